This is an optimization exercise on Yosys and OpenROAD, whose aim is small area and a short achievable clock period, not a production implementation. Only simulation tests tie the RTL to the original design; equivalence was not proved. The runs stand in the order in which they began. Some may have run side by side, so a run need not build on the results above it, and the first need not be the original design. Not every run is shown, and edits may drop behaviour that the tests do not exercise. In runs 9 to 19 the design's own scripts or RTL, not TritonCTS, make the clock network. The clock input has no modelled driver; a real chip could not lean on it and would need a root buffer or a full tree.

File: design/flow/design.v
`timescale 1ns / 1ps
module DualPortRAM #(
   parameter      DATA_W   = 16,
   parameter      ADDR_W   = 8,
   parameter      MEM_SIZE = 256
)(
   input  wire    clk,
   input  wire    rst,
   input  wire    i_wr_en,
   input  wire    i_rd_en,
   input  wire[ADDR_W-1:0] i_wr_addr,
   input  wire[ADDR_W-1:0] i_rd_addr,
   input  wire[DATA_W-1:0] i_data,
   output wire[DATA_W-1:0] o_data
);
(* ram_style = "auto" *) reg [DATA_W-1:0] memory [0:MEM_SIZE-1];
reg [ADDR_W-1:0] rd_addr_reg;
integer i;
assign o_data = memory[rd_addr_reg];
always @(posedge clk or negedge rst) begin
   if (!rst) begin
      for (i=0; i<MEM_SIZE; i=i+1) begin
         memory[i]      <= {DATA_W{1'b0}};
      end
   end
   else if (i_wr_en) begin
      memory[i_wr_addr] <= i_data;
   end
end
always @(posedge clk or negedge rst) begin
   if (!rst) begin
      rd_addr_reg <= {ADDR_W{1'b0}};
   end
   else if (i_rd_en) begin
      rd_addr_reg <= i_rd_addr;
   end
end
endmodule
`timescale 1ns / 1ps
module FIFO_DPRAM #(
   parameter      DATA_W      = 16,
   parameter      FIFO_DEPTH  = 64
)(
   input  wire    clk,
   input  wire    rst,
   input  wire    i_wr_en,
   input  wire    i_rd_en,
   output wire    o_empty,
   output wire    o_full,
   input  wire[DATA_W-1:0] i_data,
   output wire[DATA_W-1:0] o_data
);
localparam ADDR_W = $clog2(FIFO_DEPTH);
reg[ADDR_W-1:0] wr_ptr;
reg[ADDR_W-1:0] rd_ptr;
reg looped;
reg empty;
reg full;
wire wr_acc;
wire rd_acc;
wire wr_wrap;
wire rd_wrap;
wire looped_nxt;
wire[ADDR_W-1:0] wr_ptr_nxt;
wire[ADDR_W-1:0] rd_ptr_nxt;
assign o_empty = empty;
assign o_full  = full;
assign wr_acc  = i_wr_en && !full;
assign rd_acc  = i_rd_en && (!empty || wr_acc);
assign wr_wrap = wr_acc && (wr_ptr == FIFO_DEPTH -1);
assign rd_wrap = rd_acc && (rd_ptr == FIFO_DEPTH -1);
assign wr_ptr_nxt = !wr_acc ? wr_ptr :
                    (wr_ptr == FIFO_DEPTH -1) ? {ADDR_W{1'b0}} : wr_ptr +1'b1;
assign rd_ptr_nxt = !rd_acc ? rd_ptr :
                    (rd_ptr == FIFO_DEPTH -1) ? {ADDR_W{1'b0}} : rd_ptr +1'b1;
assign looped_nxt = looped ^ wr_wrap ^ rd_wrap;
always @(posedge clk or negedge rst) begin
   if (!rst) begin
      wr_ptr            <= {ADDR_W{1'b0}};
      rd_ptr            <= {ADDR_W{1'b0}};
      looped            <= 1'b0;
      full              <= 1'b0;
      empty             <= 1'b1;
   end
   else begin
      wr_ptr            <= wr_ptr_nxt;
      rd_ptr            <= rd_ptr_nxt;
      looped            <= looped_nxt;
      full              <= looped_nxt && (wr_ptr_nxt == rd_ptr_nxt);
      empty             <= !looped_nxt && (wr_ptr_nxt == rd_ptr_nxt);
   end
end
DualPortRAM #(
   .DATA_W(DATA_W),
   .ADDR_W(ADDR_W),
   .MEM_SIZE(FIFO_DEPTH))
DualPortRAM (
   .clk(clk),
   .rst(rst),
   .i_wr_en(wr_acc),
   .i_rd_en(i_rd_en),
   .i_wr_addr(wr_ptr),
   .i_rd_addr(rd_ptr),
   .i_data(i_data),
   .o_data(o_data)
);
endmodule
File: design/flow/run.sh
#!/bin/bash
# synth_recipe.tcl (not shown) runs the flow's synth.tcl, then flattens the netlist and writes it again
# the make line also repeats each setting of config.mk as NAME=value (left out here)
make -C /OpenROAD-flow-scripts/flow DESIGN_CONFIG=/design/flow/config.mk WORK_HOME=/design/flow/orfs CLKGATE_MAP_FILE= SYNTH_SCRIPT=/design/flow/synth_recipe.tcl finish
File: design/flow/config.mk
export PLATFORM = sky130hd
export DESIGN_NAME = FIFO_DPRAM
export DESIGN_NICKNAME = FIFO_DPRAM
export VERILOG_FILES = /design/flow/design.v
export SDC_FILE = /design/flow/constraint.sdc
export NUM_CORES = 4
export LEC_CHECK = 0
export CAP_MARGIN = 20
export CORE_MARGIN = 2
export CORE_UTILIZATION = 35
export SLEW_MARGIN = 20
File: design/flow/constraint.sdc
create_clock -name core_clock -period 8.0 [get_ports {clk}]
set_input_delay 1.6000 -clock core_clock [delete_from_list [all_inputs] [get_ports {clk}]]
set_output_delay 1.6000 -clock core_clock [all_outputs]
set_load 0.01 [all_outputs]
==> impl_metrics.tcl, run 1 <==
set metrics [dict create \
    cp_max_fo 30 \
    maxSlewViolCount 0 \
    wire_per_inst_um 37.7 \
    pre_cts_slack_ps 1920 \
    crit_slowest_cell "dfrtp_1" \
    drive_gt1_share_pct 42.6 \
    m1WireLength_mm 77.9 \
    wl_met2_mm 83.5 \
    clkTransAtPathRegs_ps 70 \
    htree_levels 3 \
    drtPass1Iterations 6 \
    yosysWarnings 3 \
    seq_area_frac_synth_pct 56.7 \
    path_cells "and4_1 > and2_0 > buf_4 > a22oi_1 > nand2_1 > nor3_1 > a31oi_1 > clkdlybuf4s50_1" \
    rows 133 \
    ios 38 \
    cp.required_ps 6400 \
    cts_tree "built" \
    gp_congestion 0.942 \
    critical_path.max_stage_delay_ps 1030 \
    cts_setup_buffers 0 \
    whs_ps 500 \
    cp-end-kind "output port" \
    crit_arrival_ps 5500 \
    wirelength_mm 200 \
    fmax_mhz 141 \
    ctsRootBufferMaster "clkbuf_16" \
    drtAntennaViolNets 0 \
    numCtsBuffers 110 \
    die-width_um 367 \
    syn2layout_area_growth_pct 14.7 \
    fin_setup_tns_ps 0 \
    synth_fp_nets 3467 \
    start_util_pct 35.2 \
    coreArea_um2 131000 \
    highest_layer "met5" \
    synth_area_per_cell_um2 13.4 \
    layout.nets 3479 \
    gr-total-overflow 0 \
    grt_pass1_wl_mm 274 \
    detailed_place_hpwl_mm 123 \
    outcome "no timing/DRC/antenna violations" \
    synth_cells 3442 \
    setup_ws_ps 896 \
    die_y_um 367 \
    ys.flop_type "dfrtp_1" \
    finalInstanceArea_um2 52900 \
    worstSetupPathType "reg2out" \
    antenna_found_initial 11 \
    gr-usage-all-layers_pct 29.1 \
    worst_hold_path_type "reg2reg" \
    drcViolationCount 0 \
    wl_met3_mm 24.1 \
    crit_family "simple AND/OR/NAND/NOR gates" \
    largest_register_ffs 1024 \
    setup_viol 0 \
    ys_types 68 \
    cts_hold_buf 0 \
    regMostFlops "DualPortRAM.memory" \
    slew_headroom_pct 11.5 \
    syn_area_um2 46200 \
    rsz0062_at_grt "false" \
    cts.sinks 1045 \
    max_slew.worst_pin.slew_ps 1330 \
    grt_max_degree 163 \
    skew_ps 14.0 \
    io_buffers 37 \
    placed_area_um2 49100 \
    maxCapViolations 0 \
    synth-seq-cells 1045 \
    vias 33900 \
    grt_pass1_vias 32600 \
    clkLatencyLatePin_ps 710 \
    min_period_over_period_pct 88.8 \
    avgViaCountPerCell 6.39 \
    postCtsResizedCells 0 \
    report.final.hold_viol_count 0 \
    synth_edf_count 0 \
    critPathLaunchType "flop" \
    drt_iter0_markers 4439 \
    ctsLongestPathBuffers 3 \
    die-area_um2 135000 \
    async_flop_share_pct 100 \
    period_minus_slack_ps 7100 \
    crit_buf_inv 2 \
]
logic make-up after synthesis:
kind of cell,after synthesis,share of synthesized area (%)
adders and majority gates,5,0.136
and+or+nand+nor,491,5.87
muxes,1058,25.8
AOI/OAI and AO/OA,521,8.60
xor gates and xnor gates,11,0.209
buffers and inverters,311,2.76
DFF,1045,56.7
cell usage after synthesis (all sizes together) (6+ instances only):
master / instances / area (um^2)
or4: 7 / 52.6
mux2: 1042 / 11700
nand2: 57 / 214
o21ai: 8 / 40.0
a31oi: 6 / 37.5
buf: 65 / 350
nor3: 17 / 85.1
nor2b: 8 / 50.1
a221oi: 11 / 96.3
nand2b: 6 / 37.5
and2: 34 / 213
nand4: 73 / 457
dfrtp: 1044 / 26100
a22o: 24 / 210
xnor2: 8 / 70.1
mux2i: 16 / 160
and3: 80 / 505
and4: 6 / 52.6
clkbuf: 239 / 897
a2111oi: 28 / 283
nor4: 22 / 138
nor2: 105 / 394
a21oi: 30 / 150
inv: 7 / 26.3
a22oi: 378 / 2840
nand3: 46 / 230
cell usage in the layout, fill, tap and decap left out, types with 7 or more instances in the layout:
cell type | synthesis | routed
a221oi_1 | 11 | 11
a2111oi_0 | 24 | 16
bufinv_16 | 0 | 10
diode_2 | 0 | 7
nand2_1 | 57 | 52
mux2_2 | 1042 | 1042
dfrtp_1 | 1044 | 1044
clkbuf_1 | 239 | 24
or4_1 | 7 | 7
xnor2_1 | 8 | 8
nor2_1 | 105 | 38
buf_4 | 1 | 158
clkbuf_16 | 0 | 112
mux2i_1 | 16 | 16
buf_12 | 0 | 7
and2_1 | 26 | 21
a21oi_1 | 30 | 30
and3_1 | 79 | 79
a22oi_1 | 378 | 378
nor4_1 | 22 | 21
nor3_1 | 17 | 12
a22o_1 | 24 | 24
nor2_4 | 0 | 16
buf_2 | 40 | 15
o21ai_0 | 8 | 7
clkbuf_8 | 0 | 29
nand3_1 | 46 | 46
inv_1 | 7 | 7
nand4_1 | 73 | 73
and2_2 | 0 | 7
nor2_2 | 0 | 51
clkinv_2 | 0 | 20
clkdlybuf4s50_1 | 0 | 20
worst reg2reg max path: stages, from the launching register on:
cell and delay [ps]:
dfrtp_1 420, nor2b_1 530, nand3_1 730, nor2_2 1170, buf_4 540, mux2_2 400
area by class of cell:
| type | count | area (um^2) |
|---|---|---|
| Inverter | 7 | 26.3 |
| Timing Repair Buffer | 204 | 1640 |
| Clock inverter | 39 | 523 |
| Clock buffer | 165 | 3290 |
| Antenna cell | 7 | 17.5 |
| Multi-Input combinational cell | 2086 | 19100 |
| Sequential cell | 1045 | 26200 |
| Tap cell | 1755 | 2200 |
| Fill cell | 12400 | 78200 |
routing by layer:
| layer | global-route usage (%) | vias up |
|---|---|---|
| li1 | - | 12900 |
| met2 | 41.3 | 2418 |
| met1 | 38.5 | 18000 |
| met5 | 0 | - |
| met3 | 9.27 | 649 |
| met4 | 17.8 | 12 |
worst paths after layout:
kind	slack, ps	cells after the start	from	endpoint
worst max register to register	4100	5	full	DualPortRAM.memory[25][1]
worst max-delay path	900	8	DualPortRAM.rd_addr_reg[0]	o_data[15]
worst min-delay path	500	1	DualPortRAM.memory[52][9]	DualPortRAM.memory[52][9]
max in group asynchronous	5280	3	rst	DualPortRAM.memory[2][4]
min in group asynchronous	940	1	rst	DualPortRAM.memory[15][0]
worst min register to register	500	1	DualPortRAM.memory[52][9]	DualPortRAM.memory[52][9]
through the flow:
stage | instances | utilization [%]
after global routing | 5301 | 40.4
after global placement | 5094 | 37.4
final | 5308 | 40.4
after detailed placement | 5097 | 37.5
after CTS | 5301 | 40.4
after floorplan | 3442 | -
Power of run 1 is not shown: the default activity estimate is doubtful for this run.
==> run 2, diff against run 1 <==
==> design/flow/design.v (replaced) <==
`timescale 1ns / 1ps
module DualPortRAM #(
   parameter      DATA_W   = 16,
   parameter      ADDR_W   = 6,
   parameter      MEM_SIZE = 64
)(
   input  wire    clk,
   input  wire    i_wr_en,
   input  wire[ADDR_W-1:0] i_wr_addr,
   input  wire[ADDR_W-1:0] i_rd_addr,
   input  wire[DATA_W-1:0] i_data,
   output reg [DATA_W-1:0] o_data
);
reg [DATA_W*MEM_SIZE-1:0] memory;
genvar k;
generate
   for (k = 0; k < MEM_SIZE; k = k + 1) begin : g_word
      always @(posedge clk) begin
         if (i_wr_en && (i_wr_addr == k))
            memory[k*DATA_W +: DATA_W] <= i_data;
      end
   end
endgenerate
integer i;
always @(*) begin
   o_data = {DATA_W{1'b0}};
   for (i = 0; i < MEM_SIZE; i = i + 1)
      o_data = o_data | ({DATA_W{i_rd_addr == i}} & memory[i*DATA_W +: DATA_W]);
end
endmodule
`timescale 1ns / 1ps
module FIFO_DPRAM #(
   parameter      DATA_W      = 16,
   parameter      FIFO_DEPTH  = 64
)(
   input  wire    clk,
   input  wire    rst,
   input  wire    i_wr_en,
   input  wire    i_rd_en,
   output wire    o_empty,
   output wire    o_full,
   input  wire[DATA_W-1:0] i_data,
   output wire[DATA_W-1:0] o_data
);
localparam ADDR_W = $clog2(FIFO_DEPTH);
reg[ADDR_W-1:0] wr_ptr;
reg[ADDR_W-1:0] rd_ptr;
reg empty;
reg full;
reg[DATA_W-1:0] data_out;
wire[DATA_W-1:0] ram_data;
wire wr_acc;
wire rd_acc;
wire inc;
wire dec;
wire one;
wire almost_full;
assign o_empty = empty;
assign o_full  = full;
assign o_data  = data_out;
assign wr_acc  = i_wr_en && !full;
assign rd_acc  = i_rd_en && (!empty || i_wr_en);
assign inc     = wr_acc && !rd_acc;
assign dec     = rd_acc && !wr_acc;
assign one         = (wr_ptr == rd_ptr + 1'b1);
assign almost_full = (rd_ptr == wr_ptr + 1'b1);
always @(posedge clk or negedge rst) begin
   if (!rst) begin
      wr_ptr            <= {ADDR_W{1'b0}};
      rd_ptr            <= {ADDR_W{1'b0}};
      full              <= 1'b0;
      empty             <= 1'b1;
   end
   else begin
      if (wr_acc)
         wr_ptr         <= wr_ptr + 1'b1;
      if (rd_acc)
         rd_ptr         <= rd_ptr + 1'b1;
      if (inc)
         empty          <= 1'b0;
      else if (dec)
         empty          <= one;
      if (dec)
         full           <= 1'b0;
      else if (inc)
         full           <= almost_full;
   end
end
always @(posedge clk) begin
   data_out <= empty ? i_data : ram_data;
end
DualPortRAM #(
   .DATA_W(DATA_W),
   .ADDR_W(ADDR_W),
   .MEM_SIZE(FIFO_DEPTH))
DualPortRAM (
   .clk(clk),
   .i_wr_en(!full),
   .i_wr_addr(wr_ptr),
   .i_rd_addr(rd_ptr),
   .i_data(i_data),
   .o_data(ram_data)
);
endmodule
==> run 2 against run 1 <==
  * Setup slack better by 2800 ps
  * Register-to-register slack got worse by 360 ps
  * Via count fell by 22%
  * Sequential share of layout area up 19 points
  * Still clean on timing, DRC and antenna
==> impl_metrics.tcl, run 2 <==
set metrics [dict create \
    crit_arrival_ps 2680 \
    cts_hold_buf 0 \
    grt_max_degree 66 \
    m1WireLength_mm 56.2 \
    coreArea_um2 111000 \
    synth_edf_count 1024 \
    async_flop_share_pct 1.33 \
    regMostFlops "DualPortRAM.memory" \
    clkTransAtPathRegs_ps 60 \
    skew_ps 28.5 \
    post-synth-top-count-cell "edfxtp_1" \
    drcViolationCount 0 \
    wire_per_inst_um 42.0 \
    grt_pass1_wl_mm 223 \
    synth_cells 2279 \
    hold_depth 1 \
    rsz0062_at_grt "false" \
    yosysWarnings 2 \
    fin_setup_tns_ps 0 \
    final_util_pct 41.4 \
    die-area_um2 115000 \
    syn2layout_area_growth_pct 16.9 \
    die-width_um 339 \
    report.final.hold_viol_count 0 \
    r2r_setup_slack_ps 3740 \
    drtAntennaViolNets 0 \
    cp-end-kind "output port" \
    cp_max_fo 22 \
    rows 122 \
    wl_met2_mm 70.3 \
    drt_iter0_markers 6267 \
    cp.required_ps 6400 \
    ys.flop_type "edfxtp_1" \
    numCtsBuffers 107 \
    outcome "no timing/DRC/antenna violations" \
    syn_area_um2 39300 \
    ys_types 64 \
    holdPathEnd "wr_ptr[4]" \
    highest_layer "met5" \
    regToRegStartpoint "rd_ptr[2]" \
    largest_register_ffs 1024 \
    n_fill_cell 9832 \
    placed_area_um2 42300 \
    whs_ps 603 \
    most-common-layout-cells "edfxtp_1 (1024), a22oi_1 (374), buf_4 (125)" \
    vias 26500 \
    layout_commonest_cell "edfxtp_1" \
    yosysTopAreaCell "edfxtp_1" \
    finalInstanceArea_um2 45900 \
    cts.sinks 1054 \
    postCtsResizedCells 0 \
    max_slew.worst_pin.slew_ps 1280 \
    period_minus_slack_ps 4280 \
    reg.largest.list "DualPortRAM.memory x1024, data_out x16" \
    grt_pass1_vias 24500 \
    synth-seq-cells 1054 \
    synth_top_area_share_pct 78.3 \
    r2r_cells 8 \
    worstSetupPathType "reg2out" \
    seq_area_frac_synth_pct 80.0 \
    start_util_pct 35.4 \
    slew_headroom_pct 14.4 \
    gp_congestion 1.02 \
    detailed_place_hpwl_mm 99.8 \
    avgViaCountPerCell 6.59 \
    cts_setup_buffers 0 \
    drive_gt1_share_pct 16.8 \
    yosys-top-cells-area "edfxtp_1 (78%), a22oi_1 (7.1%), nor2_1 (1.4%), nand4_1 (1.1%), and3_1 (1.1%)" \
    synth_area_per_cell_um2 17.2 \
    maxCapViolations 0 \
    ctsRootBufferMaster "clkbuf_16" \
    synth_fp_nets 2309 \
    setup_viol 0 \
    worst_hold_path_type "reg2reg" \
    clkLatencyLatePin_ps 710 \
    io_buffers 37 \
    cts_tree "built" \
    regToRegEndpoint "data_out[9]" \
    htree_levels 3 \
    antenna_found_initial 14 \
    die_y_um 339 \
    synthTopCellsByCount "edfxtp_1 (1024), a22oi_1 (374), nor2_1 (142)" \
    min_period_over_period_pct 53.5 \
    drtPass1Iterations 8 \
    fmax_mhz 234 \
    critPathLaunchType "flop" \
    wl_met3_mm 28.5 \
    wirelength_mm 169 \
    gr-total-overflow 0 \
    ctsLongestPathBuffers 3 \
    holdCritStartpoint "wr_ptr[4]" \
    layout.nets 2468 \
    ios 38 \
    maxSlewViolCount 0 \
    gr-usage-all-layers_pct 28.8 \
]
==> run 2: cell types whose count changed in the layout (fill, tap and decap cells not counted), sizes merged, moves of 32 or more <==
cell    before   now
buf        184   147
nand2       57    89
mux2      1042    10
dfrtp     1044    13
edfxtp       0  1024
nor2       105   144
and2        34     2
==> run 2: logic make-up (layout without fill, tap and decap cells) <==
logic type / count (synthesis) / count (layout) / synth area share [%]
AO/OA/AOI/OAI: 516 / 516 / 10.1
multiplexers: 30 / 30 / 0.796
XOR/XNOR: 22 / 22 / 0.491
other: 0 / 8 / 0
flip-flops: 1054 / 1054 / 80.0
AND/OR/NAND/NOR: 508 / 508 / 6.72
adder cells (fa/ha/maj): 10 / 10 / 0.319
buffers and inverters: 139 / 390 / 1.56
==> run 2: how the worst max path moves through the flow <==
stage / to / from / slack, ps / cells past startpoint
2_1_floorplan: full / i_wr_en / 5180 / 6
3_3_place_gp: data_out[14] / rd_ptr[2] / 3690 / 8
3_5_place_dp: data_out[15] / rd_ptr[2] / 4010 / 8
4_1_cts: o_empty / empty / 3800 / 2
5_1_grt: o_empty / empty / 3780 / 2
6_report: o_empty / empty / 3720 / 2
==> run 2: area by class of cell <==
class | count | area, um^2 | share of cell area (%)
sequential | 1054 | 31400 | 68.4
multi-input combinational | 1086 | 7710 | 16.8
clock buffer | 137 | 2870 | 6.25
tap | 1488 | 1860 | 4.05
timing repair buffer | 169 | 1340 | 2.92
clock inverter | 64 | 618 | 1.35
inverter | 20 | 75.1 | 0.163
antenna | 8 | 20.0 | 0.0436
==> run 2: worst max-delay path, stage by stage, from the launching register on <==
cell and delay, ps:
dfstp_2 790, buf_4 550, clkdlybuf4s50_1 650
==> run 2: per-layer routing <==
metal | GRT usage (%) | vias up
met5 | 0 | -
met4 | 18.9 | 10
met3 | 11.3 | 655
met2 | 41.1 | 2843
met1 | 36.1 | 13300
li1 | - | 9691
==> run 2: stage by stage <==
stage	setup WS, ps	std cells
2_1_floorplan	5180	2279
3_3_place_gp	3690	3810
3_5_place_dp	4010	3812
4_1_cts	3800	4013
5_1_grt	3780	4018
6_report	3720	4026
Power of run 2 is not shown: the default activity estimate is doubtful for this run.
==> run 3, diff against run 2 <==
==> design/flow/design.v (replaced) <==
`timescale 1ns / 1ps
module DualPortRAM #(
   parameter      DATA_W   = 16,
   parameter      ADDR_W   = 6,
   parameter      MEM_SIZE = 64
)(
   input  wire    clk,
   input  wire    i_wr_en,
   input  wire    i_rd_en,
   input  wire[ADDR_W-1:0] i_wr_addr,
   input  wire[ADDR_W-1:0] i_rd_addr,
   input  wire[DATA_W-1:0] i_data,
   input  wire[DATA_W-1:0] i_byp_data,
   output wire[DATA_W-1:0] o_data
);
localparam NGRP = MEM_SIZE / 3;
localparam NLEFT = MEM_SIZE - 3*NGRP;
wire [DATA_W*MEM_SIZE-1:0] memory;
wire [MEM_SIZE-1:0]        rd_sel;
wire [DATA_W*(NGRP+1)-1:0] grp_n;
genvar k, b;
generate
   for (k = 0; k < MEM_SIZE; k = k + 1) begin : g_word
      wire we = i_wr_en && (i_wr_addr == k);
      MemWord #(.DATA_W(DATA_W)) u_word (
         .clk(clk),
         .i_we(we),
         .i_keep(!we),
         .i_data(i_data),
         .o_data(memory[k*DATA_W +: DATA_W])
      );
      assign rd_sel[k] = i_rd_en && (i_rd_addr == k);
   end
   for (k = 0; k < NGRP; k = k + 1) begin : g_rd
      RdSel3 #(.DATA_W(DATA_W)) u_sel (
         .i_sel0(rd_sel[3*k]),
         .i_sel1(rd_sel[3*k+1]),
         .i_sel2(rd_sel[3*k+2]),
         .i_data0(memory[(3*k)*DATA_W +: DATA_W]),
         .i_data1(memory[(3*k+1)*DATA_W +: DATA_W]),
         .i_data2(memory[(3*k+2)*DATA_W +: DATA_W]),
         .o_data_n(grp_n[k*DATA_W +: DATA_W])
      );
   end
   if (NLEFT == 1) begin : g_last
      RdSel2 #(.DATA_W(DATA_W)) u_sel (
         .i_sel0(rd_sel[MEM_SIZE-1]),
         .i_sel1(!i_rd_en),
         .i_data0(memory[(MEM_SIZE-1)*DATA_W +: DATA_W]),
         .i_data1(i_byp_data),
         .o_data_n(grp_n[NGRP*DATA_W +: DATA_W])
      );
   end
   else begin : g_last
      RdSel3 #(.DATA_W(DATA_W)) u_sel (
         .i_sel0(rd_sel[MEM_SIZE-2]),
         .i_sel1(rd_sel[MEM_SIZE-1]),
         .i_sel2(!i_rd_en),
         .i_data0(memory[(MEM_SIZE-2)*DATA_W +: DATA_W]),
         .i_data1(memory[(MEM_SIZE-1)*DATA_W +: DATA_W]),
         .i_data2(i_byp_data),
         .o_data_n(grp_n[NGRP*DATA_W +: DATA_W])
      );
   end
   for (b = 0; b < DATA_W; b = b + 1) begin : g_or
      wire [NGRP:0] terms;
      for (k = 0; k <= NGRP; k = k + 1) begin : g_t
         assign terms[k] = grp_n[k*DATA_W + b];
      end
      assign o_data[b] = !(&terms);
   end
endgenerate
endmodule
module MemWord #(
   parameter      DATA_W   = 16
)(
   input  wire    clk,
   input  wire    i_we,
   input  wire    i_keep,
   input  wire[DATA_W-1:0] i_data,
   output reg [DATA_W-1:0] o_data
);
always @(posedge clk) begin
   o_data <= (i_data & {DATA_W{i_we}}) | (o_data & {DATA_W{i_keep}});
end
endmodule
module RdSel3 #(
   parameter      DATA_W   = 16
)(
   input  wire    i_sel0,
   input  wire    i_sel1,
   input  wire    i_sel2,
   input  wire[DATA_W-1:0] i_data0,
   input  wire[DATA_W-1:0] i_data1,
   input  wire[DATA_W-1:0] i_data2,
   output wire[DATA_W-1:0] o_data_n
);
assign o_data_n = ~((i_data0 & {DATA_W{i_sel0}}) |
                    (i_data1 & {DATA_W{i_sel1}}) |
                    (i_data2 & {DATA_W{i_sel2}}));
endmodule
module RdSel2 #(
   parameter      DATA_W   = 16
)(
   input  wire    i_sel0,
   input  wire    i_sel1,
   input  wire[DATA_W-1:0] i_data0,
   input  wire[DATA_W-1:0] i_data1,
   output wire[DATA_W-1:0] o_data_n
);
assign o_data_n = ~((i_data0 & {DATA_W{i_sel0}}) |
                    (i_data1 & {DATA_W{i_sel1}}));
endmodule
`timescale 1ns / 1ps
module FIFO_DPRAM #(
   parameter      DATA_W      = 16,
   parameter      FIFO_DEPTH  = 64
)(
   input  wire    clk,
   input  wire    rst,
   input  wire    i_wr_en,
   input  wire    i_rd_en,
   output wire    o_empty,
   output wire    o_full,
   input  wire[DATA_W-1:0] i_data,
   output wire[DATA_W-1:0] o_data
);
localparam ADDR_W = $clog2(FIFO_DEPTH);
reg[ADDR_W-1:0] wr_ptr;
reg[ADDR_W-1:0] rd_ptr;
reg empty;
reg full;
reg[DATA_W-1:0] data_out;
wire[DATA_W-1:0] ram_data;
wire wr_acc;
wire rd_acc;
wire inc;
wire dec;
wire one;
wire almost_full;
wire empty_nxt;
wire full_nxt;
assign o_data  = data_out;
assign wr_acc  = i_wr_en && !full;
assign rd_acc  = i_rd_en && (!empty || i_wr_en);
assign inc     = wr_acc && !rd_acc;
assign dec     = rd_acc && !wr_acc;
assign one         = (wr_ptr == rd_ptr + 1'b1);
assign almost_full = (rd_ptr == wr_ptr + 1'b1);
assign empty_nxt   = inc ? 1'b0 : dec ? one : empty;
assign full_nxt    = dec ? 1'b0 : inc ? almost_full : full;
always @(posedge clk or negedge rst) begin
   if (!rst) begin
      wr_ptr            <= {ADDR_W{1'b0}};
      rd_ptr            <= {ADDR_W{1'b0}};
      full              <= 1'b0;
      empty             <= 1'b1;
   end
   else begin
      if (wr_acc)
         wr_ptr         <= wr_ptr + 1'b1;
      if (rd_acc)
         rd_ptr         <= rd_ptr + 1'b1;
      empty             <= empty_nxt;
      full              <= full_nxt;
   end
end
FlagReg FlagReg (
   .clk(clk),
   .rst(rst),
   .i_empty(empty_nxt),
   .i_full(full_nxt),
   .o_empty(o_empty),
   .o_full(o_full)
);
always @(posedge clk) begin
   data_out <= ram_data;
end
DualPortRAM #(
   .DATA_W(DATA_W),
   .ADDR_W(ADDR_W),
   .MEM_SIZE(FIFO_DEPTH))
DualPortRAM (
   .clk(clk),
   .i_wr_en(!full),
   .i_rd_en(!empty),
   .i_wr_addr(wr_ptr),
   .i_rd_addr(rd_ptr),
   .i_data(i_data),
   .i_byp_data(i_data),
   .o_data(ram_data)
);
endmodule
module FlagReg (
   input  wire    clk,
   input  wire    rst,
   input  wire    i_empty,
   input  wire    i_full,
   output reg     o_empty,
   output reg     o_full
);
always @(posedge clk or negedge rst) begin
   if (!rst) begin
      o_empty           <= 1'b1;
      o_full            <= 1'b0;
   end
   else begin
      o_empty           <= i_empty;
      o_full            <= i_full;
   end
end
endmodule
--- a/design/flow/config.mk
+++ b/design/flow/config.mk
@@ -8,4 +8,7 @@
 export CAP_MARGIN = 20
 export CORE_MARGIN = 2
 export CORE_UTILIZATION = 35
+export CTS_CLUSTER_SIZE = 30
 export SLEW_MARGIN = 20
+export SYNTH_HIERARCHICAL = 1
+export SYNTH_MINIMUM_KEEP_SIZE = 0
==> run 3 against run 2 <==
  * Still clean on timing, DRC and antenna
  * Global-route usage shrank 6.2 points
  * Sequential share of layout area shrank 19 points
  * Die area grew 1.4%
  * Maximum frequency grew 0.88%
  * First-iteration DRC count shrank 14%
  * Flip-flop and latch count grew 2
  * Synthesized cell count grew 42%
  * Wire length shrank 19%
  * Clock skew grew 3.6 ps
  * Non-clock buffer count grew 7
  * Register-to-register slack gained 20 ps
  * Via count grew 15%
  * Critical endpoint is now data_out[6]
  * Highest routed layer is now met4
==> impl_metrics.tcl, run 3 <==
set metrics [dict create \
    outcome "no timing/DRC/antenna violations" \
    yosys-top-cells-area "dfxtp_1 (52%), a22o_1 (23%), buf_6 (8.6%), a222oi_1 (8.4%), nor2_1 (1.3%)" \
    crit_arrival_ps 4770 \
    avgViaCountPerCell 6.39 \
    ys_types 55 \
    min_period_over_period_pct 53.0 \
    setup_viol 0 \
    report.final.hold_viol_count 0 \
    synth_fp_nets 3265 \
    worst_hold_path_type "reg2reg" \
    holdPathEnd "DualPortRAM.g_word[61].u_word.o_data[10]" \
    drcViolationCount 0 \
    gr-total-overflow 0 \
    drtAntennaViolNets 0 \
    ios 38 \
    critPathLaunchType "flop" \
    cp.required_ps 8530 \
    cts.sinks 1056 \
    async_flop_share_pct 1.52 \
    synth_edf_count 0 \
    synthTopCellsByCount "dfxtp_1 (1040), a22o_1 (1024), a222oi_1 (336)" \
    wire_per_inst_um 28.9 \
    numCtsBuffers 106 \
    coreArea_um2 113000 \
    cp_max_fo 17 \
    grt_pass1_vias 28200 \
    regToRegEndpoint "data_out[6]" \
    period_minus_slack_ps 4240 \
    gr-usage-all-layers_pct 22.6 \
    synth_area_per_cell_um2 12.3 \
    r2r_setup_slack_ps 3760 \
    most-common-layout-cells "dfxtp_1 (1040), a22o_1 (1024), a222oi_1 (336)" \
    antenna_found_initial 1 \
    ys.flop_type "dfxtp_1" \
    die_y_um 341 \
    slew_headroom_pct 24.8 \
    grt_pass1_wl_mm 201 \
    r2r_cells 8 \
    clkLatencyLatePin_ps 700 \
    cts_hold_buf 0 \
    layout_commonest_cell "dfxtp_1" \
    postCtsResizedCells 0 \
    largest_register_ffs 1024 \
    cts_setup_buffers 0 \
    syn_area_um2 39800 \
    fin_setup_tns_ps 0 \
    skew_ps 32.1 \
    die-area_um2 117000 \
    wirelength_mm 138 \
    rows 123 \
    vias 30400 \
    worstSetupPathType "reg2reg" \
    maxSlewViolCount 0 \
    hold_depth 1 \
    ctsLongestPathBuffers 3 \
    holdCritStartpoint "DualPortRAM.g_word[61].u_word.o_data[10]" \
    rsz0062_at_grt "false" \
    grt_max_degree 66 \
    regToRegStartpoint "empty" \
    htree_levels 3 \
    post-synth-top-count-cell "dfxtp_1" \
    layout.nets 3200 \
    yosysTopAreaCell "dfxtp_1" \
    regMostFlops "DualPortRAM.g_word.u_word.o_data" \
    die-width_um 341 \
    drt_iter0_markers 5395 \
    ctsRootBufferMaster "clkbuf_16" \
    reg.largest.list "DualPortRAM.g_word.u_word.o_data x1024, data_out x16" \
    start_util_pct 35.4 \
    fmax_mhz 236 \
    yosysWarnings 9 \
    maxCapViolations 0 \
    syn2layout_area_growth_pct 7.83 \
    synth_top_area_share_pct 52.3 \
    synth-seq-cells 1056 \
    synth_cells 3243 \
    gp_congestion 0.983 \
    max_slew.worst_pin.slew_ps 1120 \
    io_buffers 37 \
    drtPass1Iterations 12 \
    cts_tree "built" \
    drive_gt1_share_pct 11.0 \
    cp-end-kind "flop" \
    clkTransAtPathRegs_ps 60 \
    detailed_place_hpwl_mm 88.7 \
    seq_area_frac_synth_pct 53.3 \
]
[run 3: cell count changes in the layout (fill, tap and decap cells not counted), sizes merged, moves of 69 or more]
cell    before   now
dfxtp       16  1040
edfxtp    1024     0
a22o        25  1024
a22oi      374    18
a222oi       1   336
and3        71     2
[run 3: per-module statistics from Yosys, one instance, submodules excluded, excerpt]
| module | flops+latches | copies in the design |
|---|---|---|
| FIFO_DPRAM | 30 | 1 |
| FlagReg | 2 | 1 |
[run 3: cell families (layout without fill, tap and decap cells)]
logic type / count (synthesis) / after routing / synth area share, %
AND/OR/NAND/NOR: 415 / 415 / 5.20
flip-flops: 1056 / 1056 / 53.3
XOR/XNOR: 19 / 19 / 0.418
AO/OA/AOI/OAI: 1390 / 1390 / 31.7
buffers and inverters: 358 / 375 / 9.27
adder cells (fa/ha/maj): 2 / 2 / 0.0628
other: 0 / 1 / 0
multiplexers: 3 / 3 / 0.0817
[run 3: worst max path at each step]
stage	startpoint	slack [ps]	end	cells after the start
after floorplan	i_wr_en	5450	FlagReg.o_empty	4
after global placement	empty	3920	data_out[6]	8
after detailed placement	empty	3960	data_out[6]	8
after CTS	empty	3950	data_out[6]	8
after global routing	empty	3780	data_out[1]	8
final	empty	3760	data_out[6]	8
[run 3: layout make-up]
class,instances,area [um^2]
fill,10900,69700
sequential,1056,21200
multi-input combinational,1829,14900
clock buffer,147,3020
tap,1500,1880
timing repair buffer,176,1370
clock inverter,43,493
inverter,9,33.8
antenna,1,2.50
[run 3: metal layers]
layer  wire length (um)  GRT usage [%]
met3              13300           4.19
met5                  0              0
met1              60000           33.0
met4               5460           8.74
met2              58800           32.7
[run 3: metrics by stage]
stage | setup slack [ps] | std cells | hold slack [ps] | area (um^2) | util (%)
5_1_grt | 3780 | 4760 | 478 | 42900 | 38.1
3_5_place_dp | 3960 | 4569 | 452 | 39400 | 35.0
6_report | 3760 | 4761 | 467 | 43000 | 38.1
4_1_cts | 3950 | 4759 | 472 | 42900 | 38.1
3_3_place_gp | 3920 | 4568 | 451 | 39400 | 35.0
2_1_floorplan | 5450 | 3243 | 439 | 39800 | -
[run 3: critical path, cell delays in order (launching register included)]
cell,delay (ps)
dfstp_2,550
inv_1,100
inv_2,400
or3_1,580
nor2_1,420
a222oi_1,630
nand4_1,290
nor4_1,900
nand4_1,220
Power of run 3 is not shown: the default activity estimate is doubtful for this run.
==> run 4, diff against run 3 <==
--- a/design/flow/config.mk
+++ b/design/flow/config.mk
@@ -9,6 +9,7 @@
 export CORE_MARGIN = 2
 export CORE_UTILIZATION = 35
 export CTS_CLUSTER_SIZE = 30
+export SETUP_SLACK_MARGIN = 5
 export SLEW_MARGIN = 20
 export SYNTH_HIERARCHICAL = 1
 export SYNTH_MINIMUM_KEEP_SIZE = 0
==> run 4 against run 3 <==
  * Critical path depth rose by 3
  * Worst hold slack improved by 1.5 ps
  * Final cell count increased by 2.0%
  * Register-to-register slack better by 1000 ps
  * Synthesized area stayed put
  * Setup slack improved by 1000 ps
  * Core utilization increased by 1.1 points
  * Largest cell class unchanged
==> impl_metrics.tcl, run 4 <==
set metrics [dict create \
    use_met3_pct 4.78 \
    outcome "no timing/DRC/antenna violations" \
    busiest_layer "met2" \
    cp-end-kind "flop" \
    gr-usage-all-layers_pct 22.9 \
    period_minus_slack_ps 3210 \
    max_slew.worst_pin.slew_ps 1140 \
    start_util_pct 35.4 \
    ios 38 \
    placed_cells 4569 \
    final_cells 4855 \
    rows 123 \
    drtPass1Iterations 10 \
    hold_depth 1 \
    numCtsBuffers 106 \
    ys.flop_type "dfxtp_1" \
    worst_hold_path_type "reg2reg" \
    placed_area_um2 39400 \
    synth_cells 3243 \
    yosysWarnings 9 \
    ctsLongestPathBuffers 3 \
    async_flop_share_pct 1.52 \
    grt_max_degree 66 \
    synth_top_area_share_pct 52.3 \
    layout.nets 3295 \
    rsz0062_at_grt "true" \
    critical_path.max_stage_delay_ps 580 \
    antenna_found_initial 1 \
    coreArea_um2 113000 \
    die_y_um 341 \
    gr-total-overflow 0 \
    path_cells "clkinvlp_4 > nand3b_1 > buf_12 > buf_12 > nor2_4 > buf_6 > buf_4 > a222oi_1 > nand4_1 > nor4_4 > nand4_1" \
    avgViaCountPerCell 6.40 \
    clkTransAtPathRegs_ps 60 \
    finalInstanceArea_um2 44200 \
    post-synth-top-count-cell "dfxtp_1" \
    htree_levels 3 \
    synthTopCellsByCount "dfxtp_1 (1040), a22o_1 (1024), a222oi_1 (336)" \
    layout_commonest_cell "dfxtp_1" \
    vias 31100 \
    wire_per_inst_um 29.0 \
    grt_use_met2_pct 33.1 \
    ctsRootBufferMaster "clkbuf_16" \
    drcViolationCount 0 \
    multi_input_area_um2 15300 \
    crit_arrival_ps 3760 \
    fin_setup_tns_ps 0 \
    fmax_mhz 311 \
    cts_hold_buf 0 \
    ys_types 55 \
    largest_register_ffs 1024 \
    synth_edf_count 0 \
    drt_iter0_markers 5513 \
    report.final.hold_viol_count 0 \
    seq_area_um2 21300 \
    worstSetupPathType "reg2reg" \
    setup_viol 0 \
    synth_fp_nets 3265 \
    regMostFlops "DualPortRAM.g_word.u_word.o_data" \
    syn_area_um2 39800 \
    drtAntennaViolNets 0 \
    skew_ps 31.5 \
    clkLatencyLatePin_ps 710 \
    yosys-top-cells-area "dfxtp_1 (52%), a22o_1 (23%), buf_6 (8.6%), a222oi_1 (8.4%), nor2_1 (1.3%)" \
    slew_headroom_pct 23.5 \
    cts_tree "built" \
    grt_pass1_wl_mm 203 \
    antennaDiodeCount 0 \
    cp_max_fo 7 \
    die-area_um2 117000 \
    seq_area_frac_synth_pct 53.3 \
    grt_pass1_vias 28500 \
    critPathLaunchType "flop" \
    synth-seq-cells 1056 \
    most-common-layout-cells "dfxtp_1 (1028), a22o_1 (1024), a222oi_1 (336)" \
    drive_gt1_share_pct 15.4 \
    syn2layout_area_growth_pct 11.0 \
    cts.sinks 1056 \
    io_buffers 37 \
    cp.required_ps 8550 \
    r2r_cells 11 \
    maxSlewViolCount 0 \
    crit_slowest_cell "a222oi_1" \
    min_period_over_period_pct 40.1 \
    whs_ps 468 \
    wirelength_mm 141 \
    gp_congestion 0.983 \
    gr-usage-met1_pct 33.0 \
    n_fill_cell 10800 \
    reg.largest.list "DualPortRAM.g_word.u_word.o_data x1024, data_out x16" \
    maxCapViolations 0 \
    die-width_um 341 \
    yosysTopAreaCell "dfxtp_1" \
    synth_area_per_cell_um2 12.3 \
    detailed_place_hpwl_mm 88.7 \
]
==> run 4: path summary, 6_finish.rpt <==
path | start | to | slack, ps
max | empty | data_out[1] | 4790
min | DualPortRAM.g_word[31].u_word.o_data[3] | DualPortRAM.g_word[31].u_word.o_data[3] | 470
max reg2reg | empty | data_out[1] | 4790
min reg2reg | DualPortRAM.g_word[31].u_word.o_data[3] | DualPortRAM.g_word[31].u_word.o_data[3] | 470
max in group asynchronous | rst | rd_ptr[3] | 6720
min in group asynchronous | rst | full | 870
==> run 4: kinds of logic (layout without fill, tap and decap cells) <==
family	count (synthesis)	after routing	synth area share [%]
muxes	3	3	0.0817
and+or+nand+nor	415	418	5.20
adders and majority gates	2	2	0.0628
AOI/OAI and AO/OA	1390	1390	31.7
buffers and inverters	358	467	9.27
xor gates and xnor gates	19	19	0.418
DFF	1056	1056	53.3
==> run 4: per-layer routing <==
metal / wire (um) / vias to the layer above / part of all wire [%]
li1: - / 13400 / -
met1: 61600 / 15600 / 44
met2: 60000 / 1831 / 43
met3: 13400 / 282 / 9.5
met4: 5720 / 0 / 4.1
met5: 0 / - / 0
==> run 4: layout make-up <==
type	count	area share, %
clock buffer	147	6.83
clock inverter	43	1.12
inverter	9	0.105
multi-input combinational	1832	34.6
sequential	1056	48.1
tap	1500	4.25
timing repair buffer	268	5.05
==> run 4: timing repair <==
item	4_1_cts	5_1_grt
endpoints found under the hold margin	0	0
resized for setup	106	59
setup endpoints to repair	101	226
gates cloned	2	7
pin swaps	48	80
setup buffers	49	38
==> run 4: Yosys stat by module, one instance, submodules excluded, excerpt <==
module	flip-flops and latches	times used	area, um^2
FlagReg	2	1	51.3
FIFO_DPRAM	30	1	1270
==> run 4: critical path, delay by kind of cell (launching register included) <==
kind	cells	cell delay, ps
buf+inv	5	690
compound gates	1	580
simple gates	5	1250
flops	1	550
==> run 4: through the flow <==
step | worst slack [ps] | util, %
6_report | 4790 | 39.2
5_1_grt | 4800 | 39.2
4_1_cts | 4900 | 38.7
3_5_place_dp | 3960 | 35.0
3_3_place_gp | 3920 | 35.0
2_1_floorplan | 5450 | -
Power of run 4 is not shown: the default activity estimate is doubtful for this run.
==> run 5, diff against run 4 <==
--- a/design/flow/design.v
+++ b/design/flow/design.v
@@ -1,18 +1,21 @@
 `timescale 1ns / 1ps
 module DualPortRAM #(
    parameter      DATA_W   = 16,
-   parameter      ADDR_W   = 6,
-   parameter      MEM_SIZE = 64
+   parameter      LO_N     = 8,
+   parameter      HI_N     = 8
 )(
    input  wire    clk,
    input  wire    i_wr_en,
    input  wire    i_rd_en,
-   input  wire[ADDR_W-1:0] i_wr_addr,
-   input  wire[ADDR_W-1:0] i_rd_addr,
+   input  wire[LO_N-1:0] i_wr_lo,
+   input  wire[HI_N-1:0] i_wr_hi,
+   input  wire[LO_N-1:0] i_rd_lo,
+   input  wire[HI_N-1:0] i_rd_hi,
    input  wire[DATA_W-1:0] i_data,
    input  wire[DATA_W-1:0] i_byp_data,
    output wire[DATA_W-1:0] o_data
 );
+localparam MEM_SIZE = LO_N * HI_N;
 localparam NGRP = MEM_SIZE / 3;
 localparam NLEFT = MEM_SIZE - 3*NGRP;
 wire [DATA_W*MEM_SIZE-1:0] memory;
@@ -21,7 +24,7 @@
 genvar k, b;
 generate
    for (k = 0; k < MEM_SIZE; k = k + 1) begin : g_word
-      wire we = i_wr_en && (i_wr_addr == k);
+      wire we = i_wr_en && i_wr_hi[k / LO_N] && i_wr_lo[k % LO_N];
       MemWord #(.DATA_W(DATA_W)) u_word (
          .clk(clk),
          .i_we(we),
@@ -29,7 +32,7 @@
          .i_data(i_data),
          .o_data(memory[k*DATA_W +: DATA_W])
       );
-      assign rd_sel[k] = i_rd_en && (i_rd_addr == k);
+      assign rd_sel[k] = i_rd_en && i_rd_hi[k / LO_N] && i_rd_lo[k % LO_N];
    end
    for (k = 0; k < NGRP; k = k + 1) begin : g_rd
       RdSel3 #(.DATA_W(DATA_W)) u_sel (
@@ -125,10 +128,13 @@
    input  wire[DATA_W-1:0] i_data,
    output wire[DATA_W-1:0] o_data
 );
-localparam ADDR_W = $clog2(FIFO_DEPTH);
-reg[ADDR_W-1:0] wr_ptr;
-reg[ADDR_W-1:0] rd_ptr;
-reg empty;
+localparam LO_N = 8;
+localparam HI_N = FIFO_DEPTH / LO_N;
+reg [LO_N-1:0] wr_lo;
+reg [HI_N-1:0] wr_hi;
+reg [LO_N-1:0] rd_lo;
+reg [HI_N-1:0] rd_hi;
+reg not_empty;
 reg full;
 reg[DATA_W-1:0] data_out;
 wire[DATA_W-1:0] ram_data;
@@ -138,37 +144,50 @@
 wire dec;
 wire one;
 wire almost_full;
-wire empty_nxt;
+wire not_empty_nxt;
 wire full_nxt;
-assign o_data  = data_out;
 assign wr_acc  = i_wr_en && !full;
-assign rd_acc  = i_rd_en && (!empty || i_wr_en);
+assign rd_acc  = i_rd_en && (not_empty || i_wr_en);
 assign inc     = wr_acc && !rd_acc;
 assign dec     = rd_acc && !wr_acc;
-assign one         = (wr_ptr == rd_ptr + 1'b1);
-assign almost_full = (rd_ptr == wr_ptr + 1'b1);
-assign empty_nxt   = inc ? 1'b0 : dec ? one : empty;
-assign full_nxt    = dec ? 1'b0 : inc ? almost_full : full;
+function [LO_N-1:0] rot_lo(input [LO_N-1:0] v);
+   rot_lo = {v[LO_N-2:0], v[LO_N-1]};
+endfunction
+function [HI_N-1:0] rot_hi(input [HI_N-1:0] v);
+   rot_hi = {v[HI_N-2:0], v[HI_N-1]};
+endfunction
+assign one         = (|(wr_lo & rot_lo(rd_lo))) &&
+                     (rd_lo[LO_N-1] ? |(wr_hi & rot_hi(rd_hi)) : |(wr_hi & rd_hi));
+assign almost_full = (|(rd_lo & rot_lo(wr_lo))) &&
+                     (wr_lo[LO_N-1] ? |(rd_hi & rot_hi(wr_hi)) : |(rd_hi & wr_hi));
+assign not_empty_nxt = inc ? 1'b1 : dec ? !one : not_empty;
+assign full_nxt      = dec ? 1'b0 : inc ? almost_full : full;
 always @(posedge clk or negedge rst) begin
    if (!rst) begin
-      wr_ptr            <= {ADDR_W{1'b0}};
-      rd_ptr            <= {ADDR_W{1'b0}};
+      wr_lo             <= {{(LO_N-1){1'b0}}, 1'b1};
+      wr_hi             <= {{(HI_N-1){1'b0}}, 1'b1};
+      rd_lo             <= {{(LO_N-1){1'b0}}, 1'b1};
+      rd_hi             <= {{(HI_N-1){1'b0}}, 1'b1};
+      not_empty         <= 1'b0;
       full              <= 1'b0;
-      empty             <= 1'b1;
    end
    else begin
       if (wr_acc)
-         wr_ptr         <= wr_ptr + 1'b1;
+         wr_lo          <= rot_lo(wr_lo);
+      if (wr_acc && wr_lo[LO_N-1])
+         wr_hi          <= rot_hi(wr_hi);
       if (rd_acc)
-         rd_ptr         <= rd_ptr + 1'b1;
-      empty             <= empty_nxt;
+         rd_lo          <= rot_lo(rd_lo);
+      if (rd_acc && rd_lo[LO_N-1])
+         rd_hi          <= rot_hi(rd_hi);
+      not_empty         <= not_empty_nxt;
       full              <= full_nxt;
    end
 end
 FlagReg FlagReg (
    .clk(clk),
    .rst(rst),
-   .i_empty(empty_nxt),
+   .i_not_empty(not_empty_nxt),
    .i_full(full_nxt),
    .o_empty(o_empty),
    .o_full(o_full)
@@ -176,16 +195,19 @@
 always @(posedge clk) begin
    data_out <= ram_data;
 end
+assign o_data = data_out;
 DualPortRAM #(
    .DATA_W(DATA_W),
-   .ADDR_W(ADDR_W),
-   .MEM_SIZE(FIFO_DEPTH))
+   .LO_N(LO_N),
+   .HI_N(HI_N))
 DualPortRAM (
    .clk(clk),
    .i_wr_en(!full),
-   .i_rd_en(!empty),
-   .i_wr_addr(wr_ptr),
-   .i_rd_addr(rd_ptr),
+   .i_rd_en(not_empty),
+   .i_wr_lo(wr_lo),
+   .i_wr_hi(wr_hi),
+   .i_rd_lo(rd_lo),
+   .i_rd_hi(rd_hi),
    .i_data(i_data),
    .i_byp_data(i_data),
    .o_data(ram_data)
@@ -194,19 +216,23 @@
 module FlagReg (
    input  wire    clk,
    input  wire    rst,
-   input  wire    i_empty,
+   input  wire    i_not_empty,
    input  wire    i_full,
-   output reg     o_empty,
-   output reg     o_full
-);
+   output wire    o_empty,
+   output wire    o_full
+);
+reg not_empty;
+reg full;
 always @(posedge clk or negedge rst) begin
    if (!rst) begin
-      o_empty           <= 1'b1;
-      o_full            <= 1'b0;
+      not_empty         <= 1'b0;
+      full              <= 1'b0;
    end
    else begin
-      o_empty           <= i_empty;
-      o_full            <= i_full;
-   end
-end
-endmodule
+      not_empty         <= i_not_empty;
+      full              <= i_full;
+   end
+end
+assign o_empty = !not_empty;
+assign o_full  = full;
+endmodule
==> run 5 against run 4 <==
  * Flip-flop and latch count grew 20
  * Non-clock buffer count decreased by 186
  * Sequential share of layout area is 2.6 points higher
  * Cell area is 2.8% lower
  * Maximum frequency is 4.7% higher
  * Synthesized cell count is 0.83% lower
  * Die area rose by 1.2%
==> impl_metrics.tcl, run 5 <==
set metrics [dict create \
    slew_headroom_pct 17.1 \
    rsz0062_at_grt "false" \
    die_y_um 343 \
    pre_cts_slack_ps 4520 \
    worst_hold_path_type "reg2reg" \
    async_flop_share_pct 3.35 \
    skew_ps 28.3 \
    crit_arrival_ps 3590 \
    fmax_mhz 326 \
    r2r_cells 5 \
    cts_setup_buffers 0 \
    path_cells "and3_4 > a222oi_1 > nand4_1 > nor4_2 > nand4_1" \
    vias 30100 \
    holdCritStartpoint "DualPortRAM.g_word[35].u_word.o_data[10]" \
    drive_gt1_share_pct 10.4 \
    cp.required_ps 8520 \
    drt_iter0_markers 5155 \
    ctsRootBufferMaster "clkbuf_16" \
    layout.nets 3077 \
    layout_commonest_cell "dfxtp_1" \
    seq_area_um2 21800 \
    clkLatencyLatePin_ps 690 \
    grt_max_degree 66 \
    ys.flop_type "dfxtp_1" \
    crit_slowest_cell "dfrtp_1" \
    setup_ws_ps 4930 \
    syn_area_um2 40300 \
    yosysTopAreaCell "dfxtp_1" \
    max_slew.worst_pin.slew_ps 1240 \
    synth_edf_count 0 \
    maxSlewViolCount 0 \
    cts_tree "built" \
    rows 124 \
    regToRegStartpoint "rd_hi[4]" \
    ios 38 \
    r2r_setup_slack_ps 4930 \
    clkTransAtPathRegs_ps 70 \
    period_minus_slack_ps 3070 \
    gr-usage-all-layers_pct 21.7 \
    wirelength_mm 134 \
    synth_fp_nets 3236 \
    worstSetupPathType "reg2reg" \
    most-common-layout-cells "dfxtp_1 (1027), a22o_1 (1025), a222oi_1 (337)" \
    cts.sinks 1076 \
    n_fill_cell 10900 \
    cp-end-kind "flop" \
    whs_ps 470 \
    die-width_um 343 \
    ys_types 35 \
    regToRegEndpoint "data_out[1]" \
    min_period_over_period_pct 38.3 \
    largest_register_ffs 1024 \
    wire_per_inst_um 28.7 \
    start_util_pct 35.3 \
    synth-seq-cells 1076 \
    cp_max_fo 16 \
    cts_hold_buf 0 \
    cpMostUsedCell "nand4_1" \
    report.final.hold_viol_count 0 \
    critPathLaunchType "flop" \
    drcViolationCount 0 \
    maxCapViolations 0 \
    io_buffers 37 \
    seq_area_frac_synth_pct 53.9 \
    fin_setup_tns_ps 0 \
    htree_levels 3 \
    hold_depth 1 \
    drtAntennaViolNets 0 \
    grt_pass1_wl_mm 195 \
    yosysWarnings 9 \
    ctsLongestPathBuffers 3 \
    synth_cells 3216 \
    synthTopCellsByCount "dfxtp_1 (1040), a22o_1 (1025), a222oi_1 (337)" \
    outcome "no timing/DRC/antenna violations" \
    syn2layout_area_growth_pct 6.50 \
    gp_congestion 0.929 \
    setup_viol 0 \
    post-synth-top-count-cell "dfxtp_1" \
    yosys-top-cells-area "dfxtp_1 (52%), a22o_1 (22%), buf_6 (8.9%), a222oi_1 (8.4%), dfrtp_1 (2.0%)" \
    die-area_um2 118000 \
    reg.largest.list "DualPortRAM.g_word.u_word.o_data x1024, data_out x16" \
    synth_top_area_share_pct 51.6 \
    multi_input_area_um2 14700 \
    regMostFlops "DualPortRAM.g_word.u_word.o_data" \
    numCtsBuffers 105 \
    synth_area_per_cell_um2 12.5 \
    avgViaCountPerCell 6.46 \
    detailed_place_hpwl_mm 80.8 \
    coreArea_um2 114000 \
    grt_pass1_vias 27900 \
    drtPass1Iterations 12 \
    antenna_found_initial 5 \
    holdPathEnd "DualPortRAM.g_word[35].u_word.o_data[10]" \
    critical_path.max_stage_delay_ps 730 \
    gr-total-overflow 0 \
]
run 5: how the worst max path moves through the flow:
stage | from | slack (ps) | end
final | rd_hi[4] | 4930 | data_out[1]
after global routing | data_out[15] | 5010 | o_data[15]
after CTS | not_empty | 4950 | data_out[2]
after detailed placement | not_empty | 4520 | data_out[2]
after global placement | not_empty | 4590 | data_out[2]
after floorplan | i_wr_en | 5480 | FlagReg.not_empty
run 5: metrics by stage:
stage | area [um^2] | std cells | utilization, %
floorplan | 40300 | 3216 | -
global placement | 39100 | 4462 | 34.2
detailed placement | 39100 | 4462 | 34.2
CTS | 42900 | 4657 | 37.5
global route | 42900 | 4657 | 37.6
finish | 42900 | 4659 | 37.6
run 5: per-layer routing:
layer / part of all wire (%) / vias up / GRT usage [%]
met4: 4.7 / 4 / 9.38
met5: 0.022 / - / 0
li1: - / 12900 / -
met1: 44 / 15100 / 32.0
met2: 41 / 1801 / 30.6
met3: 9.9 / 303 / 4.21
run 5: layout make-up:
| cell class | count | share of cell area [%] |
|---|---|---|
| Clock inverter | 33 | 1.05 |
| Timing Repair Buffer | 82 | 1.52 |
| Tap cell | 1512 | 4.40 |
| Multi-Input combinational cell | 1724 | 34.3 |
| Clock buffer | 162 | 7.44 |
| Antenna cell | 2 | 0.0117 |
| Inverter | 68 | 0.594 |
| Sequential cell | 1076 | 50.7 |
run 5: what timing repair did:
item,4_1_cts,5_1_grt
pin swaps,11,13
resized for setup,66,25
setup endpoints to repair,34,17
run 5: cells by family after synthesis:
group / Yosys count / synth area share, %
buffers and inverters: 416 / 9.94
AO/OA/AOI/OAI: 1402 / 31.5
multiplexers: 16 / 0.447
adder cells (fa/ha/maj): 1 / 0.0279
flip-flops: 1076 / 53.9
AND/OR/NAND/NOR: 305 / 4.20
run 5: Yosys stat by module (local to each module, per instance), excerpt:
module | copies in the design | area (um^2) | cells | flip-flops and latches
FlagReg | 1 | 53.8 | 3 | 2
FIFO_DPRAM | 1 | 1850 | 154 | 50
run 5: worst max-delay path: cells and delay by family, from the launching register on:
kind | cells | cell delay [ps]
AOI/OAI and AO/OA | 1 | 520
and+or+nand+nor | 4 | 1660
DFF | 1 | 730
Power of run 5 is not shown: the default activity estimate is doubtful for this run.
==> run 6, diff against run 5 <==
--- a/design/flow/config.mk
+++ b/design/flow/config.mk
@@ -7,8 +7,10 @@
 export LEC_CHECK = 0
 export CAP_MARGIN = 20
 export CORE_MARGIN = 2
-export CORE_UTILIZATION = 35
-export CTS_CLUSTER_SIZE = 30
+export CORE_UTILIZATION = 55
+export CTS_BUF_LIST = sky130_fd_sc_hd__clkbuf_16
+export CTS_CLUSTER_DIAMETER = 60
+export CTS_CLUSTER_SIZE = 28
 export SETUP_SLACK_MARGIN = 5
 export SLEW_MARGIN = 20
 export SYNTH_HIERARCHICAL = 1
==> run 6 against run 5 <==
  * Critical path depth up 3
  * Final cell count down 12%
  * Flip-flop and latch count unchanged
  * Still clean on timing, DRC and antenna
  * Maximum frequency down 4.7%
  * Global-route usage up 13 points
  * Register-to-register slack worse by 150 ps
  * Die area down 36%
  * Synthesized area unchanged
  * Clock skew up 2.9 ps
  * Core utilization up 19 points
==> impl_metrics.tcl, run 6 <==
set metrics [dict create \
    critical_path.max_stage_delay_ps 720 \
    io_buffers 37 \
    pre_cts_slack_ps 4310 \
    synth_edf_count 0 \
    reg.largest.list "DualPortRAM.g_word.u_word.o_data x1024, data_out x16" \
    cp.required_ps 8500 \
    maxCapViolations 0 \
    clkTransAtPathRegs_ps 90 \
    hold_depth 1 \
    grt_max_degree 66 \
    maxSlewViolCount 0 \
    gr-usage-met1_pct 48.9 \
    synthTopCellsByCount "dfxtp_1 (1040), a22o_1 (1025), a222oi_1 (337)" \
    fin_setup_tns_ps 0 \
    syn_area_um2 40300 \
    setup_ws_ps 4780 \
    synth_cells 3216 \
    clkLatencyLatePin_ps 640 \
    syn2layout_area_growth_pct 2.75 \
    largest_register_ffs 1024 \
    synth-seq-cells 1076 \
    gr-total-overflow 0 \
    yosysWarnings 9 \
    drive_gt1_share_pct 9.50 \
    synth_fp_nets 3236 \
    numCtsBuffers 68 \
    vias 30500 \
    layout_commonest_cell "dfxtp_1" \
    seq_area_um2 21700 \
    drcViolationCount 0 \
    busiest_layer "met2" \
    ctsRootBufferMaster "clkbuf_16" \
    n_fill_cell 6019 \
    cts_hold_buf 0 \
    ctsLongestPathBuffers 3 \
    worstSetupPathType "reg2reg" \
    drtAntennaViolNets 0 \
    seq_area_frac_synth_pct 53.9 \
    ys_types 35 \
    outcome "no timing/DRC/antenna violations" \
    gp_congestion 0.935 \
    yosysTopAreaCell "dfxtp_1" \
    post-synth-top-count-cell "dfxtp_1" \
    critPathLaunchType "flop" \
    slew_headroom_pct 23.3 \
    grt_use_met2_pct 51.9 \
    die-width_um 275 \
    rsz0062_at_grt "true" \
    crit_arrival_ps 3720 \
    gr-usage-all-layers_pct 34.3 \
    cts.sinks 1076 \
    wirelength_mm 134 \
    fmax_mhz 311 \
    max_slew.worst_pin.slew_ps 1150 \
    multi_input_area_um2 14800 \
    ios 38 \
    yosys-top-cells-area "dfxtp_1 (52%), a22o_1 (22%), buf_6 (8.9%), a222oi_1 (8.4%), dfrtp_1 (2.0%)" \
    setup_viol 0 \
    r2r_cells 8 \
    period_minus_slack_ps 3220 \
    htree_levels 3 \
    regMostFlops "DualPortRAM.g_word.u_word.o_data" \
    avgViaCountPerCell 7.49 \
    synth_top_area_share_pct 51.6 \
    die-area_um2 75500 \
    drt_iter0_markers 5333 \
    path_cells "buf_6 > buf_16 > and3_1 > buf_4 > a222oi_1 > nand4_1 > nor4_2 > nand4_1" \
    use_met3_pct 6.15 \
    cts_tree "built" \
    die_y_um 275 \
    drtPass1Iterations 10 \
    wire_per_inst_um 32.8 \
    cpMostUsedCell "nand4_1" \
    antenna_found_initial 4 \
    cp_max_fo 16 \
    crit_slowest_cell "a222oi_1" \
    coreArea_um2 72800 \
    rows 99 \
    cp-end-kind "flop" \
    start_util_pct 55.4 \
    report.final.hold_viol_count 0 \
    grt_pass1_vias 28700 \
    async_flop_share_pct 3.35 \
    min_period_over_period_pct 40.2 \
    skew_ps 31.2 \
    most-common-layout-cells "dfxtp_1 (1035), a22o_1 (1025), a222oi_1 (337)" \
    ys.flop_type "dfxtp_1" \
    detailed_place_hpwl_mm 81.9 \
    layout.nets 3085 \
    grt_pass1_wl_mm 197 \
    synth_area_per_cell_um2 12.5 \
    worst_hold_path_type "reg2reg" \
]
-- run 6: cell counts after synthesis --
Identical to the previous run, type by type.
-- run 6: layer usage --
layer | part of all wire [%] | wire [um] | up-vias
li1 | - | - | 12900
met1 | 42 | 55900 | 15600
met2 | 44 | 59100 | 1805
met3 | 9.6 | 12900 | 289
met4 | 4.2 | 5620 | 6
met5 | 0.14 | 188 | -
-- run 6: worst max-delay path, delay by kind of cell, from the launching register on --
| family | cells | cell delay [ps] |
|---|---|---|
| AOI/OAI and AO/OA | 1 | 720 |
| buffers and inverters | 3 | 510 |
| DFF | 1 | 470 |
| and+or+nand+nor | 4 | 1370 |
-- run 6: final timing paths --
path / start / endpoint / slack (ps)
max in group asynchronous: rst / rd_lo[5] / 6350
max reg2reg: not_empty / data_out[9] / 4780
max: not_empty / data_out[9] / 4780
min: DualPortRAM.g_word[47].u_word.o_data[11] / DualPortRAM.g_word[47].u_word.o_data[11] / 470
min reg2reg: DualPortRAM.g_word[47].u_word.o_data[11] / DualPortRAM.g_word[47].u_word.o_data[11] / 470
min in group asynchronous: rst / wr_lo[1] / 1060
-- run 6: modules after synthesis, one instance, submodules excluded, excerpt --
module | cell area [um^2] | flops+latches | times used | cells
FIFO_DPRAM | 1850 | 50 | 1 | 154
FlagReg | 53.8 | 2 | 1 | 3
-- run 6: metrics by stage --
stage / area, um^2 / util, % / cells / hold WS, ps
floorplan: 40300 / - / 3216 / 439
global placement: 38600 / 53.0 / 3931 / 451
detailed placement: 38600 / 53.0 / 3931 / 452
CTS: 41300 / 56.7 / 4064 / 476
global route: 41400 / 56.9 / 4076 / 485
finish: 41400 / 56.9 / 4077 / 475
-- run 6: layout make-up --
class / instances / area share (%)
Antenna cell: 1 / 0.00604
Clock buffer: 73 / 4.41
Clock inverter: 49 / 1.25
Inverter: 68 / 0.616
Multi-Input combinational cell: 1725 / 35.6
Sequential cell: 1076 / 52.5
Tap cell: 959 / 2.90
Timing Repair Buffer: 126 / 2.72
-- run 6: repair_timing --
action                                 4_1_cts  5_1_grt
resized for setup                           76        5
pin swaps                                   12       15
endpoints found under the hold margin        0        0
cloned                                       3        3
setup endpoints to repair                   33        8
setup buffers                                8        9
-- run 6: cell families (layout without fill, tap and decap cells) --
family	after synthesis	in the layout	share of synthesized area, %
mux	16	16	0.447
fa+ha+maj	1	1	0.0279
buf+inv	416	316	9.94
compound gates	1402	1402	31.5
other cells	0	1	0
flops	1076	1076	53.9
simple gates	305	306	4.20
Power of run 6 is not shown: the default activity estimate is doubtful for this run.
==> run 7, diff against run 6 <==
==> design/flow/flow/run.sh (new file) <==
#!/bin/bash
# Layout flow: the standard ORFS flow (standard.sh), with a tighter
# setup-repair target and a clock tree of larger sink clusters.
set -euo pipefail
bash standard.sh \
  SETUP_SLACK_MARGIN=5.3 \
  "CTS_ARGS=-sink_clustering_enable -repair_clock_nets -buf_list sky130_fd_sc_hd__clkbuf_16 -sink_clustering_size 24 -sink_clustering_max_diameter 70" \
  finish > orfs_flow.log 2>&1
==> design/flow/standard.sh (new file) <==
#!/bin/bash
# synth_recipe.tcl (not shown) runs the flow's synth.tcl, then flattens the netlist and writes it again
# the make line also repeats each setting of config.mk as NAME=value (left out here)
make -C /OpenROAD-flow-scripts/flow DESIGN_CONFIG=/design/flow/config.mk WORK_HOME=/design/flow/orfs CLKGATE_MAP_FILE= SYNTH_SCRIPT=/design/flow/synth_recipe.tcl "${@:-finish}"
--- a/design/flow/config.mk
+++ b/design/flow/config.mk
@@ -8,10 +8,6 @@
 export CAP_MARGIN = 20
 export CORE_MARGIN = 2
 export CORE_UTILIZATION = 55
-export CTS_BUF_LIST = sky130_fd_sc_hd__clkbuf_16
-export CTS_CLUSTER_DIAMETER = 60
-export CTS_CLUSTER_SIZE = 28
-export SETUP_SLACK_MARGIN = 5
 export SLEW_MARGIN = 20
 export SYNTH_HIERARCHICAL = 1
 export SYNTH_MINIMUM_KEEP_SIZE = 0
removed: design/flow/run.sh
==> run 7 against run 6 <==
  * Still clean
  * Maximum frequency rose by 7.8%
  * Highest routed layer unchanged
  * Cell area barely moved
  * Via count rose by 0.36%
  * First-iteration DRC count rose by 6.4%
  * Wire length rose by 0.88%
  * Flip-flop and latch count did not move
==> impl_metrics.tcl, run 7 <==
set metrics [dict create \
    outcome "no timing/DRC/antenna violations" \
    cp.required_ps 8500 \
    gr-usage-met1_pct 49.0 \
    post-synth-top-count-cell "dfxtp_1" \
    drtAntennaViolNets 0 \
    skew_ps 46.4 \
    rows 99 \
    use_met3_pct 5.96 \
    ios 38 \
    seq_area_frac_synth_pct 53.9 \
    numCtsBuffers 54 \
    grt_use_met2_pct 51.7 \
    cts_tree "built" \
    gr-total-overflow 0 \
    coreArea_um2 72800 \
    synth_cells 3216 \
    synth_edf_count 0 \
    maxCapViolations 0 \
    fmax_mhz 335 \
    grt_max_degree 66 \
    cpMostUsedCell "nand4_1" \
    fin_setup_tns_ps 0 \
    startpoint "rd_lo[2]" \
    cp-end-kind "flop" \
    clkLatencyLatePin_ps 680 \
    grt_pass1_wl_mm 197 \
    yosys-top-cells-area "dfxtp_1 (52%), a22o_1 (22%), buf_6 (8.9%), a222oi_1 (8.4%), dfrtp_1 (2.0%)" \
    maxSlewViolCount 0 \
    most-common-layout-cells "a22o_1 (1025), dfxtp_1 (1024), a222oi_1 (337)" \
    cts.sinks 1076 \
    min_period_over_period_pct 37.3 \
    gr-usage-all-layers_pct 34.3 \
    async_flop_share_pct 3.35 \
    drive_gt1_share_pct 12.8 \
    io_buffers 37 \
    synth_fp_nets 3236 \
    wire_per_inst_um 33.0 \
    yosysWarnings 9 \
    busiest_layer "met2" \
    htree_levels 2 \
    start_util_pct 55.4 \
    rsz0062_at_grt "true" \
    path_cells "buf_4 > and3_4 > buf_8 > a222oi_1 > nand4_1 > nor4_4 > nand4_1" \
    critPathLaunchType "flop" \
    slew_headroom_pct 24.0 \
    die-area_um2 75500 \
    syn_area_um2 40300 \
    crit_slowest_cell "nor4_4" \
    period_minus_slack_ps 2980 \
    finalInstanceArea_um2 41500 \
    drtPass1Iterations 10 \
    synth-seq-cells 1076 \
    drt_iter0_markers 5672 \
    detailed_place_hpwl_mm 81.9 \
    avgViaCountPerCell 7.50 \
    report.final.hold_viol_count 0 \
    die-width_um 275 \
    n_fill_cell 6030 \
    reg.largest.list "DualPortRAM.g_word.u_word.o_data x1024, data_out x16" \
    cp_max_fo 16 \
    yosysTopAreaCell "dfxtp_1" \
    gp_congestion 0.935 \
    ctsRootBufferMaster "clkbuf_16" \
    setup_viol 0 \
    ys.flop_type "dfxtp_1" \
    vias 30600 \
    cts_hold_buf 0 \
    layout.nets 3121 \
    ctsLongestPathBuffers 3 \
    crit_arrival_ps 3490 \
    synth_area_per_cell_um2 12.5 \
    regToRegStartpoint "rd_lo[2]" \
    synth_top_area_share_pct 51.6 \
    clkTransAtPathRegs_ps 100 \
    worstSetupPathType "reg2reg" \
    ys_types 35 \
    placed_area_um2 38600 \
    holdCritStartpoint "DualPortRAM.g_word[23].u_word.o_data[0]" \
    regMostFlops "DualPortRAM.g_word.u_word.o_data" \
    largest_register_ffs 1024 \
    layout_commonest_cell "a22o_1" \
    antenna_found_initial 3 \
    drcViolationCount 0 \
    die_y_um 275 \
    syn2layout_area_growth_pct 2.83 \
    pre_cts_slack_ps 4310 \
    wirelength_mm 135 \
    grt_pass1_vias 28800 \
    critical_path.max_stage_delay_ps 680 \
    max_slew.worst_pin.slew_ps 1140 \
    worst_hold_path_type "reg2reg" \
    synthTopCellsByCount "dfxtp_1 (1040), a22o_1 (1025), a222oi_1 (337)" \
    setup_ws_ps 5020 \
]
-- run 7: critical path, delay by kind of cell, from the launching register on --
kind,cells,cell delay [ps]
AO/OA/AOI/OAI,1,430
buffers and inverters,2,340
flip-flops,1,390
AND/OR/NAND/NOR,4,1640
-- run 7: worst paths after layout --
kind / end / slack [ps] / depth (start not counted)
min in group asynchronous: full / 1010 / 1
min reg2reg: DualPortRAM.g_word[23].u_word.o_data[0] / 480 / 1
max in group asynchronous: rd_lo[7] / 6370 / 1
max reg2reg: data_out[13] / 5020 / 7
min: DualPortRAM.g_word[23].u_word.o_data[0] / 480 / 1
max: data_out[13] / 5020 / 7
-- run 7: repair_timing --
| action | in CTS | in global routing |
|---|---|---|
| gates resized for setup | 207 | 68 |
| setup buffers | 28 | 35 |
| pin swaps | 58 | 71 |
| endpoints found under the setup margin | 84 | 160 |
| gates cloned | 3 | 7 |
-- run 7: logic make-up (layout without fill, tap and decap cells) --
| group | count (synthesis) | count (layout) | share of synthesized area (%) |
|---|---|---|---|
| flip-flops | 1076 | 1076 | 53.9 |
| AO/OA/AOI/OAI | 1402 | 1402 | 31.5 |
| AND/OR/NAND/NOR | 305 | 312 | 4.20 |
| buffers and inverters | 416 | 319 | 9.94 |
| multiplexers | 16 | 16 | 0.447 |
| adder cells (fa/ha/maj) | 1 | 1 | 0.0279 |
| other | 0 | 2 | 0 |
-- run 7: layout make-up --
class | count | area [um^2] | area share [%]
inverters | 68 | 308 | 0.742
well taps | 959 | 1200 | 2.89
diodes | 2 | 5.00 | 0.0121
clock buffers | 55 | 1380 | 3.32
repair buffers | 170 | 1540 | 3.71
multi-input cells | 1731 | 15000 | 36.3
clock inverters | 26 | 213 | 0.513
flip-flops and latches | 1076 | 21800 | 52.5
-- run 7: modules after synthesis, one instance, submodules excluded, excerpt --
module      cells  copies in the design
FIFO_DPRAM    154                     1
FlagReg         3                     1
-- run 7: metrics by stage --
stage                     instances  utilization [%]  hold WS (ps)
after global placement         3931             53.0           451
after CTS                      4043             56.1           479
final                          4087             56.9           477
after detailed placement       3931             53.0           452
after global routing           4085             56.9           487
after floorplan                3216                -           439
-- run 7: metal layers --
metal | routed length (um) | vias up
met1 | 55900 | 15500
li1 | - | 12900
met4 | 5830 | 2
met2 | 59000 | 1963
met5 | 9 | -
met3 | 14200 | 286
Power of run 7 is not shown: the default activity estimate is doubtful for this run.
==> run 8, diff against run 7 <==
==> design/flow/flow/run.sh (replaced) <==
#!/bin/bash
# Layout flow: the standard ORFS flow (standard.sh), with a tighter
# setup-repair target and a clock tree of larger sink clusters.
set -euo pipefail
bash standard.sh \
  SETUP_SLACK_MARGIN=5.45 \
  "CTS_ARGS=-sink_clustering_enable -repair_clock_nets -buf_list sky130_fd_sc_hd__clkbuf_16 -sink_clustering_size 24 -sink_clustering_max_diameter 70" \
  finish > orfs_flow.log 2>&1
==> run 8 against run 7 <==
  * Still clean on timing, DRC and antenna
  * Critical endpoint unchanged
  * Wire length is 0.24% higher
  * Die area is the same
  * Sequential share of layout area down 0.12 points
==> impl_metrics.tcl, run 8 <==
set metrics [dict create \
    outcome "no timing/DRC/antenna violations" \
    wire_per_inst_um 33.2 \
    layout.nets 3109 \
    drcViolationCount 0 \
    placed_cells 3931 \
    critPathLaunchType "flop" \
    final_cells 4076 \
    max_slew.worst_pin.slew_ps 1150 \
    synth_fp_nets 3236 \
    n_fill_cell 6002 \
    rsz0062_at_grt "true" \
    worstSetupPathType "reg2reg" \
    htree_levels 2 \
    regMostFlops "DualPortRAM.g_word.u_word.o_data" \
    yosysWarnings 9 \
    maxSlewViolCount 0 \
    ys.flop_type "dfxtp_1" \
    gr-usage-all-layers_pct 34.5 \
    coreArea_um2 72800 \
    most-common-layout-cells "a22o_1 (1025), dfxtp_1 (1024), a222oi_1 (337)" \
    grt_pass1_vias 28900 \
    async_flop_share_pct 3.35 \
    drive_gt1_share_pct 13.9 \
    gp_congestion 0.935 \
    syn_area_um2 40300 \
    fmax_mhz 330 \
    die_y_um 275 \
    io_buffers 37 \
    clkTransAtPathRegs_ps 90 \
    maxCapViolations 0 \
    gr-total-overflow 0 \
    vias 30500 \
    cts.sinks 1076 \
    synth_area_per_cell_um2 12.5 \
    ios 38 \
    numCtsBuffers 54 \
    drtPass1Iterations 12 \
    crit_arrival_ps 3530 \
    cp-end-kind "flop" \
    grt_pass1_wl_mm 198 \
    fin_setup_tns_ps 0 \
    synth_cells 3216 \
    syn2layout_area_growth_pct 3.06 \
    detailed_place_hpwl_mm 81.9 \
    min_period_over_period_pct 37.8 \
    ctsLongestPathBuffers 3 \
    drtAntennaViolNets 0 \
    ys_types 35 \
    largest_register_ffs 1024 \
    antenna_found_initial 5 \
    report.final.hold_viol_count 0 \
    yosys-top-cells-area "dfxtp_1 (52%), a22o_1 (22%), buf_6 (8.9%), a222oi_1 (8.4%), dfrtp_1 (2.0%)" \
    slew_headroom_pct 23.6 \
    final_util_pct 57.1 \
    synth-seq-cells 1076 \
    post-synth-top-count-cell "dfxtp_1" \
    die-width_um 275 \
    cts_tree "built" \
    seq_area_frac_synth_pct 53.9 \
    cp_max_fo 19 \
    synthTopCellsByCount "dfxtp_1 (1040), a22o_1 (1025), a222oi_1 (337)" \
    yosysTopAreaCell "dfxtp_1" \
    die-area_um2 75500 \
    clkLatencyLatePin_ps 680 \
    ctsRootBufferMaster "clkbuf_16" \
    setup_viol 0 \
    start_util_pct 55.4 \
    worst_hold_path_type "reg2reg" \
    drt_iter0_markers 5289 \
    avgViaCountPerCell 7.49 \
    synth_edf_count 0 \
    rows 99 \
    period_minus_slack_ps 3030 \
    cp.required_ps 8500 \
    reg.largest.list "DualPortRAM.g_word.u_word.o_data x1024, data_out x16" \
    synth_top_area_share_pct 51.6 \
    layout_commonest_cell "a22o_1" \
    wirelength_mm 135 \
    grt_max_degree 66 \
    skew_ps 43.2 \
]
## run 8: changes by cell type in the layout (fill, tap and decap cells not counted), sizes merged
cell,previous run,this run
clkinvlp,17,36
inv,65,46
clkbuf,56,57
buf,167,154
dlymetal6s2s,0,1
bufbuf,0,1
clkdlybuf4s50,2,1
and3,72,71
diode,2,3
## run 8: metal layers
layer  vias to the layer above  share of wire [%]  GRT usage, %
li1                      12900                  -             -
met1                     15400                 41          49.0
met2                      1908                 44          52.0
met3                       293                 11          6.54
met4                         4                4.4          13.3
met5                         -              0.023             0
## run 8: final cells by class
cell class              instances  area [um^2]  area share [%]
inverters                      68          379           0.912
repair buffers                159         1510            3.64
flip-flops and latches       1076        21800            52.4
well taps                     959         1200            2.89
clock buffers                  55         1380            3.31
clock inverters                26          213           0.512
multi-input cells            1730        15100            36.3
diodes                          3         7.51          0.0181
## run 8: path summary, 6_finish.rpt
check                                                              from                                      end  slack, ps  cells past startpoint
min in group asynchronous                                           rst                                     full       1020                      1
max in group asynchronous                                           rst                                 rd_hi[2]       6390                      1
worst max-delay path                                          not_empty                             data_out[13]       4970                      7
worst min register to register  DualPortRAM.g_word[23].u_word.o_data[0]  DualPortRAM.g_word[23].u_word.o_data[0]        480                      1
worst max register to register                                not_empty                             data_out[13]       4970                      7
worst min-delay path            DualPortRAM.g_word[23].u_word.o_data[0]  DualPortRAM.g_word[23].u_word.o_data[0]        480                      1
## run 8: logic make-up (layout without fill, tap and decap cells)
kind of cell             count (synthesis)  in the layout  share of synthesized area [%]
AO/OA/AOI/OAI                         1402           1402                           31.5
adder cells (fa/ha/maj)                  1              1                         0.0279
buffers and inverters                  416            308                           9.94
flip-flops                            1076           1076                           53.9
multiplexers                            16             16                          0.447
other                                    0              3                              0
AND/OR/NAND/NOR                        305            311                           4.20
## run 8: metrics by stage
stage / instance area, um^2 / setup WS, ps / hold WS (ps)
6_report: 41600 / 4970 / 478
3_3_place_gp: 38600 / 4210 / 451
3_5_place_dp: 38600 / 4310 / 452
5_1_grt: 41600 / 4990 / 487
2_1_floorplan: 40300 / 5480 / 439
4_1_cts: 41100 / 5040 / 479
## run 8: per-module statistics from Yosys (local to each module, per instance), excerpt
module      times used  flops+latches  cells  cell area (um^2)
FIFO_DPRAM           1             50    154              1850
FlagReg              1              2      3              53.8
## run 8: critical path, stage by stage (launching register included)
cell and delay, ps:
dfrtp_2 470, buf_12 170, and3_1 160, buf_6 160, a222oi_1 410, nand4_1 590
nor4_4 710, nand4_1 180
## run 8: timing repair
| action | CTS | global route |
|---|---|---|
| gates cloned | 6 | 6 |
| setup buffers | 39 | 10 |
| setup endpoints to repair | 184 | 417 |
| gates resized for setup | 234 | 90 |
| pin swaps | 71 | 66 |
| hold buffers | 0 | 0 |
Power of run 8 is not shown: the default activity estimate is doubtful for this run.
==> run 9, diff against run 8 <==
==> design/flow/flow/run.sh (replaced) <==
#!/bin/bash
# Layout flow: the standard ORFS flow (standard.sh), with a tighter
# setup-repair target and a two-level clock tree built by flow/cts.tcl in
# place of TritonCTS.
set -euo pipefail
bash standard.sh \
  SETUP_SLACK_MARGIN=5.45 \
  PRE_CTS_TCL="$PWD/flow/cts.tcl" \
  finish > orfs_flow.log 2>&1
==> design/flow/flow/cts.tcl (new file) <==
# Clock tree for this design, built in place of TritonCTS (sourced as
# PRE_CTS_TCL, it replaces the clock_tree_synthesis command that cts.tcl
# calls next). Two buffer levels: the clock port drives NROOT root buffers,
# each root drives the leaf buffers of its part of the die, and each leaf
# drives a compact cluster of about LEAF_N flip-flops. The tree is built the
# same way for every flip-flop; no register is given extra or less delay.

set ::my_cts_leaf_n  [expr {[info exists ::env(FLOW_CTS_LEAF_N)] ? $::env(FLOW_CTS_LEAF_N) : 24}]
set ::my_cts_nroot   [expr {[info exists ::env(FLOW_CTS_NROOT)] ? $::env(FLOW_CTS_NROOT) : 4}]
set ::my_cts_buf     sky130_fd_sc_hd__clkbuf_16

proc my_center {inst} {
  set bb [$inst getBBox]
  return [list [expr {([$bb xMin] + [$bb xMax]) / 2}] [expr {([$bb yMin] + [$bb yMax]) / 2}]]
}

# split items ({x y obj} lists) into groups of about size n: strips along y,
# then runs along x within each strip
proc my_split {items n} {
  set total [llength $items]
  set ngroups [expr {max(1, int(round(double($total) / $n)))}]
  set nstrips [expr {max(1, int(round(sqrt($ngroups))))}]
  set by_y [lsort -real -index 1 $items]
  set groups {}
  set start 0
  set left_groups $ngroups
  for {set s 0} {$s < $nstrips} {incr s} {
    set strips_left [expr {$nstrips - $s}]
    set g_here [expr {int(round(double($left_groups) / $strips_left))}]
    set items_left [expr {$total - $start}]
    set cnt [expr {($s == $nstrips - 1) ? $items_left : int(round(double($items_left) * $g_here / $left_groups))}]
    set strip [lsort -real -index 0 [lrange $by_y $start [expr {$start + $cnt - 1}]]]
    # serpentine is not needed: groups of one strip are runs along x
    set sstart 0
    for {set g 0} {$g < $g_here} {incr g} {
      set gl [expr {$g_here - $g}]
      set c [expr {($g == $g_here - 1) ? ($cnt - $sstart) : int(round(double($cnt - $sstart) / $gl))}]
      lappend groups [lrange $strip $sstart [expr {$sstart + $c - 1}]]
      incr sstart $c
    }
    incr start $cnt
    incr left_groups [expr {-$g_here}]
  }
  return $groups
}

proc my_centroid {group} {
  set sx 0.0; set sy 0.0
  foreach it $group { set sx [expr {$sx + [lindex $it 0]}]; set sy [expr {$sy + [lindex $it 1]}] }
  set n [llength $group]
  return [list [expr {int($sx / $n)}] [expr {int($sy / $n)}]]
}

proc my_make_buf {block master name x y} {
  set inst [odb::dbInst_create $block $master $name]
  set w [[$inst getMaster] getWidth]
  set h [[$inst getMaster] getHeight]
  $inst setLocation [expr {$x - $w / 2}] [expr {$y - $h / 2}]
  $inst setPlacementStatus PLACED
  return $inst
}

proc my_make_net {block name} {
  set net [odb::dbNet_create $block $name]
  $net setSigType CLOCK
  return $net
}

rename clock_tree_synthesis orfs_clock_tree_synthesis
proc clock_tree_synthesis {args} {
  set block [ord::get_db_block]
  set master [[ord::get_db] findMaster $::my_cts_buf]
  set clk_net [[$block findBTerm clk] getNet]
  set sinks {}
  foreach it [$clk_net getITerms] {
    lassign [my_center [$it getInst]] x y
    lappend sinks [list $x $y $it]
  }
  puts "my_cts: [llength $sinks] sinks"
  set leaves {}
  set i 0
  foreach group [my_split $sinks $::my_cts_leaf_n] {
    lassign [my_centroid $group] x y
    set buf [my_make_buf $block $master "clkbuf_leaf_$i" $x $y]
    set net [my_make_net $block "clknet_leaf_$i"]
    [$buf findITerm X] connect $net
    foreach s $group {
      set it [lindex $s 2]
      $it disconnect
      $it connect $net
    }
    lappend leaves [list $x $y $buf]
    incr i
  }
  puts "my_cts: $i leaf buffers"
  set nroot $::my_cts_nroot
  set per [expr {double([llength $leaves]) / $nroot}]
  set j 0
  foreach group [my_split $leaves $per] {
    lassign [my_centroid $group] x y
    set buf [my_make_buf $block $master "clkbuf_root_$j" $x $y]
    set net [my_make_net $block "clknet_root_$j"]
    [$buf findITerm X] connect $net
    [$buf findITerm A] connect $clk_net
    foreach s $group { [[lindex $s 2] findITerm A] connect $net }
    puts "my_cts: root $j drives [llength $group] leaves"
    incr j
  }
  set_propagated_clock [all_clocks]
}
==> run 9 against run 8 <==
  * Still clean
  * Synthesized area did not move
  * Sequential share of layout area rose by 0.70 points
  * Wire length fell by 1.3%
  * Clock skew fell by 25 ps
  * Die area did not move
==> impl_metrics.tcl, run 9 <==
set metrics [dict create \
    layout.nets 3095 \
    die-width_um 275 \
    syn_area_um2 40300 \
    synthMuxAreaShare_pct 0.447 \
    largest_register_ffs 1024 \
    cp_max_fo 17 \
    setup_viol 0 \
    maxSlewViolCount 0 \
    reg.largest.list "DualPortRAM.g_word.u_word.o_data x1024, data_out x16" \
    drcViolationCount 0 \
    die-area_um2 75500 \
    layout_commonest_cell "dfxtp_1" \
    crit_arrival_ps 3290 \
    detailed_place_hpwl_mm 81.9 \
    drt_iter0_markers 5024 \
    drtPass1Iterations 10 \
    synth-seq-cells 1076 \
    skew_ps 18.7 \
    wire_per_inst_um 33.1 \
    synthAdderAreaFrac_pct 0.0279 \
    maxCapViolations 0 \
    report.final.hold_viol_count 0 \
    regMostFlops "DualPortRAM.g_word.u_word.o_data" \
    synth_fp_nets 3236 \
    max_slew.worst_pin.slew_ps 1160 \
    critPathLaunchType "flop" \
    gr-total-overflow 0 \
    drtAntennaViolNets 0 \
    post-synth-top-count-cell "dfxtp_1" \
    worst_hold_path_type "reg2reg" \
    grt_pass1_vias 28500 \
    async_flop_share_pct 3.35 \
    drive_gt1_share_pct 12.5 \
    placed_area_um2 38600 \
    period_minus_slack_ps 2960 \
    grt_max_degree 66 \
    synth_edf_count 0 \
    coreArea_um2 72800 \
    yosysWarnings 9 \
    clkLatencyLatePin_ps 440 \
    outcome "no timing/DRC/antenna violations" \
    fin_setup_tns_ps 0 \
    syn2layout_area_growth_pct 1.65 \
    slew_headroom_pct 22.9 \
    grt_pass1_wl_mm 195 \
    yosys.area_share.simple_pct 4.20 \
    wirelength_mm 133 \
    avgViaCountPerCell 7.53 \
    vias 30400 \
    most-common-layout-cells "dfxtp_1 (1027), a22o_1 (1025), a222oi_1 (337)" \
    yosysTopAreaCell "dfxtp_1" \
    ys_types 35 \
    min_period_over_period_pct 37.0 \
    yosys-top-cells-area "dfxtp_1 (52%), a22o_1 (22%), buf_6 (8.9%), a222oi_1 (8.4%), dfrtp_1 (2.0%)" \
    synth_cells 3216 \
    synth_top_area_share_pct 51.6 \
    synthTopCellsByCount "dfxtp_1 (1040), a22o_1 (1025), a222oi_1 (337)" \
    finalInstanceArea_um2 41000 \
    gr-usage-all-layers_pct 33.7 \
    start_util_pct 55.4 \
    gp_congestion 0.935 \
    rsz0062_at_grt "true" \
    clkTransAtPathRegs_ps 100 \
    io_buffers 37 \
    antenna_found_initial 3 \
    rows 99 \
    worstSetupPathType "reg2reg" \
    die_y_um 275 \
    n_fill_cell 6053 \
    synth_area_per_cell_um2 12.5 \
    fmax_mhz 337 \
    cp-end-kind "flop" \
    ys.flop_type "dfxtp_1" \
    cp.required_ps 8320 \
    synth_compound_area_share_pct 31.5 \
    ios 38 \
    synth_top_family_by_area "compound AO/OA/AOI/OAI gates" \
    seq_area_frac_synth_pct 53.9 \
    synth_xor_area_share_pct 0 \
    whs_ps 478 \
]
==> run 9: cell count changes in the layout (fill, tap and decap cells not counted), moves of 4 or more <==
cell,previous run,this run
clkinv_2,5,0
clkbuf_16,57,50
and3_1,30,34
and3_4,24,13
inv_6,4,0
buf_2,1,9
clkinvlp_4,36,30
buf_6,41,24
==> run 9: cell families after synthesis <==
| family | Yosys count |
|---|---|
| buffers and inverters | 416 |
| multiplexers | 16 |
| AO/OA/AOI/OAI | 1402 |
| adder cells (fa/ha/maj) | 1 |
| AND/OR/NAND/NOR | 305 |
| flip-flops | 1076 |
==> run 9: repair_timing <==
item / in CTS / in global routing
pin swaps: 65 / 53
endpoints found under the hold margin: 0 / 0
hold buffers: 0 / 0
endpoints found under the setup margin: 176 / 397
setup buffers: 37 / 11
gates cloned: 3 / 1
resized for setup: 217 / 77
==> run 9: final timing paths <==
check | startpoint | endpoint | slack, ps | cells past startpoint
max in group asynchronous | rst | rd_lo[7] | 6160 | 1
min in group asynchronous | rst | rd_hi[5] | 1240 | 1
worst max register to register | not_empty | data_out[11] | 5040 | 8
worst max-delay path | not_empty | data_out[11] | 5040 | 8
worst min register to register | DualPortRAM.g_word[8].u_word.o_data[5] | DualPortRAM.g_word[8].u_word.o_data[5] | 480 | 1
worst min-delay path | DualPortRAM.g_word[8].u_word.o_data[5] | DualPortRAM.g_word[8].u_word.o_data[5] | 480 | 1
==> run 9: worst max-delay path, stage by stage, from the launching register on <==
cell	delay, ps
dfrtp_2	450
buf_4	170
buf_16	150
and3_1	180
buf_6	170
a222oi_1	700
nand4_1	430
nor4_4	450
nand4_1	130
==> run 9: per-module statistics from Yosys, one instance, submodules excluded, a selection <==
module / copies in the design / cells inside / area [um^2] / flops+latches
FlagReg: 1 / 3 / 53.8 / 2
FIFO_DPRAM: 1 / 154 / 1850 / 50
==> run 9: layout make-up <==
cell class,count,area (um^2),area share (%)
multi-input cells,1724,15000,36.6
plain buffers,49,1230,2.99
inverters,68,368,0.897
well taps,959,1200,2.93
flip-flops and latches,1076,21800,53.1
diodes,1,2.50,0.00610
repair buffers,156,1440,3.51
==> run 9: through the flow <==
stage                     utilization (%)  cells  setup slack (ps)
after detailed placement             53.0   3931              4310
final                                56.3   4033              5040
after global placement               53.0   3931              4210
after CTS                            55.8   4020              5100
after global routing                 56.3   4032              5060
after floorplan                         -   3216              5480
==> run 9: per-layer routing <==
metal / global-route usage, % / part of all wire, %
met2: 51.6 / 44
met1: 48.7 / 41
met3: 4.75 / 10
met5: 0 / 0.0097
met4: 12.2 / 4.6
Power of run 9 is not shown: the default activity estimate is doubtful for this run.
==> run 10, diff against run 9 <==
--- a/design/flow/design.v
+++ b/design/flow/design.v
@@ -10,7 +10,7 @@
    input  wire[LO_N-1:0] i_wr_lo,
    input  wire[HI_N-1:0] i_wr_hi,
    input  wire[LO_N-1:0] i_rd_lo,
-   input  wire[HI_N-1:0] i_rd_hi,
+   input  wire[HI_N-1:0] i_rd_row,
    input  wire[DATA_W-1:0] i_data,
    input  wire[DATA_W-1:0] i_byp_data,
    output wire[DATA_W-1:0] o_data
@@ -32,7 +32,7 @@
          .i_data(i_data),
          .o_data(memory[k*DATA_W +: DATA_W])
       );
-      assign rd_sel[k] = i_rd_en && i_rd_hi[k / LO_N] && i_rd_lo[k % LO_N];
+      assign rd_sel[k] = i_rd_row[k / LO_N] && i_rd_lo[k % LO_N];
    end
    for (k = 0; k < NGRP; k = k + 1) begin : g_rd
       RdSel3 #(.DATA_W(DATA_W)) u_sel (
@@ -65,14 +65,64 @@
          .o_data_n(grp_n[NGRP*DATA_W +: DATA_W])
       );
    end
-   for (b = 0; b < DATA_W; b = b + 1) begin : g_or
-      wire [NGRP:0] terms;
-      for (k = 0; k <= NGRP; k = k + 1) begin : g_t
-         assign terms[k] = grp_n[k*DATA_W + b];
-      end
-      assign o_data[b] = !(&terms);
-   end
 endgenerate
+localparam NT  = NGRP + 1;
+localparam NL1 = (NT + 3) / 4;
+localparam NL2 = (NL1 + 1) / 2;
+wire [DATA_W*NL1-1:0] l1;
+wire [DATA_W*NL2-1:0] l2_n;
+generate
+   for (k = 0; k < NL1; k = k + 1) begin : g_l1
+      localparam N = (NT - 4*k) >= 4 ? 4 : (NT - 4*k);
+      wire [DATA_W*4-1:0] in;
+      for (b = 0; b < 4; b = b + 1) begin : g_in
+         if (b < N) begin : g_used
+            assign in[b*DATA_W +: DATA_W] = grp_n[(4*k+b)*DATA_W +: DATA_W];
+         end
+         else begin : g_pad
+            assign in[b*DATA_W +: DATA_W] = {DATA_W{1'b1}};
+         end
+      end
+      if (N == 4) begin : g_n4
+         Nand4 #(.DATA_W(DATA_W)) u_nand (
+            .i_a(in[0 +: DATA_W]), .i_b(in[DATA_W +: DATA_W]),
+            .i_c(in[2*DATA_W +: DATA_W]), .i_d(in[3*DATA_W +: DATA_W]),
+            .o_y(l1[k*DATA_W +: DATA_W]));
+      end
+      else if (N == 3) begin : g_n3
+         Nand3 #(.DATA_W(DATA_W)) u_nand (
+            .i_a(in[0 +: DATA_W]), .i_b(in[DATA_W +: DATA_W]),
+            .i_c(in[2*DATA_W +: DATA_W]),
+            .o_y(l1[k*DATA_W +: DATA_W]));
+      end
+      else if (N == 2) begin : g_n2
+         Nand2 #(.DATA_W(DATA_W)) u_nand (
+            .i_a(in[0 +: DATA_W]), .i_b(in[DATA_W +: DATA_W]),
+            .o_y(l1[k*DATA_W +: DATA_W]));
+      end
+      else begin : g_n1
+         assign l1[k*DATA_W +: DATA_W] = ~in[0 +: DATA_W];
+      end
+   end
+   for (k = 0; k < NL2; k = k + 1) begin : g_l2
+      if (2*k+1 < NL1) begin : g_nor2
+         Nor2 #(.DATA_W(DATA_W)) u_nor (
+            .i_a(l1[(2*k)*DATA_W +: DATA_W]), .i_b(l1[(2*k+1)*DATA_W +: DATA_W]),
+            .o_y(l2_n[k*DATA_W +: DATA_W]));
+      end
+      else begin : g_inv
+         assign l2_n[k*DATA_W +: DATA_W] = ~l1[(2*k)*DATA_W +: DATA_W];
+      end
+   end
+endgenerate
+integer i;
+reg [DATA_W-1:0] l3;
+always @(*) begin
+   l3 = {DATA_W{1'b1}};
+   for (i = 0; i < NL2; i = i + 1)
+      l3 = l3 & l2_n[i*DATA_W +: DATA_W];
+end
+assign o_data = ~l3;
 endmodule
 module MemWord #(
    parameter      DATA_W   = 16
@@ -113,6 +163,45 @@
 );
 assign o_data_n = ~((i_data0 & {DATA_W{i_sel0}}) |
                     (i_data1 & {DATA_W{i_sel1}}));
+endmodule
+module Nand4 #(
+   parameter      DATA_W   = 16
+)(
+   input  wire[DATA_W-1:0] i_a,
+   input  wire[DATA_W-1:0] i_b,
+   input  wire[DATA_W-1:0] i_c,
+   input  wire[DATA_W-1:0] i_d,
+   output wire[DATA_W-1:0] o_y
+);
+assign o_y = ~(i_a & i_b & i_c & i_d);
+endmodule
+module Nand3 #(
+   parameter      DATA_W   = 16
+)(
+   input  wire[DATA_W-1:0] i_a,
+   input  wire[DATA_W-1:0] i_b,
+   input  wire[DATA_W-1:0] i_c,
+   output wire[DATA_W-1:0] o_y
+);
+assign o_y = ~(i_a & i_b & i_c);
+endmodule
+module Nand2 #(
+   parameter      DATA_W   = 16
+)(
+   input  wire[DATA_W-1:0] i_a,
+   input  wire[DATA_W-1:0] i_b,
+   output wire[DATA_W-1:0] o_y
+);
+assign o_y = ~(i_a & i_b);
+endmodule
+module Nor2 #(
+   parameter      DATA_W   = 16
+)(
+   input  wire[DATA_W-1:0] i_a,
+   input  wire[DATA_W-1:0] i_b,
+   output wire[DATA_W-1:0] o_y
+);
+assign o_y = ~(i_a | i_b);
 endmodule
 `timescale 1ns / 1ps
 module FIFO_DPRAM #(
@@ -134,6 +223,9 @@
 reg [HI_N-1:0] wr_hi;
 reg [LO_N-1:0] rd_lo;
 reg [HI_N-1:0] rd_hi;
+reg [HI_N-1:0] rd_row;
+wire[LO_N-1:0] rd_lo_nxt;
+wire[HI_N-1:0] rd_hi_nxt;
 reg not_empty;
 reg full;
 reg[DATA_W-1:0] data_out;
@@ -161,6 +253,8 @@
 assign almost_full = (|(rd_lo & rot_lo(wr_lo))) &&
                      (wr_lo[LO_N-1] ? |(rd_hi & rot_hi(wr_hi)) : |(rd_hi & wr_hi));
 assign not_empty_nxt = inc ? 1'b1 : dec ? !one : not_empty;
+assign rd_lo_nxt     = rd_acc ? rot_lo(rd_lo) : rd_lo;
+assign rd_hi_nxt     = (rd_acc && rd_lo[LO_N-1]) ? rot_hi(rd_hi) : rd_hi;
 assign full_nxt      = dec ? 1'b0 : inc ? almost_full : full;
 always @(posedge clk or negedge rst) begin
    if (!rst) begin
@@ -168,6 +262,7 @@
       wr_hi             <= {{(HI_N-1){1'b0}}, 1'b1};
       rd_lo             <= {{(LO_N-1){1'b0}}, 1'b1};
       rd_hi             <= {{(HI_N-1){1'b0}}, 1'b1};
+      rd_row            <= {HI_N{1'b0}};
       not_empty         <= 1'b0;
       full              <= 1'b0;
    end
@@ -176,10 +271,9 @@
          wr_lo          <= rot_lo(wr_lo);
       if (wr_acc && wr_lo[LO_N-1])
          wr_hi          <= rot_hi(wr_hi);
-      if (rd_acc)
-         rd_lo          <= rot_lo(rd_lo);
-      if (rd_acc && rd_lo[LO_N-1])
-         rd_hi          <= rot_hi(rd_hi);
+      rd_lo             <= rd_lo_nxt;
+      rd_hi             <= rd_hi_nxt;
+      rd_row            <= not_empty_nxt ? rd_hi_nxt : {HI_N{1'b0}};
       not_empty         <= not_empty_nxt;
       full              <= full_nxt;
    end
@@ -207,7 +301,7 @@
    .i_wr_lo(wr_lo),
    .i_wr_hi(wr_hi),
    .i_rd_lo(rd_lo),
-   .i_rd_hi(rd_hi),
+   .i_rd_row(rd_row),
    .i_data(i_data),
    .i_byp_data(i_data),
    .o_data(ram_data)
==> run 10 against run 9 <==
  * Cell area shrank 1.2%
  * Maximum frequency grew 9.7%
  * Flip-flop and latch count grew 8
  * Still clean on timing, DRC and antenna
==> impl_metrics.tcl, run 10 <==
set metrics [dict create \
    grt_max_degree 96 \
    seq_area_frac_synth_pct 53.7 \
    synth-seq-cells 1084 \
    synth_fp_nets 3295 \
    worst_hold_path_type "reg2reg" \
    slew_headroom_pct 8.45 \
    critPathLaunchType "flop" \
    regMostFlops "DualPortRAM.g_word.u_word.o_data" \
    synth_xor_area_share_pct 0 \
    die-width_um 276 \
    fin_setup_tns_ps 0 \
    largest_register_ffs 1024 \
    synth_compound_area_share_pct 31.3 \
    synthTopCellsByCount "dfxtp_1 (1040), a22o_1 (1025), a222oi_1 (338)" \
    skew_ps 25.5 \
    grt_pass1_wl_mm 191 \
    synthMuxAreaShare_pct 0.635 \
    yosysWarnings 10 \
    pre_cts_slack_ps 4280 \
    maxCapViolations 0 \
    synth_top_area_share_pct 51.0 \
    async_flop_share_pct 4.06 \
    setup_ws_ps 5300 \
    syn2layout_area_growth_pct -0.751 \
    gr-usage-all-layers_pct 32.0 \
    clkLatencyLatePin_ps 450 \
    most-common-layout-cells "a22o_1 (1025), dfxtp_1 (1024), a222oi_1 (338)" \
    rows 99 \
    period_minus_slack_ps 2700 \
    cp-end-kind "flop" \
    ios 38 \
    synth_edf_count 0 \
    yosys.area_share.simple_pct 5.17 \
    drive_gt1_share_pct 9.12 \
    start_util_pct 55.7 \
    die_y_um 276 \
    synth_cells 3275 \
    min_period_over_period_pct 33.8 \
    antenna_found_initial 5 \
    cts_hold_buf 0 \
    gr-total-overflow 0 \
    layout_commonest_cell "a22o_1" \
    drcViolationCount 0 \
    yosysTopAreaCell "dfxtp_1" \
    wirelength_mm 130 \
    antennaDiodeCount 0 \
    grt_pass1_vias 27900 \
    yosys-top-cells-area "dfxtp_1 (51%), a22o_1 (22%), buf_6 (8.4%), a222oi_1 (8.3%), dfrtp_1 (2.5%)" \
    cp.required_ps 8330 \
    drtPass1Iterations 13 \
    detailed_place_hpwl_mm 76.6 \
    rsz0062_at_grt "true" \
    maxSlewViolCount 0 \
    clkTransAtPathRegs_ps 90 \
    drtAntennaViolNets 0 \
    cp_max_fo 20 \
    vias 30200 \
    ys.flop_type "dfxtp_1" \
    crit_arrival_ps 3030 \
    outcome "no timing/DRC/antenna violations" \
    final_util_pct 55.3 \
    worstSetupPathType "reg2reg" \
    fmax_mhz 370 \
    die-area_um2 76400 \
    synth_top_family_by_area "compound AO/OA/AOI/OAI gates" \
    wire_per_inst_um 32.6 \
    setup_viol 0 \
    io_buffers 37 \
    gp_congestion 0.891 \
    post-synth-top-count-cell "dfxtp_1" \
    avgViaCountPerCell 7.57 \
    layout.nets 3048 \
    synthAdderAreaFrac_pct 0.0276 \
    report.final.hold_viol_count 0 \
    synth_area_per_cell_um2 12.5 \
    coreArea_um2 73200 \
    drt_iter0_markers 5284 \
    max_slew.worst_pin.slew_ps 1370 \
    syn_area_um2 40800 \
    ys_types 31 \
    reg.largest.list "DualPortRAM.g_word.u_word.o_data x1024, data_out x16" \
]
## run 10: cell count changes after synthesis, moves of 22 or more
cell | previous run | this run
and2_1 | 0 | 64
buf_2 | 25 | 47
nand3_1 | 1 | 82
inv_1 | 68 | 5
nor2_1 | 0 | 50
nand2_1 | 112 | 45
## run 10: worst max-delay path, cell delays in order (launching register included)
cell and delay [ps]:
dfrtp_1 1270, nand3_1 880, a22o_1 440
## run 10: worst paths after layout
check | from | to | slack, ps | cells after the start
setup / recovery | wr_lo[2] | DualPortRAM.g_word[42].u_word.o_data[2] | 5300 | 2
hold / removal | DualPortRAM.g_word[27].u_word.o_data[14] | DualPortRAM.g_word[27].u_word.o_data[14] | 480 | 1
setup reg to reg | wr_lo[2] | DualPortRAM.g_word[42].u_word.o_data[2] | 5300 | 2
hold reg to reg | DualPortRAM.g_word[27].u_word.o_data[14] | DualPortRAM.g_word[27].u_word.o_data[14] | 480 | 1
max in group asynchronous | rst | rd_lo[4] | 6370 | 1
min in group asynchronous | rst | rd_hi[6] | 1170 | 1
## run 10: timing repair
action | CTS | global route
gates cloned | 0 | 0
pin swaps | 26 | 31
setup buffers | 6 | 4
gates resized for setup | 172 | 92
setup endpoints to repair | 813 | 808
## run 10: Yosys stat by module, one instance, submodules excluded, excerpt
module / cells / flops+latches / copies in the design
FIFO_DPRAM: 166 / 58 / 1
FlagReg: 3 / 2 / 1
## run 10: per-stage QoR
step	area (um^2)	cells	hold slack (ps)
after floorplan	40800	3275	439
after global placement	38700	3925	451
after detailed placement	38700	3925	452
after CTS	40200	3980	480
after global routing	40500	3985	486
final	40500	3985	477
## run 10: logic make-up (layout without fill, tap and decap cells)
| family | count (synthesis) | in the layout |
|---|---|---|
| AOI/OAI and AO/OA | 1417 | 1417 |
| DFF | 1084 | 1084 |
| and+or+nand+nor | 391 | 391 |
| buffers and inverters | 359 | 110 |
| muxes | 23 | 23 |
| adders and majority gates | 1 | 1 |
## run 10: layer usage
layer | part of all wire [%] | global-route usage, % | vias up
met5 | 0.040 | 0 | -
met3 | 11 | 6.55 | 192
li1 | - | - | 12900
met4 | 3.1 | 8.56 | 8
met1 | 43 | 47.4 | 15300
met2 | 43 | 47.3 | 1798
## run 10: cell type report
| cell class | count | area (um^2) |
|---|---|---|
| Fill cell | 6125 | 32700 |
| Multi-Input combinational cell | 1832 | 15600 |
| Sequential cell | 1084 | 22000 |
| Timing Repair Buffer | 56 | 512 |
| Inverter | 5 | 20.0 |
| Tap cell | 959 | 1200 |
| Buffer | 49 | 1230 |
Power of run 10 is not shown: the default activity estimate is doubtful for this run.
==> run 11, diff against run 10 <==
--- a/design/flow/config.mk
+++ b/design/flow/config.mk
@@ -7,7 +7,7 @@
 export LEC_CHECK = 0
 export CAP_MARGIN = 20
 export CORE_MARGIN = 2
-export CORE_UTILIZATION = 55
-export SLEW_MARGIN = 20
+export CORE_UTILIZATION = 65
+export SLEW_MARGIN = 50
 export SYNTH_HIERARCHICAL = 1
 export SYNTH_MINIMUM_KEEP_SIZE = 0
==> run 11 against run 10 <==
  * Still clean
  * Wire length is 3.6% lower
  * Global-route usage grew 4.9 points
  * Sequential share of layout area fell by 0.22 points
  * Final cell count shrank 2.8%
  * Worst hold slack got worse by 0.69 ps
  * Die area shrank 15%
  * Cell area up 0.47%
  * Highest routed layer unchanged
==> impl_metrics.tcl, run 11 <==
set metrics [dict create \
    syn_area_um2 40800 \
    holdPathEnd "DualPortRAM.g_word[46].u_word.o_data[13]" \
    synthTopCellsByCount "dfxtp_1 (1040), a22o_1 (1025), a222oi_1 (338)" \
    slew_headroom_pct 42.2 \
    drcViolationCount 0 \
    drive_gt1_share_pct 10.8 \
    avgViaCountPerCell 7.86 \
    critPathLaunchType "flop" \
    maxCapViolations 0 \
    crit_arrival_ps 1070 \
    ios 38 \
    synth_cells 3275 \
    holdCritStartpoint "DualPortRAM.g_word[46].u_word.o_data[13]" \
    post-synth-top-count-cell "dfxtp_1" \
    rows 91 \
    syn2layout_area_growth_pct -0.285 \
    grt_max_degree 96 \
    report.final.hold_viol_count 0 \
    regToRegEndpoint "data_out[3]" \
    drt_iter0_markers 6066 \
    yosysWarnings 10 \
    die-area_um2 64800 \
    largest_register_ffs 1024 \
    reg.largest.list "DualPortRAM.g_word.u_word.o_data x1024, data_out x16" \
    synth_top_area_share_pct 51.0 \
    cp.required_ps 6400 \
    period_minus_slack_ps 2670 \
    cts_hold_buf 0 \
    gr-usage-all-layers_pct 36.9 \
    die-width_um 255 \
    ys.flop_type "dfxtp_1" \
    gr-usage-met1_pct 52.5 \
    fmax_mhz 375 \
    yosysTopAreaCell "dfxtp_1" \
    yosys-top-cells-area "dfxtp_1 (51%), a22o_1 (22%), buf_6 (8.4%), a222oi_1 (8.3%), dfrtp_1 (2.5%)" \
    start_util_pct 65.9 \
    synth_fp_nets 3295 \
    min_period_over_period_pct 33.3 \
    seq_area_frac_synth_pct 53.7 \
    antenna_found_initial 4 \
    grt_use_met2_pct 55.6 \
    wirelength_mm 125 \
    synth-seq-cells 1084 \
    busiest_layer "met2" \
    wire_per_inst_um 32.4 \
    skew_ps 18.7 \
    layout.nets 3058 \
    die_y_um 255 \
    ys_types 31 \
    io_buffers 37 \
    detailed_place_hpwl_mm 73.9 \
    rsz0062_at_grt "true" \
    async_flop_share_pct 4.06 \
    synth_edf_count 0 \
    use_met3_pct 5.48 \
    hold_depth 1 \
    vias 30500 \
    maxSlewViolCount 0 \
    drtPass1Iterations 12 \
    most-common-layout-cells "dfxtp_1 (1025), a22o_1 (1025), a222oi_1 (338)" \
    clkTransAtPathRegs_ps 100 \
    grt_pass1_vias 28200 \
    setup_viol 0 \
    final_util_pct 65.7 \
    worstSetupPathType "reg2out" \
    worst_hold_path_type "reg2reg" \
    cp_max_fo 1 \
    gp_congestion 0.943 \
    clkLatencyLatePin_ps 450 \
    regMostFlops "DualPortRAM.g_word.u_word.o_data" \
    r2r_setup_slack_ps 5380 \
    outcome "no timing/DRC/antenna violations" \
    cp-end-kind "output port" \
    regToRegStartpoint "rd_lo[2]" \
    fin_setup_tns_ps 0 \
    coreArea_um2 61900 \
    max_slew.worst_pin.slew_ps 867 \
    gr-total-overflow 0 \
    synth_area_per_cell_um2 12.5 \
    r2r_cells 5 \
    drtAntennaViolNets 0 \
    grt_pass1_wl_mm 184 \
]
-- run 11: kinds of logic after synthesis --
group | after synthesis | synth area share, %
simple gates | 391 | 5.17
mux | 23 | 0.635
buf+inv | 359 | 9.09
fa+ha+maj | 1 | 0.0276
compound gates | 1417 | 31.3
flops | 1084 | 53.7
-- run 11: worst max path at each step --
stage                 startpoint                                       to  slack (ps)  cells after the start
6_report       FlagReg.not_empty                                  o_empty        5330                      2
5_1_grt        FlagReg.not_empty                                  o_empty        5320                      2
4_1_cts                     full  DualPortRAM.g_word[10].u_word.o_data[5]        5290                      4
3_5_place_dp             i_wr_en                                 wr_hi[7]        4320                      4
3_3_place_gp             i_wr_en                        FlagReg.not_empty        4370                      5
2_1_floorplan            i_wr_en                        FlagReg.not_empty        5210                      5
-- run 11: stage by stage --
stage               hold slack, ps  cell area (um^2)  std cells  setup slack, ps
floorplan                      439             40800       3275             5210
global placement               451             38600       3805             4370
detailed placement             452             38700       3807             4320
CTS                            480             40000       3861             5290
global route                   485             40700       3874             5320
finish                         476             40700       3874             5330
-- run 11: worst max-delay path, cell delays in order, from the launching register on --
cell and delay (ps):
dfrtp_1 390, inv_2 120, buf_6 120
-- run 11: per-layer routing --
layer | up-vias | wire length, um
li1 | 12900 | -
met1 | 15300 | 50500
met2 | 1930 | 55400
met3 | 316 | 12800
met4 | 2 | 6650
met5 | - | 17
-- run 11: modules after synthesis, one instance, submodules excluded, a selection --
| module | times used | area (um^2) |
|---|---|---|
| FIFO_DPRAM | 1 | 2110 |
| FlagReg | 1 | 53.8 |
-- run 11: timing repair --
action | in CTS | in global routing
pin swaps | 14 | 22
endpoints found under the setup margin | 715 | 570
resized for setup | 134 | 78
buffers inserted | 5 | 2
-- run 11: final cells by class --
class / instances / area [um^2]
Buffer: 49 / 1230
Inverter: 5 / 23.8
Fill cell: 4727 / 21200
Timing Repair Buffer: 66 / 623
Tap cell: 837 / 1050
Multi-Input combinational cell: 1832 / 15800
Sequential cell: 1084 / 22000
Antenna cell: 1 / 2.50
Power of run 11 is not shown: the default activity estimate is doubtful for this run.
==> run 12, diff against run 11 <==
--- a/design/flow/design.v
+++ b/design/flow/design.v
@@ -5,10 +5,9 @@
    parameter      HI_N     = 8
 )(
    input  wire    clk,
-   input  wire    i_wr_en,
    input  wire    i_rd_en,
    input  wire[LO_N-1:0] i_wr_lo,
-   input  wire[HI_N-1:0] i_wr_hi,
+   input  wire[HI_N-1:0] i_wr_row,
    input  wire[LO_N-1:0] i_rd_lo,
    input  wire[HI_N-1:0] i_rd_row,
    input  wire[DATA_W-1:0] i_data,
@@ -24,7 +23,7 @@
 genvar k, b;
 generate
    for (k = 0; k < MEM_SIZE; k = k + 1) begin : g_word
-      wire we = i_wr_en && i_wr_hi[k / LO_N] && i_wr_lo[k % LO_N];
+      wire we = i_wr_row[k / LO_N] && i_wr_lo[k % LO_N];
       MemWord #(.DATA_W(DATA_W)) u_word (
          .clk(clk),
          .i_we(we),
@@ -224,6 +223,9 @@
 reg [LO_N-1:0] rd_lo;
 reg [HI_N-1:0] rd_hi;
 reg [HI_N-1:0] rd_row;
+reg [HI_N-1:0] wr_row;
+wire[LO_N-1:0] wr_lo_nxt;
+wire[HI_N-1:0] wr_hi_nxt;
 wire[LO_N-1:0] rd_lo_nxt;
 wire[HI_N-1:0] rd_hi_nxt;
 reg not_empty;
@@ -253,6 +255,8 @@
 assign almost_full = (|(rd_lo & rot_lo(wr_lo))) &&
                      (wr_lo[LO_N-1] ? |(rd_hi & rot_hi(wr_hi)) : |(rd_hi & wr_hi));
 assign not_empty_nxt = inc ? 1'b1 : dec ? !one : not_empty;
+assign wr_lo_nxt     = wr_acc ? rot_lo(wr_lo) : wr_lo;
+assign wr_hi_nxt     = (wr_acc && wr_lo[LO_N-1]) ? rot_hi(wr_hi) : wr_hi;
 assign rd_lo_nxt     = rd_acc ? rot_lo(rd_lo) : rd_lo;
 assign rd_hi_nxt     = (rd_acc && rd_lo[LO_N-1]) ? rot_hi(rd_hi) : rd_hi;
 assign full_nxt      = dec ? 1'b0 : inc ? almost_full : full;
@@ -263,14 +267,14 @@
       rd_lo             <= {{(LO_N-1){1'b0}}, 1'b1};
       rd_hi             <= {{(HI_N-1){1'b0}}, 1'b1};
       rd_row            <= {HI_N{1'b0}};
+      wr_row            <= {{(HI_N-1){1'b0}}, 1'b1};
       not_empty         <= 1'b0;
       full              <= 1'b0;
    end
    else begin
-      if (wr_acc)
-         wr_lo          <= rot_lo(wr_lo);
-      if (wr_acc && wr_lo[LO_N-1])
-         wr_hi          <= rot_hi(wr_hi);
+      wr_lo             <= wr_lo_nxt;
+      wr_hi             <= wr_hi_nxt;
+      wr_row            <= full_nxt ? {HI_N{1'b0}} : wr_hi_nxt;
       rd_lo             <= rd_lo_nxt;
       rd_hi             <= rd_hi_nxt;
       rd_row            <= not_empty_nxt ? rd_hi_nxt : {HI_N{1'b0}};
@@ -296,10 +300,9 @@
    .HI_N(HI_N))
 DualPortRAM (
    .clk(clk),
-   .i_wr_en(!full),
    .i_rd_en(not_empty),
    .i_wr_lo(wr_lo),
-   .i_wr_hi(wr_hi),
+   .i_wr_row(wr_row),
    .i_rd_lo(rd_lo),
    .i_rd_row(rd_row),
    .i_data(i_data),
==> run 12 against run 11 <==
  * First-iteration DRC count decreased by 15%
  * Final cell count increased by 0.52%
  * Sequential share of layout area increased by 0.84 points
  * Cell area decreased by 0.69%
  * Setup slack improved by 9.0 ps
  * Synthesized area increased by 0.63%
  * Wire length decreased by 0.44%
  * Via count decreased by 1.0%
  * Flip-flop and latch count increased by 8
==> impl_metrics.tcl, run 12 <==
set metrics [dict create \
    outcome "no timing/DRC/antenna violations" \
    largest_register_ffs 1024 \
    cp-end-kind "output port" \
    ys_types 33 \
    gr-usage-met1_pct 52.1 \
    die_y_um 255 \
    gr-usage-all-layers_pct 36.2 \
    crit_arrival_ps 1060 \
    min_period_over_period_pct 33.2 \
    wirelength_mm 125 \
    grt_pass1_wl_mm 185 \
    cp_max_fo 1 \
    drcViolationCount 0 \
    setup_viol 0 \
    gr-total-overflow 0 \
    antenna_found_initial 2 \
    synth_cells 3284 \
    clkLatencyLatePin_ps 470 \
    use_met3_pct 5.35 \
    async_flop_share_pct 4.76 \
    seq_area_frac_synth_pct 53.9 \
    final_cells 3894 \
    worst_hold_path_type "reg2reg" \
    post-synth-top-count-cell "dfxtp_1" \
    io_buffers 37 \
    vias 30200 \
    coreArea_um2 62700 \
    crit_buf_inv 1 \
    avgViaCountPerCell 7.74 \
    placed_cells 3830 \
    multi_input_area_um2 15300 \
    seq_area_um2 22200 \
    ios 38 \
    detailed_place_hpwl_mm 74.0 \
    antennaDiodeCount 0 \
    path_cells "buf_2" \
    rsz0062_at_grt "true" \
    drtAntennaViolNets 0 \
    grt_use_met2_pct 54.3 \
    syn_area_um2 41100 \
    slew_headroom_pct 46.1 \
    layout_commonest_cell "a22o_1" \
    synth_area_per_cell_um2 12.5 \
    syn2layout_area_growth_pct -1.60 \
    regMostFlops "DualPortRAM.g_word.u_word.o_data" \
    yosys-top-cells-area "dfxtp_1 (51%), a22o_1 (22%), buf_6 (8.7%), a222oi_1 (8.2%), dfrtp_1 (2.9%)" \
    reg.largest.list "DualPortRAM.g_word.u_word.o_data x1024, data_out x16" \
    report.final.hold_viol_count 0 \
    fmax_mhz 376 \
    r2r_setup_slack_ps 5350 \
    synth_top_area_share_pct 50.7 \
    synthTopCellsByCount "dfxtp_1 (1040), a22o_1 (1025), a222oi_1 (338)" \
    cp.required_ps 6400 \
    layout.nets 3070 \
    worstSetupPathType "reg2out" \
    fin_setup_tns_ps 0 \
    n_fill_cell 4808 \
    grt_max_degree 66 \
    start_util_pct 65.5 \
    crit_slowest_cell "dfrtp_1" \
    skew_ps 38.2 \
    drt_iter0_markers 5128 \
    max_slew.worst_pin.slew_ps 809 \
    drive_gt1_share_pct 7.94 \
    most-common-layout-cells "a22o_1 (1025), dfxtp_1 (1024), a222oi_1 (338)" \
    yosysWarnings 10 \
    synth-seq-cells 1092 \
    drtPass1Iterations 10 \
    period_minus_slack_ps 2660 \
    gp_congestion 0.935 \
    crit_family "flip-flops" \
    grt_pass1_vias 28100 \
    cts_hold_buf 0 \
    synth_edf_count 0 \
    die-width_um 255 \
    clkTransAtPathRegs_ps 90 \
    yosysTopAreaCell "dfxtp_1" \
    synth_fp_nets 3304 \
    critPathLaunchType "flop" \
    die-area_um2 65200 \
    maxSlewViolCount 0 \
    critical_path.max_stage_delay_ps 450 \
    wire_per_inst_um 32.1 \
    rows 92 \
    maxCapViolations 0 \
    busiest_layer "met2" \
    ys.flop_type "dfxtp_1" \
]
## run 12: cell types whose count changed after synthesis, moves of 15 or more
cell     before  now
nand3_1      82   17
and3_1       64    0
buf_6       304  319
nand2_1      45  109
buf_2        47   22
and2_1       64  129
## run 12: Yosys stat by module (local to each module, per instance), a selection
module      cell area (um^2)  copies in the design  cells inside
FIFO_DPRAM              2440                     1           189
FlagReg                 53.8                     1             3
## run 12: worst paths after layout
path                            cells after the start                                       end                                startpoint
worst max-delay path                                1                                    o_full                              FlagReg.full
worst min register to register                      1  DualPortRAM.g_word[59].u_word.o_data[11]  DualPortRAM.g_word[59].u_word.o_data[11]
worst min-delay path                                1  DualPortRAM.g_word[59].u_word.o_data[11]  DualPortRAM.g_word[59].u_word.o_data[11]
min in group asynchronous                           2                                  rd_hi[5]                                       rst
worst max register to register                      5                              data_out[13]                                  rd_lo[6]
max in group asynchronous                           2                                  rd_lo[7]                                       rst
## run 12: cells by family (layout without fill, tap and decap cells)
| logic type | Yosys count | after routing | synth area share [%] |
|---|---|---|---|
| flip-flops | 1092 | 1092 | 53.9 |
| AO/OA/AOI/OAI | 1425 | 1425 | 31.3 |
| buffers and inverters | 348 | 112 | 9.12 |
| adder cells (fa/ha/maj) | 1 | 1 | 0.0274 |
| AND/OR/NAND/NOR | 395 | 395 | 5.01 |
| multiplexers | 23 | 23 | 0.631 |
## run 12: metrics by stage
step	worst slack, ps	area (um^2)	util [%]	hold slack, ps
5_1_grt	5340	40400	64.4	486
3_3_place_gp	4310	38800	61.8	451
3_5_place_dp	4510	38900	61.9	452
4_1_cts	5350	40200	64.1	479
6_report	5340	40400	64.4	476
2_1_floorplan	5240	41100	-	439
## run 12: repair_timing
item	4_1_cts	5_1_grt
gates cloned	0	0
setup buffers	8	0
endpoints found under the setup margin	77	37
pin swaps	30	22
resized for setup	137	37
## run 12: layout make-up
class,count,area share [%]
well taps,846,2.62
plain buffers,50,3.10
multi-input cells,1844,38.0
flip-flops and latches,1092,54.9
inverters,4,0.0372
repair buffers,58,1.38
## run 12: metal layers
layer | share of wire [%] | vias to the layer above
li1 | - | 12900
met1 | 41 | 15100
met2 | 44 | 1889
met3 | 10 | 281
met4 | 5.2 | 2
met5 | 0.0072 | -
Power of run 12 is not shown: the default activity estimate is doubtful for this run.
==> run 13, diff against run 12 <==
--- a/design/flow/design.v
+++ b/design/flow/design.v
@@ -5,9 +5,10 @@
    parameter      HI_N     = 8
 )(
    input  wire    clk,
+   input  wire    i_wr_en,
    input  wire    i_rd_en,
    input  wire[LO_N-1:0] i_wr_lo,
-   input  wire[HI_N-1:0] i_wr_row,
+   input  wire[HI_N-1:0] i_wr_hi,
    input  wire[LO_N-1:0] i_rd_lo,
    input  wire[HI_N-1:0] i_rd_row,
    input  wire[DATA_W-1:0] i_data,
@@ -23,7 +24,7 @@
 genvar k, b;
 generate
    for (k = 0; k < MEM_SIZE; k = k + 1) begin : g_word
-      wire we = i_wr_row[k / LO_N] && i_wr_lo[k % LO_N];
+      wire we = i_wr_en && i_wr_hi[k / LO_N] && i_wr_lo[k % LO_N];
       MemWord #(.DATA_W(DATA_W)) u_word (
          .clk(clk),
          .i_we(we),
@@ -223,9 +224,6 @@
 reg [LO_N-1:0] rd_lo;
 reg [HI_N-1:0] rd_hi;
 reg [HI_N-1:0] rd_row;
-reg [HI_N-1:0] wr_row;
-wire[LO_N-1:0] wr_lo_nxt;
-wire[HI_N-1:0] wr_hi_nxt;
 wire[LO_N-1:0] rd_lo_nxt;
 wire[HI_N-1:0] rd_hi_nxt;
 reg not_empty;
@@ -255,8 +253,6 @@
 assign almost_full = (|(rd_lo & rot_lo(wr_lo))) &&
                      (wr_lo[LO_N-1] ? |(rd_hi & rot_hi(wr_hi)) : |(rd_hi & wr_hi));
 assign not_empty_nxt = inc ? 1'b1 : dec ? !one : not_empty;
-assign wr_lo_nxt     = wr_acc ? rot_lo(wr_lo) : wr_lo;
-assign wr_hi_nxt     = (wr_acc && wr_lo[LO_N-1]) ? rot_hi(wr_hi) : wr_hi;
 assign rd_lo_nxt     = rd_acc ? rot_lo(rd_lo) : rd_lo;
 assign rd_hi_nxt     = (rd_acc && rd_lo[LO_N-1]) ? rot_hi(rd_hi) : rd_hi;
 assign full_nxt      = dec ? 1'b0 : inc ? almost_full : full;
@@ -267,14 +263,14 @@
       rd_lo             <= {{(LO_N-1){1'b0}}, 1'b1};
       rd_hi             <= {{(HI_N-1){1'b0}}, 1'b1};
       rd_row            <= {HI_N{1'b0}};
-      wr_row            <= {{(HI_N-1){1'b0}}, 1'b1};
       not_empty         <= 1'b0;
       full              <= 1'b0;
    end
    else begin
-      wr_lo             <= wr_lo_nxt;
-      wr_hi             <= wr_hi_nxt;
-      wr_row            <= full_nxt ? {HI_N{1'b0}} : wr_hi_nxt;
+      if (wr_acc)
+         wr_lo          <= rot_lo(wr_lo);
+      if (wr_acc && wr_lo[LO_N-1])
+         wr_hi          <= rot_hi(wr_hi);
       rd_lo             <= rd_lo_nxt;
       rd_hi             <= rd_hi_nxt;
       rd_row            <= not_empty_nxt ? rd_hi_nxt : {HI_N{1'b0}};
@@ -300,9 +296,10 @@
    .HI_N(HI_N))
 DualPortRAM (
    .clk(clk),
+   .i_wr_en(!full),
    .i_rd_en(not_empty),
    .i_wr_lo(wr_lo),
-   .i_wr_row(wr_row),
+   .i_wr_hi(wr_hi),
    .i_rd_lo(rd_lo),
    .i_rd_row(rd_row),
    .i_data(i_data),
--- a/design/flow/config.mk
+++ b/design/flow/config.mk
@@ -7,7 +7,7 @@
 export LEC_CHECK = 0
 export CAP_MARGIN = 20
 export CORE_MARGIN = 2
-export CORE_UTILIZATION = 65
+export CORE_UTILIZATION = 75
 export SLEW_MARGIN = 50
 export SYNTH_HIERARCHICAL = 1
 export SYNTH_MINIMUM_KEEP_SIZE = 0
==> run 13 against run 12 <==
  * Die area decreased by 14%
  * Flip-flop and latch count decreased by 8
  * Highest routed layer unchanged
  * First-iteration DRC count increased by 15%
==> impl_metrics.tcl, run 13 <==
set metrics [dict create \
    hold_depth 1 \
    rows 85 \
    async_flop_share_pct 4.06 \
    die-area_um2 56300 \
    period_minus_slack_ps 2680 \
    regMostFlops "DualPortRAM.g_word.u_word.o_data" \
    reg.largest.list "DualPortRAM.g_word.u_word.o_data x1024, data_out x16" \
    min_period_over_period_pct 33.5 \
    yosysTopAreaCell "dfxtp_1" \
    cp.required_ps 8300 \
    drt_iter0_markers 5877 \
    yosys-top-cells-area "dfxtp_1 (51%), a22o_1 (22%), buf_6 (8.4%), a222oi_1 (8.3%), dfrtp_1 (2.5%)" \
    syn2layout_area_growth_pct -1.46 \
    die_y_um 237 \
    drtPass1Iterations 10 \
    crit_end "data_out[3]" \
    cp-end-kind "flop" \
    start_util_pct 75.8 \
    detailed_place_hpwl_mm 70.8 \
    post-synth-top-count-cell "dfxtp_1" \
    report.final.hold_viol_count 0 \
    wirelength_mm 119 \
    ios 38 \
    regToRegStartpoint "rd_row[1]" \
    yosysWarnings 10 \
    startpoint "rd_row[1]" \
    gr-usage-all-layers_pct 40.3 \
    ys.flop_type "dfxtp_1" \
    io_buffers 37 \
    most-common-layout-cells "dfxtp_1 (1025), a22o_1 (1025), a222oi_1 (338)" \
    drtAntennaViolNets 0 \
    largest_register_ffs 1024 \
    syn_area_um2 40800 \
    synth_cells 3275 \
    synth_top_area_share_pct 51.0 \
    antenna_found_initial 1 \
    vias 30700 \
    pre_cts_slack_ps 4390 \
    critical_path.max_stage_delay_ps 730 \
    die-width_um 237 \
    max_slew.worst_pin.slew_ps 777 \
    synth_area_per_cell_um2 12.5 \
    synth-seq-cells 1084 \
    gr-total-overflow 0 \
    synthTopCellsByCount "dfxtp_1 (1040), a22o_1 (1025), a222oi_1 (338)" \
    maxCapViolations 0 \
    path_cells "and2_2 > a222oi_1 > nand4_1 > nor2_1 > nand3_1" \
    grt_max_degree 73 \
    drcViolationCount 0 \
    wire_per_inst_um 32.0 \
    worst_hold_path_type "reg2reg" \
    skew_ps 42.7 \
    avgViaCountPerCell 8.21 \
    coreArea_um2 53800 \
    clkTransAtPathRegs_ps 90 \
    drive_gt1_share_pct 10.6 \
    maxSlewViolCount 0 \
    layout.nets 3060 \
    grt_pass1_wl_mm 179 \
    crit_arrival_ps 2980 \
    grt_pass1_vias 29100 \
    clkLatencyLatePin_ps 460 \
    fin_setup_tns_ps 0 \
    fmax_mhz 373 \
    worstSetupPathType "reg2reg" \
    regToRegEndpoint "data_out[3]" \
    cp_max_fo 16 \
    slew_headroom_pct 48.2 \
    rsz0062_at_grt "true" \
    outcome "no timing/DRC/antenna violations" \
    setup_ws_ps 5320 \
    r2r_cells 5 \
    setup_viol 0 \
    crit_slowest_cell "a222oi_1" \
    seq_area_frac_synth_pct 53.7 \
    synth_edf_count 0 \
    gp_congestion 0.929 \
    synth_fp_nets 3295 \
    cts_hold_buf 0 \
    ys_types 31 \
    r2r_setup_slack_ps 5320 \
    critPathLaunchType "flop" \
]
[run 13: cell count changes in the layout (fill, tap and decap cells not counted), sizes merged, moves of 2 or more]
cell    previous run  this run
and3               0        64
nand2b             2         0
nand3             17        82
buf               52        65
inv                3         5
diode              0         2
a21boi             7         0
dfrtp             47        40
clkbuf            55        51
nand2            110        45
and2             129        64
nand4             81        83
[run 13: worst max-delay path: cells and delay by family, from the launching register on]
kind | cells | cell delay, ps
flip-flops | 1 | 550
AND/OR/NAND/NOR | 4 | 1270
AO/OA/AOI/OAI | 1 | 730
[run 13: worst min path at each step]
stage / startpoint / to / slack (ps)
final: DualPortRAM.g_word[2].u_word.o_data[6] / DualPortRAM.g_word[2].u_word.o_data[6] / 480
after global routing: DualPortRAM.g_word[50].u_word.o_data[1] / DualPortRAM.g_word[50].u_word.o_data[1] / 490
after CTS: DualPortRAM.g_word[50].u_word.o_data[1] / DualPortRAM.g_word[50].u_word.o_data[1] / 480
after detailed placement: DualPortRAM.g_word[15].u_word.o_data[0] / DualPortRAM.g_word[15].u_word.o_data[0] / 450
after global placement: DualPortRAM.g_word[28].u_word.o_data[13] / DualPortRAM.g_word[28].u_word.o_data[13] / 450
after floorplan: DualPortRAM.g_word[10].u_word.o_data[0] / DualPortRAM.g_word[10].u_word.o_data[0] / 440
[run 13: what timing repair did]
action | CTS | global route
gates cloned | 1 | 0
gates resized for setup | 161 | 44
endpoints found under the setup margin | 628 | 605
pin swaps | 16 | 21
buffers inserted | 4 | 0
hold endpoints to repair | 0 | 0
[run 13: cells by family (layout without fill, tap and decap cells)]
family,Yosys count,in the layout,synth area share (%)
AO/OA/AOI/OAI,1417,1417,31.3
flip-flops,1084,1084,53.7
AND/OR/NAND/NOR,391,391,5.17
buffers and inverters,359,122,9.09
multiplexers,23,23,0.635
adder cells (fa/ha/maj),1,1,0.0276
other,0,2,0
[run 13: cell type report]
type,instances,area (um^2)
antenna,2,5.00
buffer,49,1230
fill,3544,13600
inverter,5,23.8
multi-input combinational,1832,15600
sequential,1084,22000
tap,696,871
timing repair buffer,68,524
[run 13: per-module statistics from Yosys, one instance, submodules excluded, excerpt]
module,cells,area [um^2]
FIFO_DPRAM,166,2110
FlagReg,3,53.8
[run 13: per-stage QoR]
step,instances,utilization (%),hold slack [ps],cell area [um^2]
global placement,3674,71.4,451,38400
global route,3734,74.7,486,40200
CTS,3730,74.4,479,40000
finish,3736,74.7,476,40200
floorplan,3275,-,439,40800
detailed placement,3676,71.7,452,38600
[run 13: routing by layer]
| layer | global-route usage [%] | up-vias | share of wire (%) |
|---|---|---|---|
| met1 | 55.3 | 15200 | 38 |
| li1 | - | 12900 | - |
| met4 | 23.3 | 2 | 6.7 |
| met2 | 61.2 | 2102 | 44 |
| met3 | 6.22 | 384 | 11 |
| met5 | 0 | - | 0.010 |
Power of run 13 is not shown: the default activity estimate is doubtful for this run.
==> run 14, diff against run 13 <==
--- a/design/flow/design.v
+++ b/design/flow/design.v
@@ -5,10 +5,9 @@
    parameter      HI_N     = 8
 )(
    input  wire    clk,
-   input  wire    i_wr_en,
    input  wire    i_rd_en,
    input  wire[LO_N-1:0] i_wr_lo,
-   input  wire[HI_N-1:0] i_wr_hi,
+   input  wire[HI_N-1:0] i_wr_row,
    input  wire[LO_N-1:0] i_rd_lo,
    input  wire[HI_N-1:0] i_rd_row,
    input  wire[DATA_W-1:0] i_data,
@@ -24,7 +23,7 @@
 genvar k, b;
 generate
    for (k = 0; k < MEM_SIZE; k = k + 1) begin : g_word
-      wire we = i_wr_en && i_wr_hi[k / LO_N] && i_wr_lo[k % LO_N];
+      wire we = i_wr_row[k / LO_N] && i_wr_lo[k % LO_N];
       MemWord #(.DATA_W(DATA_W)) u_word (
          .clk(clk),
          .i_we(we),
@@ -224,6 +223,9 @@
 reg [LO_N-1:0] rd_lo;
 reg [HI_N-1:0] rd_hi;
 reg [HI_N-1:0] rd_row;
+reg [HI_N-1:0] wr_row;
+wire[LO_N-1:0] wr_lo_nxt;
+wire[HI_N-1:0] wr_hi_nxt;
 wire[LO_N-1:0] rd_lo_nxt;
 wire[HI_N-1:0] rd_hi_nxt;
 reg not_empty;
@@ -253,6 +255,8 @@
 assign almost_full = (|(rd_lo & rot_lo(wr_lo))) &&
                      (wr_lo[LO_N-1] ? |(rd_hi & rot_hi(wr_hi)) : |(rd_hi & wr_hi));
 assign not_empty_nxt = inc ? 1'b1 : dec ? !one : not_empty;
+assign wr_lo_nxt     = wr_acc ? rot_lo(wr_lo) : wr_lo;
+assign wr_hi_nxt     = (wr_acc && wr_lo[LO_N-1]) ? rot_hi(wr_hi) : wr_hi;
 assign rd_lo_nxt     = rd_acc ? rot_lo(rd_lo) : rd_lo;
 assign rd_hi_nxt     = (rd_acc && rd_lo[LO_N-1]) ? rot_hi(rd_hi) : rd_hi;
 assign full_nxt      = dec ? 1'b0 : inc ? almost_full : full;
@@ -263,14 +267,14 @@
       rd_lo             <= {{(LO_N-1){1'b0}}, 1'b1};
       rd_hi             <= {{(HI_N-1){1'b0}}, 1'b1};
       rd_row            <= {HI_N{1'b0}};
+      wr_row            <= {{(HI_N-1){1'b0}}, 1'b1};
       not_empty         <= 1'b0;
       full              <= 1'b0;
    end
    else begin
-      if (wr_acc)
-         wr_lo          <= rot_lo(wr_lo);
-      if (wr_acc && wr_lo[LO_N-1])
-         wr_hi          <= rot_hi(wr_hi);
+      wr_lo             <= wr_lo_nxt;
+      wr_hi             <= wr_hi_nxt;
+      wr_row            <= full_nxt ? {HI_N{1'b0}} : wr_hi_nxt;
       rd_lo             <= rd_lo_nxt;
       rd_hi             <= rd_hi_nxt;
       rd_row            <= not_empty_nxt ? rd_hi_nxt : {HI_N{1'b0}};
@@ -296,10 +300,9 @@
    .HI_N(HI_N))
 DualPortRAM (
    .clk(clk),
-   .i_wr_en(!full),
    .i_rd_en(not_empty),
    .i_wr_lo(wr_lo),
-   .i_wr_hi(wr_hi),
+   .i_wr_row(wr_row),
    .i_rd_lo(rd_lo),
    .i_rd_row(rd_row),
    .i_data(i_data),
--- a/design/flow/flow/run.sh
+++ b/design/flow/flow/run.sh
@@ -4,6 +4,6 @@
 # place of TritonCTS.
 set -euo pipefail
 bash standard.sh \
-  SETUP_SLACK_MARGIN=5.45 \
+  SETUP_SLACK_MARGIN=5.6 \
   PRE_CTS_TCL="$PWD/flow/cts.tcl" \
   finish > orfs_flow.log 2>&1
--- a/design/flow/config.mk
+++ b/design/flow/config.mk
@@ -7,7 +7,7 @@
 export LEC_CHECK = 0
 export CAP_MARGIN = 20
 export CORE_MARGIN = 2
-export CORE_UTILIZATION = 75
+export CORE_UTILIZATION = 65
 export SLEW_MARGIN = 50
 export SYNTH_HIERARCHICAL = 1
 export SYNTH_MINIMUM_KEEP_SIZE = 0
==> run 14 against run 13 <==
  * Still clean on timing, DRC and antenna
  * Clock skew down 8.4 ps
  * Core utilization is 9.5 points lower
  * Final cell count up 5.0%
  * Maximum frequency is 0.41% higher
  * First-iteration DRC count down 9.4%
  * Worst hold slack gained 3.0 ps
  * Via count shrank 0.85%
  * Global-route usage is 4.2 points lower
  * Synthesized area is 0.63% higher
  * Sequential share of layout area decreased by 0.45 points
==> impl_metrics.tcl, run 14 <==
set metrics [dict create \
    outcome "no timing/DRC/antenna violations" \
    setup_viol 0 \
    start_util_pct 65.5 \
    layout_commonest_cell "a22o_1" \
    crit_arrival_ps 1070 \
    drtPass1Iterations 10 \
    yosysTopAreaCell "dfxtp_1" \
    syn_area_um2 41100 \
    maxSlewViolCount 0 \
    ys_types 33 \
    grt_pass1_vias 28400 \
    ys.flop_type "dfxtp_1" \
    vias 30400 \
    avgViaCountPerCell 7.75 \
    slew_headroom_pct 47.0 \
    ios 38 \
    grt_max_degree 66 \
    gp_congestion 0.920 \
    min_period_over_period_pct 33.4 \
    coreArea_um2 62700 \
    cp-end-kind "output port" \
    synth_cells 3284 \
    synth_top_area_share_pct 50.7 \
    reg.largest.list "DualPortRAM.g_word.u_word.o_data x1024, data_out x16" \
    clkLatencyLatePin_ps 450 \
    regMostFlops "DualPortRAM.g_word.u_word.o_data" \
    n_fill_cell 4779 \
    syn2layout_area_growth_pct -0.283 \
    maxCapViolations 0 \
    rsz0062_at_grt "true" \
    drcViolationCount 0 \
    gr-total-overflow 0 \
    rows 92 \
    die-area_um2 65200 \
    io_buffers 37 \
    synth_edf_count 0 \
    yosys-top-cells-area "dfxtp_1 (51%), a22o_1 (22%), buf_6 (8.7%), a222oi_1 (8.2%), dfrtp_1 (2.9%)" \
    max_slew.worst_pin.slew_ps 795 \
    report.final.hold_viol_count 0 \
    seq_area_frac_synth_pct 53.9 \
    cp.required_ps 6400 \
    largest_register_ffs 1024 \
    wirelength_mm 125 \
    drtAntennaViolNets 0 \
    most-common-layout-cells "a22o_1 (1025), dfxtp_1 (1024), a222oi_1 (338)" \
    period_minus_slack_ps 2670 \
    synthTopCellsByCount "dfxtp_1 (1040), a22o_1 (1025), a222oi_1 (338)" \
    drt_iter0_markers 5325 \
    antenna_found_initial 1 \
    cts_hold_buf 0 \
    die_y_um 255 \
    synth-seq-cells 1092 \
    die-width_um 255 \
    clkTransAtPathRegs_ps 90 \
    skew_ps 34.3 \
    worst_hold_path_type "reg2reg" \
    grt_pass1_wl_mm 185 \
    fmax_mhz 375 \
    synth_fp_nets 3304 \
    async_flop_share_pct 4.76 \
    fin_setup_tns_ps 0 \
    critPathLaunchType "flop" \
    layout.nets 3095 \
    cp_max_fo 1 \
    drive_gt1_share_pct 10.1 \
    post-synth-top-count-cell "dfxtp_1" \
    worstSetupPathType "reg2out" \
    wire_per_inst_um 32.0 \
    synth_area_per_cell_um2 12.5 \
    yosysWarnings 10 \
    detailed_place_hpwl_mm 72.6 \
    gr-usage-all-layers_pct 36.1 \
]
==> run 14: cell types whose count changed after synthesis, moves of 15 or more <==
cell | before | now
buf_6 | 304 | 319
buf_2 | 47 | 22
and3_1 | 64 | 0
nand2_1 | 45 | 109
nand3_1 | 82 | 17
and2_1 | 64 | 129
==> run 14: kinds of logic (layout without fill, tap and decap cells) <==
family / Yosys count / after routing / synth area share [%]
AO/OA/AOI/OAI: 1425 / 1425 / 31.3
flip-flops: 1092 / 1092 / 53.9
AND/OR/NAND/NOR: 395 / 395 / 5.01
buffers and inverters: 348 / 137 / 9.12
multiplexers: 23 / 23 / 0.631
adder cells (fa/ha/maj): 1 / 1 / 0.0274
other: 0 / 2 / 0
==> run 14: layout make-up <==
cell class / instances / area, um^2 / area share, %
flip-flops and latches: 1092 / 22200 / 54.2
inverters: 4 / 15.0 / 0.0367
repair buffers: 83 / 885 / 2.16
plain buffers: 50 / 1250 / 3.06
multi-input cells: 1844 / 15500 / 37.9
well taps: 846 / 1060 / 2.58
diodes: 2 / 5.00 / 0.0122
==> run 14: metal layers <==
metal,vias to the layer above,part of all wire [%],track usage [%]
met5,-,0,0
met2,1949,44,53.7
li1,12900,-,-
met1,15300,40,52.5
met4,0,4.8,16.1
met3,252,11,5.02
==> run 14: worst max-delay path, stage by stage (launching register included) <==
cell,delay (ps)
dfrtp_2,460
inv_2,70
buf_6,90
==> run 14: repair_timing <==
| item | CTS | global route |
|---|---|---|
| gates resized for setup | 216 | 68 |
| buffers inserted | 16 | 15 |
| endpoints found under the setup margin | 86 | 46 |
| pin swaps | 66 | 62 |
==> run 14: worst paths after layout <==
kind / start / endpoint / slack [ps] / depth (start not counted)
worst max-delay path: FlagReg.not_empty / o_empty / 5330 / 2
worst min-delay path: DualPortRAM.g_word[50].u_word.o_data[6] / DualPortRAM.g_word[50].u_word.o_data[6] / 480 / 1
worst max register to register: rd_lo[3] / data_out[4] / 5430 / 6
worst min register to register: DualPortRAM.g_word[50].u_word.o_data[6] / DualPortRAM.g_word[50].u_word.o_data[6] / 480 / 1
max in group asynchronous: rst / wr_lo[6] / 6480 / 1
min in group asynchronous: rst / rd_lo[7] / 1100 / 1
==> run 14: metrics by stage <==
| step | setup slack (ps) | util, % | instance area [um^2] | hold slack, ps | instances |
|---|---|---|---|---|---|
| 6_report | 5330 | 65.3 | 40900 | 479 | 3921 |
| 5_1_grt | 5290 | 65.3 | 40900 | 486 | 3919 |
| 4_1_cts | 5320 | 64.5 | 40500 | 479 | 3895 |
| 3_5_place_dp | 4370 | 61.9 | 38900 | 452 | 3829 |
| 3_3_place_gp | 4440 | 61.8 | 38800 | 451 | 3829 |
| 2_1_floorplan | 5240 | - | 41100 | 439 | 3284 |
==> run 14: modules after synthesis, one instance, submodules excluded, a selection <==
module | area (um^2) | cells inside | flip-flops and latches | copies in the design
FIFO_DPRAM | 2440 | 189 | 66 | 1
FlagReg | 53.8 | 3 | 2 | 1
Power of run 14 is not shown: the default activity estimate is doubtful for this run.
==> run 15, diff against run 14 <==
==> design/flow/flow/run.sh (replaced) <==
#!/bin/bash
# Layout flow: the standard ORFS flow (standard.sh), with a tighter
# setup-repair target, the registers that drive the empty and full outputs
# moved next to their port buffers after placement (flow/place.tcl), and a
# two-level clock tree built by flow/cts.tcl in place of TritonCTS.
set -euo pipefail
bash standard.sh \
  SETUP_SLACK_MARGIN=5.45 \
  POST_DETAIL_PLACE_TCL="$PWD/flow/place.tcl" \
  PRE_CTS_TCL="$PWD/flow/cts.tcl" \
  finish > orfs_flow.log 2>&1
==> design/flow/flow/place.tcl (new file) <==
# Sourced as POST_DETAIL_PLACE_TCL. Each output port in FLOW_MOVE_PORTS is
# driven by a register (through its port buffer and at most a few inverters
# or buffers, each with no other load); move that chain next to the port
# buffer, so that the register drives a short wire and the port buffer drives
# the long one to the pin. Then legalize again.

proc my_driver {net} {
  foreach it [$net getITerms] {
    if {[$it isOutputSignal]} { return [$it getInst] }
  }
  return ""
}

proc my_move_chain {port} {
  set block [ord::get_db_block]
  set bterm [$block findBTerm $port]
  if {$bterm eq "NULL" || $bterm eq ""} { return }
  set pbuf [my_driver [$bterm getNet]]
  if {$pbuf eq ""} { return }
  lassign [$pbuf getLocation] x y
  set inst $pbuf
  for {set n 0} {$n < 4} {incr n} {
    set in ""
    foreach it [$inst getITerms] {
      if {[$it isInputSignal]} { set in $it; break }
    }
    if {$in eq ""} { return }
    set net [$in getNet]
    if {$net eq "NULL" || $net eq ""} { return }
    # only a chain: the net feeds nothing else
    if {[llength [$net getITerms]] != 2 || [llength [$net getBTerms]] != 0} { return }
    set drv [my_driver $net]
    if {$drv eq ""} { return }
    if {[[$drv getMaster] isSequential]} {
      puts "my_place: $port: moving [$drv getName] next to [$pbuf getName]"
      $drv setLocation $x $y
      return
    }
    set ni 0
    foreach it [$drv getITerms] { if {[$it isInputSignal]} { incr ni } }
    if {$ni != 1} { return }
    puts "my_place: $port: moving [$drv getName] next to [$pbuf getName]"
    $drv setLocation $x $y
    set inst $drv
  }
}

set ports [expr {[info exists ::env(FLOW_MOVE_PORTS)] ? $::env(FLOW_MOVE_PORTS) : "o_empty o_full"}]
foreach p $ports { my_move_chain $p }
detailed_placement
utl::info FLW 12 "Placement violations [check_placement -verbose]."
estimate_parasitics -placement
==> run 15 against run 14 <==
  * Still clean on timing, DRC and antenna
  * Die area stayed put
  * Global-route usage is 0.18 points higher
  * Critical path depth rose by 3
  * Setup slack improved by 19 ps
  * Register-to-register slack got worse by 80 ps
  * First-iteration DRC count shrank 4.3%
  * Final cell count decreased by 0.64%
  * Critical endpoint is now data_out[13]
==> impl_metrics.tcl, run 15 <==
set metrics [dict create \
    worstSetupPathType "reg2reg" \
    drt_iter0_markers 5095 \
    crit_end "data_out[13]" \
    drcViolationCount 0 \
    most-common-layout-cells "a22o_1 (1025), dfxtp_1 (1024), a222oi_1 (338)" \
    synth_area_per_cell_um2 12.5 \
    die-width_um 255 \
    synth_cells 3284 \
    syn2layout_area_growth_pct -1.43 \
    maxCapViolations 0 \
    worst_hold_path_type "reg2reg" \
    rows 92 \
    fmax_mhz 377 \
    grt_max_degree 66 \
    post-synth-top-count-cell "dfxtp_1" \
    fin_setup_tns_ps 0 \
    gp_congestion 0.935 \
    r2r_cells 5 \
    cts_hold_buf 0 \
    cp-end-kind "flop" \
    largest_register_ffs 1024 \
    cp_max_fo 16 \
    slew_headroom_pct 46.3 \
    crit_arrival_ps 2970 \
    ios 38 \
    outcome "no timing/DRC/antenna violations" \
    report.final.hold_viol_count 0 \
    n_fill_cell 4803 \
    yosysTopAreaCell "dfxtp_1" \
    ys_types 33 \
    startpoint "rd_lo[7]" \
    r2r_setup_slack_ps 5350 \
    layout_commonest_cell "a22o_1" \
    path_cells "and2_1 > a222oi_1 > nand4_1 > nor2_1 > nand3_1" \
    critPathLaunchType "flop" \
    synth-seq-cells 1092 \
    rsz0062_at_grt "true" \
    gr-total-overflow 0 \
    vias 30100 \
    synth_top_area_share_pct 50.7 \
    ys.flop_type "dfxtp_1" \
    avgViaCountPerCell 7.73 \
    regToRegEndpoint "data_out[13]" \
    cp.required_ps 8320 \
    syn_area_um2 41100 \
    placed_cells 3830 \
    gr-usage-all-layers_pct 36.3 \
    clkLatencyLatePin_ps 460 \
    die_y_um 255 \
    yosys-top-cells-area "dfxtp_1 (51%), a22o_1 (22%), buf_6 (8.7%), a222oi_1 (8.2%), dfrtp_1 (2.9%)" \
    drtAntennaViolNets 0 \
    skew_ps 37.6 \
    drtPass1Iterations 13 \
    detailed_place_hpwl_mm 74.0 \
    critical_path.max_stage_delay_ps 680 \
    start_util_pct 65.5 \
    clkTransAtPathRegs_ps 90 \
    wire_per_inst_um 32.2 \
    reg.largest.list "DualPortRAM.g_word.u_word.o_data x1024, data_out x16" \
    synth_edf_count 0 \
    antenna_found_initial 3 \
    coreArea_um2 62700 \
    layout.nets 3071 \
    regToRegStartpoint "rd_lo[7]" \
    grt_pass1_wl_mm 185 \
    final_cells 3896 \
    period_minus_slack_ps 2650 \
    yosysWarnings 10 \
    max_slew.worst_pin.slew_ps 806 \
    seq_area_frac_synth_pct 53.9 \
    crit_slowest_cell "a222oi_1" \
    crit_family "simple AND/OR/NAND/NOR gates" \
    synth_fp_nets 3304 \
    wirelength_mm 125 \
    regMostFlops "DualPortRAM.g_word.u_word.o_data" \
    min_period_over_period_pct 33.1 \
    synthTopCellsByCount "dfxtp_1 (1040), a22o_1 (1025), a222oi_1 (338)" \
    async_flop_share_pct 4.76 \
    maxSlewViolCount 0 \
    drive_gt1_share_pct 8.13 \
    final_util_pct 64.5 \
    crit_buf_inv 0 \
    grt_pass1_vias 28200 \
    die-area_um2 65200 \
    setup_viol 0 \
    io_buffers 37 \
    critical_path_depth 5 \
]
[run 15: cell counts after synthesis]
Identical to the previous run, type by type.
[run 15: worst register-to-register path, cell delays in order (launching register included)]
cell      delay, ps
dfrtp_2         600
and2_1          470
a222oi_1        680
nand4_1         290
nor2_1          380
nand3_1         120
[run 15: timing repair]
action                     4_1_cts  5_1_grt
setup buffers                    7        0
pin swaps                       28       27
gates resized for setup        146       31
setup endpoints to repair       77       34
[run 15: cell families (layout without fill, tap and decap cells)]
logic type | count (synthesis) | count (layout) | share of synthesized area (%)
AND/OR/NAND/NOR | 395 | 395 | 5.01
adder cells (fa/ha/maj) | 1 | 1 | 0.0274
other | 0 | 1 | 0
buffers and inverters | 348 | 113 | 9.12
flip-flops | 1092 | 1092 | 53.9
AO/OA/AOI/OAI | 1425 | 1425 | 31.3
multiplexers | 23 | 23 | 0.631
[run 15: per-stage QoR]
step | hold slack, ps | worst slack, ps | instance area (um^2)
after floorplan | 439 | 5240 | 41100
after global placement | 451 | 4310 | 38800
after detailed placement | 452 | 4510 | 38900
after CTS | 479 | 5400 | 40200
after global routing | 486 | 5380 | 40500
final | 476 | 5350 | 40500
[run 15: how the worst min path moves through the flow]
| stage | startpoint | to | cells past startpoint |
|---|---|---|---|
| final | DualPortRAM.g_word[55].u_word.o_data[2] | DualPortRAM.g_word[55].u_word.o_data[2] | 1 |
| after CTS | DualPortRAM.g_word[41].u_word.o_data[7] | DualPortRAM.g_word[41].u_word.o_data[7] | 1 |
| after global routing | DualPortRAM.g_word[34].u_word.o_data[0] | DualPortRAM.g_word[34].u_word.o_data[0] | 1 |
| after global placement | DualPortRAM.g_word[48].u_word.o_data[6] | DualPortRAM.g_word[48].u_word.o_data[6] | 1 |
| after floorplan | DualPortRAM.g_word[10].u_word.o_data[0] | DualPortRAM.g_word[10].u_word.o_data[0] | 1 |
| after detailed placement | DualPortRAM.g_word[37].u_word.o_data[1] | DualPortRAM.g_word[37].u_word.o_data[1] | 1 |
[run 15: final cells by class]
class	instances	area (um^2)	share of cell area, %
timing repair buffer	59	616	1.52
multi-input combinational	1844	15300	37.9
sequential	1092	22200	54.8
antenna	1	2.50	0.00618
tap	846	1060	2.61
buffer	50	1250	3.09
inverter	4	15.0	0.0371
[run 15: layer usage]
layer  routed length, um  up-vias  share of wire (%)  GRT usage, %
met5                   9        -             0.0072             0
met4                6400        2                5.1          16.0
met3               13300      269                 11          5.73
met2               54600     1920                 44          54.2
met1               51000    15100                 41          52.1
li1                    -    12800                  -             -
[run 15: per-module statistics from Yosys (local to each module, per instance), excerpt]
module	cells	flip-flops and latches
FIFO_DPRAM	189	66
FlagReg	3	2
Power of run 15 is not shown: the default activity estimate is doubtful for this run.
==> run 16, diff against run 15 <==
==> design/flow/flow/run.sh (replaced) <==
#!/bin/bash
# Layout flow: the standard ORFS flow (standard.sh), with a tighter
# setup-repair target, the registers that drive the empty and full outputs
# moved next to their port buffers after placement (flow/place.tcl), and a
# two-level clock tree built by flow/cts.tcl in place of TritonCTS (leaf
# buffers clkbuf_8 with about 16 flip-flops each).
set -euo pipefail
export FLOW_CTS_LEAF_BUF=sky130_fd_sc_hd__clkbuf_8
export FLOW_CTS_LEAF_N=16
bash standard.sh \
  SETUP_SLACK_MARGIN=5.45 \
  POST_DETAIL_PLACE_TCL="$PWD/flow/place.tcl" \
  PRE_CTS_TCL="$PWD/flow/cts.tcl" \
  finish > orfs_flow.log 2>&1
--- a/design/flow/flow/cts.tcl
+++ b/design/flow/flow/cts.tcl
@@ -8,6 +8,7 @@
 set ::my_cts_leaf_n  [expr {[info exists ::env(FLOW_CTS_LEAF_N)] ? $::env(FLOW_CTS_LEAF_N) : 24}]
 set ::my_cts_nroot   [expr {[info exists ::env(FLOW_CTS_NROOT)] ? $::env(FLOW_CTS_NROOT) : 4}]
 set ::my_cts_buf     sky130_fd_sc_hd__clkbuf_16
+set ::my_cts_leaf_buf [expr {[info exists ::env(FLOW_CTS_LEAF_BUF)] ? $::env(FLOW_CTS_LEAF_BUF) : $::my_cts_buf}]
 
 proc my_center {inst} {
   set bb [$inst getBBox]
@@ -70,6 +71,7 @@
 proc clock_tree_synthesis {args} {
   set block [ord::get_db_block]
   set master [[ord::get_db] findMaster $::my_cts_buf]
+  set leaf_master [[ord::get_db] findMaster $::my_cts_leaf_buf]
   set clk_net [[$block findBTerm clk] getNet]
   set sinks {}
   foreach it [$clk_net getITerms] {
@@ -81,7 +83,7 @@
   set i 0
   foreach group [my_split $sinks $::my_cts_leaf_n] {
     lassign [my_centroid $group] x y
-    set buf [my_make_buf $block $master "clkbuf_leaf_$i" $x $y]
+    set buf [my_make_buf $block $leaf_master "clkbuf_leaf_$i" $x $y]
     set net [my_make_net $block "clknet_leaf_$i"]
     [$buf findITerm X] connect $net
     foreach s $group {
==> run 16 against run 15 <==
  * Setup slack got worse by 24 ps
  * Die area did not move
  * Flip-flop and latch count did not move
  * Highest routed layer unchanged
  * Core utilization fell by 0.29 points
  * Still clean on timing, DRC and antenna
  * Largest cell class unchanged
  * Wire length rose by 0.21%
  * Via count rose by 0.30%
  * First-iteration DRC count fell by 3.0%
  * Sequential share of layout area rose by 0.26 points
  * Maximum frequency fell by 0.89%
==> impl_metrics.tcl, run 16 <==
set metrics [dict create \
    crit_slowest_cell "dfrtp_2" \
    die_y_um 255 \
    yosysWarnings 10 \
    grt_max_degree 66 \
    drive_gt1_share_pct 9.14 \
    crit_arrival_ps 2990 \
    outcome "no timing/DRC/antenna violations" \
    cp.required_ps 8320 \
    ys_types 33 \
    reg.largest.list "DualPortRAM.g_word.u_word.o_data x1024, data_out x16" \
    fin_setup_tns_ps 0 \
    rows 92 \
    critical_path_depth 5 \
    n_fill_cell 4833 \
    regToRegStartpoint "rd_lo[3]" \
    report.final.hold_viol_count 0 \
    yosysTopAreaCell "dfxtp_1" \
    gp_congestion 0.935 \
    grt_pass1_wl_mm 186 \
    wirelength_mm 126 \
    synth_top_area_share_pct 50.7 \
    largest_register_ffs 1024 \
    detailed_place_hpwl_mm 74.0 \
    rsz0062_at_grt "true" \
    ios 38 \
    whs_ps 479 \
    avgViaCountPerCell 7.71 \
    seq_area_frac_synth_pct 53.9 \
    layout.nets 3097 \
    synth_area_per_cell_um2 12.5 \
    clkLatencyLatePin_ps 450 \
    slew_headroom_pct 47.2 \
    synth_edf_count 0 \
    worstSetupPathType "reg2reg" \
    syn_area_um2 41100 \
    drcViolationCount 0 \
    die-area_um2 65200 \
    crit_end "data_out[12]" \
    yosys-top-cells-area "dfxtp_1 (51%), a22o_1 (22%), buf_6 (8.7%), a222oi_1 (8.2%), dfrtp_1 (2.9%)" \
    antennaDiodeCount 0 \
    die-width_um 255 \
    drtAntennaViolNets 0 \
    grt_pass1_vias 28400 \
    regMostFlops "DualPortRAM.g_word.u_word.o_data" \
    r2r_setup_slack_ps 5330 \
    finalInstanceArea_um2 40300 \
    synthTopCellsByCount "dfxtp_1 (1040), a22o_1 (1025), a222oi_1 (338)" \
    cp_max_fo 16 \
    cp-end-kind "flop" \
    start_util_pct 65.5 \
    synth_fp_nets 3304 \
    critPathLaunchType "flop" \
    critical_path.max_stage_delay_ps 640 \
    maxSlewViolCount 0 \
    io_buffers 37 \
    vias 30200 \
    worst_hold_path_type "reg2reg" \
    min_period_over_period_pct 33.4 \
    crit_family "simple AND/OR/NAND/NOR gates" \
    r2r_cells 5 \
    clkTransAtPathRegs_ps 100 \
    synth_cells 3284 \
    regToRegEndpoint "data_out[12]" \
    antenna_found_initial 3 \
    skew_ps 19.9 \
    setup_viol 0 \
    wire_per_inst_um 32.0 \
    max_slew.worst_pin.slew_ps 792 \
    layout_commonest_cell "a22o_1" \
    most-common-layout-cells "a22o_1 (1025), dfxtp_1 (1024), a222oi_1 (338)" \
    gr-total-overflow 0 \
    placed_area_um2 38900 \
    ys.flop_type "dfxtp_1" \
    period_minus_slack_ps 2670 \
    path_cells "and2_2 > a222oi_1 > nand4_1 > nor2_4 > nand3_1" \
    fmax_mhz 374 \
    maxCapViolations 0 \
    drt_iter0_markers 4941 \
    synth-seq-cells 1092 \
    post-synth-top-count-cell "dfxtp_1" \
    crit_buf_inv 0 \
    async_flop_share_pct 4.76 \
    startpoint "rd_lo[3]" \
    syn2layout_area_growth_pct -1.87 \
    drtPass1Iterations 10 \
    coreArea_um2 62700 \
    gr-usage-all-layers_pct 36.4 \
]
## run 16: changes by cell type in the layout (fill, tap and decap cells not counted), moves of 5 or more
cell / delta
clkbuf_8: +68
nor2_1: -5
clkbuf_16: -46
nor2_2: +6
## run 16: cell type report
class                      instances  area (um^2)  share of cell area (%)
sequential                      1092        22200                    55.1
multi-input combinational       1844        15400                    38.1
tap                              846         1060                    2.63
buffer                            72         1040                    2.57
timing repair buffer              63          632                    1.57
inverter                           4         15.0                  0.0373
## run 16: worst min-delay path by stage
| stage | from | to | slack (ps) | depth (start not counted) |
|---|---|---|---|---|
| after global routing | DualPortRAM.g_word[55].u_word.o_data[7] | DualPortRAM.g_word[55].u_word.o_data[7] | 490 | 1 |
| after detailed placement | DualPortRAM.g_word[37].u_word.o_data[1] | DualPortRAM.g_word[37].u_word.o_data[1] | 450 | 1 |
| final | DualPortRAM.g_word[26].u_word.o_data[8] | DualPortRAM.g_word[26].u_word.o_data[8] | 480 | 1 |
| after global placement | DualPortRAM.g_word[48].u_word.o_data[6] | DualPortRAM.g_word[48].u_word.o_data[6] | 450 | 1 |
| after CTS | DualPortRAM.g_word[32].u_word.o_data[6] | DualPortRAM.g_word[32].u_word.o_data[6] | 480 | 1 |
| after floorplan | DualPortRAM.g_word[10].u_word.o_data[0] | DualPortRAM.g_word[10].u_word.o_data[0] | 440 | 1 |
## run 16: modules after synthesis, one instance, submodules excluded, excerpt
module | cell area [um^2] | times used
FIFO_DPRAM | 2440 | 1
FlagReg | 53.8 | 1
## run 16: through the flow
stage,std cells,setup slack [ps],utilization (%)
finish,3921,5330,64.2
global route,3921,5390,64.2
CTS,3909,5400,63.8
detailed placement,3830,4510,61.9
global placement,3828,4310,61.8
floorplan,3284,5240,-
## run 16: kinds of logic after synthesis
| group | Yosys count | synth area share (%) |
|---|---|---|
| compound gates | 1425 | 31.3 |
| fa+ha+maj | 1 | 0.0274 |
| buf+inv | 348 | 9.12 |
| flops | 1092 | 53.9 |
| mux | 23 | 0.631 |
| simple gates | 395 | 5.01 |
## run 16: layer usage
metal	wire length, um	share of wire [%]	track usage (%)	vias up
li1	-	-	-	12900
met1	50400	40	52.0	15100
met2	54900	44	54.6	1933
met3	13600	11	5.94	301
met4	6650	5.3	16.1	4
met5	22	0.018	0	-
## run 16: timing repair
item / CTS / global route
hold buffers: 0 / 0
setup buffers: 7 / 3
resized for setup: 147 / 44
setup endpoints to repair: 77 / 32
pin swaps: 27 / 33
Power of run 16 is not shown: the default activity estimate is doubtful for this run.
==> run 17, diff against run 16 <==
--- a/design/flow/flow/run.sh
+++ b/design/flow/flow/run.sh
@@ -8,7 +8,7 @@
 export FLOW_CTS_LEAF_BUF=sky130_fd_sc_hd__clkbuf_8
 export FLOW_CTS_LEAF_N=16
 bash standard.sh \
-  SETUP_SLACK_MARGIN=5.45 \
+  SETUP_SLACK_MARGIN=5.52 \
   POST_DETAIL_PLACE_TCL="$PWD/flow/place.tcl" \
   PRE_CTS_TCL="$PWD/flow/cts.tcl" \
   finish > orfs_flow.log 2>&1
==> run 17 against run 16 <==
  * Still clean on timing, DRC and antenna
  * Die area unchanged
  * Final cell count rose by 0.26%
  * Cell area increased by 0.20%
  * First-iteration DRC count rose by 6.6%
  * Worst hold slack got worse by 0.66 ps
  * Via count rose by 0.41%
  * Critical path type unchanged
==> impl_metrics.tcl, run 17 <==
set metrics [dict create \
    die-area_um2 65200 \
    synth-seq-cells 1092 \
    crit_arrival_ps 2900 \
    drtPass1Iterations 10 \
    worstSetupPathType "reg2reg" \
    ys.flop_type "dfxtp_1" \
    ios 38 \
    yosysWarnings 10 \
    avgViaCountPerCell 7.72 \
    drive_gt1_share_pct 9.70 \
    clkLatencyLatePin_ps 450 \
    drcViolationCount 0 \
    post-synth-top-count-cell "dfxtp_1" \
    gr-total-overflow 0 \
    rows 92 \
    drtAntennaViolNets 0 \
    syn_area_um2 41100 \
    wirelength_mm 124 \
    die_y_um 255 \
    vias 30300 \
    most-common-layout-cells "a22o_1 (1025), dfxtp_1 (1024), a222oi_1 (338)" \
    grt_max_degree 66 \
    detailed_place_hpwl_mm 73.6 \
    maxCapViolations 0 \
    async_flop_share_pct 4.76 \
    synthTopCellsByCount "dfxtp_1 (1040), a22o_1 (1025), a222oi_1 (338)" \
    skew_ps 23.1 \
    coreArea_um2 62700 \
    cp_max_fo 16 \
    fmax_mhz 385 \
    cp-end-kind "flop" \
    crit_buf_inv 0 \
    worst_hold_path_type "reg2reg" \
    outcome "no timing/DRC/antenna violations" \
    antenna_found_initial 2 \
    yosysTopAreaCell "dfxtp_1" \
    path_cells "and2_2 > a222oi_1 > nand4_1 > nor2_2 > nand3_1" \
    cp.required_ps 8310 \
    layout_commonest_cell "a22o_1" \
    regMostFlops "DualPortRAM.g_word.u_word.o_data" \
    min_period_over_period_pct 32.4 \
    synth_fp_nets 3304 \
    synth_edf_count 0 \
    gp_congestion 0.880 \
    setup_viol 0 \
    report.final.hold_viol_count 0 \
    period_minus_slack_ps 2600 \
    clkTransAtPathRegs_ps 110 \
    crit_slowest_cell "a222oi_1" \
    max_slew.worst_pin.slew_ps 783 \
    maxSlewViolCount 0 \
    reg.largest.list "DualPortRAM.g_word.u_word.o_data x1024, data_out x16" \
    gr-usage-all-layers_pct 35.8 \
    critical_path.max_stage_delay_ps 650 \
    layout.nets 3106 \
    largest_register_ffs 1024 \
    synth_area_per_cell_um2 12.5 \
    die-width_um 255 \
    n_fill_cell 4778 \
    grt_pass1_vias 28500 \
    critPathLaunchType "flop" \
    start_util_pct 65.5 \
    synth_top_area_share_pct 50.7 \
    drt_iter0_markers 5268 \
    wire_per_inst_um 31.4 \
    crit_family "simple AND/OR/NAND/NOR gates" \
    yosys-top-cells-area "dfxtp_1 (51%), a22o_1 (22%), buf_6 (8.7%), a222oi_1 (8.2%), dfrtp_1 (2.9%)" \
    rsz0062_at_grt "true" \
    fin_setup_tns_ps 0 \
    synth_cells 3284 \
    seq_area_frac_synth_pct 53.9 \
    ys_types 33 \
    slew_headroom_pct 47.8 \
    grt_pass1_wl_mm 185 \
    io_buffers 37 \
    syn2layout_area_growth_pct -1.67 \
]
## run 17: cell counts after synthesis
No cell type changed its count.
## run 17: routing by layer
| metal | GRT usage [%] | part of all wire [%] |
|---|---|---|
| met1 | 52.4 | 41 |
| met2 | 54.6 | 44 |
| met3 | 5.22 | 10 |
| met4 | 12.0 | 4.0 |
| met5 | 0 | 0 |
## run 17: final cells by class
class	instances	area [um^2]	share of cell area, %
inverter	4	15.0	0.0372
antenna	1	2.50	0.00620
multi-input combinational	1844	15400	38.2
sequential	1092	22200	55.0
buffer	72	1040	2.57
timing repair buffer	72	662	1.64
tap	846	1060	2.62
## run 17: cells by family after synthesis
family | share of synthesized area [%]
flip-flops | 53.9
multiplexers | 0.631
adder cells (fa/ha/maj) | 0.0274
buffers and inverters | 9.12
AND/OR/NAND/NOR | 5.01
AO/OA/AOI/OAI | 31.3
## run 17: final timing paths
path / start / endpoint / slack, ps / cells after the start
setup / recovery: rd_lo[2] / data_out[6] / 5400 / 5
hold / removal: DualPortRAM.g_word[41].u_word.o_data[7] / DualPortRAM.g_word[41].u_word.o_data[7] / 480 / 1
setup reg to reg: rd_lo[2] / data_out[6] / 5400 / 5
hold reg to reg: DualPortRAM.g_word[41].u_word.o_data[7] / DualPortRAM.g_word[41].u_word.o_data[7] / 480 / 1
max in group asynchronous: rst / wr_lo[4] / 6410 / 2
min in group asynchronous: rst / FlagReg.not_empty / 1180 / 2
## run 17: through the flow
| step | instance area, um^2 | util [%] | hold WS, ps | worst slack (ps) | cells |
|---|---|---|---|---|---|
| after floorplan | 41100 | - | 439 | 5240 | 3284 |
| after global placement | 38800 | 61.8 | 451 | 4510 | 3832 |
| after detailed placement | 38900 | 62.0 | 452 | 4470 | 3834 |
| after CTS | 40200 | 64.1 | 481 | 5410 | 3920 |
| after global routing | 40400 | 64.4 | 489 | 5350 | 3930 |
| final | 40400 | 64.4 | 479 | 5400 | 3931 |
## run 17: per-module statistics from Yosys (local to each module, per instance), a selection
module | area (um^2) | cells | times used | flip-flops and latches
FlagReg | 53.8 | 3 | 1 | 2
FIFO_DPRAM | 2440 | 189 | 1 | 66
## run 17: timing repair
action                                  4_1_cts  5_1_grt
hold buffers                                  0        0
pin swaps                                    37       30
setup buffers                                14        1
endpoints found under the setup margin       78       43
cloned                                        0        0
gates resized for setup                     188       36
Power of run 17 is not shown: the default activity estimate is doubtful for this run.
==> run 18, diff against run 17 <==
--- a/design/flow/design.v
+++ b/design/flow/design.v
@@ -223,6 +223,7 @@
 reg [LO_N-1:0] rd_lo;
 reg [HI_N-1:0] rd_hi;
 reg [HI_N-1:0] rd_row;
+reg [LO_N-1:0] rd_col;
 reg [HI_N-1:0] wr_row;
 wire[LO_N-1:0] wr_lo_nxt;
 wire[HI_N-1:0] wr_hi_nxt;
@@ -267,6 +268,7 @@
       rd_lo             <= {{(LO_N-1){1'b0}}, 1'b1};
       rd_hi             <= {{(HI_N-1){1'b0}}, 1'b1};
       rd_row            <= {HI_N{1'b0}};
+      rd_col            <= {LO_N{1'b0}};
       wr_row            <= {{(HI_N-1){1'b0}}, 1'b1};
       not_empty         <= 1'b0;
       full              <= 1'b0;
@@ -278,6 +280,7 @@
       rd_lo             <= rd_lo_nxt;
       rd_hi             <= rd_hi_nxt;
       rd_row            <= not_empty_nxt ? rd_hi_nxt : {HI_N{1'b0}};
+      rd_col            <= not_empty_nxt ? rd_lo_nxt : {LO_N{1'b0}};
       not_empty         <= not_empty_nxt;
       full              <= full_nxt;
    end
@@ -303,7 +306,7 @@
    .i_rd_en(not_empty),
    .i_wr_lo(wr_lo),
    .i_wr_row(wr_row),
-   .i_rd_lo(rd_lo),
+   .i_rd_lo(rd_col),
    .i_rd_row(rd_row),
    .i_data(i_data),
    .i_byp_data(i_data),
==> run 18 against run 17 <==
  * First-iteration DRC count is 3.1% higher
  * Final cell count hardly changed
  * Global-route usage down 0.12 points
  * Synthesized area grew 0.50%
  * Clock skew decreased by 0.83 ps
  * Worst hold slack got worse by 1.9 ps
  * Wire length is essentially flat
  * Maximum frequency rose by 0.30%
  * Via count shrank 0.38%
  * Sequential share of layout area increased by 0.19 points
  * Flip-flop and latch count rose by 8
==> impl_metrics.tcl, run 18 <==
set metrics [dict create \
    coreArea_um2 63000 \
    post-synth-top-count-cell "dfxtp_1" \
    worstSetupPathType "reg2out" \
    synthTopCellsByCount "dfxtp_1 (1040), a22o_1 (1026), a222oi_1 (338)" \
    regToRegEndpoint "data_out[7]" \
    slew_headroom_pct 48.3 \
    crit_end "o_empty" \
    vias 30200 \
    r2r_cells 5 \
    syn2layout_area_growth_pct -1.73 \
    antenna_found_initial 3 \
    seq_area_frac_synth_pct 54.1 \
    synth-seq-cells 1100 \
    setup_viol 0 \
    synth_fp_nets 3310 \
    ys_types 38 \
    die-area_um2 65500 \
    grt_pass1_vias 29000 \
    die_y_um 256 \
    gr-usage-all-layers_pct 35.7 \
    r2r_setup_slack_ps 5450 \
    ios 38 \
    holdCritStartpoint "DualPortRAM.g_word[39].u_word.o_data[12]" \
    critical_path_depth 2 \
    io_buffers 37 \
    crit_slowest_cell "dfrtp_1" \
    gr-total-overflow 0 \
    min_period_over_period_pct 32.3 \
    crit_buf_inv 2 \
    yosysWarnings 10 \
    drive_gt1_share_pct 9.86 \
    max_slew.worst_pin.slew_ps 775 \
    regToRegStartpoint "rd_col[2]" \
    synth_cells 3290 \
    wirelength_mm 124 \
    regMostFlops "DualPortRAM.g_word.u_word.o_data" \
    die-width_um 256 \
    clkLatencyLatePin_ps 450 \
    fmax_mhz 386 \
    maxSlewViolCount 0 \
    cp.required_ps 6400 \
    synth_top_family_by_area "compound AO/OA/AOI/OAI gates" \
    synth_xor_area_share_pct 0.0212 \
    crit_family "flip-flops" \
    fin_setup_tns_ps 0 \
    critical_path.max_stage_delay_ps 380 \
    crit_arrival_ps 990 \
    path_cells "inv_1 > buf_2" \
    drtPass1Iterations 10 \
    report.final.hold_viol_count 0 \
    outcome "no timing/DRC/antenna violations" \
    synth_top_area_share_pct 50.4 \
    largest_register_ffs 1024 \
    reg.largest.list "DualPortRAM.g_word.u_word.o_data x1024, data_out x16" \
    cp-end-kind "output port" \
    worst_hold_path_type "reg2reg" \
    gp_congestion 0.903 \
    grt_pass1_wl_mm 184 \
    synth_compound_area_share_pct 30.9 \
    synth_edf_count 0 \
    synthAdderAreaFrac_pct 0 \
    start_util_pct 65.5 \
    grt_max_degree 66 \
    skew_ps 22.2 \
    async_flop_share_pct 5.45 \
    yosys.area_share.simple_pct 5.29 \
    detailed_place_hpwl_mm 73.3 \
    avgViaCountPerCell 7.69 \
    syn_area_um2 41300 \
    drcViolationCount 0 \
    layout.nets 3105 \
    rows 92 \
    most-common-layout-cells "dfxtp_1 (1026), a22o_1 (1026), a222oi_1 (338)" \
    synthMuxAreaShare_pct 0.628 \
    rsz0062_at_grt "true" \
    yosysTopAreaCell "dfxtp_1" \
    drtAntennaViolNets 0 \
    synth_area_per_cell_um2 12.5 \
    maxCapViolations 0 \
    wire_per_inst_um 31.5 \
    cp_max_fo 1 \
    ys.flop_type "dfxtp_1" \
    clkTransAtPathRegs_ps 100 \
    period_minus_slack_ps 2590 \
    drt_iter0_markers 5430 \
    yosys-top-cells-area "dfxtp_1 (50%), a22o_1 (22%), buf_6 (8.7%), a222oi_1 (8.2%), dfrtp_1 (3.3%)" \
    critPathLaunchType "flop" \
    startpoint "FlagReg.not_empty" \
]
run 18: cell types whose count changed after synthesis, moves of 2 or more:
| cell | before | now |
|---|---|---|
| and2_1 | 129 | 143 |
| a21boi_1 | 7 | 1 |
| a21oi_1 | 10 | 1 |
| a22oi_1 | 20 | 18 |
| nor2b_1 | 2 | 8 |
| dfrtp_1 | 47 | 55 |
| o21ai_0 | 9 | 0 |
| nor3b_1 | 0 | 2 |
run 18: metal layers:
metal	track usage, %	vias to the layer above	routed length [um]
li1	-	12900	-
met1	49.9	15200	49700
met2	53.7	1844	54600
met3	5.43	320	12100
met4	18.8	2	7300
met5	0	-	13
run 18: layout make-up:
cell class	count	area, um^2
inverters	4	17.5
multi-input cells	1843	15400
flip-flops and latches	1100	22400
plain buffers	73	1050
fillers	4886	22400
repair buffers	63	622
well taps	846	1060
diodes	1	2.50
run 18: how the worst min path moves through the flow:
stage,cells past startpoint,slack [ps],end
2_1_floorplan,1,440,DualPortRAM.g_word[10].u_word.o_data[0]
3_3_place_gp,1,450,DualPortRAM.g_word[46].u_word.o_data[0]
3_5_place_dp,1,450,DualPortRAM.g_word[31].u_word.o_data[12]
4_1_cts,1,480,DualPortRAM.g_word[24].u_word.o_data[3]
5_1_grt,1,490,DualPortRAM.g_word[23].u_word.o_data[1]
6_report,1,480,DualPortRAM.g_word[39].u_word.o_data[12]
run 18: repair_timing:
action,4_1_cts,5_1_grt
hold buffers,0,0
pin swaps,23,12
hold endpoints to repair,0,0
buffers inserted,4,1
resized for setup,178,18
gates cloned,1,0
endpoints found under the setup margin,93,36
run 18: cells by family after synthesis:
family                 after synthesis
buffers and inverters              347
AO/OA/AOI/OAI                     1404
multiplexers                        23
XOR/XNOR                             1
flip-flops                        1100
AND/OR/NAND/NOR                    415
run 18: modules after synthesis, one instance, submodules excluded, excerpt:
| module | cells inside | flops+latches |
|---|---|---|
| FIFO_DPRAM | 195 | 74 |
| FlagReg | 3 | 2 |
run 18: per-stage QoR:
| step | hold slack [ps] | setup slack, ps | utilization [%] | cell area (um^2) | std cells |
|---|---|---|---|---|---|
| after global placement | 451 | 4340 | 62.0 | 39000 | 3844 |
| final | 477 | 5410 | 64.4 | 40600 | 3930 |
| after global routing | 489 | 5360 | 64.4 | 40600 | 3930 |
| after CTS | 479 | 5410 | 64.2 | 40400 | 3923 |
| after floorplan | 439 | 5300 | - | 41300 | 3290 |
| after detailed placement | 452 | 4310 | 62.1 | 39100 | 3845 |
Power of run 18 is not shown: the default activity estimate is doubtful for this run.
==> run 19, diff against run 18 <==
--- a/design/flow/flow/run.sh
+++ b/design/flow/flow/run.sh
@@ -8,7 +8,7 @@
 export FLOW_CTS_LEAF_BUF=sky130_fd_sc_hd__clkbuf_8
 export FLOW_CTS_LEAF_N=16
 bash standard.sh \
-  SETUP_SLACK_MARGIN=5.52 \
+  SETUP_SLACK_MARGIN=5.45 \
   POST_DETAIL_PLACE_TCL="$PWD/flow/place.tcl" \
   PRE_CTS_TCL="$PWD/flow/cts.tcl" \
   finish > orfs_flow.log 2>&1
==> run 19 against run 18 <==
  * Largest cell class unchanged
  * Clock skew decreased by 7.4 ps
  * Global-route usage down 0.067 points
  * Wire length is essentially flat
  * Still clean
  * Via count grew 0.13%
  * Synthesized cell count unchanged
==> impl_metrics.tcl, run 19 <==
set metrics [dict create \
    outcome "no timing/DRC/antenna violations" \
    wirelength_mm 124 \
    worstSetupPathType "reg2reg" \
    report.final.hold_viol_count 0 \
    syn_area_um2 41300 \
    clkTransAtPathRegs_ps 100 \
    yosysWarnings 10 \
    holdPathEnd "DualPortRAM.g_word[39].u_word.o_data[12]" \
    n_fill_cell 4907 \
    setup_viol 0 \
    maxCapViolations 0 \
    hold_depth 1 \
    critPathLaunchType "flop" \
    reg.largest.list "DualPortRAM.g_word.u_word.o_data x1024, data_out x16" \
    largest_register_ffs 1024 \
    regMostFlops "DualPortRAM.g_word.u_word.o_data" \
    synth_top_area_share_pct 50.4 \
    placed_cells 3845 \
    fin_setup_tns_ps 0 \
    io_buffers 37 \
    ys_types 38 \
    gp_congestion 0.903 \
    final_cells 3931 \
    avgViaCountPerCell 7.70 \
    clkLatencyLatePin_ps 450 \
    yosysTopAreaCell "dfxtp_1" \
    wire_per_inst_um 31.5 \
    post-synth-top-count-cell "dfxtp_1" \
    holdCritStartpoint "DualPortRAM.g_word[39].u_word.o_data[12]" \
    synth_edf_count 0 \
    most-common-layout-cells "dfxtp_1 (1027), a22o_1 (1026), a222oi_1 (338)" \
    grt_pass1_vias 29000 \
    cts_hold_buf 0 \
    detailed_place_hpwl_mm 73.3 \
    worst_hold_path_type "reg2reg" \
    yosys-top-cells-area "dfxtp_1 (50%), a22o_1 (22%), buf_6 (8.7%), a222oi_1 (8.2%), dfrtp_1 (3.3%)" \
    ys.flop_type "dfxtp_1" \
    drtAntennaViolNets 0 \
    maxSlewViolCount 0 \
    start_util_pct 65.5 \
    min_period_over_period_pct 32.8 \
    fmax_mhz 382 \
    gr-usage-all-layers_pct 35.7 \
    synth-seq-cells 1100 \
    cp_max_fo 16 \
    regToRegStartpoint "rd_row[2]" \
    finalInstanceArea_um2 40400 \
    cp-end-kind "flop" \
    die-area_um2 65500 \
    multi_input_area_um2 15400 \
    vias 30300 \
    layout_commonest_cell "dfxtp_1" \
    crit_arrival_ps 2930 \
    setup_ws_ps 5380 \
    drcViolationCount 0 \
    synth_fp_nets 3310 \
    skew_ps 14.8 \
    die-width_um 256 \
    period_minus_slack_ps 2620 \
    slew_headroom_pct 48.8 \
    grt_max_degree 66 \
    rows 92 \
    r2r_cells 5 \
    seq_area_frac_synth_pct 54.1 \
    regToRegEndpoint "data_out[11]" \
    synthTopCellsByCount "dfxtp_1 (1040), a22o_1 (1026), a222oi_1 (338)" \
    synth_area_per_cell_um2 12.5 \
    placed_area_um2 39100 \
    seq_area_um2 22400 \
    synth_cells 3290 \
    antenna_found_initial 4 \
    rsz0062_at_grt "true" \
    grt_pass1_wl_mm 184 \
    syn2layout_area_growth_pct -2.01 \
    cp.required_ps 8310 \
    r2r_setup_slack_ps 5380 \
    gr-total-overflow 0 \
    ios 38 \
    die_y_um 256 \
    max_slew.worst_pin.slew_ps 768 \
    layout.nets 3106 \
    drt_iter0_markers 5317 \
    drive_gt1_share_pct 9.60 \
    async_flop_share_pct 5.45 \
    pre_cts_slack_ps 4310 \
    coreArea_um2 63000 \
    drtPass1Iterations 13 \
]
==> run 19: layer usage <==
| metal | vias to the layer above | part of all wire [%] | GRT usage (%) |
|---|---|---|---|
| li1 | 12900 | - | - |
| met1 | 15100 | 40 | 49.5 |
| met2 | 1969 | 44 | 53.7 |
| met3 | 299 | 10 | 5.89 |
| met4 | 2 | 5.9 | 18.6 |
| met5 | - | 0.0081 | 0 |
==> run 19: how the worst max path moves through the flow <==
stage / start / endpoint / depth (start not counted)
CTS: FlagReg.not_empty / o_empty / 2
floorplan: i_wr_en / rd_col[1] / 8
detailed placement: i_wr_en / wr_row[4] / 5
global placement: i_wr_en / wr_row[5] / 5
global route: FlagReg.not_empty / o_empty / 2
finish: rd_row[2] / data_out[11] / 5
==> run 19: metrics by stage <==
stage | hold WS (ps) | util [%]
after detailed placement | 452 | 62.1
after floorplan | 439 | -
final | 476 | 64.2
after CTS | 479 | 63.9
after global placement | 451 | 62.0
after global routing | 489 | 64.2
==> run 19: cell families (layout without fill, tap and decap cells) <==
logic type / after synthesis / after routing / synth area share (%)
other: 0 / 1 / 0
AO/OA/AOI/OAI: 1404 / 1404 / 30.9
AND/OR/NAND/NOR: 415 / 415 / 5.29
XOR/XNOR: 1 / 1 / 0.0212
buffers and inverters: 347 / 141 / 9.06
flip-flops: 1100 / 1100 / 54.1
multiplexers: 23 / 23 / 0.628
==> run 19: critical path, stage by stage, from the launching register on <==
cell      delay [ps]
dfrtp_1          550
and2_2           410
a222oi_1         670
nand4_1          440
nor2_4           270
nand3_1          140
==> run 19: Yosys stat by module, one instance, submodules excluded, a selection <==
module | copies in the design | cell area (um^2)
FlagReg | 1 | 53.8
FIFO_DPRAM | 1 | 2650
==> run 19: cell type report <==
| type | count | share of cell area, % |
|---|---|---|
| Tap cell | 846 | 2.62 |
| Inverter | 4 | 0.0495 |
| Timing Repair Buffer | 64 | 1.34 |
| Antenna cell | 1 | 0.00619 |
| Sequential cell | 1100 | 55.3 |
| Multi-Input combinational cell | 1843 | 38.1 |
| Buffer | 73 | 2.60 |
==> run 19: timing repair <==
item	4_1_cts	5_1_grt
pin swaps	19	14
endpoints found under the hold margin	0	0
setup buffers	3	4
resized for setup	141	20
endpoints found under the setup margin	93	34
Power of run 19 is not shown: the default activity estimate is doubtful for this run.

## what the ideal ports hide
The results above use ideal ports. As a check the final layouts listed here were re-extracted and re-timed, cells and wires unchanged.
Step 1 (the two cells are an assumption about what drives the block):
set clk [get_ports {clk}]
set_driving_cell -lib_cell sky130_fd_sc_hd__clkbuf_16 $clk
set_driving_cell -lib_cell sky130_fd_sc_hd__buf_2 [delete_from_list [all_inputs] $clk]
Step 2 adds t to the input delays and takes it off the output delays; t is the mean of the earliest and latest rising clock arrival at the registers after step 1. Input paths then give back, and output paths get back, about the clock's delay inside the block.
Slacks: ideal / step 1 / step 2; pairs: ideal / step 1.
run	t (ns)	setup WS [ns]	worst setup path at the end	worst data-port slew with drivers (ns)	pins driven straight from the clock port
run 1	0.784	0.896 / 0.817 / 1.600	register to output	0.05	1
run 2	0.762	3.721 / 3.648 / 3.739	register to register	0.04	1
run 3	0.762	3.759 / 3.759 / 3.759	register to register	0.08	1
run 4	0.769	4.790 / 4.790 / 4.468	input to register	0.08	1
run 5	0.750	4.933 / 4.933 / 4.541	input to register	0.05	1
run 6	0.693	4.784 / 4.784 / 4.460	input to register	0.14	1
run 7	0.726	5.016 / 5.016 / 4.614	input to register	0.14	1
run 8	0.722	4.973 / 4.973 / 4.607	input to register	0.15	1
run 9	0.581	5.036 / 5.036 / 4.684	input to register	0.16	4
run 10	0.577	5.299 / 5.175 / 4.977	input to register	0.11	4
run 11	0.577	5.334 / 5.190 / 4.949	input to register	0.11	4
run 12	0.583	5.343 / 5.208 / 5.034	input to register	0.12	4
run 13	0.579	5.320 / 5.223 / 5.029	input to register	0.09	4
run 14	0.571	5.331 / 5.192 / 5.052	input to register	0.13	4
run 15	0.587	5.350 / 5.272 / 4.920	input to register	0.12	4
run 16	0.589	5.327 / 5.270 / 4.956	input to register	0.13	4
run 17	0.580	5.404 / 5.285 / 4.977	input to register	0.16	4
run 18	0.577	5.412 / 5.275 / 5.009	input to register	0.11	4
run 19	0.577	5.379 / 5.283 / 4.931	input to register	0.10	4
After both steps every run listed still meets setup and hold. For run 19, which loses most, drivers alone change the setup slack by -0.096 ns; drivers and shift together by -0.448 ns.
